What follows belongs to an exercise in optimizing a design on an open flow for small area; a production flow would make more cautious choices.
In this exercise RTL edits were held to simulation tests only and were not proved equivalent to the original.
Runs are listed by start time; runs that overlapped did not see each other's results, and the first one shown may already differ from the original design.
The series may have gaps, and a smaller design here may also do less where the tests do not look.
The clock input has no modelled driver; a real chip could not lean on it and would need a root buffer or a full tree.
Power and IR drop assume default switching activity.

==> flow/run.sh <==
#!/bin/bash
# synth_recipe.tcl (not shown) runs the flow's synth.tcl, then flattens the netlist and writes it again
# the make line also repeats each setting of config.mk as NAME=value (left out here)
make -C /OpenROAD-flow-scripts/flow DESIGN_CONFIG=/design/flow/config.mk WORK_HOME=/design/flow/orfs CLKGATE_MAP_FILE= SYNTH_SCRIPT=/design/flow/synth_recipe.tcl finish
==> flow/constraint.sdc <==
create_clock -name core_clock -period 20.0 [get_ports {pclk_50M}]
set_input_delay 4.0000 -clock core_clock [delete_from_list [all_inputs] [get_ports {pclk_50M}]]
set_output_delay 4.0000 -clock core_clock [all_outputs]
set_load 0.01 [all_outputs]
==> flow/design.v <==
module	outCPLD	(
	input	pclk_50M,
	input	rst,
	input	[1:8]	outP,
	input	[1:28]	out,
	output	logic	[1:8]	eoutP,
	output	logic	[1:28]	eout);
enum	{	IDLE,
			EXU_OFF,
			WAIT,
			EXU_ON
		}	current_state,	next_state;	
logic	[0:31]	cnt;	
localparam	logic	[0:31]	delay	=	32'd500000;
logic	[1:8]	last_outP;
logic	[1:28]	last_out;
logic	check;
logic	[6:0]	g1;
logic	[6:0]	g2;
logic	[6:0]	g3;
logic	[6:0]	g4;
logic	[6:0]	g5;
logic	[6:0]	g6;
logic	[6:0]	g7;
logic	[6:0]	g8;
always_ff	@(posedge	pclk_50M)
	if	(rst)	current_state	<=	IDLE;
	else		current_state	<=	next_state;
always_comb	begin
	next_state	=	IDLE;
	case	(current_state)
	IDLE:	
	if	(!check)					next_state	=	EXU_OFF;
	else							next_state	=	IDLE;
	EXU_OFF:	
	if	(!check)					next_state	=	EXU_OFF;	
	else							next_state	=	WAIT;
	WAIT:	
	if	(!check)					next_state	=	EXU_OFF;
	else	if	(cnt	==	delay)	next_state	=	EXU_ON;
	else							next_state	=	WAIT;
	EXU_ON:
	if	(!check)					next_state	=	EXU_OFF;	
	else							next_state	=	IDLE;
	default:						next_state	=	IDLE;
	endcase
end
always_ff	@(posedge	pclk_50M)	begin
	if	(rst)	begin
	last_outP	<=	8'b0;
	last_out	<=	28'b0;
	check	<=	1'b0;
	eoutP	<=	8'b0;
	eout	<=	28'b0;
	end	else	begin
	if	(outP	>=	0)	
	begin	
	last_outP	<=	outP;
	last_out	<=	out;
	check	<=	(outP	==	last_outP)	&	(out	==	last_out);
	g1	=	{outP[8]	&	out[22],	outP[7]	&	out[16],	outP[6]	&	out[11],	outP[5]	&	out[7],		outP[4]	&	out[4],		outP[3]	&	out[2],		outP[2]	&	out[1]};
	g2	=	{outP[8]	&	out[23],	outP[7]	&	out[17],	outP[6]	&	out[12],	outP[5]	&	out[8],		outP[4]	&	out[5],		outP[3]	&	out[3],		outP[1]	&	out[1]};
	g3	=	{outP[8]	&	out[24],	outP[7]	&	out[18],	outP[6]	&	out[13],	outP[5]	&	out[9],		outP[4]	&	out[6],		outP[2]	&	out[3],		outP[1]	&	out[2]};
	g4	=	{outP[8]	&	out[25],	outP[7]	&	out[19],	outP[6]	&	out[14],	outP[5]	&	out[10],	outP[3]	&	out[6],		outP[2]	&	out[5],		outP[1]	&	out[4]};
	g5	=	{outP[8]	&	out[26],	outP[7]	&	out[20],	outP[6]	&	out[15],	outP[4]	&	out[10],	outP[3]	&	out[9],		outP[2]	&	out[8],		outP[1]	&	out[7]};
	g6	=	{outP[8]	&	out[27],	outP[7]	&	out[21],	outP[5]	&	out[15],	outP[4]	&	out[14],	outP[3]	&	out[13],	outP[2]	&	out[12],	outP[1]	&	out[11]};
	g7	=	{outP[8]	&	out[28],	outP[6]	&	out[21],	outP[5]	&	out[20],	outP[4]	&	out[19],	outP[3]	&	out[18],	outP[2]	&	out[17],	outP[1]	&	out[16]};
	g8	=	{outP[7]	&	out[28],	outP[6]	&	out[27],	outP[5]	&	out[26],	outP[4]	&	out[25],	outP[3]	&	out[24],	outP[2]	&	out[23],	outP[1]	&	out[22]};
	end
	case	(next_state)
	EXU_OFF:
	begin
	cnt	<=	0;
	if	(outP[1]	==	1'b0)	eoutP[1]	<=	(outP[1]	&	1'b1);
	if	(outP[2]	==	1'b0)	eoutP[2]	<=	(outP[2]	&	1'b1);
	if	(outP[3]	==	1'b0)	eoutP[3]	<=	(outP[3]	&	1'b1);
	if	(outP[4]	==	1'b0)	eoutP[4]	<=	(outP[4]	&	1'b1);
	if	(outP[5]	==	1'b0)	eoutP[5]	<=	(outP[5]	&	1'b1);
	if	(outP[6]	==	1'b0)	eoutP[6]	<=	(outP[6]	&	1'b1);
	if	(outP[7]	==	1'b0)	eoutP[7]	<=	(outP[7]	&	1'b1);
	if	(outP[8]	==	1'b0)	eoutP[8]	<=	(outP[8]	&	1'b1);
	if	(~(outP[1]	^	outP[2]))	eout[1]	<=	out[1]	&	1'b0;	
	if	(~(outP[1]	^	outP[3]))	eout[2]	<=	out[2]	&	1'b0;	
	if	(~(outP[2]	^	outP[3]))	eout[3]	<=	out[3]	&	1'b0;	
	if	(~(outP[1]	^	outP[4]))	eout[4]	<=	out[4]	&	1'b0;	
	if	(~(outP[2]	^	outP[4]))	eout[5]	<=	out[5]	&	1'b0;
	if	(~(outP[3]	^	outP[4]))	eout[6]	<=	out[6]	&	1'b0;	
	if	(~(outP[1]	^	outP[5]))	eout[7]	<=	out[7]	&	1'b0;	
	if	(~(outP[2]	^	outP[5]))	eout[8]	<=	out[8]	&	1'b0;	
	if	(~(outP[3]	^	outP[5]))	eout[9]	<=	out[9]	&	1'b0;	
	if	(~(outP[4]	^	outP[5]))	eout[10]	<=	out[10]	&	1'b0;	
	if	(~(outP[1]	^	outP[6]))	eout[11]	<=	out[11]	&	1'b0;	
	if	(~(outP[2]	^	outP[6]))	eout[12]	<=	out[12]	&	1'b0;	
	if	(~(outP[3]	^	outP[6]))	eout[13]	<=	out[13]	&	1'b0;	
	if	(~(outP[4]	^	outP[6]))	eout[14]	<=	out[14]	&	1'b0;	
	if	(~(outP[5]	^	outP[6]))	eout[15]	<=	out[15]	&	1'b0;	
	if	(~(outP[1]	^	outP[7]))	eout[16]	<=	out[16]	&	1'b0;	
	if	(~(outP[2]	^	outP[7]))	eout[17]	<=	out[17]	&	1'b0;	
	if	(~(outP[3]	^	outP[7]))	eout[18]	<=	out[18]	&	1'b0;	
	if	(~(outP[4]	^	outP[7]))	eout[19]	<=	out[19]	&	1'b0;	
	if	(~(outP[5]	^	outP[7]))	eout[20]	<=	out[20]	&	1'b0;	
	if	(~(outP[6]	^	outP[7]))	eout[21]	<=	out[21]	&	1'b0;	
	if	(~(outP[1]	^	outP[8]))	eout[22]	<=	out[22]	&	1'b0;	
	if	(~(outP[2]	^	outP[8]))	eout[23]	<=	out[23]	&	1'b0;	
	if	(~(outP[3]	^	outP[8]))	eout[24]	<=	out[24]	&	1'b0;	
	if	(~(outP[4]	^	outP[8]))	eout[25]	<=	out[25]	&	1'b0;	
	if	(~(outP[5]	^	outP[8]))	eout[26]	<=	out[26]	&	1'b0;	
	if	(~(outP[6]	^	outP[8]))	eout[27]	<=	out[27]	&	1'b0;	
	if	(~(outP[7]	^	outP[8]))	eout[28]	<=	out[28]	&	1'b0;	
	if	(outP[1]	==	1'b0)	
	if	((g1	&	7'b0000001)	==	7'b0000001)	begin
	eout[1]	<=	out[1]	&	1'b1;
	if	(outP[3]	==	1'b1)	eout[2]		<=	out[2]	&	1'b0;
	if	(outP[4]	==	1'b1)	eout[4]		<=	out[4]	&	1'b0;
	if	(outP[5]	==	1'b1)	eout[7]		<=	out[7]	&	1'b0;
	if	(outP[6]	==	1'b1)	eout[11]	<=	out[11]	&	1'b0;
	if	(outP[7]	==	1'b1)	eout[16]	<=	out[16]	&	1'b0;
	if	(outP[8]	==	1'b1)	eout[22]	<=	out[22]	&	1'b0;
	end	else
	if	((g1	&	7'b0000011)	==	7'b0000010)	begin
	if	(outP[2]	==	1'b1)	eout[1]		<=	out[1]	&	1'b0;	
	eout[2]	<=	out[2]	&	1'b1;
	if	(outP[4]	==	1'b1)	eout[4]		<=	out[4]	&	1'b0;
	if	(outP[5]	==	1'b1)	eout[7]		<=	out[7]	&	1'b0;
	if	(outP[6]	==	1'b1)	eout[11]	<=	out[11]	&	1'b0;
	if	(outP[7]	==	1'b1)	eout[16]	<=	out[16]	&	1'b0;
	if	(outP[8]	==	1'b1)	eout[22]	<=	out[22]	&	1'b0;
	end	else
	if	((g1	&	7'b0000111)	==	7'b0000100)	begin
	if	(outP[2]	==	1'b1)	eout[1]		<=	out[1]	&	1'b0;	
	if	(outP[3]	==	1'b1)	eout[2]		<=	out[2]	&	1'b0;	
	eout[4]	<=	out[4]	&	1'b1;
	if	(outP[5]	==	1'b1)	eout[7]		<=	out[7]	&	1'b0;
	if	(outP[6]	==	1'b1)	eout[11]	<=	out[11]	&	1'b0;
	if	(outP[7]	==	1'b1)	eout[16]	<=	out[16]	&	1'b0;
	if	(outP[8]	==	1'b1)	eout[22]	<=	out[22]	&	1'b0;
	end	else
	if	((g1	&	7'b0001111)	==	7'b0001000)	begin
	if	(outP[2]	==	1'b1)	eout[1]		<=	out[1]	&	1'b0;	
	if	(outP[3]	==	1'b1)	eout[2]		<=	out[2]	&	1'b0;	
	if	(outP[4]	==	1'b1)	eout[4]		<=	out[4]	&	1'b0;
	eout[7]	<=	out[7]	&	1'b1;
	if	(outP[6]	==	1'b1)	eout[11]	<=	out[11]	&	1'b0;
	if	(outP[7]	==	1'b1)	eout[16]	<=	out[16]	&	1'b0;
	if	(outP[8]	==	1'b1)	eout[22]	<=	out[22]	&	1'b0;
	end	else
	if	((g1	&	7'b0011111)	==	7'b0010000)	begin
	if	(outP[2]	==	1'b1)	eout[1]		<=	out[1]	&	1'b0;	
	if	(outP[3]	==	1'b1)	eout[2]		<=	out[2]	&	1'b0;	
	if	(outP[4]	==	1'b1)	eout[4]		<=	out[4]	&	1'b0;
	if	(outP[5]	==	1'b1)	eout[7]		<=	out[7]	&	1'b0;
	eout[11]	<=	out[11]	&	1'b1;
	if	(outP[7]	==	1'b1)	eout[16]	<=	out[16]	&	1'b0;
	if	(outP[8]	==	1'b1)	eout[22]	<=	out[22]	&	1'b0;
	end	else
	if	((g1	&	7'b0111111)	==	7'b0100000)	begin
	if	(outP[2]	==	1'b1)	eout[1]		<=	out[1]	&	1'b0;	
	if	(outP[3]	==	1'b1)	eout[2]		<=	out[2]	&	1'b0;	
	if	(outP[4]	==	1'b1)	eout[4]		<=	out[4]	&	1'b0;
	if	(outP[5]	==	1'b1)	eout[7]		<=	out[7]	&	1'b0;
	if	(outP[6]	==	1'b1)	eout[11]	<=	out[11]	&	1'b0;
	eout[16]	<=	out[16]	&	1'b1;
	if	(outP[8]	==	1'b1)	eout[22]	<=	out[22]	&	1'b0;
	end	else
	if	((g1	&	7'b1111111)	==	7'b1000000)	begin
	if	(outP[2]	==	1'b1)	eout[1]		<=	out[1]	&	1'b0;	
	if	(outP[3]	==	1'b1)	eout[2]		<=	out[2]	&	1'b0;	
	if	(outP[4]	==	1'b1)	eout[4]		<=	out[4]	&	1'b0;
	if	(outP[5]	==	1'b1)	eout[7]		<=	out[7]	&	1'b0;
	if	(outP[6]	==	1'b1)	eout[11]	<=	out[11]	&	1'b0;
	if	(outP[7]	==	1'b1)	eout[16]	<=	out[16]	&	1'b0;
	eout[22]	<=	out[22]	&	1'b1;
	end
	if	(outP[2]	==	1'b0)	
	if	((g2	&	7'b0000001)	==	7'b0000001)	begin
	eout[1]	<=	out[1]	&	1'b1;
	if	(outP[3]	==	1'b1)	eout[3]		<=	out[3]	&	1'b0;
	if	(outP[4]	==	1'b1)	eout[5]		<=	out[5]	&	1'b0;
	if	(outP[5]	==	1'b1)	eout[8]		<=	out[8]	&	1'b0;
	if	(outP[6]	==	1'b1)	eout[12]	<=	out[12]	&	1'b0;
	if	(outP[7]	==	1'b1)	eout[17]	<=	out[17]	&	1'b0;
	if	(outP[8]	==	1'b1)	eout[23]	<=	out[23]	&	1'b0;
	end	else
	if	((g2	&	7'b0000011)	==	7'b0000010)	begin
	if	(outP[1]	==	1'b1)	eout[1]		<=	out[1]	&	1'b0;
	eout[3]	<=	out[3]	&	1'b1;
	if	(outP[4]	==	1'b1)	eout[5]		<=	out[5]	&	1'b0;
	if	(outP[5]	==	1'b1)	eout[8]		<=	out[8]	&	1'b0;
	if	(outP[6]	==	1'b1)	eout[12]	<=	out[12]	&	1'b0;
	if	(outP[7]	==	1'b1)	eout[17]	<=	out[17]	&	1'b0;
	if	(outP[8]	==	1'b1)	eout[23]	<=	out[23]	&	1'b0;
	end	else
	if	((g2	&	7'b0000111)	==	7'b0000100)	begin
	if	(outP[1]	==	1'b1)	eout[1]		<=	out[1]	&	1'b0;
	if	(outP[3]	==	1'b1)	eout[3]		<=	out[3]	&	1'b0;
	eout[5]	<=	out[5]	&	1'b1;
	if	(outP[5]	==	1'b1)	eout[8]		<=	out[8]	&	1'b0;
	if	(outP[6]	==	1'b1)	eout[12]	<=	out[12]	&	1'b0;
	if	(outP[7]	==	1'b1)	eout[17]	<=	out[17]	&	1'b0;
	if	(outP[8]	==	1'b1)	eout[23]	<=	out[23]	&	1'b0;
	end	else
	if	((g2	&	7'b0001111)	==	7'b0001000)	begin
	if	(outP[1]	==	1'b1)	eout[1]		<=	out[1]	&	1'b0;
	if	(outP[3]	==	1'b1)	eout[3]		<=	out[3]	&	1'b0;
	if	(outP[4]	==	1'b1)	eout[5]		<=	out[5]	&	1'b0;
	eout[8]	<=	out[8]	&	1'b1;
	if	(outP[6]	==	1'b1)	eout[12]	<=	out[12]	&	1'b0;
	if	(outP[7]	==	1'b1)	eout[17]	<=	out[17]	&	1'b0;
	if	(outP[8]	==	1'b1)	eout[23]	<=	out[23]	&	1'b0;
	end	else
	if	((g2	&	7'b0011111)	==	7'b0010000)	begin
	if	(outP[1]	==	1'b1)	eout[1]		<=	out[1]	&	1'b0;
	if	(outP[3]	==	1'b1)	eout[3]		<=	out[3]	&	1'b0;
	if	(outP[4]	==	1'b1)	eout[5]		<=	out[5]	&	1'b0;
	if	(outP[5]	==	1'b1)	eout[8]		<=	out[8]	&	1'b0;
	eout[12]	<=	out[12]	&	1'b1;
	if	(outP[7]	==	1'b1)	eout[17]	<=	out[17]	&	1'b0;
	if	(outP[8]	==	1'b1)	eout[23]	<=	out[23]	&	1'b0;
	end	else
	if	((g2	&	7'b0111111)	==	7'b0100000)	begin
	if	(outP[1]	==	1'b1)	eout[1]		<=	out[1]	&	1'b0;
	if	(outP[3]	==	1'b1)	eout[3]		<=	out[3]	&	1'b0;
	if	(outP[4]	==	1'b1)	eout[5]		<=	out[5]	&	1'b0;
	if	(outP[5]	==	1'b1)	eout[8]		<=	out[8]	&	1'b0;
	if	(outP[6]	==	1'b1)	eout[12]	<=	out[12]	&	1'b0;
	eout[17]	<=	out[17]	&	1'b1;
	if	(outP[8]	==	1'b1)	eout[23]	<=	out[23]	&	1'b0;
	end	else
	if	((g2	&	7'b1111111)	==	7'b1000000)	begin
	if	(outP[1]	==	1'b1)	eout[1]		<=	out[1]	&	1'b0;
	if	(outP[3]	==	1'b1)	eout[3]		<=	out[3]	&	1'b0;
	if	(outP[4]	==	1'b1)	eout[5]		<=	out[5]	&	1'b0;
	if	(outP[5]	==	1'b1)	eout[8]		<=	out[8]	&	1'b0;
	if	(outP[6]	==	1'b1)	eout[12]	<=	out[12]	&	1'b0;
	if	(outP[7]	==	1'b1)	eout[17]	<=	out[17]	&	1'b0;
	eout[23]	<=	out[23]	&	1'b1;
	end
	if	(outP[3]	==	1'b0)	
	if	((g3	&	7'b0000001)	==	7'b0000001)	begin
	eout[2]	<=	out[2]	&	1'b1;
	if	(outP[2]	==	1'b1)	eout[3]		<=	out[3]	&	1'b0;
	if	(outP[4]	==	1'b1)	eout[6]		<=	out[6]	&	1'b0;
	if	(outP[5]	==	1'b1)	eout[9]		<=	out[9]	&	1'b0;
	if	(outP[6]	==	1'b1)	eout[13]	<=	out[13]	&	1'b0;
	if	(outP[7]	==	1'b1)	eout[18]	<=	out[18]	&	1'b0;
	if	(outP[8]	==	1'b1)	eout[24]	<=	out[24]	&	1'b0;
	end	else
	if	((g3	&	7'b0000011)	==	7'b0000010)	begin
	if	(outP[1]	==	1'b1)	eout[2]		<=	out[2]	&	1'b0;
	eout[3]	<=	out[3]	&	1'b1;
	if	(outP[4]	==	1'b1)	eout[6]		<=	out[6]	&	1'b0;
	if	(outP[5]	==	1'b1)	eout[9]		<=	out[9]	&	1'b0;
	if	(outP[6]	==	1'b1)	eout[13]	<=	out[13]	&	1'b0;
	if	(outP[7]	==	1'b1)	eout[18]	<=	out[18]	&	1'b0;
	if	(outP[8]	==	1'b1)	eout[24]	<=	out[24]	&	1'b0;
	end	else
	if	((g3	&	7'b0000111)	==	7'b0000100)	begin
	if	(outP[1]	==	1'b1)	eout[2]		<=	out[2]	&	1'b0;
	if	(outP[2]	==	1'b1)	eout[3]		<=	out[3]	&	1'b0;
	eout[6]	<=	out[6]	&	1'b1;
	if	(outP[5]	==	1'b1)	eout[9]		<=	out[9]	&	1'b0;
	if	(outP[6]	==	1'b1)	eout[13]	<=	out[13]	&	1'b0;
	if	(outP[7]	==	1'b1)	eout[18]	<=	out[18]	&	1'b0;
	if	(outP[8]	==	1'b1)	eout[24]	<=	out[24]	&	1'b0;
	end	else
	if	((g3	&	7'b0001111)	==	7'b0001000)	begin
	if	(outP[1]	==	1'b1)	eout[2]		<=	out[2]	&	1'b0;
	if	(outP[2]	==	1'b1)	eout[3]		<=	out[3]	&	1'b0;
	if	(outP[4]	==	1'b1)	eout[6]		<=	out[6]	&	1'b0;
	eout[9]	<=	out[9]	&	1'b1;
	if	(outP[6]	==	1'b1)	eout[13]	<=	out[13]	&	1'b0;
	if	(outP[7]	==	1'b1)	eout[18]	<=	out[18]	&	1'b0;
	if	(outP[8]	==	1'b1)	eout[24]	<=	out[24]	&	1'b0;
	end	else
	if	((g3	&	7'b0011111)	==	7'b0010000)	begin
	if	(outP[1]	==	1'b1)	eout[2]		<=	out[2]	&	1'b0;
	if	(outP[2]	==	1'b1)	eout[3]		<=	out[3]	&	1'b0;
	if	(outP[4]	==	1'b1)	eout[6]		<=	out[6]	&	1'b0;
	if	(outP[5]	==	1'b1)	eout[9]		<=	out[9]	&	1'b0;
	eout[13]	<=	out[13]	&	1'b1;
	if	(outP[7]	==	1'b1)	eout[18]	<=	out[18]	&	1'b0;
	if	(outP[8]	==	1'b1)	eout[24]	<=	out[24]	&	1'b0;
	end	else
	if	((g3	&	7'b0111111)	==	7'b0100000)	begin
	if	(outP[1]	==	1'b1)	eout[2]		<=	out[2]	&	1'b0;
	if	(outP[2]	==	1'b1)	eout[3]		<=	out[3]	&	1'b0;
	if	(outP[4]	==	1'b1)	eout[6]		<=	out[6]	&	1'b0;
	if	(outP[5]	==	1'b1)	eout[9]		<=	out[9]	&	1'b0;
	if	(outP[6]	==	1'b1)	eout[13]	<=	out[13]	&	1'b0;
	eout[18]	<=	out[18]	&	1'b1;
	if	(outP[8]	==	1'b1)	eout[24]	<=	out[24]	&	1'b0;
	end	else
	if	((g3	&	7'b1111111)	==	7'b1000000)	begin
	if	(outP[1]	==	1'b1)	eout[2]		<=	out[2]	&	1'b0;
	if	(outP[2]	==	1'b1)	eout[3]		<=	out[3]	&	1'b0;
	if	(outP[4]	==	1'b1)	eout[6]		<=	out[6]	&	1'b0;
	if	(outP[5]	==	1'b1)	eout[9]		<=	out[9]	&	1'b0;
	if	(outP[6]	==	1'b1)	eout[13]	<=	out[13]	&	1'b0;
	if	(outP[7]	==	1'b1)	eout[18]	<=	out[18]	&	1'b0;
	eout[24]	<=	out[24]	&	1'b1;
	end
	if	(outP[4]	==	1'b0)	
	if	((g4	&	7'b0000001)	==	7'b0000001)	begin
	eout[4]	<=	out[4]	&	1'b1;
	if	(outP[2]	==	1'b1)	eout[5]		<=	out[5]	&	1'b0;
	if	(outP[3]	==	1'b1)	eout[6]		<=	out[6]	&	1'b0;
	if	(outP[5]	==	1'b1)	eout[10]	<=	out[10]	&	1'b0;
	if	(outP[6]	==	1'b1)	eout[14]	<=	out[14]	&	1'b0;
	if	(outP[7]	==	1'b1)	eout[19]	<=	out[19]	&	1'b0;
	if	(outP[8]	==	1'b1)	eout[25]	<=	out[25]	&	1'b0;
	end	else
	if	((g4	&	7'b0000011)	==	7'b0000010)	begin
	if	(outP[1]	==	1'b1)	eout[4]		<=	out[4]	&	1'b0;
	eout[5]	<=	out[5]	&	1'b1;
	if	(outP[3]	==	1'b1)	eout[6]		<=	out[6]	&	1'b0;
	if	(outP[5]	==	1'b1)	eout[10]	<=	out[10]	&	1'b0;
	if	(outP[6]	==	1'b1)	eout[14]	<=	out[14]	&	1'b0;
	if	(outP[7]	==	1'b1)	eout[19]	<=	out[19]	&	1'b0;
	if	(outP[8]	==	1'b1)	eout[25]	<=	out[25]	&	1'b0;
	end	else
	if	((g4	&	7'b0000111)	==	7'b0000100)	begin
	if	(outP[1]	==	1'b1)	eout[4]		<=	out[4]	&	1'b0;
	if	(outP[2]	==	1'b1)	eout[5]		<=	out[5]	&	1'b0;
	eout[6]	<=	out[6]	&	1'b1;
	if	(outP[5]	==	1'b1)	eout[10]	<=	out[10]	&	1'b0;
	if	(outP[6]	==	1'b1)	eout[14]	<=	out[14]	&	1'b0;
	if	(outP[7]	==	1'b1)	eout[19]	<=	out[19]	&	1'b0;
	if	(outP[8]	==	1'b1)	eout[25]	<=	out[25]	&	1'b0;
	end	else
	if	((g4	&	7'b0001111)	==	7'b0001000)	begin
	if	(outP[1]	==	1'b1)	eout[4]		<=	out[4]	&	1'b0;
	if	(outP[2]	==	1'b1)	eout[5]		<=	out[5]	&	1'b0;
	if	(outP[3]	==	1'b1)	eout[6]		<=	out[6]	&	1'b0;
	eout[10]	<=	out[10]	&	1'b1;
	if	(outP[6]	==	1'b1)	eout[14]	<=	out[14]	&	1'b0;
	if	(outP[7]	==	1'b1)	eout[19]	<=	out[19]	&	1'b0;
	if	(outP[8]	==	1'b1)	eout[25]	<=	out[25]	&	1'b0;
	end	else
	if	((g4	&	7'b0011111)	==	7'b0010000)	begin
	if	(outP[1]	==	1'b1)	eout[4]		<=	out[4]	&	1'b0;
	if	(outP[2]	==	1'b1)	eout[5]		<=	out[5]	&	1'b0;
	if	(outP[3]	==	1'b1)	eout[6]		<=	out[6]	&	1'b0;
	if	(outP[5]	==	1'b1)	eout[10]	<=	out[10]	&	1'b0;
	eout[14]	<=	out[14]	&	1'b1;
	if	(outP[7]	==	1'b1)	eout[19]	<=	out[19]	&	1'b0;
	if	(outP[8]	==	1'b1)	eout[25]	<=	out[25]	&	1'b0;
	end	else
	if	((g4	&	7'b0111111)	==	7'b0100000)	begin
	if	(outP[1]	==	1'b1)	eout[4]		<=	out[4]	&	1'b0;
	if	(outP[2]	==	1'b1)	eout[5]		<=	out[5]	&	1'b0;
	if	(outP[3]	==	1'b1)	eout[6]		<=	out[6]	&	1'b0;
	if	(outP[5]	==	1'b1)	eout[10]	<=	out[10]	&	1'b0;
	if	(outP[6]	==	1'b1)	eout[14]	<=	out[14]	&	1'b0;
	eout[19]	<=	out[19]	&	1'b1;
	if	(outP[8]	==	1'b1)	eout[25]	<=	out[25]	&	1'b0;
	end	else
	if	((g4	&	7'b1111111)	==	7'b1000000)	begin
	if	(outP[1]	==	1'b1)	eout[4]		<=	out[4]	&	1'b0;
	if	(outP[2]	==	1'b1)	eout[5]		<=	out[5]	&	1'b0;
	if	(outP[3]	==	1'b1)	eout[6]		<=	out[6]	&	1'b0;
	if	(outP[5]	==	1'b1)	eout[10]	<=	out[10]	&	1'b0;
	if	(outP[6]	==	1'b1)	eout[14]	<=	out[14]	&	1'b0;
	if	(outP[7]	==	1'b1)	eout[19]	<=	out[19]	&	1'b0;
	eout[25]	<=	out[25]	&	1'b1;
	end
	if	(outP[5]	==	1'b0)	
	if	((g5	&	7'b0000001)	==	7'b0000001)	begin
	eout[7]	<=	out[7]	&	1'b1;
	if	(outP[2]	==	1'b1)	eout[8]		<=	out[8]	&	1'b0;
	if	(outP[3]	==	1'b1)	eout[9]		<=	out[9]	&	1'b0;
	if	(outP[4]	==	1'b1)	eout[10]	<=	out[10]	&	1'b0;
	if	(outP[6]	==	1'b1)	eout[15]	<=	out[15]	&	1'b0;
	if	(outP[7]	==	1'b1)	eout[20]	<=	out[20]	&	1'b0;
	if	(outP[8]	==	1'b1)	eout[26]	<=	out[26]	&	1'b0;
	end	else
	if	((g5	&	7'b0000011)	==	7'b0000010)	begin
	if	(outP[1]	==	1'b1)	eout[7]		<=	out[7]	&	1'b0;
	eout[8]	<=	out[8]	&	1'b1;
	if	(outP[3]	==	1'b1)	eout[9]		<=	out[9]	&	1'b0;
	if	(outP[4]	==	1'b1)	eout[10]	<=	out[10]	&	1'b0;
	if	(outP[6]	==	1'b1)	eout[15]	<=	out[15]	&	1'b0;
	if	(outP[7]	==	1'b1)	eout[20]	<=	out[20]	&	1'b0;
	if	(outP[8]	==	1'b1)	eout[26]	<=	out[26]	&	1'b0;
	end	else
	if	((g5	&	7'b0000111)	==	7'b0000100)	begin
	if	(outP[1]	==	1'b1)	eout[7]		<=	out[7]	&	1'b0;
	if	(outP[2]	==	1'b1)	eout[8]		<=	out[8]	&	1'b0;
	eout[9]	<=	out[9]	&	1'b1;
	if	(outP[4]	==	1'b1)	eout[10]	<=	out[10]	&	1'b0;
	if	(outP[6]	==	1'b1)	eout[15]	<=	out[15]	&	1'b0;
	if	(outP[7]	==	1'b1)	eout[20]	<=	out[20]	&	1'b0;
	if	(outP[8]	==	1'b1)	eout[26]	<=	out[26]	&	1'b0;
	end	else
	if	((g5	&	7'b0001111)	==	7'b0001000)	begin
	if	(outP[1]	==	1'b1)	eout[7]		<=	out[7]	&	1'b0;
	if	(outP[2]	==	1'b1)	eout[8]		<=	out[8]	&	1'b0;
	if	(outP[3]	==	1'b1)	eout[9]		<=	out[9]	&	1'b0;
	eout[10]	<=	out[10]	&	1'b1;
	if	(outP[6]	==	1'b1)	eout[15]	<=	out[15]	&	1'b0;
	if	(outP[7]	==	1'b1)	eout[20]	<=	out[20]	&	1'b0;
	if	(outP[8]	==	1'b1)	eout[26]	<=	out[26]	&	1'b0;
	end	else
	if	((g5	&	7'b0011111)	==	7'b0010000)	begin
	if	(outP[1]	==	1'b1)	eout[7]		<=	out[7]	&	1'b0;
	if	(outP[2]	==	1'b1)	eout[8]		<=	out[8]	&	1'b0;
	if	(outP[3]	==	1'b1)	eout[9]		<=	out[9]	&	1'b0;
	if	(outP[4]	==	1'b1)	eout[10]	<=	out[10]	&	1'b0;
	eout[15]	<=	out[15]	&	1'b1;
	if	(outP[7]	==	1'b1)	eout[20]	<=	out[20]	&	1'b0;
	if	(outP[8]	==	1'b1)	eout[26]	<=	out[26]	&	1'b0;
	end	else
	if	((g5	&	7'b0111111)	==	7'b0100000)	begin
	if	(outP[1]	==	1'b1)	eout[7]		<=	out[7]	&	1'b0;
	if	(outP[2]	==	1'b1)	eout[8]		<=	out[8]	&	1'b0;
	if	(outP[3]	==	1'b1)	eout[9]		<=	out[9]	&	1'b0;
	if	(outP[4]	==	1'b1)	eout[10]	<=	out[10]	&	1'b0;
	if	(outP[6]	==	1'b1)	eout[15]	<=	out[15]	&	1'b0;
	eout[20]	<=	out[20]	&	1'b1;
	if	(outP[8]	==	1'b1)	eout[26]	<=	out[26]	&	1'b0;
	end	else
	if	((g5	&	7'b1111111)	==	7'b1000000)	begin
	if	(outP[1]	==	1'b1)	eout[7]		<=	out[7]	&	1'b0;
	if	(outP[2]	==	1'b1)	eout[8]		<=	out[8]	&	1'b0;
	if	(outP[3]	==	1'b1)	eout[9]		<=	out[9]	&	1'b0;
	if	(outP[4]	==	1'b1)	eout[10]	<=	out[10]	&	1'b0;
	if	(outP[6]	==	1'b1)	eout[15]	<=	out[15]	&	1'b0;
	if	(outP[7]	==	1'b1)	eout[20]	<=	out[20]	&	1'b0;
	eout[26]	<=	out[26]	&	1'b1;
	end
	if	(outP[6]	==	1'b0)	
	if	((g6	&	7'b0000001)	==	7'b0000001)	begin
	eout[11]	<=	out[11]	&	1'b1;
	if	(outP[2]	==	1'b1)	eout[12]	<=	out[12]	&	1'b0;
	if	(outP[3]	==	1'b1)	eout[13]	<=	out[13]	&	1'b0;
	if	(outP[4]	==	1'b1)	eout[14]	<=	out[14]	&	1'b0;
	if	(outP[5]	==	1'b1)	eout[15]	<=	out[15]	&	1'b0;
	if	(outP[7]	==	1'b1)	eout[21]	<=	out[21]	&	1'b0;
	if	(outP[8]	==	1'b1)	eout[27]	<=	out[27]	&	1'b0;
	end	else
	if	((g6	&	7'b0000011)	==	7'b0000010)	begin
	if	(outP[1]	==	1'b1)	eout[11]	<=	out[11]	&	1'b0;
	eout[12]	<=	out[12]	&	1'b1;
	if	(outP[3]	==	1'b1)	eout[13]	<=	out[13]	&	1'b0;
	if	(outP[4]	==	1'b1)	eout[14]	<=	out[14]	&	1'b0;
	if	(outP[5]	==	1'b1)	eout[15]	<=	out[15]	&	1'b0;
	if	(outP[7]	==	1'b1)	eout[21]	<=	out[21]	&	1'b0;
	if	(outP[8]	==	1'b1)	eout[27]	<=	out[27]	&	1'b0;
	end	else
	if	((g6	&	7'b0000111)	==	7'b0000100)	begin
	if	(outP[1]	==	1'b1)	eout[11]	<=	out[11]	&	1'b0;
	if	(outP[2]	==	1'b1)	eout[12]	<=	out[12]	&	1'b0;
	eout[13]	<=	out[13]	&	1'b1;
	if	(outP[4]	==	1'b1)	eout[14]	<=	out[14]	&	1'b0;
	if	(outP[5]	==	1'b1)	eout[15]	<=	out[15]	&	1'b0;
	if	(outP[7]	==	1'b1)	eout[21]	<=	out[21]	&	1'b0;
	if	(outP[8]	==	1'b1)	eout[27]	<=	out[27]	&	1'b0;
	end	else
	if	((g6	&	7'b0001111)	==	7'b0001000)	begin
	if	(outP[1]	==	1'b1)	eout[11]	<=	out[11]	&	1'b0;
	if	(outP[2]	==	1'b1)	eout[12]	<=	out[12]	&	1'b0;
	if	(outP[3]	==	1'b1)	eout[13]	<=	out[13]	&	1'b0;
	eout[14]	<=	out[14]	&	1'b1;
	if	(outP[5]	==	1'b1)	eout[15]	<=	out[15]	&	1'b0;
	if	(outP[7]	==	1'b1)	eout[21]	<=	out[21]	&	1'b0;
	if	(outP[8]	==	1'b1)	eout[27]	<=	out[27]	&	1'b0;
	end	else
	if	((g6	&	7'b0011111)	==	7'b0010000)	begin
	if	(outP[1]	==	1'b1)	eout[11]	<=	out[11]	&	1'b0;
	if	(outP[2]	==	1'b1)	eout[12]	<=	out[12]	&	1'b0;
	if	(outP[3]	==	1'b1)	eout[13]	<=	out[13]	&	1'b0;
	if	(outP[4]	==	1'b1)	eout[14]	<=	out[14]	&	1'b0;
	eout[15]	<=	out[15]	&	1'b1;
	if	(outP[7]	==	1'b1)	eout[21]	<=	out[21]	&	1'b0;
	if	(outP[8]	==	1'b1)	eout[27]	<=	out[27]	&	1'b0;
	end	else
	if	((g6	&	7'b0111111)	==	7'b0100000)	begin
	if	(outP[1]	==	1'b1)	eout[11]	<=	out[11]	&	1'b0;
	if	(outP[2]	==	1'b1)	eout[12]	<=	out[12]	&	1'b0;
	if	(outP[3]	==	1'b1)	eout[13]	<=	out[13]	&	1'b0;
	if	(outP[4]	==	1'b1)	eout[14]	<=	out[14]	&	1'b0;
	if	(outP[5]	==	1'b1)	eout[15]	<=	out[15]	&	1'b0;
	eout[21]	<=	out[21]	&	1'b1;
	if	(outP[8]	==	1'b1)	eout[27]	<=	out[27]	&	1'b0;
	end	else
	if	((g6	&	7'b1111111)	==	7'b1000000)	begin
	if	(outP[1]	==	1'b1)	eout[11]	<=	out[11]	&	1'b0;
	if	(outP[2]	==	1'b1)	eout[12]	<=	out[12]	&	1'b0;
	if	(outP[3]	==	1'b1)	eout[13]	<=	out[13]	&	1'b0;
	if	(outP[4]	==	1'b1)	eout[14]	<=	out[14]	&	1'b0;
	if	(outP[5]	==	1'b1)	eout[15]	<=	out[15]	&	1'b0;
	if	(outP[7]	==	1'b1)	eout[21]	<=	out[21]	&	1'b0;
	eout[27]	<=	out[27]	&	1'b1;
	end
	if	(outP[7]	==	1'b0)	
	if	((g7	&	7'b0000001)	==	7'b0000001)	begin
	eout[16]	<=	out[16]	&	1'b1;
	if	(outP[2]	==	1'b1)	eout[17]	<=	out[17]	&	1'b0;
	if	(outP[3]	==	1'b1)	eout[18]	<=	out[18]	&	1'b0;
	if	(outP[4]	==	1'b1)	eout[19]	<=	out[19]	&	1'b0;
	if	(outP[5]	==	1'b1)	eout[20]	<=	out[20]	&	1'b0;
	if	(outP[6]	==	1'b1)	eout[21]	<=	out[21]	&	1'b0;
	if	(outP[8]	==	1'b1)	eout[28]	<=	out[28]	&	1'b0;
	end	else
	if	((g7	&	7'b0000011)	==	7'b0000010)	begin
	if	(outP[1]	==	1'b1)	eout[16]	<=	out[16]	&	1'b0;
	eout[17]	<=	out[17]	&	1'b1;
	if	(outP[3]	==	1'b1)	eout[18]	<=	out[18]	&	1'b0;
	if	(outP[4]	==	1'b1)	eout[19]	<=	out[19]	&	1'b0;
	if	(outP[5]	==	1'b1)	eout[20]	<=	out[20]	&	1'b0;
	if	(outP[6]	==	1'b1)	eout[21]	<=	out[21]	&	1'b0;
	if	(outP[8]	==	1'b1)	eout[28]	<=	out[28]	&	1'b0;
	end	else
	if	((g7	&	7'b0000111)	==	7'b0000100)	begin
	if	(outP[1]	==	1'b1)	eout[16]	<=	out[16]	&	1'b0;
	if	(outP[2]	==	1'b1)	eout[17]	<=	out[17]	&	1'b0;
	eout[18]	<=	out[18]	&	1'b1;
	if	(outP[4]	==	1'b1)	eout[19]	<=	out[19]	&	1'b0;
	if	(outP[5]	==	1'b1)	eout[20]	<=	out[20]	&	1'b0;
	if	(outP[6]	==	1'b1)	eout[21]	<=	out[21]	&	1'b0;
	if	(outP[8]	==	1'b1)	eout[28]	<=	out[28]	&	1'b0;
	end	else
	if	((g7	&	7'b0001111)	==	7'b0001000)	begin
	if	(outP[1]	==	1'b1)	eout[16]	<=	out[16]	&	1'b0;
	if	(outP[2]	==	1'b1)	eout[17]	<=	out[17]	&	1'b0;
	if	(outP[3]	==	1'b1)	eout[18]	<=	out[18]	&	1'b0;
	eout[19]	<=	out[19]	&	1'b1;
	if	(outP[5]	==	1'b1)	eout[20]	<=	out[20]	&	1'b0;
	if	(outP[6]	==	1'b1)	eout[21]	<=	out[21]	&	1'b0;
	if	(outP[8]	==	1'b1)	eout[28]	<=	out[28]	&	1'b0;
	end	else
	if	((g7	&	7'b0011111)	==	7'b0010000)	begin
	if	(outP[1]	==	1'b1)	eout[16]	<=	out[16]	&	1'b0;
	if	(outP[2]	==	1'b1)	eout[17]	<=	out[17]	&	1'b0;
	if	(outP[3]	==	1'b1)	eout[18]	<=	out[18]	&	1'b0;
	if	(outP[4]	==	1'b1)	eout[19]	<=	out[19]	&	1'b0;
	eout[20]	<=	out[20]	&	1'b1;
	if	(outP[6]	==	1'b1)	eout[21]	<=	out[21]	&	1'b0;
	if	(outP[8]	==	1'b1)	eout[28]	<=	out[28]	&	1'b0;
	end	else
	if	((g7	&	7'b0111111)	==	7'b0100000)	begin
	if	(outP[1]	==	1'b1)	eout[16]	<=	out[16]	&	1'b0;
	if	(outP[2]	==	1'b1)	eout[17]	<=	out[17]	&	1'b0;
	if	(outP[3]	==	1'b1)	eout[18]	<=	out[18]	&	1'b0;
	if	(outP[4]	==	1'b1)	eout[19]	<=	out[19]	&	1'b0;
	if	(outP[5]	==	1'b1)	eout[20]	<=	out[20]	&	1'b0;
	eout[21]	<=	out[21]	&	1'b1;
	if	(outP[8]	==	1'b1)	eout[28]	<=	out[28]	&	1'b0;
	end	else
	if	((g7	&	7'b1111111)	==	7'b1000000)	begin
	if	(outP[1]	==	1'b1)	eout[16]	<=	out[16]	&	1'b0;
	if	(outP[2]	==	1'b1)	eout[17]	<=	out[17]	&	1'b0;
	if	(outP[3]	==	1'b1)	eout[18]	<=	out[18]	&	1'b0;
	if	(outP[4]	==	1'b1)	eout[19]	<=	out[19]	&	1'b0;
	if	(outP[5]	==	1'b1)	eout[20]	<=	out[20]	&	1'b0;
	if	(outP[6]	==	1'b1)	eout[21]	<=	out[21]	&	1'b0;
	eout[28]	<=	out[28]	&	1'b1;
	end
	if	(outP[8]	==	1'b0)	
	if	((g8	&	7'b0000001)	==	7'b0000001)	begin
	eout[22]	<=	out[22]	&	1'b1;
	if	(outP[2]	==	1'b1)	eout[23]	<=	out[23]	&	1'b0;
	if	(outP[3]	==	1'b1)	eout[24]	<=	out[24]	&	1'b0;
	if	(outP[4]	==	1'b1)	eout[25]	<=	out[25]	&	1'b0;
	if	(outP[5]	==	1'b1)	eout[26]	<=	out[26]	&	1'b0;
	if	(outP[6]	==	1'b1)	eout[27]	<=	out[27]	&	1'b0;
	if	(outP[7]	==	1'b1)	eout[28]	<=	out[28]	&	1'b0;
	end	else
	if	((g8	&	7'b0000011)	==	7'b0000010)	begin
	if	(outP[1]	==	1'b1)	eout[22]	<=	out[22]	&	1'b0;
	eout[23]	<=	out[23]	&	1'b1;
	if	(outP[3]	==	1'b1)	eout[24]	<=	out[24]	&	1'b0;
	if	(outP[4]	==	1'b1)	eout[25]	<=	out[25]	&	1'b0;
	if	(outP[5]	==	1'b1)	eout[26]	<=	out[26]	&	1'b0;
	if	(outP[6]	==	1'b1)	eout[27]	<=	out[27]	&	1'b0;
	if	(outP[7]	==	1'b1)	eout[28]	<=	out[28]	&	1'b0;
	end	else
	if	((g8	&	7'b0000111)	==	7'b0000100)	begin
	if	(outP[1]	==	1'b1)	eout[22]	<=	out[22]	&	1'b0;
	if	(outP[2]	==	1'b1)	eout[23]	<=	out[23]	&	1'b0;
	eout[24]	<=	out[24]	&	1'b1;
	if	(outP[4]	==	1'b1)	eout[25]	<=	out[25]	&	1'b0;
	if	(outP[5]	==	1'b1)	eout[26]	<=	out[26]	&	1'b0;
	if	(outP[6]	==	1'b1)	eout[27]	<=	out[27]	&	1'b0;
	if	(outP[7]	==	1'b1)	eout[28]	<=	out[28]	&	1'b0;
	end	else
	if	((g8	&	7'b0001111)	==	7'b0001000)	begin
	if	(outP[1]	==	1'b1)	eout[22]	<=	out[22]	&	1'b0;
	if	(outP[2]	==	1'b1)	eout[23]	<=	out[23]	&	1'b0;
	if	(outP[3]	==	1'b1)	eout[24]	<=	out[24]	&	1'b0;
	eout[25]	<=	out[25]	&	1'b1;
	if	(outP[5]	==	1'b1)	eout[26]	<=	out[26]	&	1'b0;
	if	(outP[6]	==	1'b1)	eout[27]	<=	out[27]	&	1'b0;
	if	(outP[7]	==	1'b1)	eout[28]	<=	out[28]	&	1'b0;
	end	else
	if	((g8	&	7'b0011111)	==	7'b0010000)	begin
	if	(outP[1]	==	1'b1)	eout[22]	<=	out[22]	&	1'b0;
	if	(outP[2]	==	1'b1)	eout[23]	<=	out[23]	&	1'b0;
	if	(outP[3]	==	1'b1)	eout[24]	<=	out[24]	&	1'b0;
	if	(outP[4]	==	1'b1)	eout[25]	<=	out[25]	&	1'b0;
	eout[26]	<=	out[26]	&	1'b1;
	if	(outP[6]	==	1'b1)	eout[27]	<=	out[27]	&	1'b0;
	if	(outP[7]	==	1'b1)	eout[28]	<=	out[28]	&	1'b0;
	end	else
	if	((g8	&	7'b0111111)	==	7'b0100000)	begin
	if	(outP[1]	==	1'b1)	eout[22]	<=	out[22]	&	1'b0;
	if	(outP[2]	==	1'b1)	eout[23]	<=	out[23]	&	1'b0;
	if	(outP[3]	==	1'b1)	eout[24]	<=	out[24]	&	1'b0;
	if	(outP[4]	==	1'b1)	eout[25]	<=	out[25]	&	1'b0;
	if	(outP[5]	==	1'b1)	eout[26]	<=	out[26]	&	1'b0;
	eout[27]	<=	out[27]	&	1'b1;
	if	(outP[7]	==	1'b1)	eout[28]	<=	out[28]	&	1'b0;
	end	else
	if	((g8	&	7'b1111111)	==	7'b1000000)	begin
	if	(outP[1]	==	1'b1)	eout[22]	<=	out[22]	&	1'b0;
	if	(outP[2]	==	1'b1)	eout[23]	<=	out[23]	&	1'b0;
	if	(outP[3]	==	1'b1)	eout[24]	<=	out[24]	&	1'b0;
	if	(outP[4]	==	1'b1)	eout[25]	<=	out[25]	&	1'b0;
	if	(outP[5]	==	1'b1)	eout[26]	<=	out[26]	&	1'b0;
	if	(outP[6]	==	1'b1)	eout[27]	<=	out[27]	&	1'b0;
	eout[28]	<=	out[28]	&	1'b1;
	end
	end
	WAIT:	cnt	<=	cnt	+	1;
	EXU_ON:	
	begin	if	(outP[1]	==	1'b1)	eoutP[1]	<=	(outP[1]	&	1'b1);
	if	(outP[2]	==	1'b1)	eoutP[2]	<=	(outP[2]	&	1'b1);
	if	(outP[3]	==	1'b1)	eoutP[3]	<=	(outP[3]	&	1'b1);
	if	(outP[4]	==	1'b1)	eoutP[4]	<=	(outP[4]	&	1'b1);
	if	(outP[5]	==	1'b1)	eoutP[5]	<=	(outP[5]	&	1'b1);
	if	(outP[6]	==	1'b1)	eoutP[6]	<=	(outP[6]	&	1'b1);
	if	(outP[7]	==	1'b1)	eoutP[7]	<=	(outP[7]	&	1'b1);
	if	(outP[8]	==	1'b1)	eoutP[8]	<=	(outP[8]	&	1'b1);
	end
	endcase	
	end
end
endmodule
==> flow/config.mk <==
export PLATFORM = sky130hd
export DESIGN_NAME = outCPLD
export DESIGN_NICKNAME = outCPLD
export VERILOG_FILES = /design/flow/design.v
export SDC_FILE = /design/flow/constraint.sdc
export NUM_CORES = 4
export LEC_CHECK = 0
export CAP_MARGIN = 20
export CORE_MARGIN = 2
export CORE_UTILIZATION = 40
export PLACE_DENSITY = 0.6
export SLEW_MARGIN = 20
==> flow_summary_export.csv, run 1 <==
group,metric,value,unit
critical_path,endpoint_kind,"flip-flop",
clocking,numCtsBuffers,9,
cells_and_area,seqCellArea,2462,um^2
run_status,status,"no timing/DRC/antenna violations",
place,numPortBuffers,73,
cells_and_area,diodes,0,
pwr,power,0.5133,mW
critical_path,max_stage_delay,0.63,ns
critical_path,worst-setup-path-type,"in2reg",
sta,period_needed,5.932,ns
critical_path,path_max_fanout,39,
grt,grt_pass1_wl,32190,um
sta,max_freq,0.1686,GHz
cells_and_area,drive_gt1_frac,0.05330,
synthesis,netlist_instances,766,
grt,grt_pass1_vias,5855,
clocking,cts_tree,"yes",
synthesis,syn-num-nets,811,
synthesis,ys_async_sr_fraction,0,
grt,grt_start_max_net_pins,73,
pwr,leakage,2.530,nW
critical_path,required,20.20,ns
synthesis,synthFlopType,"dfxtp_1",
cells_and_area,post-route-util,0.4783,
clocking,cts_resized,0,
critical_path,regToRegStartpoint,"cnt[31]$_SDFFCE_PP0P_",
synthesis,synth-edff-count,32,
critical_path,cp_cell_sequence,"clkdlybuf4s50_1, buf_4, a222oi_1, or4b_2, o211ai_1, a311oi_1",
critical_path,startpoint_type,"input pin",
floorplanning,die-area,17440,um^2
route,via_count,6192,
synthesis,avgSynthCellArea,8.564,um^2
sta,setup_viol,0,
critical_path,reg2reg_to,"eout[4]$_SDFFE_PP0P_",
floorplanning,ios,74,
sta,post-route-period-util,0.2966,
synthesis,synth_area_leaders,"dfxtp_1 23%, edfxtp_1 15%, xnor2_1 5.3%",
sta,fin_setup_tns,0,ns
synthesis,synthTopCellsByCount,"75 x dfxtp_1, 64 x nand2_1, 60 x clkbuf_1, 49 x a21oi_1, 41 x nor2_1",
cells_and_area,fillCellCount,1519,
clocking,cts.path.max_buffers,2,
pwr,p_per_area,67.32,nW/um^2
place,place_congestion,0.9062,
cells_and_area,final_cell_count_no_fill,1004,
floorplanning,coreArea,15940,um^2
synthesis,yosysSeqAreaShare,0.3754,
worst_hold_path,whs_path_depth,2,
route,via_per_inst,6.167,
floorplanning,initial_core_util,0.4115,
critical_path,path_buf_inv,2,
sta,slew_viol_final,0,
floorplanning,rows,46,
synthesis,synth_area,6560,um^2
synthesis,synth_top_area_share,0.2289,
grt,track_usage,0.2299,
sta,grt_setup_unrepaired,"no",
pwr,ir_worst_vdd,0.00004875,V
clocking,clkSinkCount,107,
critical_path,crit_cells,6,
critical_path,endpoint,"eout[2]$_SDFFE_PP0P_",
synthesis,synth_seq_cells,107,
place,place_hpwl,13690,um
cells_and_area,finalNetCount,828,
cells_and_area,multi_input_area,3712,um^2
sta,hold_viol,0,
clocking,htreeDepth,3,
grt,antenna_found_initial,0,
critical_path,slowest_stage,"or4b_2",
synthesis,synthDistinctLibCells,75,
sta,relSlewSlack,0.3071,
synthesis,yosysWarningCount,1,
critical_path,arrival,6.13,ns
floorplanning,die_h,132.1,um
synthesis,yosysMostFrequentCell,"dfxtp_1",
floorplanning,die_w,132.1,um
route,drt.antenna.violating_nets,0,
cells_and_area,area_delta_synth_final,16.23,%
synthesis,synth_area_leader_cell,"dfxtp_1",
clocking,cts_setup_buffers,0,
clocking,clkLatencyLatePin,0.35,ns
route,wl,20000,um
grt,grt_overflow_total,0,
sta,worst_slew_pin_slew,1.038,ns
route,wire_per_inst,19.92,um
critical_path,critPathTopFamily,"compound AO/OA/AOI/OAI gates",
worst_hold_path,worstHoldPathType,"reg2reg",
route,firstDrtPassIters,6,
place,place_inst,988,
sta,fin_worst_skew,0.006694,ns
critical_path,r2r_slack,16.01,ns
route,drc,0,
critical_path,critPathLaunch,"outP[4]",
clocking,cts_hold_buf,0,
clocking,clk_pin_slew_worst_paths,0.08,ns
clocking,root_buffer,"clkbuf_16",
critical_path,rr_worst_depth,12,
route,drt_iter0_markers,542,
run,max_cap_viol_count,0,
cell type report:
class,count,area share
clock buffers,10,0.03003
clock inverters,6,0.007877
inverters,22,0.01083
multi-input cells,559,0.4869
flip-flops and latches,107,0.3229
well taps,216,0.03544
repair buffers,84,0.1060
per-stage QoR:
| step | hold WS (ns) | setup WS (ns) | cell area, um^2 |
|---|---|---|---|
| 2_1_floorplan | 0.4983 | 13.62 | 6560 |
| 4_1_cts | 0.5094 | 14.10 | 7625 |
| 5_1_grt | 0.5520 | 13.94 | 7625 |
| 3_5_place_dp | 0.4982 | 13.72 | 7336 |
| 3_3_place_gp | 0.4964 | 13.82 | 7336 |
| 6_report | 0.5054 | 14.07 | 7625 |
cell usage in the layout, fill, tap and decap left out, types with 9 or more instances in the layout:
| master | count |
|---|---|
| xor2_1 | 14 |
| nand4_1 | 21 |
| nand3_1 | 21 |
| o21ai_0 | 25 |
| inv_1 | 21 |
| a311oi_1 | 13 |
| a222oi_1 | 12 |
| nand2_1 | 64 |
| a22oi_1 | 12 |
| o2111ai_1 | 9 |
| buf_4 | 11 |
| o211ai_1 | 10 |
| clkdlybuf4s50_1 | 72 |
| nor2_1 | 40 |
| xnor2_1 | 40 |
| a31oi_1 | 15 |
| dfxtp_1 | 75 |
| o21a_1 | 9 |
| a21oi_1 | 49 |
| o31ai_1 | 17 |
| or4_1 | 16 |
| edfxtp_1 | 32 |
| clkbuf_16 | 9 |
| nor2b_1 | 36 |
how the worst min path moves through the flow:
stage	slack, ns	to	from
2_1_floorplan	0.50	current_state[1]$_SDFF_PP0_	check$_SDFF_PP0_
3_3_place_gp	0.50	eout[28]$_SDFFE_PP0P_	eout[28]$_SDFFE_PP0P_
3_5_place_dp	0.50	eout[15]$_SDFFE_PP0P_	eout[15]$_SDFFE_PP0P_
4_1_cts	0.51	eout[15]$_SDFFE_PP0P_	eout[15]$_SDFFE_PP0P_
5_1_grt	0.55	eout[15]$_SDFFE_PP0P_	eout[15]$_SDFFE_PP0P_
6_report	0.51	eout[15]$_SDFFE_PP0P_	eout[15]$_SDFFE_PP0P_
worst reg2reg max path, cell delays in order (launching register included):
cell      delay, ns
edfxtp_1       0.45
inv_1          0.09
ha_1           0.17
nor4b_1        0.29
nand3_1        0.13
o31ai_1        0.42
o31a_1         0.25
ha_2           0.17
buf_4          0.50
clkinv_1       0.61
a2111o_1       0.53
a22oi_1        0.16
o31ai_1        0.09
state kept, by name (all words and copies together) (netlist names):
register,cells
eoutP,8
current_state,2
eout,28
cnt,32
last_out,28
last_outP,8
check,1
power breakdown:
part	total, mW	internal (mW)	leakage (nW)	switching (mW)
clock	0.177	0.0877	0.141	0.0891
sequential	0.244	0.234	0.939	0.0100
combinational	0.0926	0.0381	1.45	0.0545
total	0.513	0.360	2.53	0.154
logic make-up after synthesis:
group | synth area share
and+or+nand+nor | 0.2167
AOI/OAI and AO/OA | 0.2600
DFF | 0.3754
buffers and inverters | 0.05951
xor gates and xnor gates | 0.07210
adders and majority gates | 0.01335
muxes | 0.003052
layer usage:
| metal | up-vias | share of wire | track usage |
|---|---|---|---|
| met5 | - | 0 | 0 |
| met4 | 0 | 0.017 | 0.06703 |
| met3 | 20 | 0.070 | 0.04460 |
| met2 | 274 | 0.44 | 0.3420 |
| met1 | 2976 | 0.47 | 0.3369 |
| li1 | 2922 | - | - |
==> inputs of run 2 (changes only) <==
==> flow/design.v (replaced) <==
module	outCPLD	(
	input	pclk_50M,
	input	rst,
	input	[1:8]	outP,
	input	[1:28]	out,
	output	logic	[1:8]	eoutP,
	output	logic	[1:28]	eout);
localparam	int	T	=	500000;
localparam	logic	[18:0]	TV	=	T;
logic	[18:0]	cnt;
logic	[1:8]	last_outP;
logic	[1:28]	last_out;
logic	check;
wire	top	=	&(cnt	|	~TV);
wire	fire	=	check	&	top	&	~cnt[0];	 
wire	sat	=	top	&	cnt[0];
function automatic integer pidx(input integer a, input integer b);
	pidx	=	(b-1)*(b-2)/2 + a;
endfunction
logic	[1:8]	c	[1:8];
logic	[1:8]	first	[1:8];
logic	[1:8]	wr;		 
logic	[1:28]	nxt;	 
always_comb	begin
	for	(int i = 1; i <= 8; i++)	begin
		logic	seen;
		seen	=	1'b0;
		for	(int j = 1; j <= 8; j++)	begin
			if	(j == i)	c[i][j]	=	1'b0;
			else	if	(i < j)	c[i][j]	=	outP[j]	&	out[pidx(i,j)];
			else	c[i][j]	=	outP[j]	&	out[pidx(j,i)];
			first[i][j]	=	c[i][j]	&	~seen;
			seen	=	seen	|	c[i][j];
		end
		wr[i]	=	~outP[i]	&	seen;
	end
	for	(int b = 2; b <= 8; b++)
		for	(int a = 1; a <= 7; a++) if (a < b)
			nxt[pidx(a,b)]	=	(~outP[a]	&	first[a][b])
						|	(~outP[b]	&	first[b][a])
						|	((outP[a]	^	outP[b])	&	~wr[a]	&	~wr[b]	&	eout[pidx(a,b)]);
end
always_ff	@(posedge	pclk_50M)	begin
	last_outP	<=	rst	?	8'b0	:	outP;
	last_out	<=	rst	?	28'b0	:	out;
	check	<=	~rst	&	(outP	==	last_outP)	&	(out	==	last_out);
	cnt	<=	check	?	cnt	+	{18'b0,	~sat}	:	19'b0;
	if	(rst)	begin
		eoutP	<=	8'b0;
		eout	<=	28'b0;
	end	else	if	(~check)	begin
		eoutP	<=	eoutP	&	outP;
		eout	<=	nxt;
	end	else	if	(fire)
		eoutP	<=	eoutP	|	outP;
end
endmodule
==> run 2 against run 1 <==
First-iteration DRC count increased by 12%. Power fell by 17%. Area after synthesis fell by 25%. Via count shrank 22%. Clock skew increased by 0.0022 ns. Sequential share of layout area shrank 1.6 points. Critical path depth fell by 1. Non-clock buffer count decreased by 1. Routed wire length shrank 18%. Critical path type unchanged. Highest routed layer unchanged.
==> flow_summary_export.csv, run 2 <==
group,metric,value,unit
synthesis,synth_area_leader_cell,"dfxtp_1",
critical_path,required,20.25,ns
route,drt_iter0_markers,607,
sta,grt_setup_unrepaired,"no",
synthesis,synth-edff-count,0,
floorplanning,ios,74,
clocking,htreeDepth,3,
sta,slew_viol_final,0,
critical_path,worst-setup-path-type,"in2reg",
critical_path,r2r_slack,16.88,ns
sta,fin_setup_tns,0,ns
synthesis,synth_seq_cells,92,
place,dpl_worst_slack,13.15,ns
pwr,leakage,2.104,nW
critical_path,slowest_stage,"clkdlybuf4s50_1",
clocking,clkSinkCount,92,
synthesis,yosysSeqAreaShare,0.3734,
worst_hold_path,worstHoldPathType,"reg2reg",
cells_and_area,fin_area,5996,um^2
synthesis,yosysMostFrequentCell,"dfxtp_1",
critical_path,path_buf_inv,1,
cells_and_area,area_delta_synth_final,21.56,%
clocking,clk_pin_slew_worst_paths,0.06,ns
place,placedInstanceArea,5708,um^2
grt,grt_pass1_wl,25480,um
cells_and_area,drive_gt1_frac,0.05573,
floorplanning,die_w,115.0,um
sta,max_freq,0.1537,GHz
route,wire_per_inst,20.65,um
clocking,root_buffer,"clkbuf_16",
grt,grt_start_max_net_pins,76,
route,via_per_inst,6.111,
grt,met3_usage,0.04481,
clocking,cts_setup_buffers,0,
place,place_hpwl,11000,um
synthesis,synthTopCellsByCount,"92 x dfxtp_1, 59 x nand2_1, 40 x nor2_1, 40 x nor2b_1, 34 x a21oi_1",
cells_and_area,final_cell_count_no_fill,793,
synthesis,ys_async_sr_fraction,0,
critical_path,cp_cell_sequence,"clkdlybuf4s50_1, a22o_1, nor4b_2, a221oi_1, o32ai_1",
floorplanning,coreArea,12010,um^2
clocking,cts_resized,0,
run_status,status,"no timing/DRC/antenna violations",
sta,setup_viol,0,
route,firstDrtPassIters,6,
grt,grt_pass1_vias,4649,
clocking,clkLatencyLatePin,0.35,ns
cells_and_area,diodes,0,
synthesis,yosysWarningCount,3,
clocking,cts_tree,"yes",
place,numPortBuffers,73,
synthesis,synth_area,4932,um^2
clocking,cts.path.max_buffers,2,
route,drc,0,
grt,top_usage_layer,"met2",
critical_path,startpoint_type,"input pin",
cells_and_area,finalNetCount,680,
critical_path,path_max_fanout,28,
clocking,cts_hold_buf,0,
pwr,ir_worst_vdd,0.00003997,V
synthesis,synth_area_leaders,"dfxtp_1 37%, xor2_1 5.5%, nor2b_1 5.1%",
cells_and_area,largest_registers,"eout (28), last_out (28), cnt (19)",
place,place_congestion,0.8545,
cells_and_area,layout_commonest_cell,"dfxtp_1",
synthesis,netlist_instances,595,
critical_path,critPathTopFamily,"buffers and inverters",
route,via_count,4846,
route,drt.antenna.violating_nets,0,
floorplanning,initial_core_util,0.4106,
floorplanning,die-area,13240,um^2
synthesis,syn-num-nets,634,
grt,antenna_found_initial,0,
sta,hold_viol,0,
grt,use_met2,0.3722,
grt,grt_overflow_total,0,
clocking,numCtsBuffers,9,
cells_and_area,fillCellCount,1223,
synthesis,synthDistinctLibCells,57,
cells_and_area,final_cell_mix,"92 x dfxtp_1, 72 x clkdlybuf4s50_1, 59 x nand2_1",
sta,whs,0.4784,ns
synthesis,avgSynthCellArea,8.289,um^2
run,max_cap_viol_count,0,
route,wl,16370,um
grt,grtUsageMet1,0.3591,
critical_path,max_stage_delay,0.97,ns
floorplanning,die_h,115.0,um
floorplanning,rows,40,
sta,worst_slew_pin_slew,1.071,ns
sta,timing.final.ws_setup,13.49,ns
synthesis,synthFlopType,"dfxtp_1",
synthesis,synth_top_area_share,0.3734,
sta,period_needed,6.508,ns
critical_path,arrival,6.76,ns
sta,fin_worst_skew,0.008930,ns
pwr,p_per_area,71.05,nW/um^2
sta,post-route-period-util,0.3254,
grt,track_usage,0.2518,
place,place_inst,777,
sta,relSlewSlack,0.2835,
critical_path,endpoint_kind,"flip-flop",
run 2: changes by cell type after synthesis, sizes merged, moves of 9 or more:
cell     previous run  this run
a21oi              49        34
xnor2              40        21
or4                17         1
xor2               14        31
inv                21        12
dfxtp              75        92
o31ai              17         1
a311oi             13         2
edfxtp             32         0
o2111ai             9         0
clkbuf             62        27
run 2: where the power goes:
group / internal, mW / switching [mW]
clock network: 0.0913 / 0.0755
registers: 0.189 / 0.00313
logic: 0.0272 / 0.0399
total: 0.307 / 0.118
run 2: worst paths after layout:
| kind | depth (start not counted) | startpoint | endpoint |
|---|---|---|---|
| hold reg to reg | 1 | eout[13]$_SDFFE_PP0N_ | eout[13]$_SDFFE_PP0N_ |
| setup reg to reg | 6 | check$_DFF_P_ | eoutP[4]$_SDFFE_PP0P_ |
| hold / removal | 1 | eout[13]$_SDFFE_PP0N_ | eout[13]$_SDFFE_PP0N_ |
| setup / recovery | 5 | outP[4] | eout[18]$_SDFFE_PP0N_ |
run 2: metal layers:
layer  vias up  routed length (um)
li1       2255                   -
met1      2313                7230
met2       246                7258
met3        32                1490
met4         0                 395
met5         -                   0
run 2: per-stage QoR:
step | util | total power, mW
6_report | 0.4992 | 0.4260
5_1_grt | 0.4992 | 0.4429
4_1_cts | 0.4992 | 0.4284
3_5_place_dp | 0.4752 | 0.2622
3_3_place_gp | 0.4752 | 0.2614
2_1_floorplan | - | 0.2347
run 2: cell type report:
class	instances	area (um^2)	share of cell area
clock buffer	11	252.7	0.04215
clock inverter	5	35.03	0.005843
inverter	14	52.55	0.008765
multi-input combinational	441	2829	0.4718
sequential	92	1842	0.3072
tap	147	183.9	0.03068
timing repair buffer	83	800.8	0.1336
run 2: kinds of logic after synthesis:
logic type      synth area share
simple gates              0.2448
compound gates            0.2171
flops                     0.3734
buf+inv                  0.05302
xor+xnor                 0.09234
mux                      0.01674
fa+ha+maj               0.002536
==> inputs of run 3 (changes only) <==
==> flow/design.v (replaced) <==
module	outCPLD	(
	input	pclk_50M,
	input	rst,
	input	[1:8]	outP,
	input	[1:28]	out,
	output	logic	[1:8]	eoutP,
	output	logic	[1:28]	eout);
localparam	int	T	=	500000;
localparam	logic	[18:0]	S0	=	19'h4db31;
logic	[18:0]	cnt;
logic	[1:8]	last_outP;
logic	[1:28]	last_out;
logic	check;
logic	rst_d;
wire	z18	=	~|cnt[17:0];
wire	at_t	=	cnt[18]	&	z18;		 
wire	fb	=	(cnt[18]	^	cnt[5])	&	~at_t;
wire	upd	=	~check	&	~rst;		 
wire	hld	=	check	&	~rst;
wire	fire	=	hld	&	at_t;		 
function automatic integer pidx(input integer a, input integer b);
	pidx	=	(a < b) ? (b-1)*(b-2)/2 + a : (a-1)*(a-2)/2 + b;
endfunction
logic	[1:8]	g	[1:8];
logic	[1:8]	k;
logic	[1:28]	nxt;
always_comb	begin
	for	(int i = 1; i <= 8; i++)	begin
		logic	run;
		run	=	upd	&	~outP[i];
		for	(int j = 1; j <= 8; j++)	begin
			g[i][j]	=	run;
			if	(j != i)	run	=	run	&	~(outP[j]	&	out[pidx(i,j)]);
		end
		k[i]	=	run;
	end
	for	(int b = 2; b <= 8; b++)
		for	(int a = 1; a <= 7; a++)
			if	(a < b)
				nxt[pidx(a,b)]	=	(out[pidx(a,b)]	&	((g[a][b]	&	outP[b])	|	(g[b][a]	&	outP[a])))
							|	(eout[pidx(a,b)]	&	(hld	|	(k[a]	&	outP[b])	|	(k[b]	&	outP[a])));
end
always_ff	@(posedge	pclk_50M)	begin
	last_outP	<=	outP;
	last_out	<=	out;
	rst_d	<=	rst;
	check	<=	~rst	&	(rst_d	?	(outP	==	8'b0)	&	(out	==	28'b0)
						:	(outP	==	last_outP)	&	(out	==	last_out));
	cnt	<=	check	?	{cnt[17:0],	fb}	:	S0;
	eout	<=	nxt;
	for	(int i = 1; i <= 8; i++)
		eoutP[i]	<=	(outP[i]	&	(fire	|	(eoutP[i]	&	~rst)))	|	(eoutP[i]	&	hld);
end
endmodule
==> flow/flow/run.sh (new file) <==
#!/bin/bash
# Own flow: the standard layout (standard.sh) with
#  - the standard synthesis, but an area-oriented abc script (flow/synth.tcl),
#  - every port still buffered, with the smallest buffer (buf_1),
#  - CTS from small clock buffers and without dummy loads.
set -euo pipefail
W=$(pwd)
sed "s#SYNTH_SCRIPT=[^ ]*#SYNTH_SCRIPT=$W/flow/synth.tcl#" standard.sh > own_standard.sh
bash own_standard.sh finish \
  "BUFFER_PORTS_ARGS=-buffer_cell sky130_fd_sc_hd__buf_1" \
  "CTS_ARGS=-sink_clustering_enable -repair_clock_nets -buf_list sky130_fd_sc_hd__clkbuf_8 -dont_use_dummy_load" \
  > flow.log 2>&1
==> flow/flow/area.abc (new file) <==
strash
&get -n
&deepsyn -T 20
&dch -f
&nf -R 1000
&put
topo
==> flow/flow/synth.tcl (new file) <==
# The standard synthesis (synth_recipe.tcl), with only the abc script for
# the combinational logic changed to an area-oriented one (area.abc).
set ::area_abc [file join [file dirname [file normalize [info script]]] area.abc]
proc synth {args} { yosys synth -nofsm -noshare {*}$args }
proc abc {args} {
  set i [lsearch -exact $args -script]
  if { $i >= 0 } { lset args [expr { $i + 1 }] $::area_abc }
  yosys abc {*}$args
}
source $::env(SCRIPTS_DIR)/synth.tcl
# left out here: clear keep_hierarchy, flatten, clean up, hide names made inside functions, write 1_2_yosys.v
==> flow/standard.sh (new file) <==
#!/bin/bash
# synth_recipe.tcl (not shown) runs the flow's synth.tcl, then flattens the netlist and writes it again
# the make line also repeats each setting of config.mk as NAME=value (left out here)
make -C /OpenROAD-flow-scripts/flow DESIGN_CONFIG=/design/flow/config.mk WORK_HOME=/design/flow/orfs CLKGATE_MAP_FILE= SYNTH_SCRIPT=/design/flow/synth_recipe.tcl "${@:-finish}"
removed: flow/run.sh
==> run 3 against run 2 <==
Cell count shrank 17%. Synthesized cell count shrank 26%. Global-route usage grew 0.61 points. Sequential power is essentially flat. Clock-buffer cell count shrank 2. Maximum frequency shrank 10%. Critical endpoint is now eout[5]$_DFF_P_. Largest cell class is now sequential cells.
==> flow_summary_export.csv, run 3 <==
group,metric,value,unit
synthesis,yosysMostFrequentCell,"dfxtp_1",
synthesis,yosysWarningCount,2,
clocking,cts_tree,"yes",
synthesis,ys_async_sr_fraction,0,
critical_path,max_stage_delay,0.91,ns
synthesis,netlist_instances,441,
sta,setup_viol,0,
sta,hold_viol,0,
critical_path,startpoint_type,"input pin",
run,max_cap_viol_count,0,
route,wire_per_inst,19.74,um
grt,grt_overflow_total,0,
floorplanning,coreArea,9284,um^2
pwr,leakage,1.535,nW
clocking,clkLatencyLatePin,0.36,ns
clocking,clkSinkCount,93,
sta,post-route-period-util,0.3623,
synthesis,synth_area,3851,um^2
floorplanning,rows,35,
place,place_hpwl,9517,um
critical_path,path_buf_inv,1,
critical_path,slowest_stage,"a21boi_0",
clocking,clk_pin_slew_worst_paths,0.09,ns
sta,slew_viol_final,0,
grt,grt_start_max_net_pins,30,
floorplanning,die_w,102.1,um
route,drt_iter0_markers,305,
cells_and_area,area_delta_synth_final,16.28,%
route,via_count,3962,
critical_path,path_max_fanout,11,
grt,grt_pass1_vias,3723,
floorplanning,ios,74,
critical_path,arrival,7.51,ns
floorplanning,die_h,102.1,um
sta,whs,0.4510,ns
place,place_congestion,0.9481,
synthesis,synthFlopType,"dfxtp_1",
critical_path,cp_cell_sequence,"buf_1, or2_0, a211oi_1, nand2_1, a21oi_1, nand2_1, a21oi_1, a21boi_0, a21boi_0, a221o_1, a32oi_1, o21ai_0",
grt,antenna_found_initial,0,
route,drt.antenna.violating_nets,0,
synthesis,synth_seq_cells,93,
synthesis,avgSynthCellArea,8.733,um^2
grt,track_usage,0.2579,
synthesis,syn-num-nets,479,
critical_path,worst-setup-path-type,"in2reg",
cells_and_area,diodes,0,
sta,fin_worst_skew,0.01468,ns
pwr,p_per_area,74.82,nW/um^2
cells_and_area,final_cell_mix,"93 x dfxtp_1, 76 x nand2_1, 73 x buf_1",
run_status,status,"no timing/DRC/antenna violations",
sta,grt_setup_unrepaired,"no",
floorplanning,die-area,10430,um^2
floorplanning,initial_core_util,0.4148,
synthesis,synthTopCellsByCount,"93 x dfxtp_1, 76 x nand2_1, 43 x clkinv_1, 32 x a21oi_1, 21 x o21ai_0",
clocking,htreeDepth,3,
route,drc,0,
critical_path,critPathTopFamily,"compound AO/OA/AOI/OAI gates",
clocking,cts_hold_buf,0,
route,via_per_inst,5.994,
critical_path,endpoint_kind,"flip-flop",
synthesis,synth_area_leader_cell,"dfxtp_1",
pwr,ir_worst_vdd,0.00003142,V
synthesis,synth_top_area_share,0.4834,
sta,fin_setup_tns,0,ns
worst_hold_path,worstHoldPathType,"reg2reg",
synthesis,yosysSeqAreaShare,0.4834,
synthesis,synthDistinctLibCells,36,
clocking,cts.path.max_buffers,2,
cells_and_area,layout_commonest_cell,"dfxtp_1",
clocking,root_buffer,"clkbuf_8",
cells_and_area,finalNetCount,572,
sta,period_needed,7.246,ns
clocking,cts_setup_buffers,0,
synthesis,synth-edff-count,0,
grt,grt_pass1_wl,20310,um
cells_and_area,largest_registers,"eout (28), last_out (28), cnt (19)",
route,wl,13050,um
route,firstDrtPassIters,5,
sta,worst_slew_pin_slew,1.093,ns
sta,max_freq,0.1380,GHz
clocking,numCtsBuffers,9,
sta,relSlewSlack,0.2648,
place,numPortBuffers,73,
cells_and_area,drive_gt1_frac,0.03383,
synthesis,synth_area_leaders,"dfxtp_1 48%, nand2_1 7.4%, a221o_1 5.2%",
critical_path,r2r_slack,15.96,ns
critical_path,required,20.27,ns
clocking,cts_resized,0,
[run 3: changes by cell type after synthesis, sizes merged, moves of 14 or more]
cell / delta
xnor2: -21
clkinv: +41
xor2: -28
clkbuf: -27
nor2b: -38
buf: -21
nor2: -28
nand4: -14
nand2: +17
[run 3: per-stage QoR]
step           instance area, um^2  power, mW  std cells  setup WS (ns)  utilization
2_1_floorplan                 3851     0.2150        441          13.78            -
6_report                      4478     0.3350        661          12.75       0.4823
3_5_place_dp                  4354     0.2378        652          12.44       0.4690
5_1_grt                       4478     0.3487        661          12.53       0.4823
4_1_cts                       4478     0.3365        661          12.80       0.4823
3_3_place_gp                  4354     0.2377        652          12.46       0.4690
[run 3: area by class of cell]
| class | count | area (um^2) |
|---|---|---|
| repair buffers | 82 | 341.6 |
| inverters | 43 | 161.4 |
| flip-flops and latches | 93 | 1862 |
| multi-input cells | 305 | 1828 |
| clock buffers | 9 | 123.9 |
| fillers | 968 | 4806 |
| well taps | 129 | 161.4 |
[run 3: cells by family (layout without fill, tap and decap cells)]
| group | Yosys count | count (layout) | share of synthesized area |
|---|---|---|---|
| compound gates | 147 | 147 | 0.2791 |
| flops | 93 | 93 | 0.4834 |
| buf+inv | 43 | 134 | 0.04191 |
| xor+xnor | 3 | 3 | 0.006824 |
| simple gates | 155 | 155 | 0.1888 |
[run 3: worst paths after layout]
kind,startpoint,depth (start not counted),end
hold / removal,cnt[13]$_SDFF_PN0_,1,cnt[14]$_SDFF_PN1_
hold reg to reg,cnt[13]$_SDFF_PN0_,1,cnt[14]$_SDFF_PN1_
setup reg to reg,check$_DFF_P_,11,eout[5]$_DFF_P_
setup / recovery,rst,12,eout[5]$_DFF_P_
[run 3: routing by layer]
metal / GRT usage / routed length, um / vias to the layer above
met5: 0 / 0 / -
met4: 0.1005 / 255 / 0
met3: 0.04036 / 1035 / 23
met2: 0.3917 / 5702 / 208
met1: 0.3683 / 6057 / 1884
li1: - / - / 1847
[run 3: where the power goes]
group,switching [mW],internal [mW],leakage (nW)
registers,0.00332,0.191,0.766
logic,0.0281,0.0118,0.704
clock network,0.0601,0.0405,0.0647
total,0.0915,0.244,1.53
==> inputs of run 4 (changes only) <==
--- a/flow/config.mk
+++ b/flow/config.mk
@@ -7,6 +7,7 @@
 export LEC_CHECK = 0
-export CAP_MARGIN = 20
+export CAP_MARGIN = 0
 export CORE_MARGIN = 2
 export CORE_UTILIZATION = 40
+export GPL_TIMING_DRIVEN = 0
 export PLACE_DENSITY = 0.6
-export SLEW_MARGIN = 20
+export SLEW_MARGIN = 0
==> run 4 against run 3 <==
Still clean on timing, DRC and antenna. Synthesized cell count stayed put. Sequential power hardly changed. Core utilization down 0.54 points. Clock skew up 0.0051 ns. Cell count is 1.2% lower. Sequential share of layout area grew 0.47 points. Cell area decreased by 1.1%. First-iteration DRC count shrank 23%.
==> flow_summary_export.csv, run 4 <==
group,metric,value,unit
run_status,status,"no timing/DRC/antenna violations",
place,dpl_worst_slack,12.40,ns
critical_path,arrival,7.56,ns
synthesis,synth_area_leader_cell,"dfxtp_1",
synthesis,avgSynthCellArea,8.733,um^2
synthesis,syn-num-nets,479,
synthesis,synth_top_area_share,0.4834,
grt,met3_usage,0.03215,
floorplanning,die_h,102.1,um
cells_and_area,diodes,0,
floorplanning,coreArea,9284,um^2
floorplanning,die-area,10430,um^2
clocking,cts_hold_buf,0,
sta,whs,0.4544,ns
grt,grt_start_max_net_pins,30,
floorplanning,ios,74,
sta,worst_slew_pin_slew,1.198,ns
clocking,clk_pin_slew_worst_paths,0.09,ns
cells_and_area,finalNetCount,564,
critical_path,path_max_fanout,25,
place,place_congestion,0.8896,
clocking,clkLatencyLatePin,0.37,ns
clocking,clkSinkCount,93,
clocking,htreeDepth,3,
synthesis,yosysSeqAreaShare,0.4834,
sta,timing.final.ws_setup,12.68,ns
route,wl,12210,um
synthesis,synthTopCellsByCount,"93 x dfxtp_1, 76 x nand2_1, 43 x clkinv_1, 32 x a21oi_1, 21 x o21ai_0",
pwr,leakage,1.498,nW
route,drt.antenna.violating_nets,0,
pwr,p_per_area,75.17,nW/um^2
route,drc,0,
synthesis,synthDistinctLibCells,36,
synthesis,yosysMostFrequentCell,"dfxtp_1",
critical_path,regToRegStartpoint,"check$_DFF_P_",
grt,grt_pass1_vias,3640,
floorplanning,initial_core_util,0.4148,
cells_and_area,layout_commonest_cell,"dfxtp_1",
synthesis,synth_seq_cells,93,
worst_hold_path,worstHoldPathType,"reg2reg",
critical_path,reg2reg_to,"eout[6]$_DFF_P_",
route,firstDrtPassIters,5,
sta,slew_viol_final,0,
route,wire_per_inst,18.70,um
sta,relSlewSlack,0.1944,
place,place_hpwl,8744,um
synthesis,synthFlopType,"dfxtp_1",
floorplanning,rows,35,
cells_and_area,final_cell_mix,"93 x dfxtp_1, 76 x nand2_1, 73 x buf_1",
cells_and_area,largest_registers,"eout (28), last_out (28), cnt (19)",
synthesis,yosysWarningCount,2,
synthesis,synth_area_leaders,"dfxtp_1 48%, nand2_1 7.4%, a221o_1 5.2%",
sta,max_freq,0.1367,GHz
critical_path,r2r_slack,15.95,ns
clocking,cts.path.max_buffers,2,
route,via_per_inst,5.868,
grt,grtUsageMet1,0.3542,
cells_and_area,area_delta_synth_final,14.98,%
critical_path,worst-setup-path-type,"in2reg",
synthesis,synth-edff-count,0,
sta,fin_worst_skew,0.01982,ns
cells_and_area,fillCellCount,971,
clocking,numCtsBuffers,9,
sta,post-route-period-util,0.3658,
floorplanning,die_w,102.1,um
critical_path,startpoint_type,"input pin",
route,via_count,3832,
grt,antenna_found_initial,0,
grt,grt_overflow_total,0,
critical_path,rr_worst_depth,11,
clocking,cts_tree,"yes",
sta,fin_setup_tns,0,ns
sta,hold_viol,0,
route,drt_iter0_markers,236,
synthesis,ys_async_sr_fraction,0,
critical_path,endpoint,"eout[6]$_DFF_P_",
sta,grt_setup_unrepaired,"no",
critical_path,critPathLaunch,"outP[4]",
place,numPortBuffers,73,
run,max_cap_viol_count,0,
clocking,cts_resized,0,
synthesis,netlist_instances,441,
pwr,ir_worst_vdd,0.00003122,V
grt,top_usage_layer,"met2",
critical_path,endpoint_kind,"flip-flop",
clocking,cts_setup_buffers,0,
grt,grt_pass1_wl,19330,um
cells_and_area,drive_gt1_frac,0.02099,
grt,track_usage,0.2454,
clocking,root_buffer,"clkbuf_8",
grt,use_met2,0.3836,
sta,period_needed,7.316,ns
synthesis,synth_area,3851,um^2
critical_path,required,20.24,ns
sta,setup_viol,0,
## run 4: logic make-up after synthesis
kind of cell,synth area share
buffers and inverters,0.04191
and+or+nand+nor,0.1888
AOI/OAI and AO/OA,0.2791
DFF,0.4834
xor gates and xnor gates,0.006824
## run 4: cell type report
class | count | area (um^2) | area share
Sequential cell | 93 | 1862 | 0.4205
Multi-Input combinational cell | 305 | 1831 | 0.4134
Timing Repair Buffer | 74 | 289.0 | 0.06527
Inverter | 43 | 161.4 | 0.03645
Tap cell | 129 | 161.4 | 0.03645
Clock buffer | 9 | 123.9 | 0.02797
## run 4: how the worst min path moves through the flow
stage	startpoint	to	cells after the start
6_report	cnt[14]$_SDFF_PN1_	cnt[15]$_SDFF_PN1_	1
4_1_cts	cnt[3]$_SDFF_PN0_	cnt[4]$_SDFF_PN1_	1
3_5_place_dp	cnt[14]$_SDFF_PN1_	cnt[15]$_SDFF_PN1_	1
5_1_grt	cnt[3]$_SDFF_PN0_	cnt[4]$_SDFF_PN1_	1
3_3_place_gp	cnt[3]$_SDFF_PN0_	cnt[4]$_SDFF_PN1_	1
2_1_floorplan	cnt[4]$_SDFF_PN1_	cnt[5]$_SDFF_PN1_	1
## run 4: power breakdown
part	total [mW]	internal, mW	switching [mW]
Clock	0.101	0.0405	0.0603
Sequential	0.194	0.191	0.00293
Combinational	0.0379	0.0108	0.0271
## run 4: worst max-delay path: stages
cell	delay, ns
buf_1	0.44
a211oi_1	0.56
nand2_1	0.14
a21oi_1	0.20
nand2_1	0.15
a21oi_1	0.20
a21boi_0	0.40
a21boi_0	0.99
a221o_1	0.29
nand2_1	0.05
o311ai_0	0.10
## run 4: per-layer routing
layer  wire [um]  up-vias
met2        5343      182
met1        5701     1806
met5           0        -
met3         992       17
met4         172        0
li1            -     1827
## run 4: per-stage QoR
step,cells,instance area [um^2],utilization,total power [mW]
after global routing,653,4428,0.4770,0.3460
final,653,4428,0.4770,0.3329
after floorplan,441,3851,-,0.2150
after CTS,653,4428,0.4770,0.3335
after detailed placement,644,4304,0.4636,0.2355
after global placement,643,4287,0.4617,0.2352
==> inputs of run 5 (changes only) <==
--- a/flow/flow/run.sh
+++ b/flow/flow/run.sh
@@ -10,3 +10,3 @@
   "BUFFER_PORTS_ARGS=-buffer_cell sky130_fd_sc_hd__buf_1" \
-  "CTS_ARGS=-sink_clustering_enable -repair_clock_nets -buf_list sky130_fd_sc_hd__clkbuf_8 -dont_use_dummy_load" \
+  "CTS_ARGS=-sink_clustering_enable -repair_clock_nets -root_buf sky130_fd_sc_hd__clkbuf_8 -buf_list sky130_fd_sc_hd__clkbuf_4 -dont_use_dummy_load" \
   > flow.log 2>&1
--- a/flow/config.mk
+++ b/flow/config.mk
@@ -7,7 +7,6 @@
 export LEC_CHECK = 0
-export CAP_MARGIN = 0
+export CAP_MARGIN = 20
 export CORE_MARGIN = 2
 export CORE_UTILIZATION = 40
-export GPL_TIMING_DRIVEN = 0
 export PLACE_DENSITY = 0.6
-export SLEW_MARGIN = 0
+export SLEW_MARGIN = 20
==> run 5 against run 4 <==
Largest cell class unchanged. Area after synthesis unchanged. Power increased by 0.65%. Clock skew decreased by 0.0051 ns. Non-clock buffer count increased by 8. Routed wire length increased by 6.9%. Clock-buffer cell count unchanged. Core utilization increased by 0.54 points. Global-route usage increased by 1.3 points. Critical path depth increased by 1. First-iteration DRC count increased by 29%. Largest power group unchanged.
==> flow_summary_export.csv, run 5 <==
group,metric,value,unit
clocking,numCtsBuffers,9,
run_status,status,"no timing/DRC/antenna violations",
route,drt.antenna.violating_nets,0,
critical_path,crit_cells,12,
grt,grt_start_max_net_pins,30,
clocking,root_buffer,"clkbuf_8",
sta,slew_viol_final,0,
grt,grt_pass1_wl,20310,um
grt,grt_overflow_total,0,
place,dpl_worst_slack,12.44,ns
cells_and_area,multi_input_area,1828,um^2
place,numPortBuffers,73,
sta,fin_worst_skew,0.01468,ns
critical_path,endpoint,"eout[5]$_DFF_P_",
route,drc,0,
cells_and_area,finalNetCount,572,
synthesis,avgSynthCellArea,8.733,um^2
synthesis,syn-num-nets,479,
worst_hold_path,min-delay-start,"cnt[13]$_SDFF_PN0_",
critical_path,path_max_fanout,11,
run,max_cap_viol_count,0,
cells_and_area,final_cell_mix,"93 x dfxtp_1, 76 x nand2_1, 73 x buf_1",
sta,post-route-period-util,0.3623,
route,via_count,3962,
critical_path,regToRegStartpoint,"check$_DFF_P_",
cells_and_area,diodes,0,
place,place_hpwl,9517,um
synthesis,synthDistinctLibCells,36,
cells_and_area,drive_gt1_frac,0.03383,
clocking,clkSinkCount,93,
floorplanning,die_h,102.1,um
critical_path,endpoint_kind,"flip-flop",
synthesis,synthFlopType,"dfxtp_1",
synthesis,yosysMostFrequentCell,"dfxtp_1",
pwr,leakage,1.535,nW
clocking,cts_resized,0,
synthesis,synth_top_area_share,0.4834,
synthesis,yosysSeqAreaShare,0.4834,
sta,relSlewSlack,0.2648,
place,placedInstanceArea,4354,um^2
route,drt_iter0_markers,305,
cells_and_area,post-route-util,0.4823,
cells_and_area,layout_commonest_cell,"dfxtp_1",
route,via_per_inst,5.994,
critical_path,arrival,7.51,ns
critical_path,max_stage_delay,0.91,ns
synthesis,yosysWarningCount,2,
grt,track_usage,0.2579,
critical_path,path_buf_inv,1,
synthesis,synth_area_leader_cell,"dfxtp_1",
cells_and_area,fin_area,4478,um^2
worst_hold_path,worstHoldPathType,"reg2reg",
floorplanning,die-area,10430,um^2
synthesis,synth_seq_cells,93,
clocking,clk_pin_slew_worst_paths,0.09,ns
sta,grt_setup_unrepaired,"no",
critical_path,reg2reg_to,"eout[5]$_DFF_P_",
synthesis,netlist_instances,441,
pwr,p_per_area,74.82,nW/um^2
critical_path,r2r_slack,15.96,ns
floorplanning,coreArea,9284,um^2
floorplanning,rows,35,
cells_and_area,fillCellCount,968,
sta,hold_viol,0,
critical_path,rr_worst_depth,11,
cells_and_area,seqCellArea,1862,um^2
route,wire_per_inst,19.74,um
clocking,cts.path.max_buffers,2,
synthesis,synthTopCellsByCount,"93 x dfxtp_1, 76 x nand2_1, 43 x clkinv_1, 32 x a21oi_1, 21 x o21ai_0",
route,wl,13050,um
sta,max_freq,0.1380,GHz
critical_path,slowest_stage,"a21boi_0",
floorplanning,die_w,102.1,um
place,place_congestion,0.9481,
critical_path,critPathTopFamily,"compound AO/OA/AOI/OAI gates",
sta,period_needed,7.246,ns
floorplanning,ios,74,
synthesis,synth_area,3851,um^2
synthesis,synth_area_leaders,"dfxtp_1 48%, nand2_1 7.4%, a221o_1 5.2%",
clocking,cts_tree,"yes",
clocking,clkLatencyLatePin,0.36,ns
critical_path,worst-setup-path-type,"in2reg",
clocking,cts_hold_buf,0,
sta,setup_viol,0,
grt,grt_pass1_vias,3723,
sta,timing.final.ws_setup,12.75,ns
pwr,ir_worst_vdd,0.00003142,V
cells_and_area,largest_registers,"eout (28), last_out (28), cnt (19)",
floorplanning,initial_core_util,0.4148,
cells_and_area,area_delta_synth_final,16.28,%
clocking,htreeDepth,3,
route,firstDrtPassIters,5,
critical_path,required,20.27,ns
critical_path,cp_cell_sequence,"buf_1, or2_0, a211oi_1, nand2_1, a21oi_1, nand2_1, a21oi_1, a21boi_0, a21boi_0, a221o_1, a32oi_1, o21ai_0",
critical_path,startpoint_type,"input pin",
sta,fin_setup_tns,0,ns
grt,antenna_found_initial,0,
critical_path,critPathLaunch,"rst",
synthesis,synth-edff-count,0,
clocking,cts_setup_buffers,0,
sta,worst_slew_pin_slew,1.093,ns
synthesis,ys_async_sr_fraction,0,
==> run 5: worst min path at each step <==
stage | to | slack, ns | cells after the start
global placement | cnt[5]$_SDFF_PN1_ | 0.42 | 1
finish | cnt[14]$_SDFF_PN1_ | 0.45 | 1
global route | cnt[14]$_SDFF_PN1_ | 0.48 | 1
CTS | cnt[15]$_SDFF_PN1_ | 0.46 | 1
detailed placement | cnt[11]$_SDFF_PN1_ | 0.43 | 1
floorplan | cnt[5]$_SDFF_PN1_ | 0.41 | 1
==> run 5: worst reg2reg max path: stages (launching register included) <==
cell and delay (ns):
dfxtp_1 0.61, or2_0 0.39, a211oi_1 0.48, nand2_1 0.15
a21oi_1 0.20, nand2_1 0.17, a21oi_1 0.23, a21boi_0 0.37
a21boi_0 0.91, a221o_1 0.30, a32oi_1 0.05, o21ai_0 0.10
==> run 5: cells by family (layout without fill, tap and decap cells) <==
family,count (synthesis),in the layout,synth area share
compound gates,147,147,0.2791
xor+xnor,3,3,0.006824
buf+inv,43,134,0.04191
flops,93,93,0.4834
simple gates,155,155,0.1888
==> run 5: per-layer routing <==
| metal | global-route usage | wire (um) | vias up |
|---|---|---|---|
| met3 | 0.04036 | 1035 | 23 |
| met2 | 0.3917 | 5702 | 208 |
| met1 | 0.3683 | 6057 | 1884 |
| li1 | - | - | 1847 |
| met5 | 0 | 0 | - |
| met4 | 0.1005 | 255 | 0 |
==> run 5: layout make-up <==
| class | count | share of cell area |
|---|---|---|
| well taps | 129 | 0.03604 |
| multi-input cells | 305 | 0.4082 |
| flip-flops and latches | 93 | 0.4158 |
| inverters | 43 | 0.03604 |
| clock buffers | 9 | 0.02766 |
| repair buffers | 82 | 0.07628 |
==> run 5: power by group <==
group	switching, mW	internal (mW)	total, mW	leakage (nW)
clock network	0.0601	0.0405	0.101	0.0647
logic	0.0281	0.0118	0.0399	0.704
registers	0.00332	0.191	0.195	0.766
==> run 5: through the flow <==
stage | std cells | total power [mW] | hold WS [ns]
detailed placement | 652 | 0.2378 | 0.4346
finish | 661 | 0.3350 | 0.4510
floorplan | 441 | 0.2150 | 0.4113
CTS | 661 | 0.3365 | 0.4589
global placement | 652 | 0.2377 | 0.4186
global route | 661 | 0.3487 | 0.4781
==> inputs of run 6 (changes only) <==
--- a/flow/flow/run.sh
+++ b/flow/flow/run.sh
@@ -10,3 +10,3 @@
   "BUFFER_PORTS_ARGS=-buffer_cell sky130_fd_sc_hd__buf_1" \
-  "CTS_ARGS=-sink_clustering_enable -repair_clock_nets -root_buf sky130_fd_sc_hd__clkbuf_8 -buf_list sky130_fd_sc_hd__clkbuf_4 -dont_use_dummy_load" \
+  "CTS_ARGS=-sink_clustering_enable -repair_clock_nets -buf_list sky130_fd_sc_hd__clkbuf_8 -sink_clustering_size 24 -dont_use_dummy_load" \
   > flow.log 2>&1
--- a/flow/config.mk
+++ b/flow/config.mk
@@ -7,6 +7,7 @@
 export LEC_CHECK = 0
-export CAP_MARGIN = 20
+export CAP_MARGIN = 0
 export CORE_MARGIN = 2
 export CORE_UTILIZATION = 40
+export GPL_TIMING_DRIVEN = 0
 export PLACE_DENSITY = 0.6
-export SLEW_MARGIN = 20
+export SLEW_MARGIN = 0
==> run 6 against run 5 <==
Sequential power is essentially flat. Cell count shrank 1.2%. Cell area shrank 1.1%. Maximum frequency shrank 0.95%. Power shrank 0.65%. Setup slack lost 0.069 ns. Global-route usage shrank 1.3 points. Critical path depth shrank 1. Synthesized cell count is the same. Routed wire length shrank 6.4%. Highest routed layer unchanged.
==> flow_summary_export.csv, run 6 <==
group,metric,value,unit
run_status,status,"no timing/DRC/antenna violations",
sta,setup_viol,0,
sta,grt_setup_unrepaired,"no",
cells_and_area,area_delta_synth_final,14.98,%
synthesis,netlist_instances,441,
synthesis,synthTopCellsByCount,"93 x dfxtp_1, 76 x nand2_1, 43 x clkinv_1, 32 x a21oi_1, 21 x o21ai_0",
critical_path,cp_cell_sequence,"buf_1, a211oi_1, nand2_1, a21oi_1, nand2_1, a21oi_1, a21boi_0, a21boi_0, a221o_1, nand2_1, o311ai_0",
pwr,pwr-share-clk,0.303,
cells_and_area,fillCellCount,971,
sta,fin_worst_skew,0.01982,ns
synthesis,synth_area_leaders,"dfxtp_1 48%, nand2_1 7.4%, a221o_1 5.2%",
floorplanning,die_w,102.1,um
sta,fin_setup_tns,0,ns
synthesis,syn-num-nets,479,
clocking,numCtsBuffers,9,
synthesis,yosysWarningCount,2,
place,place_congestion,0.8896,
route,wire_per_inst,18.70,um
route,drt.antenna.violating_nets,0,
critical_path,r2r_slack,15.95,ns
synthesis,synthFlopType,"dfxtp_1",
synthesis,synth_seq_cells,93,
synthesis,synth-edff-count,0,
floorplanning,coreArea,9284,um^2
place,place_hpwl,8744,um
synthesis,muxShareOfSynthArea,0,
cells_and_area,diodes,0,
pwr,leakage,1.498,nW
route,via_per_inst,5.868,
critical_path,startpoint_type,"input pin",
clocking,cts_hold_buf,0,
cells_and_area,finalNetCount,564,
pwr,p_per_area,75.17,nW/um^2
sta,hold_viol,0,
synthesis,synth_area_leader_cell,"dfxtp_1",
sta,relSlewSlack,0.1944,
critical_path,path_max_fanout,25,
clocking,htreeDepth,3,
grt,grt_pass1_vias,3640,
critical_path,endpoint_kind,"flip-flop",
synthesis,yosysMostFrequentCell,"dfxtp_1",
pwr,power,0.3329,mW
clocking,cts_tree,"yes",
synthesis,synth-compound-area-share,0.2791,
critical_path,arrival,7.56,ns
critical_path,crit_top_cell,"nand2_1",
grt,grt_overflow_total,0,
floorplanning,die-area,10430,um^2
sta,worst_slew_pin_slew,1.198,ns
place,dpl_worst_slack,12.40,ns
clocking,cts_resized,0,
route,firstDrtPassIters,5,
worst_hold_path,worstHoldPathType,"reg2reg",
sta,period_needed,7.316,ns
cells_and_area,seqCellArea,1862,um^2
pwr,power.internal,0.2425,mW
sta,slew_viol_final,0,
cells_and_area,post-route-util,0.4770,
critical_path,required,20.24,ns
pwr,power_frac_comb,0.114,
synthesis,synth_top_family_by_area,"compound AO/OA/AOI/OAI gates",
clocking,root_buffer,"clkbuf_8",
clocking,cts_setup_buffers,0,
cells_and_area,final_cell_mix,"93 x dfxtp_1, 76 x nand2_1, 73 x buf_1",
synthesis,synth_top_area_share,0.4834,
floorplanning,die_h,102.1,um
synthesis,synthAdderAreaFrac,0,
place,numPortBuffers,73,
pwr,seq_power_share,0.583,
route,via_count,3832,
grt,grt_start_max_net_pins,30,
clocking,clkSinkCount,93,
critical_path,worst-setup-path-type,"in2reg",
grt,track_usage,0.2454,
synthesis,synthDistinctLibCells,36,
synthesis,ys_async_sr_fraction,0,
synthesis,synth_xor_area_frac,0.006823,
clocking,clk_pin_slew_worst_paths,0.09,ns
sta,post-route-period-util,0.3658,
pwr,power_switching,0.09034,mW
synthesis,avgSynthCellArea,8.733,um^2
clocking,clkLatencyLatePin,0.37,ns
cells_and_area,largest_registers,"eout (28), last_out (28), cnt (19)",
run,max_cap_viol_count,0,
floorplanning,ios,74,
route,drt_iter0_markers,236,
synthesis,yosysSeqAreaShare,0.4834,
pwr,swShare,0.2714,
critical_path,slowest_stage,"a21boi_0",
sta,timing.final.ws_setup,12.68,ns
sta,max_freq,0.1367,GHz
cells_and_area,layout_commonest_cell,"dfxtp_1",
grt,antenna_found_initial,0,
floorplanning,rows,35,
grt,grt_pass1_wl,19330,um
route,drc,0,
pwr,ir_worst_vdd,0.00003122,V
floorplanning,initial_core_util,0.4148,
cells_and_area,drive_gt1_frac,0.02099,
synthesis,synth_area,3851,um^2
cells_and_area,multi_input_area,1831,um^2
route,wl,12210,um
synthesis,synth-simple-area-share,0.1888,
clocking,cts.path.max_buffers,2,
critical_path,max_stage_delay,0.99,ns
## run 6: cell counts after synthesis
No cell type changed its count.
## run 6: layer usage
| metal | global-route usage | wire length, um | vias to the layer above |
|---|---|---|---|
| li1 | - | - | 1827 |
| met2 | 0.3836 | 5343 | 182 |
| met5 | 0 | 0 | - |
| met3 | 0.03215 | 992 | 17 |
| met1 | 0.3542 | 5701 | 1806 |
| met4 | 0.07590 | 172 | 0 |
## run 6: worst paths after layout
path                      startpoint                  to  depth (start not counted)
hold / removal    cnt[14]$_SDFF_PN1_  cnt[15]$_SDFF_PN1_                          1
setup / recovery             outP[4]     eout[6]$_DFF_P_                         11
setup reg to reg       check$_DFF_P_     eout[6]$_DFF_P_                         11
hold reg to reg   cnt[14]$_SDFF_PN1_  cnt[15]$_SDFF_PN1_                          1
## run 6: power groups by stage
stage / logic [mW] / clock network, mW / registers, mW
after global routing: 0.0417 / 0.110 / 0.195
after floorplan: 0.0161 / 0 / 0.199
after global placement: 0.0368 / 0 / 0.198
after detailed placement: 0.0371 / 0 / 0.198
after CTS: 0.0373 / 0.102 / 0.194
final: 0.0379 / 0.101 / 0.194
## run 6: cells by family (layout without fill, tap and decap cells)
group / Yosys count / after routing
xor+xnor: 3 / 3
compound gates: 147 / 147
simple gates: 155 / 155
buf+inv: 43 / 126
flops: 93 / 93
## run 6: per-stage QoR
step	hold WS, ns	area [um^2]	instances
2_1_floorplan	0.4113	3851	441
4_1_cts	0.4552	4428	653
6_report	0.4544	4428	653
3_3_place_gp	0.4218	4287	643
5_1_grt	0.4883	4428	653
3_5_place_dp	0.4295	4304	644
## run 6: worst max-delay path, delay by kind of cell
kind	cells	cell delay, ns
simple gates	3	0.34
buf+inv	1	0.44
compound gates	7	2.74
## run 6: area by class of cell
class,count,share of cell area
clock buffer,9,0.02797
inverter,43,0.03645
multi-input combinational,305,0.4134
sequential,93,0.4205
tap,129,0.03645
timing repair buffer,74,0.06527
==> inputs of run 7 (changes only) <==
--- a/flow/flow/run.sh
+++ b/flow/flow/run.sh
@@ -10,3 +10,3 @@
   "BUFFER_PORTS_ARGS=-buffer_cell sky130_fd_sc_hd__buf_1" \
-  "CTS_ARGS=-sink_clustering_enable -repair_clock_nets -buf_list sky130_fd_sc_hd__clkbuf_8 -sink_clustering_size 24 -dont_use_dummy_load" \
+  "CTS_ARGS=-sink_clustering_enable -repair_clock_nets -buf_list sky130_fd_sc_hd__clkbuf_16 -sink_clustering_size 50 -dont_use_dummy_load" \
   > flow.log 2>&1
==> run 7 against run 6 <==
Sequential cell count is the same. Die area is the same. Sequential share of layout area shrank 0.94 points. Clock power grew 43%. Hold slack lost 0.0099 ns. Cell area grew 2.3%. Power grew 13%. Core utilization grew 1.1 points. Global-route usage grew 0.10 points. Via count grew 0.37%. Synthesized cell count is the same. Non-clock buffer count is the same. Critical path type unchanged. Largest power group unchanged.
==> flow_summary_export.csv, run 7 <==
group,metric,value,unit
run_status,status,"no timing/DRC/antenna violations",
floorplanning,ios,74,
worst_hold_path,worstHoldPathType,"reg2reg",
clocking,clk_pin_slew_worst_paths,0.07,ns
synthesis,synth_area_leaders,"dfxtp_1 48%, nand2_1 7.4%, a221o_1 5.2%",
grt,grt_pass1_wl,19400,um
critical_path,arrival,7.56,ns
place,place_hpwl,8744,um
run,max_cap_viol_count,0,
pwr,p_per_area,83.10,nW/um^2
clocking,cts_tree,"yes",
synthesis,synth_top_area_share,0.4834,
route,drc,0,
grt,grt_overflow_total,0,
worst_hold_path,min_to,"cnt[4]$_SDFF_PN1_",
critical_path,slowest_stage,"a21boi_0",
critical_path,worst-setup-path-type,"in2reg",
clocking,cts_setup_buffers,0,
synthesis,netlist_instances,441,
synthesis,yosysWarningCount,2,
grt,grt_pass1_vias,3646,
synthesis,synthDistinctLibCells,36,
sta,setup_viol,0,
sta,max_freq,0.1368,GHz
worst_hold_path,whs_path_depth,1,
critical_path,path_buf_inv,1,
sta,relSlewSlack,0.2149,
place,dpl_worst_slack,12.40,ns
synthesis,synthTopCellsByCount,"93 x dfxtp_1, 76 x nand2_1, 43 x clkinv_1, 32 x a21oi_1, 21 x o21ai_0",
clocking,cts_hold_buf,0,
critical_path,rr_worst_depth,11,
clocking,cts.path.max_buffers,2,
cells_and_area,diodes,0,
cells_and_area,fillCellCount,952,
route,wire_per_inst,18.79,um
critical_path,startpoint_type,"input pin",
cells_and_area,layout_commonest_cell,"dfxtp_1",
floorplanning,coreArea,9284,um^2
pwr,ir_worst_vdd,0.00003634,V
clocking,clkLatencyLatePin,0.34,ns
clocking,htreeDepth,3,
route,firstDrtPassIters,5,
cells_and_area,drive_gt1_frac,0.02099,
route,via_per_inst,5.890,
critical_path,max_stage_delay,0.97,ns
floorplanning,initial_core_util,0.4148,
sta,hold_viol,0,
critical_path,reg2reg_to,"eout[14]$_DFF_P_",
synthesis,synth_area_leader_cell,"dfxtp_1",
sta,worst_slew_pin_slew,1.167,ns
cells_and_area,largest_registers,"eout (28), last_out (28), cnt (19)",
sta,period_needed,7.308,ns
sta,fin_setup_tns,0,ns
clocking,cts_resized,0,
clocking,root_buffer,"clkbuf_16",
pwr,leakage,1.544,nW
cells_and_area,final_cell_mix,"93 x dfxtp_1, 76 x nand2_1, 73 x buf_1",
clocking,clkSinkCount,93,
place,place_inst,644,
route,drt.antenna.violating_nets,0,
synthesis,ys_async_sr_fraction,0,
critical_path,critPathTopFamily,"compound AO/OA/AOI/OAI gates",
critical_path,required,20.25,ns
critical_path,endpoint_kind,"flip-flop",
sta,slew_viol_final,0,
sta,post-route-period-util,0.3654,
synthesis,yosysMostFrequentCell,"dfxtp_1",
floorplanning,die_w,102.1,um
synthesis,syn-num-nets,479,
grt,track_usage,0.2464,
place,place_congestion,0.8896,
critical_path,r2r_slack,16.01,ns
sta,fin_worst_skew,0.01282,ns
critical_path,cp_cell_sequence,"buf_1, a211oi_1, nand2_1, a21oi_1, nand2_1, a21oi_1, a21boi_0, a21boi_0, a221o_1, a32oi_1, o31ai_1",
critical_path,path_max_fanout,25,
route,via_count,3846,
cells_and_area,final_cell_count_no_fill,653,
sta,timing.final.ws_setup,12.69,ns
sta,grt_setup_unrepaired,"no",
floorplanning,die-area,10430,um^2
floorplanning,die_h,102.1,um
grt,grt_start_max_net_pins,30,
synthesis,yosysSeqAreaShare,0.4834,
cells_and_area,fin_area,4529,um^2
synthesis,synth_area,3851,um^2
clocking,numCtsBuffers,9,
synthesis,avgSynthCellArea,8.733,um^2
synthesis,synthFlopType,"dfxtp_1",
place,placedInstanceArea,4304,um^2
route,wl,12270,um
critical_path,regToRegStartpoint,"check$_DFF_P_",
cells_and_area,finalNetCount,564,
synthesis,synth_seq_cells,93,
worst_hold_path,min-delay-start,"cnt[3]$_SDFF_PN0_",
route,drt_iter0_markers,275,
floorplanning,rows,35,
place,numPortBuffers,73,
synthesis,synth-edff-count,0,
grt,antenna_found_initial,0,
cells_and_area,area_delta_synth_final,17.61,%
-- run 7: cell count changes in the layout (fill, tap and decap cells not counted) --
| cell | delta |
|---|---|
| clkbuf_16 | +9 |
| clkbuf_8 | -9 |
-- run 7: how the worst max path moves through the flow --
stage | end | cells after the start | slack, ns | start
after CTS | eout[14]$_DFF_P_ | 11 | 12.75 | outP[4]
after floorplan | eout[6]$_DFF_P_ | 11 | 13.78 | rst
after global placement | eout[14]$_DFF_P_ | 11 | 12.37 | outP[4]
after detailed placement | eout[14]$_DFF_P_ | 11 | 12.40 | outP[4]
final | eout[14]$_DFF_P_ | 11 | 12.69 | outP[4]
after global routing | eout[14]$_DFF_P_ | 11 | 12.37 | outP[4]
-- run 7: where the power goes --
part           internal (mW)  total [mW]  switching (mW)
Sequential             0.191       0.194         0.00297
Clock                 0.0793       0.144          0.0647
Combinational         0.0108      0.0380          0.0272
Total                  0.282       0.376          0.0948
-- run 7: cell type report --
type                    instances  area, um^2  area share
flip-flops and latches         93        1862      0.4111
clock buffers                   9       225.2     0.04972
repair buffers                 74       289.0     0.06381
well taps                     129       161.4     0.03564
multi-input cells             305        1831      0.4041
inverters                      43       161.4     0.03564
-- run 7: logic make-up (layout without fill, tap and decap cells) --
family / count (synthesis) / count (layout) / synth area share
buffers and inverters: 43 / 126 / 0.04191
flip-flops: 93 / 93 / 0.4834
AND/OR/NAND/NOR: 155 / 155 / 0.1888
AO/OA/AOI/OAI: 147 / 147 / 0.2791
XOR/XNOR: 3 / 3 / 0.006824
-- run 7: per-stage QoR --
stage | hold slack [ns] | total power [mW] | utilization
after floorplan | 0.4113 | 0.2150 | -
after global placement | 0.4218 | 0.2352 | 0.4617
after detailed placement | 0.4295 | 0.2355 | 0.4636
after CTS | 0.4490 | 0.3773 | 0.4879
after global routing | 0.4809 | 0.3907 | 0.4879
final | 0.4445 | 0.3764 | 0.4879
-- run 7: per-layer routing --
layer / global-route usage / routed length, um / vias up
met2: 0.3841 / 5413 / 173
met4: 0.07897 / 180 / 0
met1: 0.3501 / 5600 / 1819
met3: 0.04104 / 1072 / 16
met5: 0 / 0 / -
li1: - / - / 1838
==> inputs of run 8 (changes only) <==
--- a/flow/flow/run.sh
+++ b/flow/flow/run.sh
@@ -10,3 +10,3 @@
   "BUFFER_PORTS_ARGS=-buffer_cell sky130_fd_sc_hd__buf_1" \
-  "CTS_ARGS=-sink_clustering_enable -repair_clock_nets -buf_list sky130_fd_sc_hd__clkbuf_16 -sink_clustering_size 50 -dont_use_dummy_load" \
+  "CTS_ARGS=-repair_clock_nets -buf_list sky130_fd_sc_hd__clkbuf_16 -dont_use_dummy_load" \
   > flow.log 2>&1
==> run 8 against run 7 <==
Critical path type unchanged. Non-clock buffer count stayed put. Clock skew stayed put. Clock power hardly changed. First-iteration DRC count stayed put. Sequential share of layout area stayed put. Sequential cell count stayed put. Critical path depth stayed put. Sequential power hardly changed. Combinational power hardly changed. Synthesized cell count stayed put.
==> flow_summary_export.csv, run 8 <==
group,metric,value,unit
synthesis,synthTopCellsByCount,"93 x dfxtp_1, 76 x nand2_1, 43 x clkinv_1, 32 x a21oi_1, 21 x o21ai_0",
sta,fin_setup_tns,0,ns
pwr,leakage,1.544,nW
clocking,cts_tree,"yes",
floorplanning,die_w,102.1,um
cells_and_area,finalNetCount,564,
run_status,status,"no timing/DRC/antenna violations",
cells_and_area,drive_gt1_frac,0.02099,
clocking,cts_resized,0,
critical_path,worst-setup-path-type,"in2reg",
place,dpl_worst_slack,12.40,ns
synthesis,ys_async_sr_fraction,0,
cells_and_area,multi_input_area,1831,um^2
pwr,power,0.3764,mW
synthesis,synthDistinctLibCells,36,
synthesis,synthFlopType,"dfxtp_1",
floorplanning,initial_core_util,0.4148,
place,numPortBuffers,73,
sta,grt_setup_unrepaired,"no",
place,place_hpwl,8744,um
critical_path,cp_cell_sequence,"buf_1, a211oi_1, nand2_1, a21oi_1, nand2_1, a21oi_1, a21boi_0, a21boi_0, a221o_1, a32oi_1, o31ai_1",
critical_path,arrival,7.56,ns
route,firstDrtPassIters,5,
worst_hold_path,whs_path_depth,1,
place,place_inst,644,
synthesis,netlist_instances,441,
clocking,htreeDepth,3,
critical_path,path_max_fanout,25,
clocking,cts_hold_buf,0,
critical_path,slowest_stage,"a21boi_0",
floorplanning,rows,35,
sta,slew_viol_final,0,
synthesis,synth_top_area_share,0.4834,
sta,relSlewSlack,0.2149,
worst_hold_path,min-delay-start,"cnt[3]$_SDFF_PN0_",
critical_path,rr_worst_depth,11,
synthesis,synth_area_leaders,"dfxtp_1 48%, nand2_1 7.4%, a221o_1 5.2%",
route,via_per_inst,5.890,
sta,worst_slew_pin_slew,1.167,ns
synthesis,synth-edff-count,0,
clocking,clkSinkCount,93,
clocking,clk_pin_slew_worst_paths,0.07,ns
clocking,clkLatencyLatePin,0.34,ns
floorplanning,die-area,10430,um^2
cells_and_area,largest_registers,"eout (28), last_out (28), cnt (19)",
critical_path,endpoint_kind,"flip-flop",
place,place_congestion,0.8896,
sta,setup_viol,0,
route,drt.antenna.violating_nets,0,
grt,grt_start_max_net_pins,30,
route,wire_per_inst,18.79,um
sta,period_needed,7.308,ns
worst_hold_path,min_to,"cnt[4]$_SDFF_PN1_",
sta,fin_worst_skew,0.01282,ns
synthesis,yosysMostFrequentCell,"dfxtp_1",
critical_path,reg2reg_to,"eout[14]$_DFF_P_",
floorplanning,die_h,102.1,um
clocking,cts_setup_buffers,0,
cells_and_area,post-route-util,0.4879,
route,drt_iter0_markers,275,
synthesis,yosysWarningCount,2,
critical_path,r2r_slack,16.01,ns
sta,timing.final.ws_setup,12.69,ns
route,drc,0,
critical_path,startpoint_type,"input pin",
floorplanning,coreArea,9284,um^2
grt,track_usage,0.2464,
synthesis,syn-num-nets,479,
cells_and_area,layout_commonest_cell,"dfxtp_1",
clocking,cts.path.max_buffers,2,
sta,post-route-period-util,0.3654,
synthesis,synth_seq_cells,93,
critical_path,required,20.25,ns
pwr,ir_worst_vdd,0.00003634,V
cells_and_area,final_cell_mix,"93 x dfxtp_1, 76 x nand2_1, 73 x buf_1",
synthesis,avgSynthCellArea,8.733,um^2
critical_path,critPathTopFamily,"compound AO/OA/AOI/OAI gates",
pwr,p_per_area,83.10,nW/um^2
cells_and_area,fillCellCount,952,
clocking,root_buffer,"clkbuf_16",
synthesis,yosysSeqAreaShare,0.4834,
cells_and_area,diodes,0,
critical_path,path_buf_inv,1,
worst_hold_path,worstHoldPathType,"reg2reg",
grt,antenna_found_initial,0,
critical_path,max_stage_delay,0.97,ns
synthesis,synth_area,3851,um^2
cells_and_area,final_cell_count_no_fill,653,
cells_and_area,seqCellArea,1862,um^2
clocking,numCtsBuffers,9,
floorplanning,ios,74,
grt,grt_overflow_total,0,
grt,grt_pass1_vias,3646,
grt,grt_pass1_wl,19400,um
route,via_count,3846,
cells_and_area,area_delta_synth_final,17.61,%
synthesis,synth_area_leader_cell,"dfxtp_1",
critical_path,regToRegStartpoint,"check$_DFF_P_",
route,wl,12270,um
sta,max_freq,0.1368,GHz
sta,hold_viol,0,
run,max_cap_viol_count,0,
-- run 8: cell counts after synthesis --
Identical to the previous run, type by type.
-- run 8: cell type report --
class                      instances  area share
multi-input combinational        305      0.4041
inverter                          43     0.03564
sequential                        93      0.4111
timing repair buffer              74     0.06381
clock buffer                       9     0.04972
tap                              129     0.03564
-- run 8: cell families (layout without fill, tap and decap cells) --
family / Yosys count / in the layout / share of synthesized area
buf+inv: 43 / 126 / 0.04191
flops: 93 / 93 / 0.4834
simple gates: 155 / 155 / 0.1888
xor+xnor: 3 / 3 / 0.006824
compound gates: 147 / 147 / 0.2791
-- run 8: power breakdown --
group / internal (mW) / switching, mW
Combinational: 0.0108 / 0.0272
Sequential: 0.191 / 0.00297
Clock: 0.0793 / 0.0647
-- run 8: per-stage QoR --
step | area [um^2] | hold slack [ns]
after floorplan | 3851 | 0.4113
after detailed placement | 4304 | 0.4295
after global placement | 4287 | 0.4218
after CTS | 4529 | 0.4490
after global routing | 4529 | 0.4809
final | 4529 | 0.4445
-- run 8: worst register-to-register path, stage by stage (launching register included) --
cell      delay [ns]
dfxtp_1         0.57
or2_0           0.37
a211oi_1        0.43
nand2_1         0.14
a21oi_1         0.20
nand2_1         0.15
a21oi_1         0.20
a21boi_0        0.40
a21boi_0        0.97
a221o_1         0.30
a32oi_1         0.06
o31ai_1         0.13
-- run 8: worst max path at each step --
stage	from	end	slack, ns	cells past startpoint
detailed placement	outP[4]	eout[14]$_DFF_P_	12.40	11
finish	outP[4]	eout[14]$_DFF_P_	12.69	11
floorplan	rst	eout[6]$_DFF_P_	13.78	11
global placement	outP[4]	eout[14]$_DFF_P_	12.37	11
global route	outP[4]	eout[14]$_DFF_P_	12.37	11
CTS	outP[4]	eout[14]$_DFF_P_	12.75	11
-- run 8: per-layer routing --
layer  GRT usage  part of all wire  vias up
met1      0.3501              0.46     1819
met4     0.07897             0.015        0
met2      0.3841              0.44      173
met3     0.04104             0.087       16
met5           0                 0        -
li1            -                 -     1838
==> inputs of run 9 (changes only) <==
--- a/flow/design.v
+++ b/flow/design.v
@@ -9,3 +9,5 @@
 localparam	logic	[18:0]	S0	=	19'h4db31;
-logic	[18:0]	cnt;
+localparam	logic	[18:0]	POL	=	19'h55555;
+logic	[18:0]	cq;
+wire	[18:0]	cnt	=	cq	^	POL;
 logic	[1:8]	last_outP;
@@ -39,4 +41,6 @@
 			if	(a < b)
-				nxt[pidx(a,b)]	=	(out[pidx(a,b)]	&	((g[a][b]	&	outP[b])	|	(g[b][a]	&	outP[a])))
-							|	(eout[pidx(a,b)]	&	(hld	|	(k[a]	&	outP[b])	|	(k[b]	&	outP[a])));
+				nxt[pidx(a,b)]	=	((outP[a]	|	outP[b])
+							&	((out[pidx(a,b)]	&	(g[a][b]	|	g[b][a]))
+							|	(eout[pidx(a,b)]	&	(k[a]	|	k[b]))))
+							|	(eout[pidx(a,b)]	&	hld);
 end
@@ -48,3 +52,3 @@
 						:	(outP	==	last_outP)	&	(out	==	last_out));
-	cnt	<=	check	?	{cnt[17:0],	fb}	:	S0;
+	cq	<=	(check	?	{cnt[17:0],	fb}	:	S0)	^	POL;
 	eout	<=	nxt;
--- a/flow/flow/run.sh
+++ b/flow/flow/run.sh
@@ -4,3 +4,3 @@
 #  - every port still buffered, with the smallest buffer (buf_1),
-#  - CTS from small clock buffers and without dummy loads.
+#  - CTS from clkbuf_8 buffers only, without dummy loads.
 set -euo pipefail
@@ -10,3 +10,3 @@
   "BUFFER_PORTS_ARGS=-buffer_cell sky130_fd_sc_hd__buf_1" \
-  "CTS_ARGS=-repair_clock_nets -buf_list sky130_fd_sc_hd__clkbuf_16 -dont_use_dummy_load" \
+  "CTS_ARGS=-sink_clustering_enable -repair_clock_nets -buf_list sky130_fd_sc_hd__clkbuf_8 -dont_use_dummy_load" \
   > flow.log 2>&1
==> flow/flow/area.abc (replaced) <==
strash
&get -n
&deepsyn -T 60
&dch -f
&nf -R 1000
&put
topo
==> run 9 against run 8 <==
First-iteration DRC count down 1.8%. Hold slack worse by 0.057 ns. Register-to-register slack better by 0.09 ns. Still clean on timing, DRC and antenna. Cell area down 5.3%.
==> flow_summary_export.csv, run 9 <==
group,metric,value,unit
synthesis,synth_xor_area_frac,0.009340,
synthesis,synthAdderAreaFrac,0,
pwr,p_per_area,77.91,nW/um^2
pwr,seq_power_share,0.585,
critical_path,required,20.30,ns
critical_path,endpoint_kind,"flip-flop",
clocking,cts_resized,0,
sta,fin_worst_skew,0.01407,ns
pwr,power.internal,0.2449,mW
clocking,numCtsBuffers,9,
floorplanning,die_h,100.8,um
clocking,cts.path.max_buffers,2,
synthesis,synth_seq_cells,93,
critical_path,critPathLaunch,"rst",
synthesis,synth_area_leader_cell,"dfxtp_1",
worst_hold_path,worstHoldPathType,"reg2reg",
synthesis,synth_top_area_share,0.4963,
worst_hold_path,min-delay-start,"cq[4]$_DFF_P_",
run,max_cap_viol_count,0,
cells_and_area,drive_gt1_frac,0.01758,
synthesis,synthTopCellsByCount,"93 x dfxtp_1, 60 x nand2_1, 41 x clkinv_1, 39 x o21ai_0, 32 x a21oi_1",
floorplanning,coreArea,9153,um^2
synthesis,synth_area,3751,um^2
sta,setup_viol,0,
critical_path,arrival,7.30,ns
synthesis,synth-edff-count,0,
route,via_count,3708,
sta,fin_setup_tns,0,ns
pwr,power_frac_comb,0.120,
pwr,pwr-share-clk,0.295,
floorplanning,die_w,100.8,um
clocking,cts_tree,"yes",
synthesis,netlist_instances,430,
synthesis,synth-simple-area-share,0.1581,
sta,slew_viol_final,0,
grt,grt_pass1_vias,3474,
sta,relSlewSlack,0.2891,
sta,post-route-period-util,0.3501,
cells_and_area,post-route-util,0.4688,
synthesis,synth_top_family_by_area,"compound AO/OA/AOI/OAI gates",
cells_and_area,fillCellCount,937,
run_status,status,"no timing/DRC/antenna violations",
route,wire_per_inst,19.66,um
place,place_hpwl,9148,um
route,drt_iter0_markers,270,
pwr,leakage,1.519,nW
critical_path,startpoint_type,"input pin",
synthesis,syn-num-nets,468,
pwr,swShare,0.2672,
floorplanning,rows,35,
cells_and_area,layout_commonest_cell,"dfxtp_1",
synthesis,synthFlopType,"dfxtp_1",
grt,antenna_found_initial,1,
pwr,ir_worst_vdd,0.00002943,V
sta,max_freq,0.1428,GHz
grt,track_usage,0.2462,
synthesis,ys_async_sr_fraction,0,
cells_and_area,largest_registers,"eout (28), last_out (28), cq (19)",
sta,hold_viol,0,
cells_and_area,area_delta_synth_final,14.38,%
synthesis,yosysSeqAreaShare,0.4963,
clocking,clk_pin_slew_worst_paths,0.09,ns
grt,grt_pass1_wl,18840,um
cells_and_area,finalNetCount,552,
synthesis,muxShareOfSynthArea,0,
clocking,clkSinkCount,93,
synthesis,synthDistinctLibCells,38,
pwr,power_switching,0.08932,mW
critical_path,regToRegStartpoint,"check$_DFF_P_",
grt,grt_start_max_net_pins,31,
clocking,clkLatencyLatePin,0.36,ns
floorplanning,die-area,10170,um^2
cells_and_area,final_cell_mix,"93 x dfxtp_1, 73 x buf_1, 60 x nand2_1",
grt,grt_overflow_total,0,
route,wl,12270,um
critical_path,worst-setup-path-type,"in2reg",
route,drc,0,
synthesis,yosysWarningCount,2,
synthesis,synth-compound-area-share,0.2952,
critical_path,path_max_fanout,10,
sta,worst_slew_pin_slew,1.066,ns
place,place_congestion,0.9201,
sta,grt_setup_unrepaired,"no",
synthesis,yosysMostFrequentCell,"dfxtp_1",
clocking,cts_hold_buf,0,
clocking,root_buffer,"clkbuf_8",
synthesis,synth_area_leaders,"dfxtp_1 50%, nand2_1 6.0%, o21ai_0 5.2%",
route,drt.antenna.violating_nets,0,
synthesis,avgSynthCellArea,8.723,um^2
clocking,cts_setup_buffers,0,
route,via_per_inst,5.942,
floorplanning,ios,74,
floorplanning,initial_core_util,0.4098,
route,firstDrtPassIters,5,
place,numPortBuffers,73,
clocking,htreeDepth,3,
sta,period_needed,7.001,ns
-- run 9: changes by cell type in the layout (fill, tap and decap cells not counted), moves of 11 or more --
cell and delta:
nand3_1 -20, o21ai_0 +18, nand2_1 -16, a221o_1 -20
nor2b_1 +11
-- run 9: cells by family (layout without fill, tap and decap cells) --
group | Yosys count | count (layout)
AOI/OAI and AO/OA | 165 | 165
and+or+nand+nor | 127 | 127
DFF | 93 | 93
buffers and inverters | 41 | 123
xor gates and xnor gates | 4 | 4
other | 0 | 1
-- run 9: final timing paths --
| kind | cells after the start | slack [ns] | end |
|---|---|---|---|
| max reg2reg | 9 | 16.10 | eout[20]$_DFF_P_ |
| min reg2reg | 1 | 0.39 | cq[5]$_SDFF_PN1_ |
| min | 1 | 0.39 | cq[5]$_SDFF_PN1_ |
| max | 10 | 13.00 | eout[20]$_DFF_P_ |
-- run 9: cell type report --
type                            instances  area [um^2]  share of cell area
Sequential cell                        93         1862              0.4339
Multi-Input combinational cell        296         1735              0.4045
Inverter                               41        153.9             0.03587
Clock buffer                            9        123.9             0.02887
Timing Repair Buffer                   73        274.0             0.06387
Tap cell                              111        138.9             0.03237
Antenna cell                            1        2.502           0.0005833
-- run 9: worst max-delay path: stages --
cell       delay [ns]
buf_1            0.16
or2_0            0.43
a211oi_1         0.48
o211ai_1         0.20
a21oi_1          0.17
a21boi_0         0.27
a21boi_0         0.45
a21boi_0         0.74
o21ai_0          0.22
a2bb2oi_1        0.18
-- run 9: power by group through the flow --
stage	clock network (mW)	logic, mW	registers (mW)
floorplan	0	0.0181	0.200
global placement	0	0.0391	0.200
detailed placement	0	0.0393	0.200
CTS	0.100	0.0395	0.195
global route	0.109	0.0436	0.196
finish	0.0987	0.0401	0.196
-- run 9: through the flow --
stage	area, um^2	total power [mW]	setup slack, ns	cells	hold WS (ns)
3_5_place_dp	4164	0.2391	12.61	614	0.3689
2_1_floorplan	3751	0.2185	13.78	430	0.3578
3_3_place_gp	4164	0.2387	12.61	614	0.3662
5_1_grt	4288	0.3484	12.70	623	0.3971
4_1_cts	4288	0.3354	12.97	623	0.3902
6_report	4290	0.3343	13.00	624	0.3880
-- run 9: metal layers --
| layer | wire length (um) | vias up | global-route usage |
|---|---|---|---|
| li1 | - | 1749 | - |
| met1 | 5483 | 1762 | 0.3404 |
| met2 | 5427 | 180 | 0.3723 |
| met3 | 1158 | 17 | 0.06449 |
| met4 | 196 | 0 | 0.08430 |
| met5 | 0 | - | 0 |
==> inputs of run 10 (changes only) <==
--- a/flow/flow/run.sh
+++ b/flow/flow/run.sh
@@ -11,2 +11,3 @@
   "CTS_ARGS=-sink_clustering_enable -repair_clock_nets -buf_list sky130_fd_sc_hd__clkbuf_8 -dont_use_dummy_load" \
+  "POST_CTS_TCL=$W/flow/post_cts.tcl" \
   > flow.log 2>&1
==> flow/flow/post_cts.tcl (new file) <==
# Rebuild the clock tree that CTS made with fewer leaves: the flip-flops
# are split into NX x NY groups by position (NX columns, each cut into NY
# rows), each group is
# driven by one of CTS's leaf buffers moved to the group's centre, and the
# other leaf buffers are removed. The clock port still drives only the
# root buffer, and every flip-flop is one root and one leaf buffer away.
set nx 3
set ny 2
set nleaf [expr {$nx * $ny}]
set leaf_master sky130_fd_sc_hd__clkbuf_8
set root_master sky130_fd_sc_hd__clkbuf_2
set block [ord::get_db_block]
set db [ord::get_db]
set port_net [$block findNet pclk_50M]
set roots {}
foreach it [$port_net getITerms] {
  if { [$it isInputSignal] } { lappend roots [$it getInst] }
}
if { [llength $roots] != 1 } { error "expected one clock root buffer, found [llength $roots]" }
set root [lindex $roots 0]
set root_out [[$root findITerm X] getNet]
set leaves {}
set sinks {}
foreach it [$root_out getITerms] {
  if { ![$it isInputSignal] } { continue }
  set inst [$it getInst]
  if { ![string match "sky130_fd_sc_hd__clkbuf_*" [[$inst getMaster] getName]] } {
    error "clock root drives [$inst getName], not a buffer"
  }
  lappend leaves $inst
  foreach s [[[$inst findITerm X] getNet] getITerms] {
    if { [$s isInputSignal] } {
      set bb [[$s getInst] getBBox]
      lappend sinks [list [expr {([$bb xMin] + [$bb xMax]) / 2}] [expr {([$bb yMin] + [$bb yMax]) / 2}] $s]
    }
  }
}
if { [llength $leaves] < $nleaf } { error "CTS made [llength $leaves] leaves, fewer than $nleaf" }
set sinks [lsort -integer -index 0 $sinks]
set n [llength $sinks]
set groups {}
for { set c 0 } { $c < $nx } { incr c } {
  set col [lsort -integer -index 1 [lrange $sinks [expr {$c * $n / $nx}] [expr {($c + 1) * $n / $nx - 1}]]]
  set m [llength $col]
  for { set r 0 } { $r < $ny } { incr r } {
    lappend groups [lrange $col [expr {$r * $m / $ny}] [expr {($r + 1) * $m / $ny - 1}]]
  }
}
set keep [lrange $leaves 0 [expr {$nleaf - 1}]]
for { set g 0 } { $g < $nleaf } { incr g } {
  set leaf [lindex $keep $g]
  set net [[$leaf findITerm X] getNet]
  set xs 0; set ys 0; set cnt 0
  foreach e [lindex $groups $g] {
    lassign $e x y s
    $s disconnect
    $s connect $net
    set xs [expr {$xs + $x}]; set ys [expr {$ys + $y}]; incr cnt
  }
  $leaf swapMaster [$db findMaster $leaf_master]
  $leaf setLocation [expr {$xs / $cnt}] [expr {$ys / $cnt}]
  $leaf setPlacementStatus PLACED
  puts "post_cts: [$leaf getName] drives $cnt flip-flops"
}
foreach leaf [lrange $leaves $nleaf end] {
  set net [[$leaf findITerm X] getNet]
  foreach it [$leaf getITerms] { $it disconnect }
  odb::dbInst_destroy $leaf
  odb::dbNet_destroy $net
}
$root swapMaster [$db findMaster $root_master]
detailed_placement
check_placement -verbose
estimate_parasitics -placement
report_check_types -max_slew -max_capacitance
==> run 10 against run 9 <==
Setup slack improved by 0.13 ns. Clock-buffer cell count decreased by 2. First-iteration DRC count increased by 34%. Sequential power about the same. Combinational power about the same. Area after synthesis unchanged. Routed wire length decreased by 0.44%. Clock power decreased by 14%. Maximum frequency increased by 1.9%. Cell area decreased by 0.90%. Cell count decreased by 0.48%. Sequential cell count unchanged.
==> flow_summary_export.csv, run 10 <==
group,metric,value,unit
route,wl_met1,5519,um
sta,setup_viol,0,
critical_path,r2r_slack,16.01,ns
grt,grt_overflow_total,0,
synthesis,synth_area_leaders,"dfxtp_1 50%, nand2_1 6.0%, o21ai_0 5.2%",
synthesis,synthFlopType,"dfxtp_1",
sta,slew_viol_final,0,
synthesis,synthTopCellsByCount,"93 x dfxtp_1, 60 x nand2_1, 41 x clkinv_1, 39 x o21ai_0, 32 x a21oi_1",
route,firstDrtPassIters,5,
floorplanning,die_w,100.8,um
synthesis,yosysWarningCount,2,
cells_and_area,fillCellCount,948,
cells_and_area,seqCellArea,1862,um^2
critical_path,path_max_fanout,10,
critical_path,arrival,7.34,ns
place,place_inst,614,
synthesis,avgSynthCellArea,8.723,um^2
floorplanning,die-area,10170,um^2
route,via_per_inst,5.973,
sta,worst_slew_pin_slew,1.047,ns
route,drt_iter0_markers,361,
critical_path,critPathLaunch,"rst",
sta,timing.final.ws_setup,13.13,ns
cells_and_area,largest_registers,"eout (28), last_out (28), cq (19)",
route,wire_per_inst,19.67,um
critical_path,endpoint_kind,"flip-flop",
synthesis,syn-num-nets,468,
floorplanning,die_h,100.8,um
clocking,clk_pin_slew_worst_paths,0.11,ns
cells_and_area,multi_input_area,1735,um^2
pwr,leakage,1.502,nW
place,numPortBuffers,73,
cells_and_area,post-route-util,0.4645,
synthesis,netlist_instances,430,
worst_hold_path,whs_path_depth,1,
run,max_cap_viol_count,0,
worst_hold_path,min_to,"cq[5]$_SDFF_PN1_",
grt,track_usage,0.2461,
place,place_hpwl,9148,um
place,dpl_worst_slack,12.61,ns
synthesis,synth_seq_cells,93,
sta,fin_worst_skew,0.01388,ns
cells_and_area,final_cell_count_no_fill,621,
cells_and_area,area_delta_synth_final,13.34,%
place,place_congestion,0.9201,
sta,period_needed,6.869,ns
floorplanning,coreArea,9153,um^2
synthesis,synthDistinctLibCells,38,
route,dr_wl_met3,1044,um
cells_and_area,final_cell_mix,"93 x dfxtp_1, 73 x buf_1, 60 x nand2_1",
cells_and_area,drive_gt1_frac,0.01373,
cells_and_area,finalNetCount,550,
synthesis,synth_top_area_share,0.4963,
route,wl_met2,5258,um
grt,grt_pass1_vias,3486,
synthesis,yosysSeqAreaShare,0.4963,
pwr,p_per_area,75.31,nW/um^2
sta,max_freq,0.1456,GHz
sta,post-route-period-util,0.3435,
route,wl,12210,um
synthesis,synth_area_leader_cell,"dfxtp_1",
synthesis,synth_area,3751,um^2
critical_path,startpoint_type,"input pin",
critical_path,regToRegStartpoint,"check$_DFF_P_",
synthesis,synth-edff-count,0,
clocking,clkLatencyLatePin,0.54,ns
grt,grt_pass1_wl,18760,um
cells_and_area,diodes,0,
sta,grt_setup_unrepaired,"no",
synthesis,yosysMostFrequentCell,"dfxtp_1",
cells_and_area,layout_commonest_cell,"dfxtp_1",
pwr,ir_worst_vdd,0.00004671,V
run_status,status,"no timing/DRC/antenna violations",
floorplanning,initial_core_util,0.4098,
synthesis,ys_async_sr_fraction,0,
critical_path,worst-setup-path-type,"in2reg",
clocking,clkSinkCount,93,
worst_hold_path,min-delay-start,"cq[4]$_DFF_P_",
worst_hold_path,worstHoldPathType,"reg2reg",
critical_path,reg2reg_to,"eout[20]$_DFF_P_",
critical_path,required,20.48,ns
grt,antenna_found_initial,0,
sta,fin_setup_tns,0,ns
route,drc,0,
sta,whs,0.3904,ns
grt,grt_start_max_net_pins,31,
sta,relSlewSlack,0.3017,
route,via_count,3709,
route,top_layer,"met4",
floorplanning,ios,74,
floorplanning,rows,35,
route,drt.antenna.violating_nets,0,
critical_path,rr_worst_depth,9,
sta,hold_viol,0,
==> run 10: cell counts after synthesis <==
Identical to the previous run, type by type.
==> run 10: how the worst max path moves through the flow <==
stage | end | slack, ns | cells after the start
finish | eout[20]$_DFF_P_ | 13.13 | 10
global route | eout[20]$_DFF_P_ | 12.88 | 10
floorplan | eout[20]$_DFF_P_ | 13.78 | 9
global placement | eout[20]$_DFF_P_ | 12.61 | 10
detailed placement | eout[20]$_DFF_P_ | 12.61 | 10
==> run 10: stage by stage <==
step | cell area [um^2] | power, mW
2_1_floorplan | 3751 | 0.2185
3_3_place_gp | 4164 | 0.2387
3_5_place_dp | 4164 | 0.2391
5_1_grt | 4252 | 0.3320
6_report | 4252 | 0.3202
==> run 10: final cells by class <==
| class | instances | area share |
|---|---|---|
| clock buffers | 7 | 0.02060 |
| repair buffers | 73 | 0.06445 |
| multi-input cells | 296 | 0.4082 |
| flip-flops and latches | 93 | 0.4379 |
| inverters | 41 | 0.03620 |
| well taps | 111 | 0.03267 |
==> run 10: cell families after synthesis <==
family                    Yosys count  synth area share
xor gates and xnor gates            4          0.009341
buffers and inverters              41           0.04103
AOI/OAI and AO/OA                 165            0.2952
and+or+nand+nor                   127            0.1581
DFF                                93            0.4963
==> run 10: layer usage <==
| metal | up-vias | GRT usage |
|---|---|---|
| met5 | - | 0 |
| met4 | 0 | 0.1012 |
| met3 | 31 | 0.06380 |
| met2 | 177 | 0.3738 |
| met1 | 1753 | 0.3322 |
| li1 | 1748 | - |
==> run 10: power breakdown <==
part           total, mW  switching [mW]  internal, mW
registers          0.195         0.00343         0.192
clock network     0.0846          0.0568        0.0278
logic             0.0401          0.0276        0.0125
total              0.320          0.0878         0.232
==> run 10: critical path: stages <==
cell and delay (ns):
buf_1 0.15, or2_0 0.43, a211oi_1 0.48, o211ai_1 0.20, a21oi_1 0.18, a21boi_0 0.27
a21boi_0 0.48, a21boi_0 0.76, o21ai_0 0.22, a2bb2oi_1 0.18
==> inputs of run 11 (changes only) <==
--- a/flow/flow/run.sh
+++ b/flow/flow/run.sh
@@ -4,3 +4,4 @@
 #  - every port still buffered, with the smallest buffer (buf_1),
-#  - CTS from clkbuf_8 buffers only, without dummy loads.
+#  - CTS from clkbuf_8 buffers only, without dummy loads, then its tree
+#    rebuilt with six leaf buffers (flow/post_cts.tcl).
 set -euo pipefail
==> run 11 against run 10 <==
Via count unchanged. Cell area unchanged. Core utilization unchanged. Sequential share of layout area unchanged. Sequential cell count unchanged. Non-clock buffer count unchanged. Setup slack unchanged.
==> flow_summary_export.csv, run 11 <==
group,metric,value,unit
run_status,status,"no timing/DRC/antenna violations",
place,place_congestion,0.9201,
pwr,power,0.3202,mW
pwr,ir_worst_vdd,0.00004671,V
grt,grt_pass1_vias,3486,
pwr,power_frac_comb,0.125,
cells_and_area,multi_input_area,1735,um^2
synthesis,synthFlopType,"dfxtp_1",
critical_path,endpoint_kind,"flip-flop",
cells_and_area,drive_gt1_frac,0.01373,
clocking,clk_pin_slew_worst_paths,0.11,ns
floorplanning,die_w,100.8,um
floorplanning,rows,35,
place,place_inst,614,
cells_and_area,fillCellCount,948,
route,via_per_inst,5.973,
place,dpl_worst_slack,12.61,ns
route,drc,0,
sta,timing.final.ws_setup,13.13,ns
cells_and_area,seqCellArea,1862,um^2
floorplanning,ios,74,
critical_path,arrival,7.34,ns
synthesis,synth_area_leader_cell,"dfxtp_1",
route,drt.antenna.violating_nets,0,
route,dr_wl_met3,1044,um
cells_and_area,final_cell_count_no_fill,621,
synthesis,synth_seq_cells,93,
route,via_count,3709,
sta,max_freq,0.1456,GHz
cells_and_area,finalNetCount,550,
floorplanning,initial_core_util,0.4098,
worst_hold_path,worstHoldPathType,"reg2reg",
floorplanning,coreArea,9153,um^2
clocking,clkLatencyLatePin,0.54,ns
route,top_layer,"met4",
sta,relSlewSlack,0.3017,
critical_path,startpoint_type,"input pin",
route,wl_met2,5258,um
sta,fin_worst_skew,0.01388,ns
synthesis,avgSynthCellArea,8.723,um^2
grt,track_usage,0.2461,
floorplanning,die_h,100.8,um
grt,grt_pass1_wl,18760,um
sta,post-route-period-util,0.3435,
cells_and_area,final_cell_mix,"93 x dfxtp_1, 73 x buf_1, 60 x nand2_1",
grt,grt_overflow_total,0,
sta,grt_setup_unrepaired,"no",
sta,fin_setup_tns,0,ns
synthesis,synth_area,3751,um^2
run,max_cap_viol_count,0,
pwr,swShare,0.2742,
cells_and_area,layout_commonest_cell,"dfxtp_1",
critical_path,slowest_stage,"a21boi_0",
synthesis,yosysWarningCount,2,
pwr,power_switching,0.08781,mW
sta,worst_slew_pin_slew,1.047,ns
pwr,p_per_area,75.31,nW/um^2
pwr,seq_power_share,0.611,
synthesis,synthTopCellsByCount,"93 x dfxtp_1, 60 x nand2_1, 41 x clkinv_1, 39 x o21ai_0, 32 x a21oi_1",
grt,grt_start_max_net_pins,31,
synthesis,synth-edff-count,0,
critical_path,max_stage_delay,0.76,ns
sta,period_needed,6.869,ns
pwr,power.internal,0.2324,mW
critical_path,crit_top_cell,"a21boi_0",
critical_path,cp_cell_sequence,"buf_1, or2_0, a211oi_1, o211ai_1, a21oi_1, a21boi_0, a21boi_0, a21boi_0, o21ai_0, a2bb2oi_1",
critical_path,worst-setup-path-type,"in2reg",
critical_path,required,20.48,ns
synthesis,synth_area_leaders,"dfxtp_1 50%, nand2_1 6.0%, o21ai_0 5.2%",
cells_and_area,largest_registers,"eout (28), last_out (28), cq (19)",
sta,setup_viol,0,
route,wl_met1,5519,um
synthesis,netlist_instances,430,
synthesis,yosysMostFrequentCell,"dfxtp_1",
clocking,clkSinkCount,93,
pwr,leakage,1.502,nW
sta,hold_viol,0,
pwr,pwr-share-clk,0.264,
synthesis,synthDistinctLibCells,38,
critical_path,path_max_fanout,10,
route,wire_per_inst,19.67,um
sta,slew_viol_final,0,
grt,antenna_found_initial,0,
synthesis,synth_top_area_share,0.4963,
route,firstDrtPassIters,5,
route,drt_iter0_markers,361,
synthesis,syn-num-nets,468,
place,numPortBuffers,73,
cells_and_area,diodes,0,
synthesis,yosysSeqAreaShare,0.4963,
synthesis,ys_async_sr_fraction,0,
floorplanning,die-area,10170,um^2
cells_and_area,area_delta_synth_final,13.34,%
route,wl,12210,um
place,place_hpwl,9148,um
==> run 11: layer usage <==
| metal | global-route usage | vias up |
|---|---|---|
| met5 | 0 | - |
| met4 | 0.1012 | 0 |
| met3 | 0.06380 | 31 |
| met2 | 0.3738 | 177 |
| met1 | 0.3322 | 1753 |
| li1 | - | 1748 |
==> run 11: critical path: cells and delay by family <==
family	cells	cell delay [ns]
buffers and inverters	1	0.15
AO/OA/AOI/OAI	8	2.77
AND/OR/NAND/NOR	1	0.43
==> run 11: path summary, 6_finish.rpt <==
kind,startpoint,to,slack (ns),cells past startpoint
max reg2reg,check$_DFF_P_,eout[20]$_DFF_P_,16.01,9
max,rst,eout[20]$_DFF_P_,13.13,10
min reg2reg,cq[4]$_DFF_P_,cq[5]$_SDFF_PN1_,0.39,1
min,cq[4]$_DFF_P_,cq[5]$_SDFF_PN1_,0.39,1
==> run 11: metrics by stage <==
step / utilization / cell area [um^2] / hold slack, ns
floorplan: - / 3751 / 0.3578
global placement: 0.4550 / 4164 / 0.3662
detailed placement: 0.4550 / 4164 / 0.3689
global route: 0.4645 / 4252 / 0.3986
finish: 0.4645 / 4252 / 0.3904
==> run 11: cell families after synthesis <==
family | share of synthesized area
buf+inv | 0.04103
xor+xnor | 0.009341
flops | 0.4963
simple gates | 0.1581
compound gates | 0.2952
==> run 11: area by class of cell <==
type | count | area share
Inverter | 41 | 0.03620
Timing Repair Buffer | 73 | 0.06445
Clock buffer | 7 | 0.02060
Tap cell | 111 | 0.03267
Sequential cell | 93 | 0.4379
Multi-Input combinational cell | 296 | 0.4082
==> run 11: power groups by stage <==
stage / combinational, mW / sequential (mW) / clock [mW]
detailed placement: 0.0393 / 0.200 / 0
floorplan: 0.0181 / 0.200 / 0
finish: 0.0401 / 0.195 / 0.0846
global placement: 0.0391 / 0.200 / 0
global route: 0.0436 / 0.196 / 0.0921
==> inputs of run 12 (changes only) <==
==> flow/flow/area.abc (replaced) <==
strash
&get -n
&deepsyn -T 60
&put
strash
dch -f
amap
mfs2 -a
strash
dch -f
map -a
topo
==> run 12 against run 11 <==
Register-to-register slack gained 0.37 ns. Cell count grew 2.1%. First-iteration DRC count grew 6.1%. Sequential power is essentially flat. Routed wire length grew 8.0%. Synthesized cell count grew 3.7%. Hold slack gained 0.010 ns. Via count grew 2.1%. Critical path depth grew 3. Power is essentially flat.
==> flow_summary_export.csv, run 12 <==
group,metric,value,unit
synthesis,synth_seq_cells,93,
critical_path,worst-setup-path-type,"in2reg",
sta,post-route-period-util,0.3388,
sta,worst_slew_pin_slew,0.8011,ns
cells_and_area,finalNetCount,566,
sta,fin_worst_skew,0.01276,ns
synthesis,yosysMostFrequentCell,"dfxtp_1",
grt,grt_overflow_total,0,
critical_path,endpoint_kind,"flip-flop",
floorplanning,initial_core_util,0.4155,
floorplanning,die-area,9927,um^2
critical_path,critPathTopFamily,"compound AO/OA/AOI/OAI gates",
floorplanning,rows,34,
run_status,status,"no timing/DRC/antenna violations",
worst_hold_path,worstHoldPathType,"reg2reg",
floorplanning,ios,74,
cells_and_area,final_cell_count_no_fill,634,
sta,setup_viol,0,
sta,relSlewSlack,0.4639,
pwr,leakage,1.535,nW
cells_and_area,layout_commonest_cell,"dfxtp_1",
grt,use_met2,0.4449,
cells_and_area,largest_registers,"eout (28), last_out (28), cq (19)",
critical_path,r2r_slack,16.38,ns
cells_and_area,post-route-util,0.4719,
clocking,clkSinkCount,93,
critical_path,regToRegStartpoint,"check$_DFF_P_",
synthesis,synthDistinctLibCells,27,
clocking,clk_pin_slew_worst_paths,0.11,ns
critical_path,required,20.46,ns
cells_and_area,area_delta_synth_final,13.58,%
synthesis,syn-num-nets,484,
grt,antenna_found_initial,0,
place,place_congestion,0.9411,
pwr,ir_worst_vdd,0.00005280,V
synthesis,synth_area,3659,um^2
cells_and_area,diodes,0,
critical_path,crit_top_cell,"o21ai_0",
critical_path,max_stage_delay,0.60,ns
critical_path,slowest_stage,"nor2_1",
critical_path,path_max_fanout,9,
route,firstDrtPassIters,5,
grt,met3_usage,0.08292,
route,via_per_inst,5.975,
floorplanning,coreArea,8806,um^2
synthesis,synth_top_area_share,0.5089,
synthesis,synth_area_leader_cell,"dfxtp_1",
route,wl,13190,um
synthesis,synth_area_leaders,"dfxtp_1 51%, o21ai_0 9.8%, clkinv_1 6.4%",
grt,grtUsageMet1,0.3433,
critical_path,cp_cell_sequence,"buf_1, nor2_1, clkinv_1, a211oi_1, o21ai_0, a21oi_1, o21ai_0, a21oi_1, o21ai_0, a21oi_1, or2_2, o21ai_0, a22oi_1",
route,drc,0,
sta,hold_viol,0,
critical_path,path_buf_inv,2,
cells_and_area,final_cell_mix,"93 x dfxtp_1, 73 x buf_1, 72 x o21ai_0",
pwr,p_per_area,77.04,nW/um^2
run,max_cap_viol_count,0,
synthesis,ys_async_sr_fraction,0,
critical_path,startpoint_type,"input pin",
sta,slew_viol_final,0,
critical_path,rr_worst_depth,12,
route,via_count,3788,
synthesis,yosysSeqAreaShare,0.5089,
sta,max_freq,0.1476,GHz
synthesis,yosysWarningCount,2,
synthesis,synthFlopType,"dfxtp_1",
sta,fin_setup_tns,0,ns
route,wire_per_inst,20.81,um
route,drt_iter0_markers,383,
synthesis,avgSynthCellArea,8.203,um^2
floorplanning,die_w,99.64,um
critical_path,reg2reg_to,"eout[9]$_DFF_P_",
worst_hold_path,min-delay-start,"cq[4]$_DFF_P_",
grt,top_usage_layer,"met2",
clocking,clkLatencyLatePin,0.54,ns
grt,grt_pass1_vias,3783,
grt,track_usage,0.2728,
critical_path,arrival,7.23,ns
grt,grt_start_max_net_pins,17,
sta,grt_setup_unrepaired,"no",
worst_hold_path,min_to,"cq[5]$_SDFF_PN1_",
worst_hold_path,whs_path_depth,1,
cells_and_area,drive_gt1_frac,0.02852,
grt,grt_pass1_wl,20410,um
cells_and_area,fillCellCount,895,
place,numPortBuffers,73,
synthesis,synthTopCellsByCount,"93 x dfxtp_1, 72 x o21ai_0, 62 x clkinv_1, 45 x nand2_1, 35 x a21oi_1",
route,drt.antenna.violating_nets,0,
synthesis,synth-edff-count,0,
synthesis,netlist_instances,446,
critical_path,critPathLaunch,"outP[3]",
sta,period_needed,6.776,ns
place,place_inst,627,
place,place_hpwl,9905,um
floorplanning,die_h,99.64,um
[run 12: power breakdown]
group,internal (mW),switching (mW),total [mW]
clock network,0.0279,0.0576,0.0854
registers,0.192,0.00424,0.196
logic,0.0106,0.0278,0.0384
total,0.231,0.0896,0.320
[run 12: routing by layer]
metal	share of wire	routed length (um)
met1	0.42	5492
met2	0.47	6243
met3	0.090	1183
met4	0.021	274
met5	0	0
[run 12: cells by family (layout without fill, tap and decap cells)]
| group | Yosys count | after routing | synth area share |
|---|---|---|---|
| compound gates | 177 | 177 | 0.2921 |
| simple gates | 114 | 114 | 0.1354 |
| buf+inv | 62 | 142 | 0.06361 |
| flops | 93 | 93 | 0.5089 |
[run 12: layout make-up]
class / count / area [um^2] / area share
tap: 108 / 135.1 / 0.03252
clock buffer: 7 / 87.58 / 0.02108
sequential: 93 / 1862 / 0.4481
inverter: 62 / 232.7 / 0.05601
timing repair buffer: 73 / 274.0 / 0.06594
multi-input combinational: 291 / 1564 / 0.3764
[run 12: worst max-delay path by stage]
| stage | endpoint | slack, ns | cells after the start |
|---|---|---|---|
| global placement | eout[13]$_DFF_P_ | 12.78 | 13 |
| finish | eout[9]$_DFF_P_ | 13.22 | 13 |
| floorplan | eout[26]$_DFF_P_ | 14.00 | 17 |
| global route | eout[13]$_DFF_P_ | 12.99 | 13 |
| detailed placement | eout[9]$_DFF_P_ | 12.83 | 13 |
[run 12: through the flow]
| step | worst slack [ns] | instance area, um^2 | power (mW) | hold slack (ns) |
|---|---|---|---|---|
| finish | 13.22 | 4155 | 0.3201 | 0.4006 |
| global route | 12.99 | 4155 | 0.3318 | 0.4072 |
| floorplan | 14.00 | 3659 | 0.2183 | 0.3578 |
| global placement | 12.78 | 4068 | 0.2375 | 0.3669 |
| detailed placement | 12.83 | 4068 | 0.2374 | 0.3724 |
[run 12: worst register-to-register path, stage by stage (launching register included)]
cell and delay (ns):
dfxtp_1 0.51, nor2_1 0.62, clkinv_1 0.20, a211oi_1 0.26, o21ai_0 0.18, a21oi_1 0.19, o21ai_0 0.16, a21oi_1 0.23
o21ai_0 0.17, a21oi_1 0.55, or2_2 0.23, o21ai_0 0.08, a22oi_1 0.17
==> inputs of run 13 (changes only) <==
--- a/flow/flow/post_cts.tcl
+++ b/flow/flow/post_cts.tcl
@@ -7,5 +7,5 @@
 set nx 3
-set ny 2
+set ny 1
 set nleaf [expr {$nx * $ny}]
-set leaf_master sky130_fd_sc_hd__clkbuf_8
+set leaf_master sky130_fd_sc_hd__clkbuf_16
 set root_master sky130_fd_sc_hd__clkbuf_2
==> run 13 against run 12 <==
Combinational power increased by 3%. Via count rose by 1.5%. Register-to-register slack worse by 0.08 ns. Critical path type unchanged. Critical endpoint is now eout[8]$_DFF_P_. Largest power group unchanged.
==> flow_summary_export.csv, run 13 <==
group,metric,value,unit
synthesis,synth-simple-area-share,0.1401,
grt,grt_pass1_vias,3617,
sta,hold_viol,0,
synthesis,syn-num-nets,491,
synthesis,synth_area_leader_cell,"dfxtp_1",
cells_and_area,area_delta_synth_final,13.30,%
synthesis,synth_xor_area_frac,0.002381,
synthesis,avgSynthCellArea,8.120,um^2
sta,fin_setup_tns,0,ns
synthesis,synthFlopType,"dfxtp_1",
critical_path,rr_worst_depth,15,
sta,worst_slew_pin_slew,0.8886,ns
cells_and_area,diodes,0,
place,numPortBuffers,73,
synthesis,netlist_instances,453,
critical_path,arrival,7.18,ns
cells_and_area,multi_input_area,1577,um^2
synthesis,yosysWarningCount,2,
sta,timing.final.ws_setup,13.19,ns
sta,period_needed,6.807,ns
place,dpl_worst_slack,12.80,ns
critical_path,regToRegStartpoint,"check$_DFF_P_",
critical_path,path_max_fanout,7,
sta,slew_viol_final,0,
worst_hold_path,whs_path_depth,1,
clocking,clk_pin_slew_worst_paths,0.12,ns
pwr,p_per_area,76.47,nW/um^2
floorplanning,initial_core_util,0.4177,
grt,track_usage,0.2602,
route,via_per_inst,6.028,
cells_and_area,drive_gt1_frac,0.01132,
clocking,clkSinkCount,93,
synthesis,yosysSeqAreaShare,0.5061,
sta,fin_worst_skew,0.007666,ns
critical_path,reg2reg_to,"eout[8]$_DFF_P_",
route,wire_per_inst,20.30,um
cells_and_area,seqCellArea,1862,um^2
sta,relSlewSlack,0.4054,
pwr,leakage,1.518,nW
floorplanning,die-area,9979,um^2
synthesis,synthAdderAreaFrac,0,
synthesis,synth_seq_cells,93,
sta,whs,0.4018,ns
grt,grt_overflow_total,0,
run,max_cap_viol_count,0,
route,drt_iter0_markers,473,
route,via_count,3846,
pwr,ir_worst_vdd,0.00005633,V
grt,antenna_found_initial,0,
floorplanning,coreArea,8806,um^2
route,wl,12950,um
cells_and_area,post-route-util,0.4733,
floorplanning,rows,34,
pwr,power,0.3187,mW
place,place_congestion,0.9554,
critical_path,worst-setup-path-type,"in2reg",
floorplanning,die_h,99.90,um
sta,grt_setup_unrepaired,"no",
critical_path,endpoint_kind,"flip-flop",
route,drt.antenna.violating_nets,0,
synthesis,synth_top_area_share,0.5061,
sta,setup_viol,0,
route,drc,0,
sta,max_freq,0.1469,GHz
synthesis,yosysMostFrequentCell,"dfxtp_1",
synthesis,synth_area,3679,um^2
clocking,clkLatencyLatePin,0.45,ns
synthesis,synth_top_family_by_area,"compound AO/OA/AOI/OAI gates",
route,firstDrtPassIters,6,
worst_hold_path,min_to,"cq[11]$_SDFF_PN1_",
synthesis,muxShareOfSynthArea,0,
cells_and_area,fillCellCount,908,
cells_and_area,largest_registers,"eout (28), last_out (28), cq (19)",
synthesis,ys_async_sr_fraction,0,
floorplanning,ios,74,
critical_path,r2r_slack,16.30,ns
floorplanning,die_w,99.90,um
grt,grt_start_max_net_pins,32,
synthesis,synthDistinctLibCells,25,
synthesis,synth-edff-count,0,
critical_path,required,20.38,ns
synthesis,synthTopCellsByCount,"93 x dfxtp_1, 68 x o21ai_0, 64 x clkinv_1, 54 x nand2_1, 39 x a21oi_1",
worst_hold_path,min-delay-start,"cq[10]$_DFF_P_",
cells_and_area,final_cell_mix,"93 x dfxtp_1, 73 x buf_1, 68 x o21ai_0",
critical_path,startpoint_type,"input pin",
sta,post-route-period-util,0.3403,
worst_hold_path,worstHoldPathType,"reg2reg",
synthesis,synth_area_leaders,"dfxtp_1 51%, o21ai_0 9.3%, clkinv_1 6.5%",
synthesis,synth-compound-area-share,0.2861,
grt,grt_pass1_wl,19680,um
cells_and_area,layout_commonest_cell,"dfxtp_1",
cells_and_area,finalNetCount,570,
run_status,status,"no timing/DRC/antenna violations",
place,place_hpwl,9776,um
-- run 13: cell types whose count changed in the layout (fill, tap and decap cells not counted), moves of 4 or more --
cell / delta
a211oi_1: +5
a21oi_1: +4
a22oi_1: -5
a31oi_1: -4
clkbuf_8: -6
nand2_1: +9
o211ai_1: +4
o21ai_0: -4
-- run 13: worst max path at each step --
stage / start / end / slack, ns / cells past startpoint
finish: rst / eout[8]$_DFF_P_ / 13.19 / 16
detailed placement: rst / eout[8]$_DFF_P_ / 12.80 / 16
floorplan: rst / eout[8]$_DFF_P_ / 14.06 / 15
global route: rst / eout[13]$_DFF_P_ / 12.90 / 14
global placement: rst / eout[8]$_DFF_P_ / 12.81 / 16
-- run 13: critical path, stage by stage --
cell and delay, ns:
buf_1 0.16, nor2_1 0.16, clkinv_1 0.29, nor2_1 0.46
clkinv_1 0.17, a21oi_1 0.18, o21ai_0 0.16, a21oi_1 0.17
clkinv_1 0.14, a21oi_1 0.15, o21ai_0 0.21, a21oi_1 0.24
o21ai_0 0.25, nand2_1 0.15, o21ai_0 0.10, a32oi_1 0.19
-- run 13: layout make-up --
type,instances,share of cell area
sequential,93,0.4467
multi-input combinational,296,0.3783
timing repair buffer,73,0.06575
inverter,64,0.05764
tap,108,0.03242
clock buffer,4,0.01921
-- run 13: cells by family (layout without fill, tap and decap cells) --
| family | Yosys count | count (layout) |
|---|---|---|
| AO/OA/AOI/OAI | 175 | 175 |
| AND/OR/NAND/NOR | 120 | 120 |
| flip-flops | 93 | 93 |
| buffers and inverters | 64 | 141 |
| XOR/XNOR | 1 | 1 |
-- run 13: layer usage --
layer / track usage / vias to the layer above / routed length (um)
met3: 0.06825 / 35 / 1462
met2: 0.3950 / 244 / 5647
met5: 0 / - / 0
li1: - / 1779 / -
met4: 0.07271 / 0 / 339
met1: 0.3671 / 1788 / 5503
-- run 13: where the power goes --
group / switching (mW) / total [mW] / internal [mW]
clock: 0.0547 / 0.0832 / 0.0285
combinational: 0.0286 / 0.0395 / 0.0109
sequential: 0.00379 / 0.196 / 0.192
total: 0.0871 / 0.319 / 0.232
-- run 13: metrics by stage --
step / instance area (um^2) / instances
2_1_floorplan: 3679 / 453
3_3_place_gp: 4088 / 634
3_5_place_dp: 4088 / 634
5_1_grt: 4168 / 638
6_report: 4168 / 638
==> inputs of run 14 (changes only) <==
--- a/flow/flow/post_cts.tcl
+++ b/flow/flow/post_cts.tcl
@@ -7,5 +7,5 @@
 set nx 3
-set ny 1
+set ny 2
 set nleaf [expr {$nx * $ny}]
-set leaf_master sky130_fd_sc_hd__clkbuf_16
+set leaf_master sky130_fd_sc_hd__clkbuf_8
 set root_master sky130_fd_sc_hd__clkbuf_2
--- a/flow/config.mk
+++ b/flow/config.mk
@@ -9,5 +9,5 @@
 export CORE_MARGIN = 2
-export CORE_UTILIZATION = 40
+export CORE_UTILIZATION = 70
 export GPL_TIMING_DRIVEN = 0
-export PLACE_DENSITY = 0.6
+export PLACE_DENSITY = 0.8
 export SLEW_MARGIN = 0
==> run 14 against run 13 <==
Synthesized cell count is 0.44% higher. First-iteration DRC count up 53%. Sequential share of layout area is 0.43 points higher. Die area down 41%.
==> flow_summary_export.csv, run 14 <==
group,metric,value,unit
route,wl,12740,um
floorplanning,coreArea,5075,um^2
critical_path,startpoint_type,"input pin",
place,place_congestion,0.9834,
route,via_count,4172,
synthesis,synthTopCellsByCount,"93 x dfxtp_1, 69 x o21ai_0, 64 x clkinv_1, 53 x nand2_1, 40 x a21oi_1",
synthesis,yosysSeqAreaShare,0.5061,
floorplanning,initial_core_util,0.7249,
grt,grt_pass1_vias,3746,
critical_path,reg2reg_to,"eout[12]$_DFF_P_",
route,wire_per_inst,21.06,um
grt,grt_pass1_wl,19290,um
cells_and_area,fillCellCount,357,
floorplanning,rows,26,
critical_path,arrival,7.30,ns
synthesis,avgSynthCellArea,8.085,um^2
sta,post-route-period-util,0.3429,
sta,period_needed,6.857,ns
cells_and_area,largest_registers,"eout (28), last_out (28), cq (19)",
floorplanning,die_h,76.49,um
place,placedInstanceArea,4040,um^2
pwr,ir_worst_vdd,0.00007530,V
pwr,p_per_area,77.43,nW/um^2
run,max_cap_viol_count,0,
sta,fin_setup_tns,0,ns
cells_and_area,area_delta_synth_final,12.21,%
synthesis,yosysMostFrequentCell,"dfxtp_1",
pwr,power,0.3196,mW
route,drt_iter0_markers,726,
place,numPortBuffers,73,
sta,relSlewSlack,0.4674,
synthesis,netlist_instances,455,
synthesis,synth_seq_cells,93,
cells_and_area,finalNetCount,575,
synthesis,synth_top_area_share,0.5061,
sta,max_freq,0.1458,GHz
synthesis,synthDistinctLibCells,28,
synthesis,synth-edff-count,0,
synthesis,yosysWarningCount,2,
cells_and_area,final_cell_count_no_fill,605,
sta,grt_setup_unrepaired,"no",
sta,slew_viol_final,0,
critical_path,path_max_fanout,7,
clocking,clkSinkCount,93,
sta,setup_viol,0,
grt,grt_start_max_net_pins,17,
synthesis,syn-num-nets,493,
cells_and_area,drive_gt1_frac,0.02243,
floorplanning,ios,74,
synthesis,synth_area_leader_cell,"dfxtp_1",
grt,track_usage,0.4265,
sta,worst_slew_pin_slew,0.7960,ns
route,firstDrtPassIters,6,
cells_and_area,final_cell_mix,"93 x dfxtp_1, 73 x buf_1, 69 x o21ai_0",
pwr,leakage,1.563,nW
critical_path,required,20.44,ns
worst_hold_path,whs_path_depth,1,
run_status,status,"no timing/DRC/antenna violations",
critical_path,rr_worst_depth,13,
floorplanning,die-area,5851,um^2
floorplanning,die_w,76.49,um
worst_hold_path,min_to,"cq[11]$_SDFF_PN1_",
place,place_hpwl,9400,um
critical_path,worst-setup-path-type,"in2reg",
cells_and_area,diodes,0,
worst_hold_path,min-delay-start,"cq[10]$_DFF_P_",
cells_and_area,layout_commonest_cell,"dfxtp_1",
sta,fin_worst_skew,0.01848,ns
synthesis,synth_area_leaders,"dfxtp_1 51%, o21ai_0 9.4%, clkinv_1 6.5%",
grt,grt_overflow_total,0,
route,drc,0,
sta,whs,0.3973,ns
place,place_inst,598,
critical_path,r2r_slack,16.22,ns
synthesis,synthFlopType,"dfxtp_1",
clocking,clkLatencyLatePin,0.53,ns
synthesis,synth_area,3679,um^2
synthesis,ys_async_sr_fraction,0,
critical_path,regToRegStartpoint,"check$_DFF_P_",
critical_path,endpoint_kind,"flip-flop",
clocking,clk_pin_slew_worst_paths,0.10,ns
cells_and_area,fin_area,4128,um^2
route,via_per_inst,6.896,
grt,antenna_found_initial,0,
route,drt.antenna.violating_nets,0,
sta,hold_viol,0,
worst_hold_path,worstHoldPathType,"reg2reg",
==> run 14: cell types whose count changed after synthesis, moves of 3 or more <==
cell	change
a211oi_1	-3
o221ai_1	-3
nor4_1	-3
o22ai_1	+3
==> run 14: cell type report <==
| class | instances | area [um^2] | area share |
|---|---|---|---|
| sequential | 93 | 1862 | 0.4510 |
| inverter | 64 | 240.2 | 0.05820 |
| clock buffer | 7 | 87.58 | 0.02122 |
| multi-input combinational | 298 | 1577 | 0.3819 |
| tap | 70 | 87.58 | 0.02122 |
| timing repair buffer | 73 | 274.0 | 0.06638 |
==> run 14: kinds of logic (layout without fill, tap and decap cells) <==
group | count (synthesis) | count (layout) | synth area share
AO/OA/AOI/OAI | 176 | 176 | 0.2854
XOR/XNOR | 1 | 1 | 0.002381
buffers and inverters | 64 | 144 | 0.06531
flip-flops | 93 | 93 | 0.5061
AND/OR/NAND/NOR | 121 | 121 | 0.1408
==> run 14: how the worst max path moves through the flow <==
stage / endpoint / start / slack [ns]
6_report: eout[12]$_DFF_P_ / rst / 13.14
5_1_grt: eout[12]$_DFF_P_ / rst / 12.94
3_5_place_dp: eout[12]$_DFF_P_ / rst / 12.84
3_3_place_gp: eout[12]$_DFF_P_ / rst / 12.95
2_1_floorplan: eout[13]$_DFF_P_ / rst / 14.09
==> run 14: through the flow <==
stage / util / worst slack [ns]
2_1_floorplan: - / 14.09
3_3_place_gp: 0.7961 / 12.95
3_5_place_dp: 0.7961 / 12.84
5_1_grt: 0.8134 / 12.94
6_report: 0.8134 / 13.14
==> run 14: power breakdown <==
part           total, mW  internal, mW  switching (mW)
Clock             0.0843        0.0278          0.0564
Combinational     0.0391        0.0106          0.0285
Sequential         0.196         0.192         0.00418
Total              0.320         0.230          0.0891
==> run 14: per-layer routing <==
layer / up-vias / GRT usage / part of all wire
met5: - / 0 / 0
met4: 0 / 0.2345 / 0.068
met3: 97 / 0.1007 / 0.15
met2: 448 / 0.6575 / 0.43
met1: 1848 / 0.5541 / 0.35
li1: 1779 / - / -
==> run 14: critical path, stage by stage <==
cell	delay, ns
buf_1	0.17
nor2_1	0.13
clkinv_1	0.21
nor2_1	0.41
clkinv_1	0.16
a21oi_1	0.18
o21ai_0	0.16
a21oi_1	0.23
o21ai_0	0.24
a21oi_1	0.22
o21ai_0	0.15
a21oi_1	0.64
o21ai_0	0.21
a22oi_1	0.18
==> inputs of run 15 (changes only) <==
==> flow/flow/area.abc (replaced) <==
strash
&get -n
&deepsyn -J 500
&put
strash
dch -f
amap
mfs2 -a
strash
dch -f
map -a
topo
--- a/flow/config.mk
+++ b/flow/config.mk
@@ -9,5 +9,5 @@
 export CORE_MARGIN = 2
-export CORE_UTILIZATION = 70
+export CORE_UTILIZATION = 40
 export GPL_TIMING_DRIVEN = 0
-export PLACE_DENSITY = 0.8
+export PLACE_DENSITY = 0.6
 export SLEW_MARGIN = 0
==> run 15 against run 14 <==
Clock power rose by 2.6%. Cell area rose by 2.1%. Critical endpoint is now eout[13]$_DFF_P_. Largest power group unchanged. Core utilization fell by 35 points. Critical path type unchanged. Still clean on timing, DRC and antenna. Setup slack got worse by 0.0072 ns. Die area rose by 72%.
==> flow_summary_export.csv, run 15 <==
group,metric,value,unit
run_status,status,"no timing/DRC/antenna violations",
route,drt_iter0_markers,289,
critical_path,path_max_fanout,6,
sta,worst_slew_pin_slew,0.7024,ns
synthesis,yosysSeqAreaShare,0.5015,
pwr,ir_worst_vdd,0.00004201,V
cells_and_area,largest_registers,"eout (28), last_out (28), cq (19)",
critical_path,r2r_slack,16.24,ns
pwr,power_frac_comb,0.124,
sta,relSlewSlack,0.5317,
sta,fin_worst_skew,0.01431,ns
floorplanning,die-area,10070,um^2
pwr,pwr-share-clk,0.268,
grt,grt_pass1_wl,20600,um
floorplanning,initial_core_util,0.4076,
cells_and_area,area_delta_synth_final,13.48,%
clocking,clkSinkCount,93,
grt,grt_pass1_vias,3654,
worst_hold_path,worstHoldPathType,"reg2reg",
synthesis,synth_top_area_share,0.5015,
cells_and_area,layout_commonest_cell,"dfxtp_1",
sta,fin_setup_tns,0,ns
synthesis,synth_seq_cells,93,
pwr,power.internal,0.2311,mW
route,wl,13410,um
sta,grt_setup_unrepaired,"no",
critical_path,endpoint,"eout[13]$_DFF_P_",
cells_and_area,fin_area,4213,um^2
sta,slew_viol_final,0,
sta,hold_viol,0,
route,firstDrtPassIters,5,
floorplanning,rows,35,
synthesis,synth_area_leaders,"dfxtp_1 50%, o21ai_0 9.4%, clkinv_1 7.3%",
cells_and_area,final_cell_mix,"93 x dfxtp_1, 73 x buf_1, 72 x clkinv_1",
sta,period_needed,6.865,ns
floorplanning,ios,74,
synthesis,avgSynthCellArea,7.966,um^2
grt,antenna_found_initial,0,
sta,max_freq,0.1457,GHz
pwr,swShare,0.2843,
synthesis,yosysMostFrequentCell,"dfxtp_1",
grt,grt_start_max_net_pins,17,
synthesis,synthFlopType,"dfxtp_1",
critical_path,endpoint_kind,"flip-flop",
synthesis,synthDistinctLibCells,23,
grt,track_usage,0.2761,
floorplanning,die_h,100.3,um
run,max_cap_viol_count,0,
cells_and_area,finalNetCount,586,
pwr,seq_power_share,0.608,
synthesis,netlist_instances,466,
critical_path,arrival,7.33,ns
pwr,power_switching,0.09178,mW
pwr,p_per_area,76.64,nW/um^2
pwr,power,0.3229,mW
route,wire_per_inst,20.42,um
clocking,clkLatencyLatePin,0.55,ns
critical_path,worst-setup-path-type,"in2reg",
critical_path,startpoint_type,"input pin",
synthesis,ys_async_sr_fraction,0,
synthesis,synth_area_leader_cell,"dfxtp_1",
route,drt.antenna.violating_nets,0,
route,via_count,3813,
critical_path,required,20.47,ns
place,placedInstanceArea,4125,um^2
floorplanning,die_w,100.3,um
synthesis,syn-num-nets,504,
synthesis,synth_area,3712,um^2
place,dpl_worst_slack,12.80,ns
critical_path,regToRegStartpoint,"check$_DFF_P_",
critical_path,critPathLaunch,"rst",
synthesis,synth-edff-count,0,
cells_and_area,diodes,0,
cells_and_area,drive_gt1_frac,0.02015,
place,numPortBuffers,73,
sta,setup_viol,0,
place,place_congestion,0.9817,
critical_path,reg2reg_to,"eout[13]$_DFF_P_",
sta,timing.final.ws_setup,13.14,ns
place,place_hpwl,10270,um
clocking,clk_pin_slew_worst_paths,0.10,ns
grt,grt_overflow_total,0,
sta,whs,0.3939,ns
critical_path,rr_worst_depth,14,
floorplanning,coreArea,9109,um^2
synthesis,synthTopCellsByCount,"93 x dfxtp_1, 72 x clkinv_1, 70 x o21ai_0, 52 x nand2_1, 44 x a21oi_1",
pwr,leakage,1.544,nW
route,via_per_inst,5.804,
sta,post-route-period-util,0.3432,
route,drc,0,
synthesis,yosysWarningCount,2,
## run 15: cell types whose count changed after synthesis, moves of 3 or more
cell / previous run / this run
nor2_1: 34 / 37
a221oi_1: 4 / 7
clkinv_1: 64 / 72
xnor2_1: 0 / 3
a21oi_1: 40 / 44
## run 15: layer usage
layer / vias up / part of all wire / track usage
met2: 195 / 0.43 / 0.4078
met3: 27 / 0.091 / 0.07521
met4: 0 / 0.030 / 0.1096
met5: - / 0 / 0
met1: 1783 / 0.45 / 0.3825
li1: 1808 / - / -
## run 15: area by class of cell
cell class	instances	area [um^2]
timing repair buffer	73	274.0
multi-input combinational	301	1580
inverter	72	270.3
tap	111	138.9
sequential	93	1862
fill	982	4896
clock buffer	7	87.58
## run 15: worst min path at each step
stage,slack (ns),cells after the start,start,end
floorplan,0.36,1,cq[4]$_DFF_P_,cq[5]$_SDFF_PN1_
global placement,0.37,1,cq[10]$_DFF_P_,cq[11]$_SDFF_PN1_
detailed placement,0.38,1,cq[15]$_SDFF_PN1_,cq[16]$_DFF_P_
global route,0.42,1,cq[10]$_DFF_P_,cq[11]$_SDFF_PN1_
finish,0.39,1,cq[10]$_DFF_P_,cq[11]$_SDFF_PN1_
## run 15: worst max-delay path: stages
cell and delay [ns]:
buf_1 0.20, nor2_1 0.21, clkinv_1 0.23, nor2_1 0.27, clkinv_1 0.20, a21oi_1 0.18
o21ai_0 0.14, a21oi_1 0.20, o21ai_0 0.16, a21oi_1 0.23, o21ai_0 0.22, a21oi_1 0.59
or2_2 0.24, o21ai_0 0.08, a32oi_1 0.18
## run 15: cell families (layout without fill, tap and decap cells)
logic type / after synthesis / after routing / synth area share
AND/OR/NAND/NOR: 125 / 125 / 0.1449
AO/OA/AOI/OAI: 173 / 173 / 0.2737
buffers and inverters: 72 / 152 / 0.07280
XOR/XNOR: 3 / 3 / 0.007079
flip-flops: 93 / 93 / 0.5015
## run 15: per-stage QoR
step,instances,util
2_1_floorplan,466,-
3_3_place_gp,650,0.4529
3_5_place_dp,650,0.4529
5_1_grt,657,0.4625
6_report,657,0.4625
## run 15: power by group through the flow
stage / clock network, mW / registers (mW) / logic (mW)
2_1_floorplan: 0 / 0.201 / 0.0188
3_3_place_gp: 0 / 0.200 / 0.0393
3_5_place_dp: 0 / 0.200 / 0.0390
5_1_grt: 0.0951 / 0.197 / 0.0440
6_report: 0.0865 / 0.196 / 0.0402

## re-timing with driven ports
How much do the figures lean on ideal ports? The routed layouts below were timed once more, with nothing changed but the port constraints. Step 1: set_driving_cell puts a clkbuf_16 on pclk_50M and a buf_2 on each other input, an assumption about the parent block. Step 2 times the ports against the registers' clock, not the clock port: input delays grow and output delays shrink by t, the midpoint of the rising clock arrivals with the driver on. a / b / c = no drivers / after step 1 / after step 2; a / b = the first two.
| run | t, ns | setup slack, ns | worst setup path after step 2 | latest minus earliest clock arrival (ns) | worst register clock-pin slew, ns |
|---|---|---|---|---|---|
| run 1 | 0.394 | 14.068 / 14.092 / 13.699 | input to register | 0.007 / 0.007 | 0.08 / 0.08 |
| run 2 | 0.389 | 13.492 / 13.493 / 13.104 | input to register | 0.010 / 0.010 | 0.07 / 0.07 |
| run 3 | 0.389 | 12.754 / 12.769 / 12.380 | input to register | 0.028 / 0.029 | 0.10 / 0.10 |
| run 4 | 0.390 | 12.684 / 12.695 / 12.305 | input to register | 0.022 / 0.022 | 0.09 / 0.09 |
| run 5 | 0.389 | 12.754 / 12.769 / 12.380 | input to register | 0.028 / 0.029 | 0.10 / 0.10 |
| run 6 | 0.390 | 12.684 / 12.695 / 12.305 | input to register | 0.022 / 0.022 | 0.09 / 0.09 |
| run 7 | 0.368 | 12.692 / 12.709 / 12.340 | input to register | 0.015 / 0.015 | 0.07 / 0.07 |
| run 8 | 0.368 | 12.692 / 12.709 / 12.340 | input to register | 0.015 / 0.015 | 0.07 / 0.07 |
| run 9 | 0.382 | 12.999 / 13.011 / 12.630 | input to register | 0.019 / 0.019 | 0.09 / 0.09 |
| run 10 | 0.559 | 13.131 / 13.140 / 12.581 | input to register | 0.014 / 0.014 | 0.11 / 0.11 |
| run 11 | 0.559 | 13.131 / 13.140 / 12.581 | input to register | 0.014 / 0.014 | 0.11 / 0.11 |
| run 12 | 0.566 | 13.224 / 13.235 / 12.669 | input to register | 0.015 / 0.014 | 0.11 / 0.11 |
| run 13 | 0.478 | 13.193 / 13.203 / 12.725 | input to register | 0.013 / 0.013 | 0.12 / 0.12 |
| run 14 | 0.553 | 13.143 / 13.149 / 12.596 | input to register | 0.019 / 0.019 | 0.11 / 0.11 |
| run 15 | 0.570 | 13.136 / 13.141 / 12.571 | input to register | 0.016 / 0.016 | 0.11 / 0.11 |
After both steps setup and hold are still met in every run listed. For run 15, which loses most, drivers alone change the setup slack by +0.005 ns; drivers and shift together by -0.565 ns.
